This is an optimization exercise on Yosys and OpenROAD, whose aim is small area, not a production implementation.
Only simulation tests tie the RTL to the original design; equivalence was not proved.
Order is by start time. A run may have started before the one above it ended, and the first run may already hold edits.
The series may have gaps, and a smaller design here may also do less where the tests do not look.
The flow treats the clock pin as an ideal source, which a real chip does not have.
No activity file was given, so power comes from the tool's default toggle rates.

**flow/design.v**
```verilog
module two_port_ram #(
    parameter ADDR_WIDTH = 6,
    parameter DATA_WIDTH = 30,
    parameter RAM_DEPTH  = 1 << ADDR_WIDTH
)(
    input                   clk,
    input                   i_we,
    input  [ADDR_WIDTH-1:0] i_waddr,
    input  [DATA_WIDTH-1:0] i_din,
    input                   i_re,
    input  [ADDR_WIDTH-1:0] i_raddr,
    output [DATA_WIDTH-1:0] o_dout
);
    reg [DATA_WIDTH-1:0] r_mem [0:RAM_DEPTH-1];
    reg [DATA_WIDTH-1:0] r_tmp_data;
    assign o_dout = r_tmp_data;
    always @(posedge clk) begin
        if (i_we)
            r_mem[i_waddr] <= i_din;
    end
    always @(posedge clk) begin
        if (i_re)
            r_tmp_data <= r_mem[i_raddr];
    end
endmodule
module line_buf_ctrl #(
    parameter HTOT = 80,
    parameter HACT = 64
)(
    input             clk,
    input             rstn,
    input             i_vsync,
    input             i_hsync,
    input             i_de,
    input       [9:0] i_r_data,
    input       [9:0] i_g_data,
    input       [9:0] i_b_data,
    output wire       o_vsync,
    output wire       o_hsync,
    output wire       o_de,
    output wire [9:0] o_r_data,
    output wire [9:0] o_g_data,
    output wire [9:0] o_b_data
);
    localparam DELAY_CYCLES = 2 * HTOT;
    localparam CNT_WIDTH    = $clog2(DELAY_CYCLES + 1);
    localparam W            = 33;
    wire [W-1:0] din = {i_vsync, i_hsync, i_de, i_r_data, i_g_data, i_b_data};
    wire [W-1:0] dout;
    genvar b;
    generate
        for (b = 0; b < W; b = b + 1) begin : g_lane
            reg [DELAY_CYCLES-1:0] sr;
            always @(posedge clk)
                sr <= {sr[DELAY_CYCLES-2:0], din[b]};
            assign dout[b] = sr[DELAY_CYCLES-1];
        end
    endgenerate
    reg  [CNT_WIDTH-1:0] cnt;
    wire                 valid = (cnt == DELAY_CYCLES);
    always @(posedge clk or negedge rstn) begin
        if (!rstn)
            cnt <= {CNT_WIDTH{1'b0}};
        else if (!valid)
            cnt <= cnt + 1'b1;
    end
    assign o_vsync  = dout[32] & valid;
    assign o_hsync  = dout[31] & valid;
    assign o_de     = dout[30] & valid;
    assign o_r_data = dout[29:20];
    assign o_g_data = dout[19:10];
    assign o_b_data = dout[9:0];
endmodule
module line_buf_ctrl_top #(
    parameter HTOT = 80,   
    parameter HACT = 64    
)(
    input             clk,
    input             rstn,
    input             i_vsync,
    input             i_hsync,
    input             i_de,
    input       [9:0] i_r_data,
    input       [9:0] i_g_data,
    input       [9:0] i_b_data,
    output wire       o_vsync,
    output wire       o_hsync,
    output wire       o_de,
    output wire [9:0] o_r_data,
    output wire [9:0] o_g_data,
    output wire [9:0] o_b_data
);
    line_buf_ctrl #(
        .HTOT(HTOT),
        .HACT(HACT)
    ) u_line_buf_ctrl (
        .clk     (clk),
        .rstn    (rstn),
        .i_vsync (i_vsync),
        .i_hsync (i_hsync),
        .i_de    (i_de),
        .i_r_data(i_r_data),
        .i_g_data(i_g_data),
        .i_b_data(i_b_data),
        .o_vsync (o_vsync),
        .o_hsync (o_hsync),
        .o_de    (o_de),
        .o_r_data(o_r_data),
        .o_g_data(o_g_data),
        .o_b_data(o_b_data)
    );
endmodule
```
**flow/run.sh**
```bash
#!/bin/bash
# synth_recipe.tcl (not shown) runs the flow's synth.tcl, then flattens the netlist and writes it again
# the make line also repeats each setting of config.mk as NAME=value (left out here)
make -C /OpenROAD-flow-scripts/flow DESIGN_CONFIG=/design/flow/config.mk WORK_HOME=/design/flow/orfs CLKGATE_MAP_FILE= SYNTH_SCRIPT=/design/flow/synth_recipe.tcl finish
```
**flow/config.mk**
```make
export PLATFORM = sky130hd
export DESIGN_NAME = line_buf_ctrl_top
export DESIGN_NICKNAME = line_buf_ctrl_top
export VERILOG_FILES = /design/flow/design.v
export SDC_FILE = /design/flow/constraint.sdc
export NUM_CORES = 4
export LEC_CHECK = 0
export CAP_MARGIN = 20
export CORE_MARGIN = 2
export CORE_UTILIZATION = 45
export SLEW_MARGIN = 20
```
**flow/constraint.sdc**
```tcl
create_clock -name core_clock -period 10.0 [get_ports {clk}]
set_input_delay 2.0000 -clock core_clock [delete_from_list [all_inputs] [get_ports {clk}]]
set_output_delay 2.0000 -clock core_clock [all_outputs]
set_load 0.01 [all_outputs]
```
==> results by group, run 1 <==
Outcome
  – Status: finished clean

Worst setup path
  – Worst path cell trace: inv_1 > ha_1 > nand2b_1 > nor3_4 > and2_1 > clkdlybuf4s50_1
  – CP Capture Type: primary output
  – Crit path launch type: flip-flop
  – R2R Setup Slk: 8540 ps
  – Max incr delay on CP: about 520 ps
  – Reg2reg end: u_line_buf_ctrl.cnt[1]
  – CP Depth: 6
  – Crit path max fanout: 5
  – Crit path from: u_line_buf_ctrl.cnt[0]
  – Req. time, crit path: 8000 ps
  – Critical path's top delay family: buffers and inverters
  – WP buf/inv: 2
  – Slowest cell on crit path: clkdlybuf4s50_1
  – Reg2Reg Launch Point: u_line_buf_ctrl.cnt[0]
  – Crit path DAT: 2630 ps
  – R2R cell count: 5
  – Setup CP Type: reg -> out
  – Critical Path End: o_de

Global routing
  – Grt ovf: 0
  – First-pass GRT wire length: about 160 mm
  – Vias in the first global route: approximately 36000
  – GRT Resource Usage Total: under 10%
  – Initial antenna violation count: 1
  – Largest net degree at the start of global routing: 17

Floorplanning
  – Boundary Pins: 68
  – Die height: around 490 um
  – Rows: roughly 180
  – Core Region: around 0.24 mm^2
  – Die Wd: ~490 um
  – Initial cell density of the core: 45.2%
  – Die area: about 0.24 mm^2

Clock tree
  – Clock buffer count from CTS: around 480
  – Worst-skew pair later-pin latency: 920 ps
  – CTS H-Tree Depth: 5
  – Post-CTS Setup Bufs: 0
  – # resized after CTS: 0
  – Worst-path clk slew: approximately 60 ps
  – Clock buffer depth: 4
  – CTS root buffer: clkbuf_16
  – CTS tree: done
  – Clock Sinks: roughly 5300
  – Hold bufs inserted after CTS: 0

Finish
  – Area of the multi-input gates: 219 um^2
  – # fillers: between 15000 and 20000
  – Layout Nets: between 5000 and 6000
  – Share of cells above drive strength 1: 12.3%
  – Post-layout util: 54.0%
  – Sequential Area: 0.106 mm^2
  – Finished layout cell area: 0.127 mm^2
  – Non-filler cells, final: about 9400
  – Area Overhead vs Synth: 19.3%

Synth
  – Mapped Cells: between 5000 and 6000
  – Sequential fraction of the synthesis area: roughly 100%
  – Synth top area share: between 90% and 100%
  – Post-synth top cells: dfxtp_1, buf_4, dfrtp_1
  – Share of synthesized registers carrying an async set or reset: 0.151%
  – Net Count, Synth: approximately 5400
  – Top-count cell post-synth: dfxtp_1
  – Main area contributors after synthesis: dfxtp_1, buf_4, dfrtp_1, xnor2_1, nand4bb_4
  – Main synth FF type: dfxtp_1
  – Cell Area, Synth: roughly 0.11 mm^2
  – Post-synth top area cell: dfxtp_1
  – Mean area per synthesized cell: approximately 20 um^2
  – Synth unique cells: 19
  – Post-synth EDFFs: 0
  – #FFs+latches synth: between 5000 and 6000
  – Yosys warnings: 1

STA
  – Period minus WS final: ~4600 ps
  – Worst slew pin tran: around 340 ps
  – Clock skew: 25.4 ps
  – Final Hold Fails: 0
  – Final setup fails: 0
  – Max Fclk: ~220 MHz
  – Setup TNS: 0 ps
  – Final Slew Violations: 0
  – RSZ-0062 raised after global routing: no
  – Final Cycle Share: 46.3%
  – Slew HR: between 70% and 80%

Route
  – Post-route DRC: 0
  – WL per Instance: 9.35 um
  – First-pass DRT Iterations: 4
  – Drt initial violations: 1213
  – DRT antenna net count: 0
  – Drt via density: approximately 3.7
  – Total number of vias: roughly 35000
  – Final WL: 87.7 mm

Power and ir drop
  – Overall Power: 39.5 mW
  – Max VDD drop: about 0.17 mV
  – Leak: a little over 50 nW
  – P per Cell Area: 311 mW/mm^2

Hold path
  – Min-delay worst type: reg -> reg

Placed design
  – GP Congestion: ~0.63
  – Post-DP Area: 0.111 mm^2
  – Port bufs: between 60 and 70
  – Dpl cells: between 8000 and 9000
  – Final HPWL from detailed placement: 36.1 mm

Run
  – Max cap viols: 0
## placed cells by master (no fill, tap or decap)
| master | Yosys | layout |
|---|---|---|
| nor3_2 | 1 | 1 |
| inv_6 | 0 | 2 |
| clkinv_4 | 0 | 4 |
| xnor2_1 | 4 | 4 |
| clkinv_2 | 0 | 86 |
| o21ai_1 | 1 | 1 |
| diode_2 | 0 | 1 |
| ha_1 | 2 | 2 |
| nand4bb_4 | 1 | 1 |
| bufinv_16 | 0 | 49 |
| dfrtp_1 | 8 | 8 |
| clkinvlp_4 | 0 | 31 |
| dfxtp_1 | 5280 | 5280 |
| and3_1 | 1 | 1 |
| clkdlybuf4s50_1 | 0 | 67 |
| clkbuf_16 | 0 | 486 |
| xor2_1 | 2 | 2 |
| nand3_1 | 3 | 3 |
| inv_1 | 2 | 2 |
| mux2_4 | 1 | 1 |
| nor2_1 | 1 | 1 |
| nor3_4 | 1 | 1 |
| nand2_1 | 2 | 2 |
| clkbuf_8 | 0 | 105 |
| clkinv_8 | 0 | 1 |
| clkbuf_1 | 0 | 91 |
| and2_1 | 3 | 3 |
| nand2b_1 | 1 | 1 |
| mux2i_1 | 1 | 1 |
## report_power, final
| group | switching [mW] | internal, mW | total (mW) |
|---|---|---|---|
| logic | 0.00171 | 0.0113 | 0.0130 |
| registers | 0.0704 | 21.4 | 21.5 |
| clock network | 7.10 | 10.9 | 18.0 |
## flip-flops by register name, summed over array words and instances (netlist names)
name / cells
u_line_buf_ctrl.g_lane.sr: 5280
u_line_buf_ctrl.cnt: 8
## cell families (layout without fill, tap and decap cells)
logic type | count (synthesis) | after routing | share of synthesized area [%]
AOI/OAI and AO/OA | 1 | 1 | 0.00470
xor gates and xnor gates | 6 | 6 | 0.0494
adders and majority gates | 2 | 2 | 0.0235
buffers and inverters | 32 | 924 | 0.219
DFF | 5288 | 5288 | 99.6
muxes | 2 | 2 | 0.0235
other | 0 | 1 | 0
and+or+nand+nor | 14 | 14 | 0.105
## stage by stage
| stage | hold slack (ps) | worst slack (ps) |
|---|---|---|
| 2_1_floorplan | 310 | 6910 |
| 3_3_place_gp | 310 | 6350 |
| 3_5_place_dp | 312 | 6300 |
| 4_1_cts | 307 | 5240 |
| 5_1_grt | 308 | 5130 |
| 6_report | 303 | 5370 |
## per-layer routing
metal  vias to the layer above  wire length (um)  global-route usage (%)
met5                         -                 0                       0
met4                         0              4680                    5.00
met3                       403              5240                    2.76
met2                       593             35800                    10.8
met1                     16600             42100                    9.33
li1                      17500                 -                       -
## area by class of cell
type,count,share of cell area (%)
clock buffers,682,11.0
inverters,2,0.00592
flip-flops and latches,5288,83.5
clock inverters,173,1.74
well taps,3150,3.11
diodes,1,0.00197
multi-input cells,25,0.173
repair buffers,67,0.529
## worst min-delay path by stage
stage | from | to | slack [ps] | depth (start not counted)
floorplan | u_line_buf_ctrl.g_lane[0].sr[99] | u_line_buf_ctrl.g_lane[0].sr[100] | 310 | 0
global placement | u_line_buf_ctrl.g_lane[1].sr[158] | u_line_buf_ctrl.g_lane[1].sr[159] | 310 | 0
detailed placement | u_line_buf_ctrl.g_lane[1].sr[107] | u_line_buf_ctrl.g_lane[1].sr[108] | 310 | 0
CTS | u_line_buf_ctrl.g_lane[26].sr[46] | u_line_buf_ctrl.g_lane[26].sr[47] | 310 | 0
global route | u_line_buf_ctrl.g_lane[26].sr[46] | u_line_buf_ctrl.g_lane[26].sr[47] | 310 | 0
finish | u_line_buf_ctrl.g_lane[26].sr[46] | u_line_buf_ctrl.g_lane[26].sr[47] | 300 | 0
==> inputs of run 2 (changes only) <==
--- a/flow/config.mk
+++ b/flow/config.mk
@@ -7,5 +7,5 @@
 export LEC_CHECK = 0
 export CAP_MARGIN = 20
 export CORE_MARGIN = 2
-export CORE_UTILIZATION = 45
+export CORE_UTILIZATION = 70
 export SLEW_MARGIN = 20
==> run 2 against run 1 <==
Die area shrank 35%. Critical endpoint is now o_hsync. Global-route usage rose by 7.1 points. Worst hold slack about the same. Largest power group unchanged. Clock-buffer cell count shrank 40. Highest routed layer unchanged.
==> results by group, run 2 <==
Global routing
  – Initial antenna violation count: 0
  – Largest net degree at the start of global routing: 17
  – Grt ovf: 0
  – Vias in the first global route: ~38000
  – First-pass GRT wire length: approximately 190 mm
  – GRT Resource Usage Total: 14.6%

Finish
  – Max reg flops: approximately 5300
  – Layout Nets: 5865
  – Sequential Area: roughly 0.11 mm^2
  – Post-layout util: between 80% and 90%
  – Most frequent cells in the layout: dfxtp_1, clkbuf_16, clkbuf_8, clkbuf_1, clkinv_2
  – Number of diodes: 0
  – Top reg by flops: u_line_buf_ctrl.g_lane.sr
  – # fillers: around 7300
  – Most common cell after layout, fill and taps aside: dfxtp_1
  – Area Overhead vs Synth: 16.5%
  – Area of the multi-input gates: around 220 um^2
  – Share of cells above drive strength 1: between 10% and 20%
  – Top flop regs: u_line_buf_ctrl.g_lane.sr (5280), u_line_buf_ctrl.cnt (8)

Synth
  – Post-synth EDFFs: 0
  – Synth top area share: 99.4%
  – Main synth FF type: dfxtp_1
  – Post-synth top cells: dfxtp_1, buf_4, dfrtp_1
  – Yosys warnings: 1
  – Cell Area, Synth: between 0.1 and 0.15 mm^2
  – Net Count, Synth: 5382
  – Sequential fraction of the synthesis area: between 90% and 100%
  – Mean area per synthesized cell: around 20 um^2
  – Mapped Cells: ~5300
  – Synth unique cells: 19
  – Post-synth top area cell: dfxtp_1
  – Main area contributors after synthesis: dfxtp_1, buf_4, dfrtp_1, xnor2_1, nand4bb_4
  – Top-count cell post-synth: dfxtp_1
  – #FFs+latches synth: 5288
  – Share of synthesized registers carrying an async set or reset: 0.151%

Clock tree
  – CTS root buffer: clkbuf_16
  – Worst-skew pair later-pin latency: roughly 900 ps
  – Hold bufs inserted after CTS: 0
  – CTS H-Tree Depth: 5
  – CTS tree: done
  – Worst-path clk slew: around 60 ps
  – Post-CTS Setup Bufs: 0
  – Clock Sinks: between 5000 and 6000
  – Clock buffer depth: 4
  – Clock buffer count from CTS: about 440
  – # resized after CTS: 0

STA
  – Final Hold Fails: 0
  – Setup TNS: 0 ps
  – RSZ-0062 raised after global routing: no
  – Max Fclk: between 200 and 250 MHz
  – Final setup fails: 0
  – Final Cycle Share: between 40% and 50%
  – Final Slew Violations: 0
  – Slew HR: 76.4%
  – Worst slew pin tran: between 300 and 400 ps
  – Period minus WS final: 4560 ps
  – Clock skew: roughly 23 ps

Floorplanning
  – Boundary Pins: 68
  – Initial cell density of the core: ~70%
  – Die Wd: around 390 um
  – Rows: 143
  – Die height: just under 400 um
  – Die area: roughly 0.16 mm^2
  – Core Region: approximately 0.15 mm^2

Power and ir drop
  – P per Cell Area: 310 mW/mm^2
  – Max VDD drop: between 0.2 and 0.3 mV
  – Overall Power: 38.4 mW
  – Leak: 50.8 nW

Worst setup path
  – R2R Setup Slk: approximately 8600 ps
  – Req. time, crit path: about 8000 ps
  – CP Capture Type: primary output
  – Crit path DAT: approximately 2600 ps
  – R2R cell count: 5
  – Crit path launch type: flip-flop
  – Crit path from: u_line_buf_ctrl.cnt[0]
  – Reg2Reg Launch Point: u_line_buf_ctrl.cnt[0]
  – Setup CP Type: reg -> out
  – Critical Path End: o_hsync
  – Reg2reg end: u_line_buf_ctrl.cnt[1]
  – Crit path max fanout: 5

Route
  – First-pass DRT Iterations: 5
  – Drt initial violations: roughly 1100
  – DRT antenna net count: 0
  – Total number of vias: 34700
  – Final WL: roughly 110 mm
  – WL per Instance: between 10 and 15 um
  – Drt via density: between 4 and 5
  – Post-route DRC: 0

Outcome
  – Status: finished clean

Run
  – Max cap viols: 0

Placed design
  – Final HPWL from detailed placement: roughly 40 mm
  – GP Congestion: 0.644
  – Port bufs: 67

Hold path
  – Min-delay worst type: reg -> reg
-- run 2: cell families after synthesis --
logic type / after synthesis / share of synthesized area [%]
AOI/OAI and AO/OA: 1 / 0.00470
and+or+nand+nor: 14 / 0.105
adders and majority gates: 2 / 0.0235
xor gates and xnor gates: 6 / 0.0494
muxes: 2 / 0.0235
buffers and inverters: 32 / 0.219
DFF: 5288 / 99.6
-- run 2: per-layer routing --
metal	track usage [%]	vias to the layer above	wire length, um	part of all wire [%]
li1	-	17400	-	-
met2	24.3	493	53700	49
met5	0	-	0	0
met4	6.44	0	3150	2.9
met3	3.42	279	3880	3.6
met1	18.3	16500	48400	44
-- run 2: how the worst min path moves through the flow --
stage | start | to | slack [ps] | cells past startpoint
2_1_floorplan | u_line_buf_ctrl.g_lane[0].sr[99] | u_line_buf_ctrl.g_lane[0].sr[100] | 310 | 0
3_3_place_gp | u_line_buf_ctrl.g_lane[13].sr[83] | u_line_buf_ctrl.g_lane[13].sr[84] | 310 | 0
3_5_place_dp | u_line_buf_ctrl.g_lane[0].sr[54] | u_line_buf_ctrl.g_lane[0].sr[55] | 310 | 0
4_1_cts | u_line_buf_ctrl.g_lane[29].sr[27] | u_line_buf_ctrl.g_lane[29].sr[28] | 300 | 0
5_1_grt | u_line_buf_ctrl.g_lane[27].sr[107] | u_line_buf_ctrl.g_lane[27].sr[108] | 310 | 0
6_report | u_line_buf_ctrl.g_lane[27].sr[107] | u_line_buf_ctrl.g_lane[27].sr[108] | 300 | 0
-- run 2: per-stage QoR --
step	hold WS (ps)	instance area (um^2)	instances	setup slack, ps
2_1_floorplan	310	106000	5345	6910
3_3_place_gp	311	109000	7412	6400
3_5_place_dp	312	109000	7412	6350
4_1_cts	304	124000	8186	5340
5_1_grt	311	124000	8186	5260
6_report	303	124000	8186	5440
-- run 2: critical path, stage by stage, from the launching register on --
cell,delay (ps)
dfrtp_1,410
inv_1,80
ha_1,150
nand2b_1,120
nor3_4,230
and2_1,160
clkdlybuf4s50_1,530
-- run 2: area by class of cell --
cell class / count / share of cell area (%)
Sequential cell: 5288 / 85.4
Clock buffer: 642 / 10.5
Tap cell: 2030 / 2.05
Clock inverter: 132 / 1.24
Timing Repair Buffer: 67 / 0.541
Multi-Input combinational cell: 25 / 0.177
Inverter: 2 / 0.00606
-- run 2: power by group --
group / internal [mW] / switching (mW)
registers: 21.4 / 0.0961
logic: 0.0115 / 0.00282
clock network: 9.89 / 6.97
==> inputs of run 3 (changes only) <==
--- a/flow/config.mk
+++ b/flow/config.mk
@@ -7,5 +7,9 @@
 export LEC_CHECK = 0
 export CAP_MARGIN = 20
 export CORE_MARGIN = 2
-export CORE_UTILIZATION = 70
+export CORE_UTILIZATION = 75
+export CTS_BUF_LIST = sky130_fd_sc_hd__clkbuf_16
+export CTS_CLUSTER_DIAMETER = 60
+export CTS_CLUSTER_SIZE = 34
+export PLACE_DENSITY = 0.85
 export SLEW_MARGIN = 20
==> run 3 against run 2 <==
The flow now stops in clock tree synthesis. Synthesized area unchanged. Synthesized cell count unchanged.
==> results by group, run 3 <==
Outcome
  – Status: aborted with a tool error
  – Stop stage: clock tree synthesis
  – Err: [ERROR DPL-0033] detailed placement checks failed during check placement.

Synth
  – Post-synthesis compound-gate area fraction: 0.00471%
  – Post-synth top area cell: dfxtp_1
  – Share of synthesized registers carrying an async set or reset: less than 1%
  – Mean area per synthesized cell: 19.9 um^2
  – Sequential fraction of the synthesis area: between 90 and 100%
  – Yosys warnings: 1
  – Main area contributors after synthesis: dfxtp_1, buf_4, dfrtp_1, xnor2_1, nand4bb_4
  – Post-synth top cells: dfxtp_1, buf_4, dfrtp_1
  – Top-count cell post-synth: dfxtp_1
  – Adder-Cell Fraction of Synth Area: 0.0235%
  – Net Count, Synth: between 5000 and 6000
  – Main synth FF type: dfxtp_1
  – Post-synth EDFFs: 0
  – Synth Area in Simple Gates: 0.105%
  – Combinational family with the most area after synthesis: buffers and inverters
  – Mapped Cells: 5345
  – Synth top area share: between 90% and 100%
  – Mux share of post-synthesis cell area: less than 1%
  – #FFs+latches synth: between 5000 and 6000
  – Synth unique cells: 19
  – Cell Area, Synth: between 0.1 and 0.15 mm^2
  – Post-synthesis xor/xnor area fraction: less than 1%

Clock tree
  – Clock Sinks: around 5300
  – CTS H-Tree Depth: 4
  – # resized after CTS: 0
  – Hold bufs inserted after CTS: 0
  – Post-CTS Setup Bufs: 0
  – Clock buffer count from CTS: 184
  – CTS root buffer: clkbuf_16
  – Clock buffer depth: 3

Floorplanning
  – Boundary Pins: between 60 and 70
  – Rows: ~140
  – Initial cell density of the core: approximately 75%
  – Die height: between 300 and 400 um
  – Die Wd: 381 um

Placed design
  – Post-DP Area: between 0.1 and 0.15 mm^2
  – Port bufs: 67
  – Dpl cells: between 7000 and 8000
  – Final HPWL from detailed placement: 44.7 mm
  – GP Congestion: between 0.6 and 0.7
==> run 3: cell counts after synthesis <==
Identical to the previous run, type by type.
==> run 3: logic make-up after synthesis <==
group / after synthesis
muxes: 2
xor gates and xnor gates: 6
AOI/OAI and AO/OA: 1
and+or+nand+nor: 14
DFF: 5288
buffers and inverters: 32
adders and majority gates: 2
==> run 3: power by group through the flow <==
stage	Combinational (mW)	Sequential (mW)	Clock (mW)
2_1_floorplan	0.000000241	21.9	0
3_3_place_gp	0.0129	22.0	0
3_5_place_dp	0.0136	22.0	0
==> run 3: worst max path at each step <==
stage | from | to | slack (ps) | cells after the start
detailed placement | u_line_buf_ctrl.cnt[0] | o_hsync | 6340 | 6
global placement | u_line_buf_ctrl.cnt[0] | o_vsync | 6400 | 6
floorplan | u_line_buf_ctrl.cnt[3] | o_de | 6910 | 3
==> run 3: through the flow <==
| step | utilization [%] | setup slack (ps) |
|---|---|---|
| after floorplan | - | 6910 |
| after global placement | 77.4 | 6400 |
| after detailed placement | 77.4 | 6340 |
==> inputs of run 4 (changes only) <==
--- a/flow/config.mk
+++ b/flow/config.mk
@@ -8,8 +8,8 @@
 export CAP_MARGIN = 20
 export CORE_MARGIN = 2
 export CORE_UTILIZATION = 75
-export CTS_BUF_LIST = sky130_fd_sc_hd__clkbuf_16
-export CTS_CLUSTER_DIAMETER = 60
-export CTS_CLUSTER_SIZE = 34
+export CTS_BUF_LIST = sky130_fd_sc_hd__clkbuf_8
+export CTS_CLUSTER_DIAMETER = 50
+export CTS_CLUSTER_SIZE = 20
 export PLACE_DENSITY = 0.85
 export SLEW_MARGIN = 20
==> run 4 against run 3 <==
Now clean on timing, DRC and antenna. Synthesized area unchanged. Synthesized cell count unchanged.
==> results by group, run 4 <==
Outcome
  – Status: finished clean

Route
  – Total number of vias: roughly 33000
  – First-pass DRT Iterations: 6
  – WL per Instance: roughly 13 um
  – Post-route DRC: 0
  – Final WL: roughly 97 mm
  – Drt via density: ~4.3
  – DRT antenna net count: 0
  – Drt initial violations: 1308

STA
  – Period minus WS final: around 4700 ps
  – Worst slew pin tran: between 300 and 400 ps
  – Final setup fails: 0
  – Clock skew: about 43 ps
  – Worst Setup Slack, final: between 5000 and 6000 ps
  – RSZ-0062 raised after global routing: no
  – Setup TNS: 0 ps
  – Slew HR: 74.9%
  – Final Hold Fails: 0
  – Worst hold margin: just over 300 ps
  – Max Fclk: around 210 MHz
  – Final Cycle Share: 46.5%
  – Final Slew Violations: 0

Finish
  – Max reg flops: about 5300
  – Most common cell after layout, fill and taps aside: dfxtp_1
  – Most frequent cells in the layout: dfxtp_1, clkbuf_8, clkdlybuf4s50_1, dfrtp_1, inv_1
  – Share of cells above drive strength 1: between 5 and 6%
  – Area Overhead vs Synth: 6.98%
  – Layout Nets: 5736
  – Non-filler cells, final: 7615
  – Top reg by flops: u_line_buf_ctrl.g_lane.sr
  – Post-layout util: a little over 80%
  – Top flop regs: u_line_buf_ctrl.g_lane.sr (5280), u_line_buf_ctrl.cnt (8)
  – Finished layout cell area: between 0.1 and 0.15 mm^2

Clock tree
  – Worst-skew pair later-pin latency: 1000 ps
  – # resized after CTS: 0
  – Post-CTS Setup Bufs: 0
  – Hold bufs inserted after CTS: 0
  – Clock Sinks: between 5000 and 6000
  – Worst-path clk slew: roughly 110 ps
  – Clock buffer count from CTS: around 320
  – CTS root buffer: clkbuf_8
  – CTS H-Tree Depth: 5
  – CTS tree: done
  – Clock buffer depth: 4

Global routing
  – Grt ovf: 0
  – GRT Resource Usage Total: 13.9%
  – First-pass GRT wire length: between 150 and 200 mm
  – Vias in the first global route: 34600
  – Initial antenna violation count: 2
  – Largest net degree at the start of global routing: 22

Worst setup path
  – R2R Setup Slk: roughly 8600 ps
  – Max incr delay on CP: approximately 530 ps
  – R2R cell count: 5
  – CP Depth: 6
  – CP Capture Type: primary output
  – Reg2reg end: u_line_buf_ctrl.cnt[1]
  – Critical Path End: o_hsync
  – WP buf/inv: 2
  – Req. time, crit path: about 8000 ps
  – Worst path cell trace: inv_1 > ha_1 > nand2b_1 > nor3_4 > and2_1 > clkdlybuf4s50_1
  – Crit path max fanout: 5
  – Critical path's top delay family: buffers and inverters
  – Crit path from: u_line_buf_ctrl.cnt[0]
  – Slowest cell on crit path: clkdlybuf4s50_1
  – Setup CP Type: reg -> out
  – Reg2Reg Launch Point: u_line_buf_ctrl.cnt[0]
  – Crit path DAT: about 2700 ps
  – Crit path launch type: flip-flop

Synth
  – Post-synth top area cell: dfxtp_1
  – Share of synthesized registers carrying an async set or reset: less than 1%
  – Mapped Cells: ~5300
  – #FFs+latches synth: roughly 5300
  – Main area contributors after synthesis: dfxtp_1, buf_4, dfrtp_1, xnor2_1, nand4bb_4
  – Cell Area, Synth: approximately 0.11 mm^2
  – Post-synth EDFFs: 0
  – Net Count, Synth: about 5400
  – Post-synth top cells: dfxtp_1, buf_4, dfrtp_1
  – Sequential fraction of the synthesis area: approximately 100%
  – Top-count cell post-synth: dfxtp_1
  – Main synth FF type: dfxtp_1
  – Yosys warnings: 1
  – Synth top area share: about 100%
  – Synth unique cells: 19
  – Mean area per synthesized cell: ~20 um^2

Placed design
  – Final HPWL from detailed placement: between 40 and 50 mm
  – Port bufs: 67
  – Post-DP Area: roughly 0.11 mm^2
  – Dpl cells: about 7300
  – DP Worst Slack: 6340 ps
  – GP Congestion: between 0.6 and 0.7

Floorplanning
  – Die area: around 0.14 mm^2
  – Rows: about 140
  – Die Wd: 381 um
  – Core Region: between 0.1 and 0.15 mm^2
  – Boundary Pins: slightly below 70
  – Initial cell density of the core: between 70 and 80%
  – Die height: 381 um

Hold path
  – Min-delay worst type: reg -> reg
  – Worst Hold Depth: 0

Run
  – Max cap viols: 0

Power and ir drop
  – P per Cell Area: ~260 mW/mm^2
  – Overall Power: about 30 mW
  – Max VDD drop: approximately 0.21 mV
  – Leak: 46.0 nW
-- run 4: cell counts after synthesis --
Identical to the previous run, type by type.
-- run 4: kinds of logic after synthesis --
logic type	share of synthesized area, %
flops	99.6
buf+inv	0.219
simple gates	0.105
xor+xnor	0.0494
mux	0.0235
fa+ha+maj	0.0235
compound gates	0.00470
-- run 4: how the worst min path moves through the flow --
stage	endpoint	startpoint
3_5_place_dp	u_line_buf_ctrl.g_lane[10].sr[90]	u_line_buf_ctrl.g_lane[10].sr[89]
3_3_place_gp	u_line_buf_ctrl.g_lane[18].sr[158]	u_line_buf_ctrl.g_lane[18].sr[157]
4_1_cts	u_line_buf_ctrl.g_lane[25].sr[121]	u_line_buf_ctrl.g_lane[25].sr[120]
2_1_floorplan	u_line_buf_ctrl.g_lane[0].sr[100]	u_line_buf_ctrl.g_lane[0].sr[99]
6_report	u_line_buf_ctrl.g_lane[0].sr[119]	u_line_buf_ctrl.g_lane[0].sr[118]
5_1_grt	u_line_buf_ctrl.g_lane[3].sr[53]	u_line_buf_ctrl.g_lane[3].sr[52]
-- run 4: cell type report --
type	instances	area [um^2]
Timing Repair Buffer	67	671
Clock buffer	328	4510
Inverter	2	7.51
Sequential cell	5288	106000
Tap cell	1890	2360
Fill cell	6674	27300
Multi-Input combinational cell	25	219
Clock inverter	11	88.8
Antenna cell	4	10.0
-- run 4: worst register-to-register path, cell delays in order (launching register included) --
cell and delay [ps]:
dfrtp_1 440, inv_1 80, ha_1 150, nand2b_1 100, nor3_4 220, mux2_4 330
-- run 4: where the power goes --
part	switching [mW]	internal, mW	total (mW)
Clock	5.52	3.00	8.52
Combinational	0.00210	0.0114	0.0135
Sequential	0.0827	21.4	21.5
Total	5.60	24.4	30.0
-- run 4: routing by layer --
metal  routed length [um]  vias up  share of wire, %  GRT usage, %
met4                 2220        0               2.3          5.16
met2                44500      439                46          22.1
li1                     -    16800                 -             -
met5                    0        -                 0             0
met1                46200    15400                47          18.4
met3                 4440      216               4.6          3.89
==> inputs of run 5 (changes only) <==
==> flow/config.mk (replaced) <==
export PLATFORM = sky130hd
export DESIGN_NAME = line_buf_ctrl_top
export DESIGN_NICKNAME = line_buf_ctrl_top
export VERILOG_FILES = /design/flow/design.v
export SDC_FILE = /design/flow/constraint.sdc
export NUM_CORES = 4
export LEC_CHECK = 0
export CAP_MARGIN = 20
export CORE_MARGIN = 2
export CORE_UTILIZATION = 70
export CTS_BUF_LIST = sky130_fd_sc_hd__clkbuf_16
export CTS_CLUSTER_DIAMETER = 60
export CTS_CLUSTER_SIZE = 32
export PLACE_DENSITY = 0.8
export SLEW_MARGIN = 20
==> run 5 against run 4 <==
Still clean on timing, DRC and antenna. Maximum frequency up 3.2%. First-iteration DRC count down 1.3%. Clock-buffer cell count down 136. Final cell count up 0.84%. Highest routed layer unchanged.
==> results by group, run 5 <==
STA
  – Slew HR: between 70 and 80%
  – Worst hold margin: between 300 and 400 ps
  – Max Fclk: 222 MHz
  – Clock skew: around 22 ps
  – Final Slew Violations: 0
  – RSZ-0062 raised after global routing: no
  – Worst slew pin tran: about 350 ps
  – Final setup fails: 0
  – Period minus WS final: around 4500 ps
  – Worst Setup Slack, final: around 5500 ps
  – Final Hold Fails: 0
  – Final Cycle Share: a little under half
  – Setup TNS: 0 ps

Synth
  – Yosys warnings: 1
  – Post-synth EDFFs: 0
  – Cell Area, Synth: approximately 0.11 mm^2
  – Mapped Cells: about 5300
  – Adder-Cell Fraction of Synth Area: 0.0235%
  – Post-synth top cells: dfxtp_1, buf_4, dfrtp_1
  – Mux share of post-synthesis cell area: less than 1%
  – Top-count cell post-synth: dfxtp_1
  – Post-synthesis xor/xnor area fraction: less than 1%
  – Synth unique cells: 19
  – Main area contributors after synthesis: dfxtp_1, buf_4, dfrtp_1, xnor2_1, nand4bb_4
  – Post-synthesis compound-gate area fraction: less than 1%
  – #FFs+latches synth: about 5300
  – Combinational family with the most area after synthesis: buffers and inverters
  – Synth Area in Simple Gates: less than 1%
  – Synth top area share: between 90 and 100%
  – Net Count, Synth: around 5400
  – Sequential fraction of the synthesis area: between 90% and 100%
  – Share of synthesized registers carrying an async set or reset: less than 1%
  – Mean area per synthesized cell: around 20 um^2
  – Post-synth top area cell: dfxtp_1
  – Main synth FF type: dfxtp_1

Finish
  – Area Overhead vs Synth: 8.09%
  – Most frequent cells in the layout: dfxtp_1, clkbuf_16, clkdlybuf4s50_1, inv_6
  – Most common cell after layout, fill and taps aside: dfxtp_1
  – Share of cells above drive strength 1: under 10%
  – Max reg flops: 5280
  – Number of diodes: 0
  – Top flop regs: u_line_buf_ctrl.g_lane.sr (5280), u_line_buf_ctrl.cnt (8)
  – Post-layout util: between 70 and 80%
  – Top reg by flops: u_line_buf_ctrl.g_lane.sr
  – Layout Nets: 5613

Clock tree
  – CTS tree: done
  – Clock Sinks: roughly 5300
  – Worst-skew pair later-pin latency: around 830 ps
  – Post-CTS Setup Bufs: 0
  – Hold bufs inserted after CTS: 0
  – CTS root buffer: clkbuf_16
  – Clock buffer depth: 3
  – CTS H-Tree Depth: 4
  – # resized after CTS: 0
  – Clock buffer count from CTS: roughly 190
  – Worst-path clk slew: roughly 100 ps

Floorplanning
  – Rows: ~140
  – Core Region: about 0.15 mm^2
  – Die area: 0.155 mm^2
  – Initial cell density of the core: a little over two thirds
  – Die height: 394 um
  – Die Wd: 394 um
  – Boundary Pins: between 60 and 70

Power and ir drop
  – Leak: 46.3 nW
  – P per Cell Area: ~270 mW/mm^2
  – Overall Power: 31.0 mW
  – Max VDD drop: between 0.2 and 0.25 mV

Run
  – Max cap viols: 0

Worst setup path
  – CP Capture Type: primary output
  – Req. time, crit path: around 8000 ps
  – Crit path launch type: flip-flop
  – Crit path max fanout: 5
  – Setup CP Type: reg -> out
  – R2R Setup Slk: around 8600 ps
  – Crit path DAT: ~2500 ps
  – R2R cell count: 5

Placed design
  – Port bufs: between 60 and 70
  – Final HPWL from detailed placement: between 40 and 50 mm
  – DP Worst Slack: 6340 ps
  – GP Congestion: ~0.65

Global routing
  – GRT Resource Usage Total: 11.9%
  – Vias in the first global route: between 30000 and 40000
  – Initial antenna violation count: 0
  – First-pass GRT wire length: approximately 160 mm
  – Largest net degree at the start of global routing: 34
  – Grt ovf: 0

Route
  – First-pass DRT Iterations: 4
  – WL per Instance: approximately 12 um
  – DRT antenna net count: 0
  – Final WL: 89.1 mm
  – Drt initial violations: around 1300
  – Post-route DRC: 0
  – Drt via density: 4.21
  – Total number of vias: ~32000

Outcome
  – Status: finished clean

Hold path
  – Worst Hold Depth: 0
  – Min-delay worst type: reg -> reg
run 5: final timing paths:
kind	from	endpoint
min	u_line_buf_ctrl.g_lane[8].sr[122]	u_line_buf_ctrl.g_lane[8].sr[123]
max	u_line_buf_ctrl.cnt[0]	o_hsync
min reg2reg	u_line_buf_ctrl.g_lane[8].sr[122]	u_line_buf_ctrl.g_lane[8].sr[123]
max reg2reg	u_line_buf_ctrl.cnt[0]	u_line_buf_ctrl.cnt[1]
max in group asynchronous	rstn	u_line_buf_ctrl.cnt[7]
min in group asynchronous	rstn	u_line_buf_ctrl.cnt[5]
run 5: cell type report:
cell class / count / area (um^2)
clock inverter: 75 / 815
multi-input combinational: 25 / 219
clock buffer: 192 / 4800
timing repair buffer: 67 / 671
inverter: 2 / 7.51
fill: 8701 / 36400
sequential: 5288 / 106000
tap: 2030 / 2540
run 5: through the flow:
stage / instance area, um^2 / std cells
final: 115000 / 7679
after global routing: 115000 / 7679
after CTS: 115000 / 7679
after detailed placement: 109000 / 7412
after global placement: 109000 / 7412
after floorplan: 106000 / 5345
run 5: metal layers:
metal	GRT usage (%)	share of wire, %
met1	16.6	50
met4	4.38	2.8
met2	18.4	43
met5	0	0
met3	2.77	3.8
run 5: worst max-delay path: stages, from the launching register on:
cell	delay (ps)
dfrtp_1	440
inv_1	90
ha_1	140
nand2b_1	100
nor3_4	230
and2_1	170
clkdlybuf4s50_1	530
run 5: report_power, final:
group / internal, mW / switching, mW
Sequential: 21.4 / 0.0782
Combinational: 0.0113 / 0.00183
Clock: 3.79 / 5.67
run 5: kinds of logic after synthesis:
group | count (synthesis)
DFF | 5288
buffers and inverters | 32
and+or+nand+nor | 14
xor gates and xnor gates | 6
muxes | 2
adders and majority gates | 2
AOI/OAI and AO/OA | 1
==> inputs of run 6 (changes only) <==
==> flow/config.mk (replaced) <==
export PLATFORM = sky130hd
export DESIGN_NAME = line_buf_ctrl_top
export DESIGN_NICKNAME = line_buf_ctrl_top
export VERILOG_FILES = /design/flow/design.v
export SDC_FILE = /design/flow/constraint.sdc
export NUM_CORES = 4
export LEC_CHECK = 0
export CAP_MARGIN = 20
export CORE_MARGIN = 2
export CORE_UTILIZATION = 75
export CTS_BUF_LIST = sky130_fd_sc_hd__clkbuf_4
export CTS_CLUSTER_DIAMETER = 40
export CTS_CLUSTER_SIZE = 10
export PLACE_DENSITY = 0.85
export SLEW_MARGIN = 20
==> run 6 against run 5 <==
Final cell count up 3.2%. Synthesized area unchanged. Utilization up 4.9 points. Maximum frequency down 8.0%. Final area down 0.84%. Power down 2.9%. Critical path depth unchanged. Sequential power about the same. Clock power down 9.4%. Routed wire length up 8.0%. Non-clock buffer count unchanged.
==> results by group, run 6 <==
Outcome
  – Status: finished clean

Synth
  – Synth unique cells: 19
  – Mapped Cells: between 5000 and 6000
  – Main synth FF type: dfxtp_1
  – Cell Area, Synth: around 0.11 mm^2
  – Share of synthesized registers carrying an async set or reset: 0.151%
  – Top-count cell post-synth: dfxtp_1
  – Post-synth top cells: dfxtp_1, buf_4, dfrtp_1
  – #FFs+latches synth: around 5300
  – Net Count, Synth: about 5400
  – Mean area per synthesized cell: 19.9 um^2
  – Yosys warnings: 1
  – Main area contributors after synthesis: dfxtp_1, buf_4, dfrtp_1, xnor2_1, nand4bb_4
  – Post-synth top area cell: dfxtp_1
  – Sequential fraction of the synthesis area: 99.6%
  – Post-synth EDFFs: 0
  – Synth top area share: roughly 100%

Clock tree
  – Hold bufs inserted after CTS: 0
  – # resized after CTS: 0
  – Clock buffer count from CTS: between 600 and 700
  – CTS root buffer: clkbuf_4
  – Clock buffer depth: 4
  – CTS tree: done
  – Worst-skew pair later-pin latency: between 1000 and 1500 ps
  – Post-CTS Setup Bufs: 0
  – Clock Sinks: around 5300
  – Worst-path clk slew: about 100 ps
  – CTS H-Tree Depth: 6

STA
  – Final Slew Violations: 0
  – Clock skew: approximately 40 ps
  – Worst slew pin tran: between 500 and 600 ps
  – RSZ-0062 raised after global routing: no
  – Final setup fails: 0
  – Period minus WS final: approximately 5000 ps
  – Setup TNS: 0 ps
  – Worst hold margin: between 200 and 300 ps
  – Final Hold Fails: 0
  – Max Fclk: ~200 MHz
  – Slew HR: about 60%
  – Final Cycle Share: roughly half

Worst setup path
  – Reg2reg end: u_line_buf_ctrl.cnt[1]
  – R2R cell count: 5
  – Setup CP Type: reg -> out
  – R2R Setup Slk: about 8600 ps
  – Crit path launch type: flip-flop
  – Reg2Reg Launch Point: u_line_buf_ctrl.cnt[0]
  – Req. time, crit path: around 8000 ps
  – Crit path max fanout: 5
  – CP Capture Type: primary output
  – Crit path DAT: between 2000 and 3000 ps

Hold path
  – Worst Hold Depth: 0
  – Min-delay worst type: reg -> reg
  – Min-delay src: u_line_buf_ctrl.g_lane[8].sr[3]
  – Hold Path End: u_line_buf_ctrl.g_lane[8].sr[4]

Route
  – Post-route DRC: 0
  – Drt via density: 4.36
  – WL per Instance: 12.1 um
  – Total number of vias: about 35000
  – DRT antenna net count: 0
  – Final WL: ~96 mm
  – Drt initial violations: around 1100
  – First-pass DRT Iterations: 4

Global routing
  – GR met1 Demand/Resource: between 15 and 20%
  – GR peak layer: met2
  – First-pass GRT wire length: 164 mm
  – Grt ovf: 0
  – GRT Resource Usage Total: 13.5%
  – Initial antenna violation count: 2
  – Met3 GRT Util: 4.63%
  – Largest net degree at the start of global routing: 17
  – Met2 usage: between 20% and 30%
  – Vias in the first global route: between 30000 and 40000

Finish
  – Post-layout util: between 80% and 90%
  – Share of cells above drive strength 1: 10.7%
  – Area Overhead vs Synth: 7.18%
  – Layout Nets: 6032
  – Top flop regs: u_line_buf_ctrl.g_lane.sr (5280), u_line_buf_ctrl.cnt (8)
  – # fillers: slightly above 7000
  – Top reg by flops: u_line_buf_ctrl.g_lane.sr
  – Most common cell after layout, fill and taps aside: dfxtp_1
  – Most frequent cells in the layout: dfxtp_1, clkbuf_4, clkdlybuf4s50_1, dfrtp_1, xnor2_1
  – Finished layout cell area: 0.114 mm^2
  – Max reg flops: 5280

Power and ir drop
  – Max VDD drop: around 0.18 mV
  – Leak: about 47 nW
  – P per Cell Area: around 260 mW/mm^2

Floorplanning
  – Die area: 0.145 mm^2
  – Initial cell density of the core: 75.4%
  – Die Wd: 381 um
  – Die height: approximately 380 um
  – Boundary Pins: 68
  – Rows: around 140
  – Core Region: about 0.14 mm^2

Placed design
  – Post-DP Area: roughly 0.11 mm^2
  – GP Congestion: around 0.65
  – Final HPWL from detailed placement: 44.7 mm
  – Port bufs: between 60 and 70

Run
  – Max cap viols: 0
[run 6: cell families after synthesis]
logic type,count (synthesis),share of synthesized area (%)
flops,5288,99.6
buf+inv,32,0.219
simple gates,14,0.105
xor+xnor,6,0.0494
mux,2,0.0235
fa+ha+maj,2,0.0235
compound gates,1,0.00470
[run 6: where the power goes]
part	leakage, nW	switching, mW	internal (mW)
Clock	2.95	5.63	2.95
Combinational	0.322	0.00197	0.0114
Sequential	43.3	0.0805	21.4
Total	46.5	5.71	24.4
[run 6: worst max-delay path by stage]
stage | start | cells after the start | slack (ps) | to
after global placement | u_line_buf_ctrl.cnt[0] | 6 | 6400 | o_vsync
after detailed placement | u_line_buf_ctrl.cnt[0] | 6 | 6340 | o_hsync
after floorplan | u_line_buf_ctrl.cnt[3] | 3 | 6910 | o_de
after global routing | u_line_buf_ctrl.cnt[0] | 6 | 4740 | o_hsync
final | u_line_buf_ctrl.cnt[0] | 6 | 5090 | o_hsync
after CTS | u_line_buf_ctrl.cnt[3] | 4 | 4850 | o_hsync
[run 6: layer usage]
metal,part of all wire (%),vias up
li1,-,17600
met1,47,16100
met2,46,545
met3,4.5,206
met4,2.2,0
met5,0,-
[run 6: through the flow]
| stage | instances | setup WS (ps) | power [mW] |
|---|---|---|---|
| final | 7925 | 5090 | 30.1 |
| after global routing | 7925 | 4740 | 31.4 |
| after CTS | 7915 | 4850 | 30.5 |
| after detailed placement | 7272 | 6340 | 22.0 |
| after global placement | 7272 | 6400 | 22.0 |
| after floorplan | 5345 | 6910 | 21.9 |
[run 6: layout make-up]
cell class / instances / area (um^2) / area share (%)
well taps: 1890 / 2360 / 2.07
inverters: 2 / 7.51 / 0.00659
multi-input cells: 25 / 219 / 0.192
diodes: 10 / 25.0 / 0.0220
repair buffers: 67 / 671 / 0.588
clock inverters: 7 / 27.5 / 0.0241
flip-flops and latches: 5288 / 106000 / 92.9
clock buffers: 636 / 4770 / 4.19
[run 6: critical path: stages (launching register included)]
cell,delay (ps)
dfrtp_1,440
inv_1,80
ha_1,160
nand2b_1,100
nor3_4,220
and2_1,160
clkdlybuf4s50_1,530
==> inputs of run 7 (changes only) <==
--- a/flow/config.mk
+++ b/flow/config.mk
@@ -8,8 +8,8 @@
 export CAP_MARGIN = 20
 export CORE_MARGIN = 2
 export CORE_UTILIZATION = 75
-export CTS_BUF_LIST = sky130_fd_sc_hd__clkbuf_4
-export CTS_CLUSTER_DIAMETER = 40
-export CTS_CLUSTER_SIZE = 10
+export CTS_BUF_LIST = sky130_fd_sc_hd__clkbuf_8
+export CTS_CLUSTER_DIAMETER = 45
+export CTS_CLUSTER_SIZE = 21
 export PLACE_DENSITY = 0.85
 export SLEW_MARGIN = 20
==> run 7 against run 6 <==
Synthesized area is the same. Register-to-register slack is essentially flat. Clock skew shrank 0.82 ps. Synthesized cell count is the same. Largest cell class unchanged.
==> results by group, run 7 <==
Global routing
  – GR peak layer: met2
  – Initial antenna violation count: 1
  – First-pass GRT wire length: about 170 mm
  – Met2 usage: between 20% and 30%
  – GRT Resource Usage Total: 14.5%
  – Largest net degree at the start of global routing: 23
  – Vias in the first global route: 35300
  – GR met1 Demand/Resource: a little under a fifth
  – Met3 GRT Util: roughly 3.3%
  – Grt ovf: 0

STA
  – Slew HR: 75.2%
  – Final Hold Fails: 0
  – Clock skew: about 39 ps
  – Worst slew pin tran: approximately 370 ps
  – Final setup fails: 0
  – Worst hold margin: between 300 and 400 ps
  – Worst Setup Slack, final: between 5000 and 6000 ps
  – Period minus WS final: around 4700 ps
  – Setup TNS: 0 ps
  – Max Fclk: 215 MHz
  – Final Slew Violations: 0
  – Final Cycle Share: a little under half
  – RSZ-0062 raised after global routing: no

Placed design
  – GP Congestion: between 0.6 and 0.7
  – DP Worst Slack: 6340 ps
  – Final HPWL from detailed placement: 44.7 mm
  – Dpl cells: 7272
  – Post-DP Area: about 0.11 mm^2
  – Port bufs: 67

Floorplanning
  – Initial cell density of the core: ~75%
  – Die Wd: about 380 um
  – Rows: between 100 and 150
  – Die height: approximately 380 um
  – Boundary Pins: 68
  – Die area: 0.145 mm^2
  – Core Region: 0.141 mm^2

Synth
  – Net Count, Synth: roughly 5400
  – #FFs+latches synth: around 5300
  – Synth top area share: a little under 100%
  – Mean area per synthesized cell: slightly below 20 um^2
  – Post-synth top cells: dfxtp_1, buf_4, dfrtp_1
  – Main synth FF type: dfxtp_1
  – Sequential fraction of the synthesis area: between 90% and 100%
  – Share of synthesized registers carrying an async set or reset: less than 1%
  – Cell Area, Synth: around 0.11 mm^2
  – Yosys warnings: 1
  – Mapped Cells: between 5000 and 6000
  – Synth unique cells: 19
  – Top-count cell post-synth: dfxtp_1
  – Post-synth EDFFs: 0
  – Main area contributors after synthesis: dfxtp_1, buf_4, dfrtp_1, xnor2_1, nand4bb_4
  – Post-synth top area cell: dfxtp_1

Clock tree
  – Worst-skew pair later-pin latency: 1000 ps
  – Clock buffer count from CTS: 309
  – Clock Sinks: between 5000 and 6000
  – CTS tree: done
  – CTS root buffer: clkbuf_8
  – Post-CTS Setup Bufs: 0
  – Worst-path clk slew: about 120 ps
  – # resized after CTS: 0
  – Hold bufs inserted after CTS: 0
  – CTS H-Tree Depth: 5
  – Clock buffer depth: 4

Worst setup path
  – Slowest cell on crit path: clkdlybuf4s50_1
  – CP Capture Type: primary output
  – Worst path cell trace: inv_1 > ha_1 > nand2b_1 > nor3_4 > and2_1 > clkdlybuf4s50_1
  – Crit path launch type: flip-flop
  – Crit path max fanout: 5
  – Setup CP Type: reg -> out
  – Crit path DAT: 2650 ps
  – Max incr delay on CP: 530 ps
  – Req. time, crit path: about 8000 ps

Finish
  – Non-filler cells, final: 7634
  – # fillers: 6568
  – Most common cell after layout, fill and taps aside: dfxtp_1
  – Max reg flops: between 5000 and 6000
  – Most frequent cells in the layout: dfxtp_1, clkbuf_8, clkdlybuf4s50_1, inv_1, dfrtp_1
  – Layout Nets: ~5700
  – Top flop regs: u_line_buf_ctrl.g_lane.sr (5280), u_line_buf_ctrl.cnt (8)
  – Area Overhead vs Synth: 7.19%
  – Sequential Area: ~0.11 mm^2
  – Finished layout cell area: around 0.11 mm^2
  – Share of cells above drive strength 1: under 10%
  – Top reg by flops: u_line_buf_ctrl.g_lane.sr
  – Post-layout util: 80.8%
  – Area of the multi-input gates: around 220 um^2

Outcome
  – Status: finished clean

Power and ir drop
  – P_sw: 5.75 mW
  – Max VDD drop: about 0.19 mV
  – Internal Power: between 20 and 25 mW
  – Overall Power: between 30 and 40 mW
  – Leak: around 46 nW
  – Clock share of power: 29.0%
  – Combinational Power Share: 0%
  – Sequential Power Share: between 70% and 80%
  – Sw frac: roughly a fifth
  – P per Cell Area: between 200 and 300 mW/mm^2

Route
  – Drt via density: 4.31
  – Final WL: roughly 100 mm
  – DRT antenna net count: 0
  – Total number of vias: 32900
  – Drt initial violations: 1263
  – WL per Instance: around 13 um
  – Post-route DRC: 0
  – First-pass DRT Iterations: 4

Hold path
  – Min-delay worst type: reg -> reg

Run
  – Max cap viols: 0
==> run 7: metal layers <==
layer | wire length (um) | up-vias | part of all wire (%)
met5 | 0 | - | 0
met2 | 48200 | 417 | 47
met3 | 3730 | 278 | 3.6
met1 | 47000 | 15400 | 46
li1 | - | 16800 | -
met4 | 3320 | 0 | 3.2
==> run 7: power by group through the flow <==
stage | logic, mW | clock network [mW] | registers [mW]
2_1_floorplan | 0.000000241 | 0 | 21.9
3_3_place_gp | 0.0129 | 0 | 22.0
3_5_place_dp | 0.0136 | 0 | 22.0
4_1_cts | 0.0138 | 9.11 | 21.5
5_1_grt | 0.0145 | 9.81 | 21.5
6_report | 0.0135 | 8.77 | 21.5
==> run 7: area by class of cell <==
| type | count | area share, % |
|---|---|---|
| Multi-Input combinational cell | 25 | 0.192 |
| Antenna cell | 1 | 0.00220 |
| Timing Repair Buffer | 67 | 0.588 |
| Clock inverter | 37 | 0.327 |
| Clock buffer | 324 | 3.91 |
| Sequential cell | 5288 | 92.9 |
| Tap cell | 1890 | 2.07 |
| Inverter | 2 | 0.00659 |
==> run 7: final timing paths <==
path                                                   from                               end  slack [ps]  depth (start not counted)
max reg2reg                          u_line_buf_ctrl.cnt[0]            u_line_buf_ctrl.cnt[1]        8570                          5
min reg2reg                u_line_buf_ctrl.g_lane[9].sr[63]  u_line_buf_ctrl.g_lane[9].sr[64]         310                          0
max                                  u_line_buf_ctrl.cnt[0]                           o_hsync        5350                          6
max in group asynchronous                              rstn            u_line_buf_ctrl.cnt[6]        8450                          1
min                        u_line_buf_ctrl.g_lane[9].sr[63]  u_line_buf_ctrl.g_lane[9].sr[64]         310                          0
min in group asynchronous                              rstn            u_line_buf_ctrl.cnt[1]        1290                          1
==> run 7: worst max-delay path: cells and delay by family (launching register included) <==
family,cells,cell delay [ps]
buffers and inverters,2,610
AND/OR/NAND/NOR,3,480
flip-flops,1,440
adder cells (fa/ha/maj),1,160
==> run 7: cell families after synthesis <==
family / Yosys count / synth area share [%]
compound gates: 1 / 0.00470
xor+xnor: 6 / 0.0494
fa+ha+maj: 2 / 0.0235
buf+inv: 32 / 0.219
flops: 5288 / 99.6
mux: 2 / 0.0235
simple gates: 14 / 0.105
==> inputs of run 8 (changes only) <==
==> flow/flow/run.sh (new file) <==
#!/bin/bash
# The standard layout (standard.sh: unchanged synthesis, floorplan, power grid,
# placement, CTS and routing) with three changes:
#  - the port buffers are the smallest buffer cell instead of the resizer's default pick;
#  - CTS inserts no dummy loads (the same CTS arguments as config.mk's settings otherwise);
#  - after CTS, flow/post_cts.tcl upsizes any clock buffer whose flip-flop clock pins see
#    too high a slew.
# Make's full output goes to flow_make.log; each ORFS step keeps its own log under orfs/logs/.
set -euo pipefail
bash standard.sh finish \
  "BUFFER_PORTS_ARGS=-buffer_cell sky130_fd_sc_hd__buf_1" \
  "CTS_ARGS=-sink_clustering_enable -repair_clock_nets -dont_use_dummy_load -sink_clustering_size 20 -sink_clustering_max_diameter 50 -buf_list sky130_fd_sc_hd__clkbuf_8" \
  "POST_CTS_TCL=$PWD/flow/post_cts.tcl" \
  > flow_make.log 2>&1
==> flow/flow/post_cts.tcl (new file) <==
set target_ps 122.0
set ladder {sky130_fd_sc_hd__clkbuf_4 sky130_fd_sc_hd__clkbuf_8 sky130_fd_sc_hd__clkbuf_16}

proc load_slew_ps {inst} {
  set worst 0.0
  set opin [get_pins -of_objects $inst -filter "direction==output"]
  foreach p [get_pins -of_objects [get_nets -of_objects $opin] -filter "direction==input"] {
    foreach a {slew_max_rise slew_max_fall} {
      set s [expr {[sta::time_ui_sta [get_property $p $a]] * 1e12}]
      if {$s > $worst} { set worst $s }
    }
  }
  return $worst
}

for {set pass 0} {$pass < 12} {incr pass} {
  estimate_parasitics -placement
  set changed 0
  foreach inst [get_cells *] {
    set m [get_property $inst ref_name]
    set i [lsearch $ladder $m]
    if {$i < 0 || $i == [llength $ladder] - 1} continue
    set s [load_slew_ps $inst]
    if {$s > $target_ps} {
      set n [lindex $ladder [expr {$i + 1}]]
      puts "post_cts: [get_property $inst full_name] $m -> $n (load slew [format %.1f $s] ps)"
      replace_cell $inst $n
      incr changed
    }
  }
  puts "post_cts: pass $pass upsized $changed clock buffers"
  if {$changed == 0} break
  # Legalize before measuring again: moving a buffer changes its wires.
  detailed_placement
}

check_placement -verbose
estimate_parasitics -placement
==> flow/standard.sh (new file) <==
#!/bin/bash
# synth_recipe.tcl (not shown) runs the flow's synth.tcl, then flattens the netlist and writes it again
# the make line also repeats each setting of config.mk as NAME=value (left out here)
make -C /OpenROAD-flow-scripts/flow DESIGN_CONFIG=/design/flow/config.mk WORK_HOME=/design/flow/orfs CLKGATE_MAP_FILE= SYNTH_SCRIPT=/design/flow/synth_recipe.tcl "${@:-finish}"
--- a/flow/config.mk
+++ b/flow/config.mk
@@ -9,7 +9,7 @@
 export CORE_MARGIN = 2
 export CORE_UTILIZATION = 75
 export CTS_BUF_LIST = sky130_fd_sc_hd__clkbuf_8
-export CTS_CLUSTER_DIAMETER = 45
-export CTS_CLUSTER_SIZE = 21
+export CTS_CLUSTER_DIAMETER = 50
+export CTS_CLUSTER_SIZE = 20
 export PLACE_DENSITY = 0.85
 export SLEW_MARGIN = 20
removed: flow/run.sh
==> run 8 against run 7 <==
The run now fails in clock tree synthesis. Synthesized cell count did not move. Synthesized area did not move.
==> results by group, run 8 <==
Outcome
  – Status: aborted with a tool error
  – Stop stage: clock tree synthesis
  – Err: [ERROR DPL-0033] detailed placement checks failed during check placement.

Synth
  – Mean area per synthesized cell: around 20 um^2
  – Main area contributors after synthesis: dfxtp_1, buf_4, dfrtp_1, xnor2_1, nand4bb_4
  – Main synth FF type: dfxtp_1
  – Cell Area, Synth: about 0.11 mm^2
  – Post-synth top area cell: dfxtp_1
  – Synth unique cells: 19
  – Top-count cell post-synth: dfxtp_1
  – Post-synth top cells: dfxtp_1, buf_4, dfrtp_1
  – Yosys warnings: 1
  – Post-synth EDFFs: 0
  – Net Count, Synth: roughly 5400
  – Sequential fraction of the synthesis area: 99.6%
  – #FFs+latches synth: 5288
  – Share of synthesized registers carrying an async set or reset: less than 1%
  – Synth top area share: 99.4%
  – Mapped Cells: around 5300

Clock tree
  – Clock Sinks: 5288

Placed design
  – DP Worst Slack: 6730 ps
  – Port bufs: 67
  – GP Congestion: about 0.65
  – Final HPWL from detailed placement: approximately 50 mm

Floorplanning
  – Boundary Pins: 68
  – Rows: 138
  – Initial cell density of the core: roughly 75%
  – Die Wd: ~380 um
  – Die height: 381 um
run 8: cell counts after synthesis:
No cell type changed its count.
run 8: worst min-delay path by stage:
stage | startpoint | endpoint | slack [ps]
after detailed placement | u_line_buf_ctrl.g_lane[12].sr[152] | u_line_buf_ctrl.g_lane[12].sr[153] | 310
after global placement | u_line_buf_ctrl.g_lane[22].sr[1] | u_line_buf_ctrl.g_lane[22].sr[2] | 310
after floorplan | u_line_buf_ctrl.g_lane[0].sr[99] | u_line_buf_ctrl.g_lane[0].sr[100] | 310
run 8: through the flow:
step | util [%] | std cells | power, mW | cell area, um^2
2_1_floorplan | - | 5345 | 21.9 | 106000
3_3_place_gp | 77.1 | 7272 | 22.0 | 109000
3_5_place_dp | 77.1 | 7272 | 22.0 | 109000
run 8: cells by family after synthesis:
family | Yosys count | share of synthesized area (%)
adders and majority gates | 2 | 0.0235
muxes | 2 | 0.0235
AOI/OAI and AO/OA | 1 | 0.00470
and+or+nand+nor | 14 | 0.105
xor gates and xnor gates | 6 | 0.0494
buffers and inverters | 32 | 0.219
DFF | 5288 | 99.6
run 8: power by group through the flow:
stage | Sequential, mW | Clock (mW) | Combinational, mW
2_1_floorplan | 21.9 | 0 | 0.000000241
3_3_place_gp | 22.0 | 0 | 0.00446
3_5_place_dp | 22.0 | 0 | 0.00567
==> inputs of run 9 (changes only) <==
--- a/flow/flow/run.sh
+++ b/flow/flow/run.sh
@@ -9,6 +9,6 @@
 set -euo pipefail
 bash standard.sh finish \
   "BUFFER_PORTS_ARGS=-buffer_cell sky130_fd_sc_hd__buf_1" \
-  "CTS_ARGS=-sink_clustering_enable -repair_clock_nets -dont_use_dummy_load -sink_clustering_size 20 -sink_clustering_max_diameter 50 -buf_list sky130_fd_sc_hd__clkbuf_8" \
+  "CTS_ARGS=-sink_clustering_enable -repair_clock_nets -dont_use_dummy_load -sink_clustering_size 12 -sink_clustering_max_diameter 40 -buf_list sky130_fd_sc_hd__clkbuf_4" \
   "POST_CTS_TCL=$PWD/flow/post_cts.tcl" \
   > flow_make.log 2>&1
--- a/flow/config.mk
+++ b/flow/config.mk
@@ -8,8 +8,8 @@
 export CAP_MARGIN = 20
 export CORE_MARGIN = 2
 export CORE_UTILIZATION = 75
-export CTS_BUF_LIST = sky130_fd_sc_hd__clkbuf_8
-export CTS_CLUSTER_DIAMETER = 50
-export CTS_CLUSTER_SIZE = 20
+export CTS_BUF_LIST = sky130_fd_sc_hd__clkbuf_4
+export CTS_CLUSTER_DIAMETER = 40
+export CTS_CLUSTER_SIZE = 12
 export PLACE_DENSITY = 0.85
 export SLEW_MARGIN = 20
==> run 9 against run 8 <==
Now clean on timing, DRC and antenna. Synthesized cell count stayed put. Synthesized area is the same.
==> results by group, run 9 <==
Global routing
  – Largest net degree at the start of global routing: 17
  – Grt ovf: 0
  – Vias in the first global route: ~40000
  – First-pass GRT wire length: around 220 mm
  – Initial antenna violation count: 7
  – GRT Resource Usage Total: 19.7%

Finish
  – Top flop regs: u_line_buf_ctrl.g_lane.sr (5280), u_line_buf_ctrl.cnt (8)
  – Layout Nets: 5917
  – Most common cell after layout, fill and taps aside: dfxtp_1
  – Area of the multi-input gates: approximately 220 um^2
  – Non-filler cells, final: between 7000 and 8000
  – Sequential Area: around 0.11 mm^2
  – Area Overhead vs Synth: 7.44%
  – Top reg by flops: u_line_buf_ctrl.g_lane.sr
  – Max reg flops: 5280
  – Share of cells above drive strength 1: between 8 and 9%
  – Most frequent cells in the layout: dfxtp_1, clkbuf_4, clkbuf_8, buf_1, clkbuf_16
  – # fillers: around 6300

Floorplanning
  – Rows: roughly 140
  – Die area: approximately 0.14 mm^2
  – Boundary Pins: 68
  – Die height: about 380 um
  – Core Region: 0.141 mm^2
  – Initial cell density of the core: about three quarters
  – Die Wd: between 300 and 400 um

STA
  – Clock skew: 90.3 ps
  – Period minus WS final: 4180 ps
  – RSZ-0062 raised after global routing: no
  – Max Fclk: ~240 MHz
  – Final Cycle Share: between 40% and 50%
  – Final Slew Violations: 0
  – Setup TNS: 0 ps
  – Final Hold Fails: 0
  – Worst slew pin tran: 456 ps
  – Final setup fails: 0
  – Slew HR: a little over two thirds

Synth
  – Post-synthesis xor/xnor area fraction: less than 1%
  – Adder-Cell Fraction of Synth Area: less than 1%
  – Main area contributors after synthesis: dfxtp_1, buf_4, dfrtp_1, xnor2_1, nand4bb_4
  – Cell Area, Synth: between 0.1 and 0.15 mm^2
  – Post-synth top cells: dfxtp_1, buf_4, dfrtp_1
  – #FFs+latches synth: between 5000 and 6000
  – Mapped Cells: about 5300
  – Top-count cell post-synth: dfxtp_1
  – Share of synthesized registers carrying an async set or reset: less than 1%
  – Post-synth top area cell: dfxtp_1
  – Net Count, Synth: roughly 5400
  – Synth unique cells: 19
  – Main synth FF type: dfxtp_1
  – Synth Area in Simple Gates: less than 1%
  – Mean area per synthesized cell: about 20 um^2
  – Yosys warnings: 1
  – Post-synth EDFFs: 0
  – Sequential fraction of the synthesis area: about 100%
  – Mux share of post-synthesis cell area: 0.0235%
  – Combinational family with the most area after synthesis: buffers and inverters
  – Synth top area share: between 90 and 100%
  – Post-synthesis compound-gate area fraction: less than 1%

Clock tree
  – CTS tree: done
  – Clock Sinks: around 5300
  – Worst-skew pair later-pin latency: 910 ps
  – Worst-path clk slew: ~120 ps

Worst setup path
  – Setup CP Type: reg -> out
  – Crit path launch type: flip-flop
  – R2R Setup Slk: 8570 ps
  – Max incr delay on CP: between 400 and 500 ps
  – Crit path DAT: approximately 2200 ps
  – Crit path max fanout: 5
  – Worst path cell trace: inv_1 > ha_1 > nand2b_1 > nor3_4 > and2_1 > buf_1
  – CP Capture Type: primary output
  – Critical path's top delay family: simple AND/OR/NAND/NOR gates
  – WP buf/inv: 2
  – Req. time, crit path: ~8000 ps
  – Slowest cell on crit path: dfrtp_1

Route
  – Drt via density: approximately 4.5
  – Total number of vias: approximately 35000
  – DRT antenna net count: 0
  – Post-route DRC: 0
  – WL per Instance: about 18 um
  – Drt initial violations: between 1000 and 1500
  – Final WL: about 140 mm
  – First-pass DRT Iterations: 4

Power and ir drop
  – P per Cell Area: around 270 mW/mm^2
  – Max VDD drop: approximately 0.21 mV
  – Leak: approximately 46 nW

Placed design
  – Dpl cells: 7272
  – Port bufs: 67
  – Final HPWL from detailed placement: about 50 mm
  – GP Congestion: roughly 0.65

Run
  – Max cap viols: 0

Outcome
  – Status: finished clean

Hold path
  – Min-delay worst type: reg -> reg
run 9: cell counts after synthesis:
Identical to the previous run, type by type.
run 9: power by group:
group | switching [mW] | internal, mW
clock network | 6.23 | 3.58
logic | 0.00302 | 0.00294
registers | 0.140 | 21.4
total | 6.37 | 25.0
run 9: metal layers:
layer,global-route usage [%],routed length [um]
met5,0,0
met4,7.33,3350
met3,4.87,5420
met2,35.3,73400
met1,22.7,55000
run 9: final timing paths:
check | cells after the start | end | startpoint
worst max-delay path | 6 | o_de | u_line_buf_ctrl.cnt[0]
worst min-delay path | 0 | u_line_buf_ctrl.g_lane[8].sr[43] | u_line_buf_ctrl.g_lane[8].sr[42]
worst max register to register | 5 | u_line_buf_ctrl.cnt[1] | u_line_buf_ctrl.cnt[0]
worst min register to register | 0 | u_line_buf_ctrl.g_lane[8].sr[43] | u_line_buf_ctrl.g_lane[8].sr[42]
max in group asynchronous | 1 | u_line_buf_ctrl.cnt[3] | rstn
min in group asynchronous | 1 | u_line_buf_ctrl.cnt[7] | rstn
run 9: cells by family after synthesis:
group	after synthesis
compound gates	1
xor+xnor	6
fa+ha+maj	2
buf+inv	32
flops	5288
mux	2
simple gates	14
run 9: area by class of cell:
class,count,area share [%]
Timing Repair Buffer,67,0.220
Inverter,2,0.00657
Tap cell,1890,2.07
Antenna cell,14,0.0307
Multi-Input combinational cell,25,0.192
Clock buffer,496,4.80
Sequential cell,5288,92.7
run 9: metrics by stage:
| step | worst slack [ps] | instance area (um^2) | power [mW] | utilization (%) | hold slack [ps] |
|---|---|---|---|---|---|
| after global placement | 6770 | 109000 | 22.0 | 77.1 | 311 |
| after global routing | 5610 | 114000 | 32.5 | 81.0 | 264 |
| after floorplan | 6910 | 106000 | 21.9 | - | 310 |
| after detailed placement | 6730 | 109000 | 22.0 | 77.1 | 312 |
| final | 5820 | 114000 | 31.4 | 81.0 | 247 |
==> inputs of run 10 (changes only) <==
--- a/flow/flow/run.sh
+++ b/flow/flow/run.sh
@@ -9,6 +9,6 @@
 set -euo pipefail
 bash standard.sh finish \
   "BUFFER_PORTS_ARGS=-buffer_cell sky130_fd_sc_hd__buf_1" \
-  "CTS_ARGS=-sink_clustering_enable -repair_clock_nets -dont_use_dummy_load -sink_clustering_size 12 -sink_clustering_max_diameter 40 -buf_list sky130_fd_sc_hd__clkbuf_4" \
+  "CTS_ARGS=-sink_clustering_enable -repair_clock_nets -dont_use_dummy_load -sink_clustering_size 20 -sink_clustering_max_diameter 50 -buf_list sky130_fd_sc_hd__clkbuf_8" \
   "POST_CTS_TCL=$PWD/flow/post_cts.tcl" \
   > flow_make.log 2>&1
--- a/flow/flow/post_cts.tcl
+++ b/flow/flow/post_cts.tcl
@@ -1,4 +1,4 @@
-set target_ps 122.0
+set target_ps 127.0
 set ladder {sky130_fd_sc_hd__clkbuf_4 sky130_fd_sc_hd__clkbuf_8 sky130_fd_sc_hd__clkbuf_16}
 
 proc load_slew_ps {inst} {
==> flow/config.mk (replaced) <==
export PLATFORM = sky130hd
export DESIGN_NAME = line_buf_ctrl_top
export DESIGN_NICKNAME = line_buf_ctrl_top
export VERILOG_FILES = /design/flow/design.v
export SDC_FILE = /design/flow/constraint.sdc
export NUM_CORES = 4
export LEC_CHECK = 0
export CAP_MARGIN = 20
export CORE_MARGIN = 2
export CORE_UTILIZATION = 65
export CTS_BUF_LIST = sky130_fd_sc_hd__clkbuf_8
export CTS_CLUSTER_DIAMETER = 50
export CTS_CLUSTER_SIZE = 20
export PLACE_DENSITY = 0.75
export SLEW_MARGIN = 20
==> run 10 against run 9 <==
Still clean on timing, DRC and antenna. Sequential cell count is the same. Worst setup slack improved by 52 ps. Clock skew is 40 ps lower. Largest power group unchanged. Highest routed layer unchanged.
==> results by group, run 10 <==
Route
  – WL per Instance: 10.8 um
  – Final WL: roughly 85 mm
  – Post-route DRC: 0
  – Total number of vias: between 30000 and 40000
  – DRT antenna net count: 0
  – First-pass DRT Iterations: 4
  – Drt via density: between 4 and 5
  – Drt initial violations: approximately 1500

STA
  – Clock skew: just over 50 ps
  – Final Slew Violations: 0
  – Max Fclk: 242 MHz
  – Final setup fails: 0
  – Worst slew pin tran: 398 ps
  – Final Cycle Share: between 40% and 50%
  – Period minus WS final: ~4100 ps
  – RSZ-0062 raised after global routing: no
  – Slew HR: between 70% and 80%
  – Setup TNS: 0 ps
  – Final Hold Fails: 0
  – Worst Setup Slack, final: approximately 5900 ps

Power and ir drop
  – Leak: approximately 46 nW
  – P_sw: around 5.5 mW
  – Combinational Power Share: 0%
  – Max VDD drop: 0.178 mV
  – Clock share of power: between 20% and 30%
  – Sequential Power Share: between 70 and 80%
  – Sw frac: 18.4%
  – Internal Power: 24.5 mW
  – P per Cell Area: around 260 mW/mm^2

Worst setup path
  – CP Depth: 4
  – Crit path max fanout: 5
  – Reg2Reg Launch Point: u_line_buf_ctrl.cnt[3]
  – Req. time, crit path: 8000 ps
  – Critical Path End: o_vsync
  – Setup CP Type: reg -> out
  – Crit path from: u_line_buf_ctrl.cnt[3]
  – Worst path cell trace: nand4bb_4 > nor3_4 > and2_1 > buf_1
  – Critical path's top delay family: simple AND/OR/NAND/NOR gates
  – Crit path launch type: flip-flop
  – Max incr delay on CP: 440 ps
  – R2R cell count: 3
  – WP buf/inv: 1
  – Reg2reg end: u_line_buf_ctrl.cnt[1]
  – Crit path DAT: roughly 2100 ps
  – Slowest cell on crit path: dfrtp_1
  – R2R Setup Slk: 8550 ps
  – CP Capture Type: primary output

Synth
  – Synth top area share: between 90 and 100%
  – #FFs+latches synth: 5288
  – Main area contributors after synthesis: dfxtp_1, buf_4, dfrtp_1, xnor2_1, nand4bb_4
  – Post-synthesis compound-gate area fraction: less than 1%
  – Synth Area in Simple Gates: less than 1%
  – Synth unique cells: 19
  – Mux share of post-synthesis cell area: less than 1%
  – Cell Area, Synth: between 0.1 and 0.15 mm^2
  – Post-synth top cells: dfxtp_1, buf_4, dfrtp_1
  – Main synth FF type: dfxtp_1
  – Post-synthesis xor/xnor area fraction: 0.0494%
  – Post-synth top area cell: dfxtp_1
  – Top-count cell post-synth: dfxtp_1
  – Mapped Cells: 5345
  – Mean area per synthesized cell: just under 20 um^2
  – Net Count, Synth: about 5400
  – Sequential fraction of the synthesis area: around 100%
  – Share of synthesized registers carrying an async set or reset: less than 1%
  – Yosys warnings: 1
  – Post-synth EDFFs: 0
  – Adder-Cell Fraction of Synth Area: 0.0235%
  – Combinational family with the most area after synthesis: buffers and inverters

Floorplanning
  – Rows: approximately 150
  – Core Region: between 0.15 and 0.2 mm^2
  – Die Wd: a little over 400 um
  – Boundary Pins: 68
  – Die area: 0.167 mm^2
  – Die height: between 400 and 500 um
  – Initial cell density of the core: about 65%

Clock tree
  – CTS tree: done
  – Worst-path clk slew: ~100 ps
  – Worst-skew pair later-pin latency: roughly 860 ps
  – Clock Sinks: 5288

Global routing
  – Initial antenna violation count: 1
  – Largest net degree at the start of global routing: 21
  – Grt ovf: 0
  – Vias in the first global route: 33100
  – GRT Resource Usage Total: 10.4%
  – First-pass GRT wire length: roughly 150 mm

Placed design
  – Dpl cells: 7557
  – Port bufs: 67
  – GP Congestion: between 0.6 and 0.7
  – Final HPWL from detailed placement: 39.2 mm
  – DP Worst Slack: 6690 ps

Finish
  – Area of the multi-input gates: 219 um^2
  – Area Overhead vs Synth: 6.97%
  – Sequential Area: between 0.1 and 0.15 mm^2
  – Most common cell after layout, fill and taps aside: dfxtp_1
  – Share of cells above drive strength 1: 5.62%
  – Non-filler cells, final: between 7000 and 8000
  – Most frequent cells in the layout: dfxtp_1, clkbuf_8, buf_1, clkbuf_16, dfrtp_1
  – # fillers: around 10000
  – Max reg flops: 5280
  – Top flop regs: u_line_buf_ctrl.g_lane.sr (5280), u_line_buf_ctrl.cnt (8)
  – Layout Nets: 5737
  – Top reg by flops: u_line_buf_ctrl.g_lane.sr

Outcome
  – Status: finished clean

Hold path
  – Min-delay worst type: reg -> reg

Run
  – Max cap viols: 0
-- run 10: cell families (layout without fill, tap and decap cells) --
kind of cell | count (synthesis) | count (layout)
AOI/OAI and AO/OA | 1 | 1
xor gates and xnor gates | 6 | 6
adders and majority gates | 2 | 2
buffers and inverters | 32 | 385
DFF | 5288 | 5288
muxes | 2 | 2
other | 0 | 4
and+or+nand+nor | 14 | 14
-- run 10: cell type report --
cell class,instances,share of cell area [%]
Antenna cell,4,0.00880
Clock buffer,316,4.09
Inverter,2,0.00660
Multi-Input combinational cell,25,0.192
Sequential cell,5288,93.1
Tap cell,2175,2.39
Timing Repair Buffer,67,0.221
-- run 10: through the flow --
stage	power [mW]	utilization, %	area, um^2	hold slack (ps)
2_1_floorplan	21.9	-	106000	310
3_3_place_gp	22.0	67.1	109000	310
3_5_place_dp	22.0	67.1	109000	312
5_1_grt	31.3	70.0	114000	289
6_report	30.1	70.0	114000	288
-- run 10: how the worst min path moves through the flow --
| stage | from | endpoint | slack, ps | cells past startpoint |
|---|---|---|---|---|
| after floorplan | u_line_buf_ctrl.g_lane[0].sr[99] | u_line_buf_ctrl.g_lane[0].sr[100] | 310 | 0 |
| after global placement | u_line_buf_ctrl.g_lane[23].sr[1] | u_line_buf_ctrl.g_lane[23].sr[2] | 310 | 0 |
| after detailed placement | u_line_buf_ctrl.g_lane[10].sr[44] | u_line_buf_ctrl.g_lane[10].sr[45] | 310 | 0 |
| after global routing | u_line_buf_ctrl.g_lane[3].sr[102] | u_line_buf_ctrl.g_lane[3].sr[103] | 290 | 0 |
| final | u_line_buf_ctrl.g_lane[12].sr[5] | u_line_buf_ctrl.g_lane[12].sr[6] | 290 | 0 |
-- run 10: per-layer routing --
metal | track usage [%] | vias up | routed length (um)
met4 | 5.52 | 0 | 3680
li1 | - | 16800 | -
met3 | 3.16 | 311 | 4250
met2 | 14.8 | 421 | 34000
met1 | 14.5 | 15400 | 43200
met5 | 0 | - | 0
-- run 10: power groups by stage --
| stage | Sequential [mW] | Clock (mW) | Combinational, mW |
|---|---|---|---|
| floorplan | 21.9 | 0 | 0.000000241 |
| global placement | 21.9 | 0 | 0.00446 |
| finish | 21.5 | 8.58 | 0.00470 |
| global route | 21.5 | 9.76 | 0.00546 |
| detailed placement | 22.0 | 0 | 0.00483 |
==> inputs of run 11 (changes only) <==
==> flow/flow/run.sh (replaced) <==
#!/bin/bash
# The standard layout (standard.sh: unchanged synthesis, floorplan, power grid,
# placement, CTS and routing) with two changes:
#  - the port buffers are the smallest buffer cell instead of the resizer's default pick;
#  - CTS inserts no dummy loads (the same CTS arguments as config.mk's settings otherwise).
# Make's full output goes to flow_make.log; each ORFS step keeps its own log under orfs/logs/.
set -euo pipefail
bash standard.sh finish \
  "BUFFER_PORTS_ARGS=-buffer_cell sky130_fd_sc_hd__buf_1" \
  "CTS_ARGS=-sink_clustering_enable -repair_clock_nets -dont_use_dummy_load -sink_clustering_size 20 -sink_clustering_max_diameter 50 -buf_list sky130_fd_sc_hd__clkbuf_8" \
  > flow_make.log 2>&1
removed: flow/flow/post_cts.tcl
==> run 11 against run 10 <==
Still clean. Maximum frequency fell by 3.0%. Routed wire length down 0.33%. Critical path depth did not move. Register-to-register slack about the same. Final cell count unchanged. Sequential cell count unchanged. Global-route usage about the same. Synthesized cell count did not move. Clock power is 3.3% lower. Die area unchanged. Synthesized area unchanged.
==> results by group, run 11 <==
Outcome
  – Status: finished clean

Synth
  – Post-synth EDFFs: 0
  – Combinational family with the most area after synthesis: buffers and inverters
  – Mux share of post-synthesis cell area: less than 1%
  – Cell Area, Synth: between 0.1 and 0.15 mm^2
  – Mean area per synthesized cell: between 15 and 20 um^2
  – #FFs+latches synth: 5288
  – Synth Area in Simple Gates: 0.105%
  – Sequential fraction of the synthesis area: 99.6%
  – Main area contributors after synthesis: dfxtp_1, buf_4, dfrtp_1, xnor2_1, nand4bb_4
  – Share of synthesized registers carrying an async set or reset: less than 1%
  – Adder-Cell Fraction of Synth Area: 0.0235%
  – Synth unique cells: 19
  – Mapped Cells: 5345
  – Post-synthesis xor/xnor area fraction: less than 1%
  – Post-synthesis compound-gate area fraction: less than 1%
  – Post-synth top area cell: dfxtp_1
  – Yosys warnings: 1
  – Synth top area share: between 90% and 100%
  – Main synth FF type: dfxtp_1
  – Top-count cell post-synth: dfxtp_1
  – Net Count, Synth: 5382
  – Post-synth top cells: dfxtp_1, buf_4, dfrtp_1

Power and ir drop
  – Sw frac: around 18%
  – Combinational Power Share: 0%
  – Internal Power: approximately 24 mW
  – P_sw: 5.50 mW
  – Max VDD drop: around 0.18 mV
  – Leak: roughly 46 nW
  – Overall Power: between 20 and 30 mW
  – P per Cell Area: around 260 mW/mm^2
  – Sequential Power Share: 72.1%
  – Clock share of power: approximately 28%

STA
  – Final Hold Fails: 0
  – Final Cycle Share: 42.6%
  – Slew HR: roughly three quarters
  – Worst hold margin: around 290 ps
  – Clock skew: about 52 ps
  – RSZ-0062 raised after global routing: no
  – Final setup fails: 0
  – Worst slew pin tran: 398 ps
  – Max Fclk: between 200 and 250 MHz
  – Final Slew Violations: 0
  – Worst Setup Slack, final: 5740 ps
  – Setup TNS: 0 ps
  – Period minus WS final: about 4300 ps

Hold path
  – Worst Hold Depth: 0
  – Min-delay src: u_line_buf_ctrl.g_lane[12].sr[5]
  – Hold Path End: u_line_buf_ctrl.g_lane[12].sr[6]
  – Min-delay worst type: reg -> reg

Finish
  – Share of cells above drive strength 1: between 5 and 6%
  – Sequential Area: roughly 0.11 mm^2
  – Top flop regs: u_line_buf_ctrl.g_lane.sr (5280), u_line_buf_ctrl.cnt (8)
  – Max reg flops: approximately 5300
  – Non-filler cells, final: ~8000
  – Area of the multi-input gates: between 200 and 250 um^2
  – Most common cell after layout, fill and taps aside: dfxtp_1
  – Top reg by flops: u_line_buf_ctrl.g_lane.sr
  – Area Overhead vs Synth: 6.68%
  – # fillers: ~10000
  – Layout Nets: 5737
  – Most frequent cells in the layout: dfxtp_1, clkbuf_8, buf_1, dfrtp_1, xnor2_1

Placed design
  – Port bufs: 67
  – GP Congestion: 0.640
  – Dpl cells: 7557
  – Final HPWL from detailed placement: ~40 mm
  – DP Worst Slack: between 6000 and 7000 ps

Worst setup path
  – Crit path from: u_line_buf_ctrl.cnt[3]
  – Worst path cell trace: nand4bb_4 > nor3_4 > and2_1 > buf_1
  – Crit path launch type: flip-flop
  – R2R Setup Slk: around 8600 ps
  – Crit path DAT: 2260 ps
  – Reg2reg end: u_line_buf_ctrl.cnt[1]
  – Req. time, crit path: 8000 ps
  – Max incr delay on CP: ~440 ps
  – R2R cell count: 3
  – Setup CP Type: reg -> out
  – Slowest cell on crit path: dfrtp_1
  – CP Capture Type: primary output
  – Crit path max fanout: 5
  – Reg2Reg Launch Point: u_line_buf_ctrl.cnt[3]

Global routing
  – Largest net degree at the start of global routing: 21
  – First-pass GRT wire length: between 100 and 150 mm
  – GRT Resource Usage Total: a little over 10%
  – Grt ovf: 0
  – Initial antenna violation count: 2
  – Vias in the first global route: around 33000

Route
  – Total number of vias: 32900
  – Final WL: between 80 and 90 mm
  – Post-route DRC: 0
  – DRT antenna net count: 0
  – WL per Instance: around 11 um
  – Drt via density: about 4.2
  – Drt initial violations: about 1400
  – First-pass DRT Iterations: 4

Clock tree
  – CTS tree: done
  – Worst-skew pair later-pin latency: 990 ps
  – # resized after CTS: 0
  – Hold bufs inserted after CTS: 0
  – Post-CTS Setup Bufs: 0
  – Worst-path clk slew: ~100 ps
  – CTS H-Tree Depth: 5
  – Clock buffer depth: 4
  – Clock buffer count from CTS: between 300 and 400
  – Clock Sinks: roughly 5300
  – CTS root buffer: clkbuf_8

Floorplanning
  – Rows: ~150
  – Die area: 0.167 mm^2
  – Boundary Pins: between 60 and 70
  – Initial cell density of the core: approximately 65%
  – Die height: ~410 um
  – Die Wd: around 410 um
  – Core Region: roughly 0.16 mm^2

Run
  – Max cap viols: 0
## run 11: cell counts after synthesis
No cell type changed its count.
## run 11: cell type report
class | instances | share of cell area [%]
multi-input cells | 25 | 0.193
repair buffers | 67 | 0.222
clock buffers | 316 | 3.83
inverters | 2 | 0.00662
flip-flops and latches | 5288 | 93.3
diodes | 4 | 0.00882
well taps | 2175 | 2.40
## run 11: worst max path at each step
stage	to	cells past startpoint	slack, ps
final	o_vsync	4	5740
after CTS	o_vsync	4	5560
after detailed placement	o_vsync	6	6690
after global routing	o_vsync	4	5520
after global placement	o_hsync	6	6780
after floorplan	o_de	3	6910
## run 11: worst max-delay path, delay by kind of cell, from the launching register on
kind | cells | cell delay (ps)
flip-flops | 1 | 440
buffers and inverters | 1 | 150
AND/OR/NAND/NOR | 3 | 700
## run 11: cells by family after synthesis
logic type / Yosys count
DFF: 5288
buffers and inverters: 32
and+or+nand+nor: 14
xor gates and xnor gates: 6
muxes: 2
adders and majority gates: 2
AOI/OAI and AO/OA: 1
## run 11: metrics by stage
step | utilization, % | cell area, um^2
final | 69.8 | 113000
after global routing | 69.8 | 113000
after CTS | 69.8 | 113000
after detailed placement | 67.1 | 109000
after global placement | 67.1 | 109000
after floorplan | - | 106000
## run 11: power groups by stage
stage | Combinational, mW | Clock (mW) | Sequential [mW]
floorplan | 0.000000241 | 0 | 21.9
global placement | 0.00446 | 0 | 21.9
detailed placement | 0.00483 | 0 | 22.0
CTS | 0.00483 | 8.74 | 21.5
global route | 0.00546 | 9.47 | 21.5
finish | 0.00470 | 8.30 | 21.5
## run 11: metal layers
| metal | routed length (um) | vias to the layer above | track usage (%) |
|---|---|---|---|
| met1 | 43200 | 15400 | 14.5 |
| li1 | - | 16800 | - |
| met5 | 0 | - | 0 |
| met2 | 34000 | 427 | 14.7 |
| met3 | 4160 | 309 | 3.09 |
| met4 | 3600 | 0 | 5.57 |
==> inputs of run 12 (changes only) <==
--- a/flow/flow/run.sh
+++ b/flow/flow/run.sh
@@ -7,5 +7,5 @@
 set -euo pipefail
 bash standard.sh finish \
   "BUFFER_PORTS_ARGS=-buffer_cell sky130_fd_sc_hd__buf_1" \
-  "CTS_ARGS=-sink_clustering_enable -repair_clock_nets -dont_use_dummy_load -sink_clustering_size 20 -sink_clustering_max_diameter 50 -buf_list sky130_fd_sc_hd__clkbuf_8" \
+  "CTS_ARGS=-sink_clustering_enable -repair_clock_nets -dont_use_dummy_load -sink_clustering_size 38 -sink_clustering_max_diameter 60 -buf_list sky130_fd_sc_hd__clkbuf_16" \
   > flow_make.log 2>&1
--- a/flow/config.mk
+++ b/flow/config.mk
@@ -8,8 +8,8 @@
 export CAP_MARGIN = 20
 export CORE_MARGIN = 2
 export CORE_UTILIZATION = 65
-export CTS_BUF_LIST = sky130_fd_sc_hd__clkbuf_8
-export CTS_CLUSTER_DIAMETER = 50
-export CTS_CLUSTER_SIZE = 20
+export CTS_BUF_LIST = sky130_fd_sc_hd__clkbuf_16
+export CTS_CLUSTER_DIAMETER = 60
+export CTS_CLUSTER_SIZE = 38
 export PLACE_DENSITY = 0.75
 export SLEW_MARGIN = 20
==> run 12 against run 11 <==
Still clean. Worst setup slack better by 180 ps. Maximum frequency up 4.4%. Utilization up 0.17 points. First-iteration DRC count about the same. Synthesized cell count unchanged. Sequential power about the same. Synthesized area unchanged. Routed wire length down 1.8%. Via count down 2.9%. Non-clock buffer count unchanged. Register-to-register slack worse by 30 ps.
==> results by group, run 12 <==
Finish
  – Most common cell after layout, fill and taps aside: dfxtp_1
  – Number of diodes: 0
  – Area Overhead vs Synth: 6.94%
  – Top reg by flops: u_line_buf_ctrl.g_lane.sr
  – Most frequent cells in the layout: dfxtp_1, clkbuf_16, buf_1, dfrtp_1, xnor2_1
  – Max reg flops: ~5300
  – Post-layout util: a little over two thirds
  – Finished layout cell area: between 0.1 and 0.15 mm^2
  – Non-filler cells, final: 7742
  – Layout Nets: ~5600
  – Share of cells above drive strength 1: 3.40%
  – Top flop regs: u_line_buf_ctrl.g_lane.sr (5280), u_line_buf_ctrl.cnt (8)
  – # fillers: roughly 10000

Floorplanning
  – Die area: 0.167 mm^2
  – Die Wd: approximately 400 um
  – Initial cell density of the core: about two thirds
  – Boundary Pins: slightly below 70
  – Die height: 409 um
  – Core Region: 0.163 mm^2
  – Rows: 148

STA
  – Max Fclk: around 250 MHz
  – RSZ-0062 raised after global routing: no
  – Slew HR: 72.8%
  – Period minus WS final: approximately 4100 ps
  – Final Slew Violations: 0
  – Final setup fails: 0
  – Worst hold margin: about 290 ps
  – Clock skew: roughly 48 ps
  – Worst slew pin tran: around 410 ps
  – Final Hold Fails: 0
  – Worst Setup Slack, final: about 5900 ps
  – Final Cycle Share: roughly 41%
  – Setup TNS: 0 ps

Route
  – Drt via density: 4.13
  – WL per Instance: between 10 and 15 um
  – First-pass DRT Iterations: 4
  – Post-route DRC: 0
  – DRT antenna net count: 0
  – Final WL: between 80 and 90 mm
  – Drt initial violations: roughly 1400
  – Total number of vias: 32000

Global routing
  – Grt ovf: 0
  – First-pass GRT wire length: ~140 mm
  – Initial antenna violation count: 0
  – Largest net degree at the start of global routing: 39
  – GRT Resource Usage Total: 10.1%
  – Vias in the first global route: about 32000

Synth
  – Cell Area, Synth: ~0.11 mm^2
  – Sequential fraction of the synthesis area: about 100%
  – Main area contributors after synthesis: dfxtp_1, buf_4, dfrtp_1, xnor2_1, nand4bb_4
  – Main synth FF type: dfxtp_1
  – Net Count, Synth: between 5000 and 6000
  – Post-synth top area cell: dfxtp_1
  – Mean area per synthesized cell: between 15 and 20 um^2
  – Share of synthesized registers carrying an async set or reset: less than 1%
  – Post-synth EDFFs: 0
  – #FFs+latches synth: between 5000 and 6000
  – Yosys warnings: 1
  – Synth top area share: 99.4%
  – Mapped Cells: ~5300
  – Post-synth top cells: dfxtp_1, buf_4, dfrtp_1
  – Synth unique cells: 19
  – Top-count cell post-synth: dfxtp_1

Clock tree
  – Clock buffer depth: 3
  – Post-CTS Setup Bufs: 0
  – CTS tree: done
  – # resized after CTS: 0
  – Clock Sinks: between 5000 and 6000
  – CTS H-Tree Depth: 4
  – CTS root buffer: clkbuf_16
  – Worst-path clk slew: about 120 ps
  – Clock buffer count from CTS: between 150 and 200
  – Hold bufs inserted after CTS: 0
  – Worst-skew pair later-pin latency: roughly 780 ps

Power and ir drop
  – P per Cell Area: between 200 and 300 mW/mm^2
  – Max VDD drop: about 0.2 mV
  – Overall Power: roughly 30 mW
  – Leak: roughly 46 nW

Placed design
  – Dpl cells: roughly 7600
  – Final HPWL from detailed placement: between 30 and 40 mm
  – Post-DP Area: about 0.11 mm^2
  – DP Worst Slack: approximately 6700 ps
  – GP Congestion: around 0.64
  – Port bufs: 67

Worst setup path
  – CP Capture Type: primary output
  – Crit path launch type: flip-flop
  – Crit path max fanout: 5
  – Setup CP Type: reg -> out
  – Crit path DAT: about 2100 ps
  – Req. time, crit path: about 8000 ps

Run
  – Max cap viols: 0

Hold path
  – Min-delay worst type: reg -> reg

Outcome
  – Status: finished clean
[run 12: power by group]
group / internal [mW] / switching, mW
sequential: 21.4 / 0.0757
clock: 3.34 / 5.36
combinational: 0.00291 / 0.00179
total: 24.7 / 5.44
[run 12: per-layer routing]
| layer | vias to the layer above | routed length [um] | global-route usage [%] |
|---|---|---|---|
| met5 | - | 0 | 0 |
| met4 | 0 | 2690 | 3.93 |
| met3 | 197 | 3240 | 2.61 |
| met2 | 268 | 33600 | 14.8 |
| met1 | 15000 | 43800 | 14.5 |
| li1 | 16500 | - | - |
[run 12: logic make-up (layout without fill, tap and decap cells)]
group                    after synthesis  count (layout)  share of synthesized area (%)
flip-flops                          5288            5288                           99.6
buffers and inverters                 32             254                          0.219
AND/OR/NAND/NOR                       14              14                          0.105
XOR/XNOR                               6               6                         0.0494
adder cells (fa/ha/maj)                2               2                         0.0235
multiplexers                           2               2                         0.0235
AO/OA/AOI/OAI                          1               1                        0.00470
[run 12: worst max-delay path: stages (launching register included)]
cell and delay [ps]:
dfrtp_1 440, nand4bb_4 260, nor3_4 280, and2_1 160, buf_1 150
[run 12: final cells by class]
type                            count  area, um^2  share of cell area (%)
Inverter                            2        7.51                 0.00660
Tap cell                         2175        2720                    2.39
Multi-Input combinational cell     25         219                   0.193
Timing Repair Buffer               67         251                   0.221
Sequential cell                  5288      106000                    93.1
Clock buffer                      185        4630                    4.07
[run 12: path summary, 6_finish.rpt]
kind                            depth (start not counted)  slack [ps]                                 end                          startpoint
worst min-delay path                                    0         290  u_line_buf_ctrl.g_lane[26].sr[142]  u_line_buf_ctrl.g_lane[26].sr[141]
worst min register to register                          0         290  u_line_buf_ctrl.g_lane[26].sr[142]  u_line_buf_ctrl.g_lane[26].sr[141]
max in group asynchronous                               1        8560              u_line_buf_ctrl.cnt[1]                                rstn
worst max-delay path                                    4        5920                             o_vsync              u_line_buf_ctrl.cnt[3]
min in group asynchronous                               1        1100              u_line_buf_ctrl.cnt[4]                                rstn
worst max register to register                          3        8520              u_line_buf_ctrl.cnt[1]              u_line_buf_ctrl.cnt[3]
==> inputs of run 13 (changes only) <==
--- a/flow/flow/run.sh
+++ b/flow/flow/run.sh
@@ -7,5 +7,5 @@
 set -euo pipefail
 bash standard.sh finish \
   "BUFFER_PORTS_ARGS=-buffer_cell sky130_fd_sc_hd__buf_1" \
-  "CTS_ARGS=-sink_clustering_enable -repair_clock_nets -dont_use_dummy_load -sink_clustering_size 38 -sink_clustering_max_diameter 60 -buf_list sky130_fd_sc_hd__clkbuf_16" \
+  "CTS_ARGS=-sink_clustering_enable -repair_clock_nets -dont_use_dummy_load -sink_clustering_size 22 -sink_clustering_max_diameter 50 -buf_list sky130_fd_sc_hd__clkbuf_8" \
   > flow_make.log 2>&1
--- a/flow/config.mk
+++ b/flow/config.mk
@@ -8,8 +8,8 @@
 export CAP_MARGIN = 20
 export CORE_MARGIN = 2
 export CORE_UTILIZATION = 65
-export CTS_BUF_LIST = sky130_fd_sc_hd__clkbuf_16
-export CTS_CLUSTER_DIAMETER = 60
-export CTS_CLUSTER_SIZE = 38
+export CTS_BUF_LIST = sky130_fd_sc_hd__clkbuf_8
+export CTS_CLUSTER_DIAMETER = 50
+export CTS_CLUSTER_SIZE = 22
 export PLACE_DENSITY = 0.75
 export SLEW_MARGIN = 20
==> run 13 against run 12 <==
Largest cell class unchanged. Routed wire length increased by 1.7%. Largest power group unchanged. Clock skew increased by 21 ps. Power decreased by 2.1%. Final cell count increased by 1.4%. Utilization decreased by 0.35 points.
==> results by group, run 13 <==
Outcome
  – Status: finished clean

Power and ir drop
  – Max VDD drop: between 0.15 and 0.2 mV
  – Leak: between 40 and 50 nW
  – P per Cell Area: roughly 260 mW/mm^2

Global routing
  – First-pass GRT wire length: ~150 mm
  – Initial antenna violation count: 1
  – GR met1 Demand/Resource: approximately 15%
  – Vias in the first global route: about 33000
  – Largest net degree at the start of global routing: 23
  – Grt ovf: 0
  – Met3 GRT Util: 3.02%
  – GR peak layer: met2
  – Met2 usage: 14.6%
  – GRT Resource Usage Total: about a tenth

Floorplanning
  – Die area: ~0.17 mm^2
  – Core Region: between 0.15 and 0.2 mm^2
  – Initial cell density of the core: between 60% and 70%
  – Rows: around 150
  – Die Wd: 409 um
  – Boundary Pins: 68
  – Die height: about 410 um

Route
  – First-pass DRT Iterations: 4
  – Drt initial violations: between 1000 and 1500
  – DRT antenna net count: 0
  – Post-route DRC: 0
  – WL per Instance: ~11 um
  – Final WL: roughly 85 mm
  – Drt via density: 4.15
  – Total number of vias: 32600

Finish
  – Area Overhead vs Synth: 6.40%
  – Post-layout util: 69.6%
  – Share of cells above drive strength 1: 5.25%
  – Finished layout cell area: ~0.11 mm^2
  – Top reg by flops: u_line_buf_ctrl.g_lane.sr
  – Sequential Area: 0.106 mm^2
  – Layout Nets: between 5000 and 6000
  – Max reg flops: between 5000 and 6000
  – Area of the multi-input gates: ~220 um^2
  – Most frequent cells in the layout: dfxtp_1, clkbuf_8, buf_1, dfrtp_1, xnor2_1
  – Top flop regs: u_line_buf_ctrl.g_lane.sr (5280), u_line_buf_ctrl.cnt (8)
  – Most common cell after layout, fill and taps aside: dfxtp_1
  – # fillers: 10500

Synth
  – Mean area per synthesized cell: 19.9 um^2
  – Synth unique cells: 19
  – Net Count, Synth: about 5400
  – Main synth FF type: dfxtp_1
  – Top-count cell post-synth: dfxtp_1
  – #FFs+latches synth: approximately 5300
  – Post-synth EDFFs: 0
  – Mapped Cells: approximately 5300
  – Sequential fraction of the synthesis area: 99.6%
  – Yosys warnings: 1
  – Share of synthesized registers carrying an async set or reset: 0.151%
  – Main area contributors after synthesis: dfxtp_1, buf_4, dfrtp_1, xnor2_1, nand4bb_4
  – Synth top area share: 99.4%
  – Post-synth top cells: dfxtp_1, buf_4, dfrtp_1
  – Cell Area, Synth: roughly 0.11 mm^2
  – Post-synth top area cell: dfxtp_1

Worst setup path
  – WP buf/inv: 1
  – Req. time, crit path: around 8000 ps
  – Crit path max fanout: 5
  – Worst path cell trace: nand4bb_4 > nor3_4 > and2_1 > buf_1
  – Reg2Reg Launch Point: u_line_buf_ctrl.cnt[3]
  – Slowest cell on crit path: dfrtp_1
  – Setup CP Type: reg -> out
  – Crit path launch type: flip-flop
  – Max incr delay on CP: 440 ps
  – CP Capture Type: primary output
  – Crit path from: u_line_buf_ctrl.cnt[3]
  – Critical path's top delay family: simple AND/OR/NAND/NOR gates
  – Crit path DAT: ~2300 ps

Clock tree
  – Post-CTS Setup Bufs: 0
  – Worst-path clk slew: approximately 110 ps
  – CTS tree: done
  – Worst-skew pair later-pin latency: between 900 and 1000 ps
  – # resized after CTS: 0
  – CTS root buffer: clkbuf_8
  – Clock Sinks: around 5300
  – Hold bufs inserted after CTS: 0
  – CTS H-Tree Depth: 5
  – Clock buffer count from CTS: 294
  – Clock buffer depth: 4

Hold path
  – Min-delay src: u_line_buf_ctrl.g_lane[12].sr[2]
  – Min-delay worst type: reg -> reg

STA
  – Worst Setup Slack, final: between 5000 and 6000 ps
  – RSZ-0062 raised after global routing: no
  – Final Slew Violations: 0
  – Final Cycle Share: between 40% and 50%
  – Max Fclk: 234 MHz
  – Worst hold margin: roughly 240 ps
  – Worst slew pin tran: about 400 ps
  – Period minus WS final: approximately 4300 ps
  – Slew HR: about three quarters
  – Final setup fails: 0
  – Setup TNS: 0 ps
  – Clock skew: 68.2 ps
  – Final Hold Fails: 0

Placed design
  – Post-DP Area: around 0.11 mm^2
  – Final HPWL from detailed placement: around 40 mm
  – GP Congestion: about 0.64
  – Port bufs: 67
  – DP Worst Slack: around 6700 ps

Run
  – Max cap viols: 0
[run 13: cell counts after synthesis]
Identical to the previous run, type by type.
[run 13: through the flow]
| stage | power [mW] | cells |
|---|---|---|
| after floorplan | 21.9 | 5345 |
| after global placement | 22.0 | 7557 |
| after detailed placement | 22.0 | 7557 |
| after CTS | 30.0 | 7851 |
| after global routing | 30.8 | 7852 |
| final | 29.6 | 7854 |
[run 13: cell type report]
cell class | instances | area share [%]
Sequential cell | 5288 | 93.6
Clock buffer | 294 | 3.58
Tap cell | 2175 | 2.40
Timing Repair Buffer | 67 | 0.222
Multi-Input combinational cell | 25 | 0.194
Inverter | 2 | 0.00663
Antenna cell | 3 | 0.00663
[run 13: cells by family after synthesis]
family | after synthesis | share of synthesized area, %
AOI/OAI and AO/OA | 1 | 0.00470
xor gates and xnor gates | 6 | 0.0494
adders and majority gates | 2 | 0.0235
buffers and inverters | 32 | 0.219
DFF | 5288 | 99.6
muxes | 2 | 0.0235
and+or+nand+nor | 14 | 0.105
[run 13: worst paths after layout]
| check | to | slack (ps) | cells past startpoint |
|---|---|---|---|
| worst min register to register | u_line_buf_ctrl.g_lane[12].sr[3] | 240 | 0 |
| min in group asynchronous | u_line_buf_ctrl.cnt[4] | 910 | 1 |
| worst max register to register | u_line_buf_ctrl.cnt[1] | 8560 | 3 |
| worst max-delay path | o_vsync | 5730 | 4 |
| worst min-delay path | u_line_buf_ctrl.g_lane[12].sr[3] | 240 | 0 |
| max in group asynchronous | u_line_buf_ctrl.cnt[1] | 8780 | 1 |
[run 13: layer usage]
layer  vias up  part of all wire [%]  wire (um)
li1      16700                     -          -
met1     15200                    51      43600
met2       411                    39      33400
met3       311                   4.8       4090
met4         0                   4.3       3680
met5         -                     0          0
[run 13: where the power goes]
part           internal, mW  total, mW  switching [mW]
combinational       0.00291    0.00469         0.00178
clock                  2.68       8.07            5.39
sequential             21.4       21.5          0.0747
total                  24.1       29.6            5.47
==> inputs of run 14 (changes only) <==
--- a/flow/flow/run.sh
+++ b/flow/flow/run.sh
@@ -7,5 +7,5 @@
 set -euo pipefail
 bash standard.sh finish \
   "BUFFER_PORTS_ARGS=-buffer_cell sky130_fd_sc_hd__buf_1" \
-  "CTS_ARGS=-sink_clustering_enable -repair_clock_nets -dont_use_dummy_load -sink_clustering_size 22 -sink_clustering_max_diameter 50 -buf_list sky130_fd_sc_hd__clkbuf_8" \
+  "CTS_ARGS=-sink_clustering_enable -repair_clock_nets -dont_use_dummy_load -sink_clustering_size 11 -sink_clustering_max_diameter 40 -buf_list sky130_fd_sc_hd__clkbuf_4" \
   > flow_make.log 2>&1
--- a/flow/config.mk
+++ b/flow/config.mk
@@ -8,8 +8,8 @@
 export CAP_MARGIN = 20
 export CORE_MARGIN = 2
 export CORE_UTILIZATION = 65
-export CTS_BUF_LIST = sky130_fd_sc_hd__clkbuf_8
-export CTS_CLUSTER_DIAMETER = 50
-export CTS_CLUSTER_SIZE = 22
+export CTS_BUF_LIST = sky130_fd_sc_hd__clkbuf_4
+export CTS_CLUSTER_DIAMETER = 40
+export CTS_CLUSTER_SIZE = 11
 export PLACE_DENSITY = 0.75
 export SLEW_MARGIN = 20
==> run 14 against run 13 <==
Power is 0.38% higher. Sequential cell count stayed put. Worst setup slack worse by 270 ps. Clock-buffer cell count up 274. Global-route usage is 0.56 points higher. Non-clock buffer count stayed put. Sequential share of layout area decreased by 0.19 points. Maximum frequency fell by 5.9%. Worst hold slack improved by 25 ps. Sequential power about the same. Utilization increased by 0.14 points. First-iteration DRC count shrank 13%. Largest cell class unchanged. Highest routed layer unchanged.
==> results by group, run 14 <==
Floorplanning
  – Boundary Pins: 68
  – Die area: 0.167 mm^2
  – Core Region: ~0.16 mm^2
  – Rows: between 100 and 150
  – Die height: roughly 400 um
  – Initial cell density of the core: about two thirds
  – Die Wd: a little over 400 um

Finish
  – # fillers: 10700
  – Non-filler cells, final: roughly 8100
  – Top reg by flops: u_line_buf_ctrl.g_lane.sr
  – Max reg flops: about 5300
  – Top flop regs: u_line_buf_ctrl.g_lane.sr (5280), u_line_buf_ctrl.cnt (8)
  – Most common cell after layout, fill and taps aside: dfxtp_1
  – Area Overhead vs Synth: 6.61%
  – Share of cells above drive strength 1: 9.61%
  – Most frequent cells in the layout: dfxtp_1, clkbuf_4, buf_1, dfrtp_1, xnor2_1
  – Layout Nets: roughly 6000
  – Finished layout cell area: 0.113 mm^2

Worst setup path
  – CP Capture Type: primary output
  – WP buf/inv: 2
  – Worst path cell trace: inv_1 > ha_1 > nand2b_1 > nor3_4 > and2_1 > buf_1
  – Req. time, crit path: 8000 ps
  – Max incr delay on CP: approximately 430 ps
  – Crit path DAT: around 2500 ps
  – Setup CP Type: reg -> out
  – Crit path max fanout: 5
  – Critical path's top delay family: simple AND/OR/NAND/NOR gates
  – Crit path launch type: flip-flop
  – Slowest cell on crit path: dfrtp_1

Power and ir drop
  – Max VDD drop: roughly 0.18 mV
  – Leak: between 40 and 50 nW
  – P per Cell Area: about 260 mW/mm^2

Synth
  – Main area contributors after synthesis: dfxtp_1, buf_4, dfrtp_1, xnor2_1, nand4bb_4
  – Adder-Cell Fraction of Synth Area: less than 1%
  – Share of synthesized registers carrying an async set or reset: less than 1%
  – Cell Area, Synth: 0.106 mm^2
  – Mean area per synthesized cell: approximately 20 um^2
  – Post-synthesis compound-gate area fraction: less than 1%
  – Post-synthesis xor/xnor area fraction: 0.0494%
  – Net Count, Synth: around 5400
  – Main synth FF type: dfxtp_1
  – Synth unique cells: 19
  – Post-synth EDFFs: 0
  – Post-synth top cells: dfxtp_1, buf_4, dfrtp_1
  – Mux share of post-synthesis cell area: less than 1%
  – Yosys warnings: 1
  – Combinational family with the most area after synthesis: buffers and inverters
  – Mapped Cells: roughly 5300
  – Synth top area share: approximately 99%
  – Synth Area in Simple Gates: less than 1%
  – Post-synth top area cell: dfxtp_1
  – #FFs+latches synth: between 5000 and 6000
  – Sequential fraction of the synthesis area: 99.6%
  – Top-count cell post-synth: dfxtp_1

Clock tree
  – CTS root buffer: clkbuf_4
  – CTS H-Tree Depth: 6
  – Worst-path clk slew: around 100 ps
  – Worst-skew pair later-pin latency: between 1000 and 1500 ps
  – CTS tree: done
  – Clock Sinks: ~5300
  – Clock buffer depth: 4
  – Hold bufs inserted after CTS: 0
  – Clock buffer count from CTS: 568
  – Post-CTS Setup Bufs: 0
  – # resized after CTS: 0

Route
  – Drt via density: 4.23
  – Total number of vias: 34400
  – Final WL: 87.2 mm
  – Post-route DRC: 0
  – WL per Instance: roughly 11 um
  – First-pass DRT Iterations: 4
  – Drt initial violations: about 1300
  – DRT antenna net count: 0

Global routing
  – Initial antenna violation count: 2
  – First-pass GRT wire length: ~160 mm
  – Grt ovf: 0
  – Largest net degree at the start of global routing: 17
  – Vias in the first global route: 35700
  – GRT Resource Usage Total: a little over a tenth

STA
  – Clock skew: between 50 and 60 ps
  – Final setup fails: 0
  – Final Slew Violations: 0
  – Worst slew pin tran: ~590 ps
  – RSZ-0062 raised after global routing: no
  – Slew HR: between 60% and 70%
  – Max Fclk: approximately 220 MHz
  – Worst Setup Slack, final: roughly 5500 ps
  – Final Hold Fails: 0
  – Final Cycle Share: between 40% and 50%
  – Period minus WS final: about 4500 ps
  – Setup TNS: 0 ps

Placed design
  – DP Worst Slack: around 6700 ps
  – Post-DP Area: 0.109 mm^2
  – GP Congestion: between 0.6 and 0.7
  – Final HPWL from detailed placement: just under 40 mm
  – Port bufs: 67
  – Dpl cells: about 7600

Hold path
  – Min-delay worst type: reg -> reg

Outcome
  – Status: finished clean

Run
  – Max cap viols: 0
==> run 14: cell counts after synthesis <==
No cell type changed its count.
==> run 14: layout make-up <==
type                    instances  area (um^2)  area share [%]
multi-input cells              25          219           0.193
well taps                    2175         2720            2.40
inverters                       2         7.51         0.00662
clock buffers                 568         4260            3.76
flip-flops and latches       5288       106000            93.4
diodes                          9         22.5          0.0199
repair buffers                 67          251           0.222
==> run 14: kinds of logic after synthesis <==
kind of cell / count (synthesis)
flops: 5288
buf+inv: 32
simple gates: 14
xor+xnor: 6
mux: 2
fa+ha+maj: 2
compound gates: 1
==> run 14: path summary, 6_finish.rpt <==
| check | slack [ps] | depth (start not counted) | startpoint | to |
|---|---|---|---|---|
| min | 270 | 0 | u_line_buf_ctrl.g_lane[12].sr[3] | u_line_buf_ctrl.g_lane[12].sr[4] |
| min reg2reg | 270 | 0 | u_line_buf_ctrl.g_lane[12].sr[3] | u_line_buf_ctrl.g_lane[12].sr[4] |
| max reg2reg | 8560 | 5 | u_line_buf_ctrl.cnt[0] | u_line_buf_ctrl.cnt[1] |
| max in group asynchronous | 9050 | 1 | rstn | u_line_buf_ctrl.cnt[7] |
| max | 5470 | 6 | u_line_buf_ctrl.cnt[0] | o_vsync |
| min in group asynchronous | 660 | 1 | rstn | u_line_buf_ctrl.cnt[3] |
==> run 14: metrics by stage <==
| step | power (mW) | hold slack [ps] | util [%] |
|---|---|---|---|
| 2_1_floorplan | 21.9 | 310 | - |
| 3_3_place_gp | 22.0 | 310 | 67.1 |
| 3_5_place_dp | 22.0 | 312 | 67.1 |
| 4_1_cts | 30.2 | 268 | 69.7 |
| 5_1_grt | 31.1 | 279 | 69.7 |
| 6_report | 29.7 | 267 | 69.7 |
==> run 14: routing by layer <==
| layer | GRT usage [%] | part of all wire, % | vias up | routed length [um] |
|---|---|---|---|---|
| met5 | 0 | 0 | - | 0 |
| met4 | 7.19 | 4.3 | 0 | 3770 |
| met3 | 3.90 | 5.7 | 306 | 4940 |
| li1 | - | - | 17500 | - |
| met1 | 14.4 | 49 | 15900 | 42600 |
| met2 | 15.2 | 41 | 611 | 35800 |
==> run 14: report_power, final <==
part,internal [mW],switching (mW)
Clock,2.64,5.55
Combinational,0.00291,0.00180
Sequential,21.4,0.0744
Total,24.0,5.63
==> inputs of run 15 (changes only) <==
--- a/flow/flow/run.sh
+++ b/flow/flow/run.sh
@@ -7,5 +7,5 @@
 set -euo pipefail
 bash standard.sh finish \
   "BUFFER_PORTS_ARGS=-buffer_cell sky130_fd_sc_hd__buf_1" \
-  "CTS_ARGS=-sink_clustering_enable -repair_clock_nets -dont_use_dummy_load -sink_clustering_size 11 -sink_clustering_max_diameter 40 -buf_list sky130_fd_sc_hd__clkbuf_4" \
+  "CTS_ARGS=-sink_clustering_enable -repair_clock_nets -dont_use_dummy_load -sink_clustering_size 13 -sink_clustering_max_diameter 45 -buf_list sky130_fd_sc_hd__clkbuf_4" \
   > flow_make.log 2>&1
--- a/flow/config.mk
+++ b/flow/config.mk
@@ -9,7 +9,7 @@
 export CORE_MARGIN = 2
 export CORE_UTILIZATION = 65
 export CTS_BUF_LIST = sky130_fd_sc_hd__clkbuf_4
-export CTS_CLUSTER_DIAMETER = 40
-export CTS_CLUSTER_SIZE = 11
+export CTS_CLUSTER_DIAMETER = 45
+export CTS_CLUSTER_SIZE = 13
 export PLACE_DENSITY = 0.75
 export SLEW_MARGIN = 20
==> run 15 against run 14 <==
Via count shrank 1.7%. Largest power group unchanged. Critical path depth shrank 2. Sequential cell count is the same.
==> results by group, run 15 <==
Outcome
  – Status: finished clean

Hold path
  – Min-delay src: u_line_buf_ctrl.g_lane[6].sr[2]
  – Worst Hold Depth: 0
  – Hold Path End: u_line_buf_ctrl.g_lane[6].sr[3]
  – Min-delay worst type: reg -> reg

Worst setup path
  – CP Depth: 4
  – Worst path cell trace: nand4bb_4 > nor3_4 > and2_1 > buf_1
  – Slowest cell on crit path: dfrtp_1
  – R2R Setup Slk: ~8600 ps
  – WP buf/inv: 1
  – Setup CP Type: reg -> out
  – Max incr delay on CP: about 450 ps
  – R2R cell count: 3
  – Critical path's top delay family: simple AND/OR/NAND/NOR gates
  – Crit path from: u_line_buf_ctrl.cnt[3]
  – Req. time, crit path: about 8000 ps
  – CP Capture Type: primary output
  – Crit path launch type: flip-flop
  – Reg2Reg Launch Point: u_line_buf_ctrl.cnt[3]
  – Crit path max fanout: 5
  – Reg2reg end: u_line_buf_ctrl.cnt[1]
  – Crit path DAT: about 2600 ps

Synth
  – Top-count cell post-synth: dfxtp_1
  – Sequential fraction of the synthesis area: between 90% and 100%
  – Post-synth EDFFs: 0
  – Yosys warnings: 1
  – Cell Area, Synth: 0.106 mm^2
  – Synth unique cells: 19
  – Net Count, Synth: between 5000 and 6000
  – Main area contributors after synthesis: dfxtp_1, buf_4, dfrtp_1, xnor2_1, nand4bb_4
  – Share of synthesized registers carrying an async set or reset: 0.151%
  – Main synth FF type: dfxtp_1
  – Post-synth top cells: dfxtp_1, buf_4, dfrtp_1
  – Post-synth top area cell: dfxtp_1
  – Synth top area share: 99.4%
  – Mapped Cells: approximately 5300
  – Mean area per synthesized cell: between 15 and 20 um^2
  – #FFs+latches synth: ~5300

Clock tree
  – Worst-skew pair later-pin latency: 1280 ps
  – Clock Sinks: 5288
  – Clock buffer count from CTS: 460
  – Post-CTS Setup Bufs: 0
  – Worst-path clk slew: 120 ps
  – Hold bufs inserted after CTS: 0
  – CTS tree: done
  – # resized after CTS: 0
  – Clock buffer depth: 4
  – CTS root buffer: clkbuf_4
  – CTS H-Tree Depth: 5

Finish
  – Area Overhead vs Synth: 5.85%
  – Share of cells above drive strength 1: under 10%
  – Most frequent cells in the layout: dfxtp_1, clkbuf_4, buf_1, dfrtp_1, xnor2_1
  – Most common cell after layout, fill and taps aside: dfxtp_1
  – Top flop regs: u_line_buf_ctrl.g_lane.sr (5280), u_line_buf_ctrl.cnt (8)
  – Layout Nets: 5881
  – Top reg by flops: u_line_buf_ctrl.g_lane.sr
  – Non-filler cells, final: 8024
  – Max reg flops: 5280

Route
  – DRT antenna net count: 0
  – Final WL: approximately 86 mm
  – Drt via density: 4.21
  – Total number of vias: about 34000
  – First-pass DRT Iterations: 4
  – WL per Instance: 10.7 um
  – Drt initial violations: 1375
  – Post-route DRC: 0

STA
  – Period minus WS final: around 4600 ps
  – Final Hold Fails: 0
  – Slew HR: 61.9%
  – Final Slew Violations: 0
  – Worst Setup Slack, final: around 5400 ps
  – Max Fclk: 219 MHz
  – Final setup fails: 0
  – Final Cycle Share: ~46%
  – Setup TNS: 0 ps
  – RSZ-0062 raised after global routing: no
  – Worst slew pin tran: between 500 and 600 ps
  – Clock skew: 67.4 ps

Placed design
  – DP Worst Slack: around 6700 ps
  – Port bufs: 67
  – GP Congestion: roughly 0.64
  – Dpl cells: between 7000 and 8000
  – Final HPWL from detailed placement: just under 40 mm

Floorplanning
  – Core Region: around 0.16 mm^2
  – Die area: 0.167 mm^2
  – Die Wd: around 410 um
  – Die height: 409 um
  – Rows: approximately 150
  – Initial cell density of the core: around two thirds
  – Boundary Pins: a little under 70

Global routing
  – Vias in the first global route: 34600
  – First-pass GRT wire length: approximately 150 mm
  – GRT Resource Usage Total: 10.6%
  – Largest net degree at the start of global routing: 17
  – Initial antenna violation count: 2
  – Grt ovf: 0

Run
  – Max cap viols: 0

Power and ir drop
  – Max VDD drop: 0.149 mV
  – P per Cell Area: 258 mW/mm^2
  – Leak: 45.5 nW
[run 15: cell counts after synthesis]
No cell type changed its count.
[run 15: cells by family (layout without fill, tap and decap cells)]
family                   after synthesis  after routing  synth area share (%)
adder cells (fa/ha/maj)                2              2                0.0235
AND/OR/NAND/NOR                       14             14                 0.105
multiplexers                           2              2                0.0235
buffers and inverters                 32            529                 0.219
flip-flops                          5288           5288                  99.6
AO/OA/AOI/OAI                          1              1               0.00470
other                                  0              7                     0
XOR/XNOR                               6              6                0.0494
[run 15: worst max path at each step]
| stage | endpoint |
|---|---|
| 2_1_floorplan | o_de |
| 5_1_grt | o_vsync |
| 3_5_place_dp | o_vsync |
| 6_report | o_de |
| 4_1_cts | o_vsync |
| 3_3_place_gp | o_hsync |
[run 15: cell type report]
cell class                      instances  area (um^2)
Antenna cell                            7         17.5
Clock buffer                          460         3450
Fill cell                           10700        50000
Inverter                                2         7.51
Multi-Input combinational cell         25          219
Sequential cell                      5288       106000
Tap cell                             2175         2720
Timing Repair Buffer                   67          251
[run 15: per-layer routing]
metal	track usage [%]	share of wire [%]
met1	14.4	50
met3	3.24	4.9
met5	0	0
met2	15.1	41
met4	6.67	4.3
[run 15: through the flow]
step | hold WS [ps] | total power, mW | utilization, % | cell area, um^2
after floorplan | 310 | 21.9 | - | 106000
after global placement | 310 | 22.0 | 67.1 | 109000
after detailed placement | 312 | 22.0 | 67.1 | 109000
after CTS | 243 | 29.5 | 69.2 | 113000
after global routing | 230 | 30.3 | 69.2 | 113000
final | 245 | 29.0 | 69.2 | 113000
[run 15: power by group]
group          internal [mW]  switching [mW]  total, mW
clock                   2.13            5.39       7.52
combinational        0.00291         0.00177    0.00469
sequential              21.4          0.0743       21.5
==> inputs of run 16 (changes only) <==
--- a/flow/design.v
+++ b/flow/design.v
@@ -56,14 +56,35 @@
             assign dout[b] = sr[DELAY_CYCLES-1];
         end
     endgenerate
-    reg  [CNT_WIDTH-1:0] cnt;
-    wire                 valid = (cnt == DELAY_CYCLES);
-    always @(posedge clk or negedge rstn) begin
-        if (!rstn)
-            cnt <= {CNT_WIDTH{1'b0}};
-        else if (!valid)
-            cnt <= cnt + 1'b1;
-    end
+    reg valid;
+    generate
+        if (DELAY_CYCLES == 160) begin : g_lfsr
+            reg  [7:0] lfsr;
+            wire       last = lfsr[6] & ~lfsr[4] & ~lfsr[3] &
+                              lfsr[2] &  lfsr[1] &  lfsr[0];
+            always @(posedge clk or negedge rstn) begin
+                if (!rstn) begin
+                    lfsr  <= 8'd0;
+                    valid <= 1'b0;
+                end else begin
+                    lfsr  <= {lfsr[6:0], ~(lfsr[7] ^ lfsr[2])};
+                    valid <= valid | last;
+                end
+            end
+        end else begin : g_cnt
+            reg [CNT_WIDTH-1:0] cnt;
+            always @(posedge clk or negedge rstn) begin
+                if (!rstn) begin
+                    cnt   <= {CNT_WIDTH{1'b0}};
+                    valid <= 1'b0;
+                end else begin
+                    if (!valid)
+                        cnt <= cnt + 1'b1;
+                    valid <= valid | (cnt == DELAY_CYCLES - 1);
+                end
+            end
+        end
+    endgenerate
     assign o_vsync  = dout[32] & valid;
     assign o_hsync  = dout[31] & valid;
     assign o_de     = dout[30] & valid;
--- a/flow/flow/run.sh
+++ b/flow/flow/run.sh
@@ -7,5 +7,5 @@
 set -euo pipefail
 bash standard.sh finish \
   "BUFFER_PORTS_ARGS=-buffer_cell sky130_fd_sc_hd__buf_1" \
-  "CTS_ARGS=-sink_clustering_enable -repair_clock_nets -dont_use_dummy_load -sink_clustering_size 13 -sink_clustering_max_diameter 45 -buf_list sky130_fd_sc_hd__clkbuf_4" \
+  "CTS_ARGS=-sink_clustering_enable -repair_clock_nets -dont_use_dummy_load -sink_clustering_size 22 -sink_clustering_max_diameter 50 -buf_list sky130_fd_sc_hd__clkbuf_8" \
   > flow_make.log 2>&1
--- a/flow/config.mk
+++ b/flow/config.mk
@@ -8,8 +8,8 @@
 export CAP_MARGIN = 20
 export CORE_MARGIN = 2
 export CORE_UTILIZATION = 65
-export CTS_BUF_LIST = sky130_fd_sc_hd__clkbuf_4
-export CTS_CLUSTER_DIAMETER = 45
-export CTS_CLUSTER_SIZE = 13
+export CTS_BUF_LIST = sky130_fd_sc_hd__clkbuf_8
+export CTS_CLUSTER_DIAMETER = 50
+export CTS_CLUSTER_SIZE = 22
 export PLACE_DENSITY = 0.75
 export SLEW_MARGIN = 20
==> run 16 against run 15 <==
Still clean. Clock power increased by 7.2%. Sequential cell count increased by 1. First-iteration DRC count increased by 0.80%. Clock skew decreased by 19 ps. Critical endpoint is now o_hsync.
==> results by group, run 16 <==
Outcome
  – Status: finished clean

Placed design
  – Port bufs: 67
  – Final HPWL from detailed placement: ~38 mm
  – GP Congestion: between 0.6 and 0.7

Route
  – Total number of vias: 32600
  – First-pass DRT Iterations: 4
  – Drt initial violations: around 1400
  – DRT antenna net count: 0
  – Post-route DRC: 0
  – Final WL: 83.9 mm
  – Drt via density: approximately 4.2
  – WL per Instance: 10.7 um

Global routing
  – Grt ovf: 0
  – Vias in the first global route: around 33000
  – First-pass GRT wire length: 149 mm
  – Largest net degree at the start of global routing: 23
  – Initial antenna violation count: 1
  – GRT Resource Usage Total: approximately a tenth

Synth
  – Sequential fraction of the synthesis area: between 90 and 100%
  – Synth unique cells: 7
  – #FFs+latches synth: 5289
  – Top-count cell post-synth: dfxtp_1
  – Mapped Cells: around 5300
  – Post-synth top cells: dfxtp_1, buf_4, dfrtp_1
  – Main synth FF type: dfxtp_1
  – Post-synth EDFFs: 0
  – Cell Area, Synth: roughly 0.11 mm^2
  – Share of synthesized registers carrying an async set or reset: less than 1%
  – Main area contributors after synthesis: dfxtp_1, buf_4, dfrtp_1, and2_1, nor4bb_1
  – Yosys warnings: 1
  – Post-synth top area cell: dfxtp_1
  – Net Count, Synth: 5360
  – Mean area per synthesized cell: approximately 20 um^2
  – Synth top area share: between 90% and 100%

Worst setup path
  – Slowest cell on crit path: dfrtp_1
  – Reg2Reg Launch Point: u_line_buf_ctrl.g_lfsr.lfsr[4]
  – Critical path's top delay family: flip-flops
  – Max incr delay on CP: approximately 410 ps
  – Crit path launch type: flip-flop
  – Crit path max fanout: 4
  – WP buf/inv: 1
  – Worst path cell trace: and2_1 > buf_1
  – Crit path DAT: between 1500 and 2000 ps
  – CP Capture Type: primary output
  – R2R Setup Slk: around 9000 ps
  – Crit path from: u_line_buf_ctrl.valid
  – Setup CP Type: reg -> out
  – Req. time, crit path: about 8000 ps

Power and ir drop
  – P per Cell Area: 262 mW/mm^2
  – Leak: ~45 nW
  – Max VDD drop: around 0.18 mV

STA
  – Final Hold Fails: 0
  – RSZ-0062 raised after global routing: no
  – Slew HR: 70.0%
  – Final Slew Violations: 0
  – Final setup fails: 0
  – Setup TNS: 0 ps
  – Max Fclk: 274 MHz
  – Period minus WS final: 3660 ps
  – Final Cycle Share: 36.6%
  – Worst slew pin tran: between 400 and 500 ps
  – Worst hold margin: ~290 ps
  – Clock skew: between 40 and 50 ps

Hold path
  – Min-delay worst type: reg -> reg
  – Min-delay src: u_line_buf_ctrl.g_lane[12].sr[152]

Finish
  – Top flop regs: u_line_buf_ctrl.g_lane.sr (5280), u_line_buf_ctrl.g_lfsr.lfsr (8), u_line_buf_ctrl.valid (1)
  – Most common cell after layout, fill and taps aside: dfxtp_1
  – Area Overhead vs Synth: 6.39%
  – Top reg by flops: u_line_buf_ctrl.g_lane.sr
  – Layout Nets: 5692
  – # fillers: 10600
  – Area of the multi-input gates: 46.3 um^2
  – Sequential Area: between 0.1 and 0.15 mm^2
  – Share of cells above drive strength 1: under 10%
  – Post-layout util: 69.5%
  – Most frequent cells in the layout: dfxtp_1, clkbuf_8, buf_1, dfrtp_1, and2_1
  – Max reg flops: ~5300

Clock tree
  – Clock buffer count from CTS: 293
  – Clock Sinks: approximately 5300
  – Worst-path clk slew: roughly 110 ps
  – Post-CTS Setup Bufs: 0
  – CTS root buffer: clkbuf_8
  – # resized after CTS: 0
  – Clock buffer depth: 4
  – Worst-skew pair later-pin latency: slightly below 1000 ps
  – CTS H-Tree Depth: 5
  – Hold bufs inserted after CTS: 0
  – CTS tree: done

Floorplanning
  – Rows: 148
  – Boundary Pins: roughly 70
  – Die height: approximately 410 um
  – Die Wd: about 410 um
  – Core Region: between 0.15 and 0.2 mm^2
  – Die area: roughly 0.17 mm^2
  – Initial cell density of the core: around 65%

Run
  – Max cap viols: 0
## run 16: cell types whose count changed after synthesis, sizes merged, moves of 2 or more
cell,previous run,this run
nor3,2,0
nand3,3,0
xnor2,4,1
inv,2,0
nand2,2,0
ha,2,0
xor2,2,0
## run 16: per-stage QoR
step	instances	power, mW	setup WS (ps)	instance area [um^2]
6_report	7831	29.5	6340	113000
5_1_grt	7831	30.8	6150	113000
4_1_cts	7830	30.0	6160	113000
3_5_place_dp	7537	22.0	7360	109000
3_3_place_gp	7537	22.0	7370	109000
2_1_floorplan	5325	21.9	7470	106000
## run 16: final timing paths
path,to,depth (start not counted)
worst max-delay path,o_hsync,2
worst max register to register,u_line_buf_ctrl.valid,2
worst min-delay path,u_line_buf_ctrl.g_lane[12].sr[153],0
max in group asynchronous,u_line_buf_ctrl.valid,1
worst min register to register,u_line_buf_ctrl.g_lane[12].sr[153],0
min in group asynchronous,u_line_buf_ctrl.g_lfsr.lfsr[0],1
## run 16: per-layer routing
layer  vias to the layer above  track usage, %  part of all wire, %
met1                     15200            14.5                   52
met5                         -               0                    0
met4                         0            5.04                  3.5
met3                       240            3.52                  5.7
met2                       424            14.8                   39
li1                      16700               -                    -
## run 16: cells by family after synthesis
kind of cell | Yosys count | share of synthesized area (%)
simple gates | 4 | 0.0271
buf+inv | 30 | 0.212
xor+xnor | 1 | 0.00825
flops | 5289 | 99.7
compound gates | 1 | 0.00825
## run 16: report_power, final
group	switching (mW)	total, mW	internal [mW]
Sequential	0.0745	21.5	21.4
Clock	5.39	8.06	2.67
Combinational	0.00183	0.00474	0.00291
## run 16: final cells by class
| cell class | count | area share (%) |
|---|---|---|
| Multi-Input combinational cell | 6 | 0.0410 |
| Sequential cell | 5289 | 93.8 |
| Clock buffer | 293 | 3.57 |
| Tap cell | 2175 | 2.41 |
| Antenna cell | 1 | 0.00221 |
| Timing Repair Buffer | 67 | 0.223 |
==> inputs of run 17 (changes only) <==
--- a/flow/flow/run.sh
+++ b/flow/flow/run.sh
@@ -7,5 +7,5 @@
 set -euo pipefail
 bash standard.sh finish \
   "BUFFER_PORTS_ARGS=-buffer_cell sky130_fd_sc_hd__buf_1" \
-  "CTS_ARGS=-sink_clustering_enable -repair_clock_nets -dont_use_dummy_load -sink_clustering_size 22 -sink_clustering_max_diameter 50 -buf_list sky130_fd_sc_hd__clkbuf_8" \
+  "CTS_ARGS=-sink_clustering_enable -repair_clock_nets -dont_use_dummy_load -sink_clustering_size 12 -sink_clustering_max_diameter 45 -buf_list sky130_fd_sc_hd__clkbuf_4" \
   > flow_make.log 2>&1
--- a/flow/config.mk
+++ b/flow/config.mk
@@ -8,8 +8,8 @@
 export CAP_MARGIN = 20
 export CORE_MARGIN = 2
 export CORE_UTILIZATION = 65
-export CTS_BUF_LIST = sky130_fd_sc_hd__clkbuf_8
-export CTS_CLUSTER_DIAMETER = 50
-export CTS_CLUSTER_SIZE = 22
+export CTS_BUF_LIST = sky130_fd_sc_hd__clkbuf_4
+export CTS_CLUSTER_DIAMETER = 45
+export CTS_CLUSTER_SIZE = 12
 export PLACE_DENSITY = 0.75
 export SLEW_MARGIN = 20
==> run 17 against run 16 <==
Die area stayed put. Non-clock buffer count unchanged. Clock power is 4.7% lower. Sequential cell count unchanged. Highest routed layer unchanged. Maximum frequency fell by 7.1%. Clock-buffer cell count grew 199. Register-to-register slack about the same.
==> results by group, run 17 <==
Outcome
  – Status: finished clean

Finish
  – Share of cells above drive strength 1: about 8.4%
  – Top flop regs: u_line_buf_ctrl.g_lane.sr (5280), u_line_buf_ctrl.g_lfsr.lfsr (8), u_line_buf_ctrl.valid (1)
  – Area Overhead vs Synth: 6.08%
  – # fillers: between 10000 and 15000
  – Most common cell after layout, fill and taps aside: dfxtp_1
  – Most frequent cells in the layout: dfxtp_1, clkbuf_4, buf_1, dfrtp_1, and2_1
  – Top reg by flops: u_line_buf_ctrl.g_lane.sr
  – Layout Nets: ~5900
  – Max reg flops: roughly 5300

Synth
  – Synth unique cells: 7
  – Cell Area, Synth: around 0.11 mm^2
  – Net Count, Synth: 5360
  – Post-synth top area cell: dfxtp_1
  – Yosys warnings: 1
  – Main synth FF type: dfxtp_1
  – Synth top area share: about 100%
  – Post-synth top cells: dfxtp_1, buf_4, dfrtp_1
  – Top-count cell post-synth: dfxtp_1
  – Mapped Cells: approximately 5300
  – Share of synthesized registers carrying an async set or reset: 0.170%
  – #FFs+latches synth: roughly 5300
  – Post-synth EDFFs: 0
  – Mean area per synthesized cell: between 15 and 20 um^2
  – Main area contributors after synthesis: dfxtp_1, buf_4, dfrtp_1, and2_1, nor4bb_1
  – Sequential fraction of the synthesis area: 99.7%

Placed design
  – Final HPWL from detailed placement: 38.4 mm
  – Port bufs: between 60 and 70
  – GP Congestion: about 0.63

Global routing
  – Initial antenna violation count: 4
  – GRT Resource Usage Total: between 10% and 20%
  – Grt ovf: 0
  – Vias in the first global route: 35300
  – Largest net degree at the start of global routing: 17
  – First-pass GRT wire length: 154 mm

Worst setup path
  – Req. time, crit path: 8000 ps
  – Crit path DAT: 1940 ps
  – Crit path launch type: flip-flop
  – Max incr delay on CP: roughly 410 ps
  – Critical path's top delay family: flip-flops
  – Setup CP Type: reg -> out
  – WP buf/inv: 1
  – Crit path max fanout: 4
  – Slowest cell on crit path: dfrtp_1
  – CP Capture Type: primary output
  – Worst path cell trace: and2_1 > buf_1

Floorplanning
  – Boundary Pins: 68
  – Die height: just over 400 um
  – Die area: around 0.17 mm^2
  – Rows: about 150
  – Initial cell density of the core: between 60% and 70%
  – Core Region: 0.163 mm^2
  – Die Wd: around 400 um

Clock tree
  – Clock Sinks: about 5300
  – Clock buffer depth: 4
  – Post-CTS Setup Bufs: 0
  – Worst-skew pair later-pin latency: about 1300 ps
  – Worst-path clk slew: around 110 ps
  – # resized after CTS: 0
  – CTS H-Tree Depth: 5
  – Hold bufs inserted after CTS: 0
  – Clock buffer count from CTS: about 490
  – CTS tree: done
  – CTS root buffer: clkbuf_4

Route
  – Drt via density: around 4.2
  – First-pass DRT Iterations: 4
  – Final WL: around 85 mm
  – WL per Instance: 10.5 um
  – Total number of vias: between 30000 and 40000
  – DRT antenna net count: 0
  – Post-route DRC: 0
  – Drt initial violations: around 1100

Hold path
  – Min-delay worst type: reg -> reg

STA
  – Slew HR: 62.4%
  – Max Fclk: ~250 MHz
  – Worst slew pin tran: 564 ps
  – Setup TNS: 0 ps
  – Final Slew Violations: 0
  – RSZ-0062 raised after global routing: no
  – Worst hold margin: approximately 300 ps
  – Period minus WS final: 3940 ps
  – Clock skew: 45.5 ps
  – Final setup fails: 0
  – Final Cycle Share: roughly two fifths
  – Final Hold Fails: 0

Power and ir drop
  – Leak: 45.6 nW
  – P per Cell Area: 259 mW/mm^2
  – Overall Power: ~30 mW
  – Max VDD drop: approximately 0.14 mV

Run
  – Max cap viols: 0
==> run 17: cell counts after synthesis <==
Identical to the previous run, type by type.
==> run 17: stage by stage <==
step | worst slack [ps] | std cells | util [%] | cell area [um^2]
3_3_place_gp | 7370 | 7537 | 67.0 | 109000
4_1_cts | 5780 | 8029 | 69.3 | 113000
3_5_place_dp | 7360 | 7537 | 67.0 | 109000
5_1_grt | 5760 | 8037 | 69.3 | 113000
2_1_floorplan | 7470 | 5325 | - | 106000
6_report | 6060 | 8037 | 69.3 | 113000
==> run 17: cells by family after synthesis <==
logic type             Yosys count  synth area share (%)
AO/OA/AOI/OAI                    1               0.00825
XOR/XNOR                         1               0.00825
buffers and inverters           30                 0.212
flip-flops                    5289                  99.7
AND/OR/NAND/NOR                  4                0.0271
==> run 17: worst paths after layout <==
kind	from	to	depth (start not counted)	slack (ps)
min reg2reg	u_line_buf_ctrl.g_lane[2].sr[71]	u_line_buf_ctrl.g_lane[2].sr[72]	0	300
max in group asynchronous	rstn	u_line_buf_ctrl.g_lfsr.lfsr[0]	1	9060
min in group asynchronous	rstn	u_line_buf_ctrl.g_lfsr.lfsr[6]	1	630
max	u_line_buf_ctrl.valid	o_hsync	2	6060
min	u_line_buf_ctrl.g_lane[2].sr[71]	u_line_buf_ctrl.g_lane[2].sr[72]	0	300
max reg2reg	u_line_buf_ctrl.g_lfsr.lfsr[4]	u_line_buf_ctrl.valid	2	9080
==> run 17: layout make-up <==
type | count | area, um^2 | area share [%]
flip-flops and latches | 5289 | 106000 | 94.0
clock buffers | 492 | 3690 | 3.28
multi-input cells | 6 | 46.3 | 0.0411
well taps | 2175 | 2720 | 2.42
repair buffers | 67 | 251 | 0.223
diodes | 8 | 20.0 | 0.0178
==> run 17: worst register-to-register path, delay by kind of cell, from the launching register on <==
family          cells  cell delay (ps)
compound gates      1              190
simple gates        1              290
flops               1              400
==> run 17: routing by layer <==
metal	track usage, %	up-vias	part of all wire [%]
met5	0	-	0
met4	6.44	0	3.8
met3	3.52	306	5.2
met2	15.4	536	41
met1	14.3	15800	50
li1	-	17300	-
==> run 17: power breakdown <==
group / switching, mW / internal [mW] / leakage [nW]
Combinational: 0.00185 / 0.00291 / 0.0992
Clock: 5.41 / 2.27 / 2.26
Sequential: 0.0742 / 21.4 / 43.3
Total: 5.48 / 23.7 / 45.6
==> inputs of run 18 (changes only) <==
--- a/flow/flow/run.sh
+++ b/flow/flow/run.sh
@@ -7,5 +7,5 @@
 set -euo pipefail
 bash standard.sh finish \
   "BUFFER_PORTS_ARGS=-buffer_cell sky130_fd_sc_hd__buf_1" \
-  "CTS_ARGS=-sink_clustering_enable -repair_clock_nets -dont_use_dummy_load -sink_clustering_size 12 -sink_clustering_max_diameter 45 -buf_list sky130_fd_sc_hd__clkbuf_4" \
+  "CTS_ARGS=-sink_clustering_enable -repair_clock_nets -dont_use_dummy_load -sink_clustering_size 14 -sink_clustering_max_diameter 35 -buf_list sky130_fd_sc_hd__clkbuf_4" \
   > flow_make.log 2>&1
--- a/flow/config.mk
+++ b/flow/config.mk
@@ -7,9 +7,9 @@
 export LEC_CHECK = 0
 export CAP_MARGIN = 20
 export CORE_MARGIN = 2
-export CORE_UTILIZATION = 65
+export CORE_UTILIZATION = 78
 export CTS_BUF_LIST = sky130_fd_sc_hd__clkbuf_4
-export CTS_CLUSTER_DIAMETER = 45
-export CTS_CLUSTER_SIZE = 12
-export PLACE_DENSITY = 0.75
+export CTS_CLUSTER_DIAMETER = 35
+export CTS_CLUSTER_SIZE = 14
+export PLACE_DENSITY = 0.88
 export SLEW_MARGIN = 20
==> run 18 against run 17 <==
The run now fails in detailed placement. Synthesized area did not move. Synthesized cell count is the same.
==> results by group, run 18 <==
Outcome
  – Status: aborted with a tool error
  – Stop stage: detailed placement
  – Err: [ERROR DPL-0033] detailed placement checks failed during check placement.

Synth
  – Synth unique cells: 7
  – Main synth FF type: dfxtp_1
  – Mux share of post-synthesis cell area: 0%
  – Main area contributors after synthesis: dfxtp_1, buf_4, dfrtp_1, and2_1, nor4bb_1
  – Top-count cell post-synth: dfxtp_1
  – Post-synth top cells: dfxtp_1, buf_4, dfrtp_1
  – Post-synth EDFFs: 0
  – Post-synth top area cell: dfxtp_1
  – Sequential fraction of the synthesis area: 99.7%
  – Cell Area, Synth: roughly 0.11 mm^2
  – Mean area per synthesized cell: between 15 and 20 um^2
  – Adder-Cell Fraction of Synth Area: 0%
  – Mapped Cells: between 5000 and 6000
  – #FFs+latches synth: 5289
  – Synth top area share: 99.5%
  – Net Count, Synth: around 5400
  – Post-synthesis compound-gate area fraction: less than 1%
  – Share of synthesized registers carrying an async set or reset: less than 1%
  – Combinational family with the most area after synthesis: buffers and inverters
  – Synth Area in Simple Gates: 0.0271%
  – Yosys warnings: 1
  – Post-synthesis xor/xnor area fraction: less than 1%

Floorplanning
  – Die Wd: ~370 um
  – Boundary Pins: around 70
  – Initial cell density of the core: between 70% and 80%
  – Die height: about 370 um
  – Rows: roughly 140

Placed design
  – Final HPWL from detailed placement: about 56 mm
  – GP Congestion: between 0.6 and 0.7
  – Port bufs: 67
## run 18: cell counts after synthesis
No cell type changed its count.
## run 18: cells by family after synthesis
group	after synthesis
DFF	5289
buffers and inverters	30
and+or+nand+nor	4
AOI/OAI and AO/OA	1
xor gates and xnor gates	1
## run 18: worst max-delay path by stage
stage / start / end / slack, ps / cells after the start
2_1_floorplan: u_line_buf_ctrl.valid / o_de / 7470 / 1
3_3_place_gp: u_line_buf_ctrl.valid / o_de / 7370 / 2
## run 18: stage by stage
step | hold WS [ps] | setup WS [ps] | instances | power [mW] | cell area, um^2
after floorplan | 310 | 7470 | 5325 | 21.9 | 106000
after global placement | 309 | 7370 | 7143 | 22.0 | 108000
## run 18: power by group through the flow
stage / logic [mW] / clock network (mW) / registers, mW
2_1_floorplan: 0.000000184 / 0 / 21.9
3_3_place_gp: 0.00445 / 0 / 22.0
==> inputs of run 19 (changes only) <==
--- a/flow/flow/run.sh
+++ b/flow/flow/run.sh
@@ -7,5 +7,5 @@
 set -euo pipefail
 bash standard.sh finish \
   "BUFFER_PORTS_ARGS=-buffer_cell sky130_fd_sc_hd__buf_1" \
-  "CTS_ARGS=-sink_clustering_enable -repair_clock_nets -dont_use_dummy_load -sink_clustering_size 14 -sink_clustering_max_diameter 35 -buf_list sky130_fd_sc_hd__clkbuf_4" \
+  "CTS_ARGS=-sink_clustering_enable -repair_clock_nets -dont_use_dummy_load -sink_clustering_size 13 -sink_clustering_max_diameter 40 -buf_list sky130_fd_sc_hd__clkbuf_4" \
   > flow_make.log 2>&1
--- a/flow/config.mk
+++ b/flow/config.mk
@@ -7,9 +7,9 @@
 export LEC_CHECK = 0
 export CAP_MARGIN = 20
 export CORE_MARGIN = 2
-export CORE_UTILIZATION = 78
+export CORE_UTILIZATION = 60
 export CTS_BUF_LIST = sky130_fd_sc_hd__clkbuf_4
-export CTS_CLUSTER_DIAMETER = 35
-export CTS_CLUSTER_SIZE = 14
-export PLACE_DENSITY = 0.88
+export CTS_CLUSTER_DIAMETER = 40
+export CTS_CLUSTER_SIZE = 13
+export PLACE_DENSITY = 0.7
 export SLEW_MARGIN = 20
==> run 19 against run 18 <==
The run now finishes clean. Synthesized area did not move. Synthesized cell count is the same.
==> results by group, run 19 <==
Synth
  – Mapped Cells: 5325
  – Yosys warnings: 1
  – Mean area per synthesized cell: approximately 20 um^2
  – Main synth FF type: dfxtp_1
  – Sequential fraction of the synthesis area: roughly 100%
  – #FFs+latches synth: roughly 5300
  – Post-synth top area cell: dfxtp_1
  – Synth unique cells: 7
  – Net Count, Synth: between 5000 and 6000
  – Top-count cell post-synth: dfxtp_1
  – Share of synthesized registers carrying an async set or reset: 0.170%
  – Main area contributors after synthesis: dfxtp_1, buf_4, dfrtp_1, and2_1, nor4bb_1
  – Cell Area, Synth: 0.106 mm^2
  – Post-synth EDFFs: 0
  – Synth top area share: approximately 100%
  – Post-synth top cells: dfxtp_1, buf_4, dfrtp_1

Global routing
  – Grt ovf: 0
  – Initial antenna violation count: 5
  – First-pass GRT wire length: between 150 and 200 mm
  – GRT Resource Usage Total: 9.80%
  – Largest net degree at the start of global routing: 17
  – Vias in the first global route: 34800

Power and ir drop
  – P_sw: 5.52 mW
  – Sw frac: 18.9%
  – Clock share of power: between 20% and 30%
  – Leak: between 40 and 50 nW
  – Sequential Power Share: between 70% and 80%
  – Max VDD drop: ~0.13 mV
  – Combinational Power Share: 0%
  – P per Cell Area: ~260 mW/mm^2
  – Internal Power: ~24 mW

Route
  – Drt via density: just over 4
  – DRT antenna net count: 0
  – Final WL: about 84 mm
  – WL per Instance: about 10 um
  – Drt initial violations: 1114
  – First-pass DRT Iterations: 4
  – Total number of vias: between 30000 and 40000
  – Post-route DRC: 0

Clock tree
  – Clock buffer count from CTS: just under 500
  – Clock buffer depth: 4
  – CTS tree: done
  – CTS root buffer: clkbuf_4
  – Post-CTS Setup Bufs: 0
  – CTS H-Tree Depth: 5
  – Worst-path clk slew: between 100 and 150 ps
  – Worst-skew pair later-pin latency: ~1300 ps
  – # resized after CTS: 0
  – Clock Sinks: between 5000 and 6000
  – Hold bufs inserted after CTS: 0

Run
  – Max cap viols: 0

Finish
  – Area Overhead vs Synth: 6.30%
  – Layout Nets: around 6000
  – Area of the multi-input gates: approximately 46 um^2
  – Share of cells above drive strength 1: ~8.4%
  – Max reg flops: 5280
  – Sequential Area: 0.106 mm^2
  – # fillers: ~12000
  – Most frequent cells in the layout: dfxtp_1, clkbuf_4, buf_1, dfrtp_1, and2_1
  – Post-layout util: roughly 64%
  – Top reg by flops: u_line_buf_ctrl.g_lane.sr
  – Most common cell after layout, fill and taps aside: dfxtp_1
  – Top flop regs: u_line_buf_ctrl.g_lane.sr (5280), u_line_buf_ctrl.g_lfsr.lfsr (8), u_line_buf_ctrl.valid (1)

STA
  – Worst slew pin tran: 598 ps
  – Final Cycle Share: 39.8%
  – Slew HR: about three fifths
  – Max Fclk: 251 MHz
  – Clock skew: around 64 ps
  – Setup TNS: 0 ps
  – Final Slew Violations: 0
  – Period minus WS final: between 3000 and 4000 ps
  – Final Hold Fails: 0
  – RSZ-0062 raised after global routing: no
  – Final setup fails: 0

Worst setup path
  – Crit path max fanout: 4
  – Crit path DAT: approximately 2000 ps
  – Req. time, crit path: around 8000 ps
  – Setup CP Type: reg -> out
  – CP Capture Type: primary output
  – Crit path launch type: flip-flop
  – R2R Setup Slk: slightly above 9000 ps

Hold path
  – Min-delay worst type: reg -> reg

Placed design
  – Port bufs: 67
  – Final HPWL from detailed placement: 36.6 mm
  – GP Congestion: approximately 0.63

Floorplanning
  – Boundary Pins: 68
  – Die area: 0.180 mm^2
  – Rows: approximately 150
  – Initial cell density of the core: between 60% and 70%
  – Die height: approximately 420 um
  – Core Region: around 0.18 mm^2
  – Die Wd: between 400 and 500 um

Outcome
  – Status: finished clean
-- run 19: cells by family (layout without fill, tap and decap cells) --
family	Yosys count	in the layout	share of synthesized area, %
compound gates	1	1	0.00825
other cells	0	13	0
flops	5289	5289	99.7
buf+inv	30	560	0.212
xor+xnor	1	1	0.00825
simple gates	4	4	0.0271
-- run 19: stage by stage --
step | instances | area [um^2] | power (mW) | setup WS (ps) | hold slack [ps]
2_1_floorplan | 5325 | 106000 | 21.9 | 7470 | 310
3_3_place_gp | 7702 | 109000 | 22.0 | 7350 | 310
3_5_place_dp | 7702 | 109000 | 22.0 | 7350 | 312
4_1_cts | 8195 | 113000 | 29.8 | 5730 | 264
5_1_grt | 8206 | 113000 | 30.6 | 5740 | 245
6_report | 8208 | 113000 | 29.2 | 6020 | 263
-- run 19: path summary, 6_finish.rpt --
check	from	cells after the start	to
max in group asynchronous	rstn	1	u_line_buf_ctrl.valid
min in group asynchronous	rstn	1	u_line_buf_ctrl.g_lfsr.lfsr[4]
hold reg to reg	u_line_buf_ctrl.g_lane[32].sr[158]	0	u_line_buf_ctrl.g_lane[32].sr[159]
hold / removal	u_line_buf_ctrl.g_lane[32].sr[158]	0	u_line_buf_ctrl.g_lane[32].sr[159]
setup / recovery	u_line_buf_ctrl.valid	2	o_hsync
setup reg to reg	u_line_buf_ctrl.g_lfsr.lfsr[4]	2	u_line_buf_ctrl.valid
-- run 19: worst max-delay path: stages (launching register included) --
cell and delay, ps:
dfrtp_1 420, and2_1 150, buf_1 120
-- run 19: cell type report --
| class | count | share of cell area, % |
|---|---|---|
| diodes | 13 | 0.0288 |
| clock buffers | 493 | 3.28 |
| multi-input cells | 6 | 0.0410 |
| flip-flops and latches | 5289 | 93.8 |
| well taps | 2340 | 2.59 |
| repair buffers | 67 | 0.223 |
-- run 19: routing by layer --
layer / GRT usage [%] / part of all wire (%)
met1: 13.0 / 50
met2: 13.8 / 40
met3: 3.25 / 5.2
met4: 6.46 / 4.6
met5: 0 / 0
-- run 19: power groups by stage --
stage	sequential [mW]	combinational (mW)	clock, mW
finish	21.5	0.00472	7.72
global route	21.5	0.00552	9.10
CTS	21.5	0.00482	8.27
detailed placement	22.0	0.00488	0
global placement	22.0	0.00446	0
floorplan	21.9	0.000000184	0
==> inputs of run 20 (changes only) <==
--- a/flow/config.mk
+++ b/flow/config.mk
@@ -7,9 +7,9 @@
 export LEC_CHECK = 0
 export CAP_MARGIN = 20
 export CORE_MARGIN = 2
-export CORE_UTILIZATION = 60
+export CORE_UTILIZATION = 72
 export CTS_BUF_LIST = sky130_fd_sc_hd__clkbuf_4
 export CTS_CLUSTER_DIAMETER = 40
 export CTS_CLUSTER_SIZE = 13
-export PLACE_DENSITY = 0.7
+export PLACE_DENSITY = 0.82
 export SLEW_MARGIN = 20
==> run 20 against run 19 <==
Sequential share of layout area rose by 0.61 points. Sequential cell count did not move. Largest cell class unchanged. Routed wire length rose by 3.9%. Maximum frequency rose by 2.5%. Register-to-register slack got worse by 40 ps. Non-clock buffer count did not move. Power fell by 0.66%. First-iteration DRC count fell by 35%. Highest routed layer unchanged. Critical path type unchanged. Via count fell by 0.83%.
==> results by group, run 20 <==
STA
  – Period minus WS final: 3880 ps
  – Max Fclk: between 200 and 300 MHz
  – Final setup fails: 0
  – Final Slew Violations: 0
  – Worst slew pin tran: 512 ps
  – Worst Setup Slack, final: approximately 6000 ps
  – Slew HR: 65.8%
  – RSZ-0062 raised after global routing: no
  – Setup TNS: 0 ps
  – Final Hold Fails: 0
  – Final Cycle Share: 38.8%
  – Clock skew: 59.6 ps

Synth
  – Main area contributors after synthesis: dfxtp_1, buf_4, dfrtp_1, and2_1, nor4bb_1
  – #FFs+latches synth: approximately 5300
  – Sequential fraction of the synthesis area: approximately 100%
  – Yosys warnings: 1
  – Post-synth top cells: dfxtp_1, buf_4, dfrtp_1
  – Share of synthesized registers carrying an async set or reset: 0.170%
  – Net Count, Synth: around 5400
  – Synth top area share: roughly 100%
  – Synth unique cells: 7
  – Post-synth EDFFs: 0
  – Main synth FF type: dfxtp_1
  – Cell Area, Synth: ~0.11 mm^2
  – Mapped Cells: approximately 5300
  – Mean area per synthesized cell: around 20 um^2
  – Top-count cell post-synth: dfxtp_1
  – Post-synth top area cell: dfxtp_1

Floorplanning
  – Initial cell density of the core: about 73%
  – Rows: between 100 and 150
  – Core Region: about 0.15 mm^2
  – Die area: approximately 0.15 mm^2
  – Die Wd: approximately 390 um
  – Boundary Pins: 68
  – Die height: just under 400 um

Finish
  – Max reg flops: ~5300
  – Top reg by flops: u_line_buf_ctrl.g_lane.sr
  – Top flop regs: u_line_buf_ctrl.g_lane.sr (5280), u_line_buf_ctrl.g_lfsr.lfsr (8), u_line_buf_ctrl.valid (1)
  – Area of the multi-input gates: between 40 and 50 um^2
  – Layout Nets: around 6000
  – Finished layout cell area: roughly 0.11 mm^2
  – Post-layout util: between 70% and 80%
  – # fillers: around 8300
  – Area Overhead vs Synth: 5.61%
  – Share of cells above drive strength 1: 8.04%
  – Sequential Area: about 0.11 mm^2
  – Most frequent cells in the layout: dfxtp_1, clkbuf_4, buf_1, dfrtp_1, and2_1
  – Most common cell after layout, fill and taps aside: dfxtp_1
  – Non-filler cells, final: approximately 7800

Worst setup path
  – R2R Setup Slk: 9060 ps
  – Reg2Reg Launch Point: u_line_buf_ctrl.g_lfsr.lfsr[4]
  – R2R cell count: 2
  – Reg2reg end: u_line_buf_ctrl.valid
  – Crit path launch type: flip-flop
  – Crit path DAT: between 1500 and 2000 ps
  – CP Capture Type: primary output
  – Crit path max fanout: 4
  – Setup CP Type: reg -> out
  – Req. time, crit path: about 8000 ps

Clock tree
  – # resized after CTS: 0
  – Hold bufs inserted after CTS: 0
  – CTS tree: done
  – Clock buffer count from CTS: around 470
  – Worst-skew pair later-pin latency: between 1000 and 1500 ps
  – Clock Sinks: 5289
  – Post-CTS Setup Bufs: 0
  – Clock buffer depth: 4
  – Worst-path clk slew: 120 ps
  – CTS H-Tree Depth: 5
  – CTS root buffer: clkbuf_4

Global routing
  – Vias in the first global route: between 30000 and 40000
  – Initial antenna violation count: 2
  – GRT Resource Usage Total: between 10% and 20%
  – Grt ovf: 0
  – First-pass GRT wire length: 153 mm
  – Largest net degree at the start of global routing: 17

Placed design
  – Dpl cells: 7279
  – Final HPWL from detailed placement: slightly above 40 mm
  – Port bufs: between 60 and 70
  – DP Worst Slack: between 7000 and 8000 ps
  – GP Congestion: roughly 0.65
  – Post-DP Area: approximately 0.11 mm^2

Power and ir drop
  – P per Cell Area: between 200 and 300 mW/mm^2
  – Sw frac: a little under a fifth
  – P_sw: around 5.4 mW
  – Max VDD drop: 0.156 mV
  – Leak: ~46 nW
  – Sequential Power Share: roughly three quarters
  – Internal Power: around 24 mW
  – Combinational Power Share: 0%
  – Clock share of power: between 20% and 30%

Run
  – Max cap viols: 0

Route
  – Total number of vias: ~34000
  – Drt via density: ~4.3
  – Drt initial violations: 726
  – Final WL: between 80 and 90 mm
  – DRT antenna net count: 0
  – Post-route DRC: 0
  – First-pass DRT Iterations: 3
  – WL per Instance: about 11 um

Hold path
  – Hold Path End: u_line_buf_ctrl.g_lane[11].sr[2]
  – Min-delay src: u_line_buf_ctrl.g_lane[11].sr[1]
  – Worst Hold Depth: 0
  – Min-delay worst type: reg -> reg

Outcome
  – Status: finished clean
-- run 20: changes by cell type in the layout (fill, tap and decap cells not counted) --
cell      change
clkbuf_4     -24
diode_2       -7
-- run 20: metal layers --
| metal | GRT usage (%) | part of all wire, % |
|---|---|---|
| met4 | 6.49 | 3.5 |
| met3 | 3.38 | 4.2 |
| met5 | 0 | 0 |
| met2 | 17.6 | 43 |
| met1 | 16.2 | 49 |
-- run 20: layout make-up --
type	count	area share [%]
Tap cell	1917	2.14
Multi-Input combinational cell	6	0.0413
Sequential cell	5289	94.4
Timing Repair Buffer	67	0.224
Clock buffer	469	3.14
Antenna cell	6	0.0134
-- run 20: logic make-up (layout without fill, tap and decap cells) --
family	count (synthesis)	count (layout)	share of synthesized area, %
compound gates	1	1	0.00825
simple gates	4	4	0.0271
xor+xnor	1	1	0.00825
other cells	0	6	0
buf+inv	30	536	0.212
flops	5289	5289	99.7
-- run 20: worst max-delay path by stage --
stage	endpoint	startpoint	slack, ps
global route	o_de	u_line_buf_ctrl.valid	5860
floorplan	o_de	u_line_buf_ctrl.valid	7470
detailed placement	o_hsync	u_line_buf_ctrl.valid	7350
global placement	o_vsync	u_line_buf_ctrl.valid	7380
CTS	o_hsync	u_line_buf_ctrl.valid	5860
finish	o_hsync	u_line_buf_ctrl.valid	6120
-- run 20: worst max-delay path: stages (launching register included) --
cell	delay, ps
dfrtp_1	420
and2_1	140
buf_1	120
-- run 20: per-stage QoR --
step,power (mW),hold WS [ps]
detailed placement,22.0,312
CTS,29.4,265
floorplan,21.9,310
global placement,22.0,311
finish,29.0,264
global route,30.3,263
-- run 20: power by group through the flow --
stage | registers [mW] | clock network, mW | logic [mW]
global route | 21.5 | 8.73 | 0.00551
CTS | 21.5 | 7.94 | 0.00501
finish | 21.5 | 7.52 | 0.00481
detailed placement | 22.0 | 0 | 0.00505
floorplan | 21.9 | 0 | 0.000000184
global placement | 22.0 | 0 | 0.00447

## port drivers added, routing unchanged
The results above use ideal ports. As a check the final layouts listed here were re-extracted and re-timed, cells and wires unchanged. Step 1, drivers: a clkbuf_16 drives clk and a buf_2 each remaining input, both assumed. Step 2 times the ports against the registers' clock, not the clock port: input delays grow and output delays shrink by t, the midpoint of the rising clock arrivals with the driver on. Three values: no drivers, after step 1, after step 2; two values: the first two.
run	t, ns	slack for setup (ns)	worst setup path at the end
run 1	0.998	5.372 / 5.286 / 6.283	register to output
run 2	0.968	5.443 / 5.367 / 6.334	register to output
run 4	1.046	5.346 / 5.274 / 6.320	register to output
run 5	0.883	5.488 / 5.416 / 6.300	register to output
run 6	1.296	5.093 / 5.027 / 6.323	register to output
run 7	1.043	5.347 / 5.280 / 6.323	register to output
run 9	0.940	5.816 / 5.736 / 6.676	register to output
run 10	0.896	5.868 / 5.795 / 6.691	register to output
run 11	1.034	5.741 / 5.674 / 6.707	register to output
run 12	0.846	5.919 / 5.848 / 6.694	register to output
run 13	1.029	5.734 / 5.666 / 6.695	register to output
run 14	1.312	5.465 / 5.398 / 6.710	register to output
run 15	1.334	5.431 / 5.364 / 6.698	register to output
run 16	1.050	6.344 / 6.274 / 7.324	register to output
run 17	1.329	6.064 / 5.995 / 7.324	register to output
run 19	1.360	6.017 / 5.949 / 7.309	register to output
run 20	1.269	6.115 / 6.047 / 7.316	register to output
After both steps every run listed still meets setup and hold.
